This design comes from an exercise in tuning for small area and a short achievable clock period on the open sky130 flow, not from production work.
The RTL was checked by simulation tests, not by an equivalence proof against the original design.
The runs stand in the order in which they began. Some may have run side by side, so a run need not build on the results above it, and the first need not be the original design.
Some runs may be left out. An edit can pass the tests and still lose a function that they never use.
Power is estimated from default activity; no workload was simulated.

===== design/flow/design.v =====
module fullchip (clk, mem_in, inst, reset, out);
parameter col = 8;
parameter bw = 8;
parameter bw_psum = 2*bw+4;
parameter pr = 8;
input  clk;
input  [pr*bw-1:0] mem_in;
input  [16:0] inst;
input  reset;
output [bw_psum*col-1:0] out;
core core_instance (
      .reset(reset),
      .clk(clk),
      .mem_in(mem_in),
      .inst(inst),
      .out(out)
);
endmodule
module core (clk, mem_in, out, inst, reset);
input  clk;
input  [63:0] mem_in;
input  [16:0] inst;
input  reset;
output [159:0] out;
wire [63:0]  kmem_out;
wire [63:0]  qmem_out;
wire [63:0]  mac_in;
wire [151:0] array_out;
wire [151:0] fifo_out;
wire [151:0] pmem_out;
wire [7:0]   fifo_wr;
wire       ofifo_rd  = inst[16];
wire [2:0] qkmem_add = inst[14:12];
wire [2:0] pmem_add  = inst[10:8];
wire qmem_rd = inst[5];
wire qmem_wr = inst[4];
wire kmem_rd = inst[3];
wire kmem_wr = inst[2];
wire pmem_rd = inst[1];
wire pmem_wr = inst[0];
assign mac_in = inst[6] ? kmem_out : qmem_out;
genvar c;
for (c = 0; c < 8; c = c + 1) begin : out_idx
  assign out[20*c+18:20*c] = pmem_out[19*c+18:19*c];
  assign out[20*c+19]      = pmem_out[19*c+18];
end
mac_array mac_array_instance (
        .clk(clk),
        .reset(reset),
        .in(mac_in),
        .inst(inst[7:6]),
        .fifo_wr(fifo_wr),
        .out(array_out)
);
ofifo ofifo_inst (
        .clk(clk),
        .reset(reset),
        .in(array_out),
        .wr(fifo_wr),
        .rd(ofifo_rd),
        .out(fifo_out)
);
sram_w16 #(.sram_bit(64)) qmem_instance (
        .CLK(clk), .D(mem_in), .Q(qmem_out),
        .RD(qmem_rd), .WR(qmem_wr), .A(qkmem_add)
);
sram_w16 #(.sram_bit(64)) kmem_instance (
        .CLK(clk), .D(mem_in), .Q(kmem_out),
        .RD(kmem_rd), .WR(kmem_wr), .A(qkmem_add)
);
sram_w16 #(.sram_bit(152)) psum_mem_instance (
        .CLK(clk), .D(fifo_out), .Q(pmem_out),
        .RD(pmem_rd), .WR(pmem_wr), .A(pmem_add)
);
endmodule
module mac_array (clk, reset, in, out, fifo_wr, inst);
input  clk, reset;
input  [63:0] in;
input  [1:0] inst;
output [151:0] out;
output [7:0] fifo_wr;
reg [1:0] inst_d [1:9];
wire [63:0] q [0:8];
assign q[0] = in;
always @ (posedge clk or posedge reset) begin
  if (reset) begin
    inst_d[1] <= 2'b00; inst_d[2] <= 2'b00; inst_d[3] <= 2'b00;
    inst_d[4] <= 2'b00; inst_d[5] <= 2'b00; inst_d[6] <= 2'b00;
    inst_d[7] <= 2'b00; inst_d[8] <= 2'b00; inst_d[9] <= 2'b00;
  end
  else begin
    inst_d[1] <= inst;
    inst_d[2] <= inst_d[1]; inst_d[3] <= inst_d[2]; inst_d[4] <= inst_d[3];
    inst_d[5] <= inst_d[4]; inst_d[6] <= inst_d[5]; inst_d[7] <= inst_d[6];
    inst_d[8] <= inst_d[7]; inst_d[9] <= inst_d[8];
  end
end
genvar i;
for (i = 1; i <= 8; i = i + 1) begin : col_idx
  assign fifo_wr[i-1] = inst_d[i+1][1];
  mac_col #(.col_id(i)) mac_col_inst (
        .clk(clk),
        .reset(reset),
        .q_in(q[i-1]),
        .q_out(q[i]),
        .load(inst_d[i][0]),
        .out(out[19*i-1:19*(i-1)])
  );
end
endmodule
module mac_col (clk, reset, q_in, q_out, load, out);
parameter col_id = 1;
input  clk, reset;
input  [63:0] q_in;
output [63:0] q_out;
input  load;
output [18:0] out;
reg  [3:0]  cnt_q;
reg         load_ready_q;
reg  [63:0] key_q;
reg  [63:0] query_q;
assign q_out = query_q;
mac_16in mac_16in_instance (.a(query_q), .b(key_q), .out(out));
always @ (posedge clk)
  query_q <= q_in;
wire capture = load && (cnt_q == 9 - col_id);
always @ (posedge clk or posedge reset) begin
  if (reset) begin
    cnt_q <= 4'd0;
    load_ready_q <= 1'b1;
    key_q <= 64'd0;
  end
  else if (load) begin
    if (capture) begin
      cnt_q <= 4'd0;
      key_q <= q_in;
      load_ready_q <= 1'b0;
    end
    else if (load_ready_q)
      cnt_q <= cnt_q + 4'd1;
  end
end
endmodule
module mac_16in (out, a, b);
  input  [63:0] a;
  input  [63:0] b;
  output [18:0] out;
  wire p1 = a[0] & b[0];
  wire p2 = a[0] & b[1];
  wire p3 = a[0] & b[2];
  wire p4 = a[0] & b[3];
  wire p5 = a[0] & b[4];
  wire p6 = a[0] & b[5];
  wire p7 = a[0] & b[6];
  wire p8 = ~(a[0] & b[7]);
  wire p9 = a[1] & b[0];
  wire p10 = a[1] & b[1];
  wire p11 = a[1] & b[2];
  wire p12 = a[1] & b[3];
  wire p13 = a[1] & b[4];
  wire p14 = a[1] & b[5];
  wire p15 = a[1] & b[6];
  wire p16 = ~(a[1] & b[7]);
  wire p17 = a[2] & b[0];
  wire p18 = a[2] & b[1];
  wire p19 = a[2] & b[2];
  wire p20 = a[2] & b[3];
  wire p21 = a[2] & b[4];
  wire p22 = a[2] & b[5];
  wire p23 = a[2] & b[6];
  wire p24 = ~(a[2] & b[7]);
  wire p25 = a[3] & b[0];
  wire p26 = a[3] & b[1];
  wire p27 = a[3] & b[2];
  wire p28 = a[3] & b[3];
  wire p29 = a[3] & b[4];
  wire p30 = a[3] & b[5];
  wire p31 = a[3] & b[6];
  wire p32 = ~(a[3] & b[7]);
  wire p33 = a[4] & b[0];
  wire p34 = a[4] & b[1];
  wire p35 = a[4] & b[2];
  wire p36 = a[4] & b[3];
  wire p37 = a[4] & b[4];
  wire p38 = a[4] & b[5];
  wire p39 = a[4] & b[6];
  wire p40 = ~(a[4] & b[7]);
  wire p41 = a[5] & b[0];
  wire p42 = a[5] & b[1];
  wire p43 = a[5] & b[2];
  wire p44 = a[5] & b[3];
  wire p45 = a[5] & b[4];
  wire p46 = a[5] & b[5];
  wire p47 = a[5] & b[6];
  wire p48 = ~(a[5] & b[7]);
  wire p49 = a[6] & b[0];
  wire p50 = a[6] & b[1];
  wire p51 = a[6] & b[2];
  wire p52 = a[6] & b[3];
  wire p53 = a[6] & b[4];
  wire p54 = a[6] & b[5];
  wire p55 = a[6] & b[6];
  wire p56 = ~(a[6] & b[7]);
  wire p57 = ~(a[7] & b[0]);
  wire p58 = ~(a[7] & b[1]);
  wire p59 = ~(a[7] & b[2]);
  wire p60 = ~(a[7] & b[3]);
  wire p61 = ~(a[7] & b[4]);
  wire p62 = ~(a[7] & b[5]);
  wire p63 = ~(a[7] & b[6]);
  wire p64 = a[7] & b[7];
  wire p65 = a[8] & b[8];
  wire p66 = a[8] & b[9];
  wire p67 = a[8] & b[10];
  wire p68 = a[8] & b[11];
  wire p69 = a[8] & b[12];
  wire p70 = a[8] & b[13];
  wire p71 = a[8] & b[14];
  wire p72 = ~(a[8] & b[15]);
  wire p73 = a[9] & b[8];
  wire p74 = a[9] & b[9];
  wire p75 = a[9] & b[10];
  wire p76 = a[9] & b[11];
  wire p77 = a[9] & b[12];
  wire p78 = a[9] & b[13];
  wire p79 = a[9] & b[14];
  wire p80 = ~(a[9] & b[15]);
  wire p81 = a[10] & b[8];
  wire p82 = a[10] & b[9];
  wire p83 = a[10] & b[10];
  wire p84 = a[10] & b[11];
  wire p85 = a[10] & b[12];
  wire p86 = a[10] & b[13];
  wire p87 = a[10] & b[14];
  wire p88 = ~(a[10] & b[15]);
  wire p89 = a[11] & b[8];
  wire p90 = a[11] & b[9];
  wire p91 = a[11] & b[10];
  wire p92 = a[11] & b[11];
  wire p93 = a[11] & b[12];
  wire p94 = a[11] & b[13];
  wire p95 = a[11] & b[14];
  wire p96 = ~(a[11] & b[15]);
  wire p97 = a[12] & b[8];
  wire p98 = a[12] & b[9];
  wire p99 = a[12] & b[10];
  wire p100 = a[12] & b[11];
  wire p101 = a[12] & b[12];
  wire p102 = a[12] & b[13];
  wire p103 = a[12] & b[14];
  wire p104 = ~(a[12] & b[15]);
  wire p105 = a[13] & b[8];
  wire p106 = a[13] & b[9];
  wire p107 = a[13] & b[10];
  wire p108 = a[13] & b[11];
  wire p109 = a[13] & b[12];
  wire p110 = a[13] & b[13];
  wire p111 = a[13] & b[14];
  wire p112 = ~(a[13] & b[15]);
  wire p113 = a[14] & b[8];
  wire p114 = a[14] & b[9];
  wire p115 = a[14] & b[10];
  wire p116 = a[14] & b[11];
  wire p117 = a[14] & b[12];
  wire p118 = a[14] & b[13];
  wire p119 = a[14] & b[14];
  wire p120 = ~(a[14] & b[15]);
  wire p121 = ~(a[15] & b[8]);
  wire p122 = ~(a[15] & b[9]);
  wire p123 = ~(a[15] & b[10]);
  wire p124 = ~(a[15] & b[11]);
  wire p125 = ~(a[15] & b[12]);
  wire p126 = ~(a[15] & b[13]);
  wire p127 = ~(a[15] & b[14]);
  wire p128 = a[15] & b[15];
  wire p129 = a[16] & b[16];
  wire p130 = a[16] & b[17];
  wire p131 = a[16] & b[18];
  wire p132 = a[16] & b[19];
  wire p133 = a[16] & b[20];
  wire p134 = a[16] & b[21];
  wire p135 = a[16] & b[22];
  wire p136 = ~(a[16] & b[23]);
  wire p137 = a[17] & b[16];
  wire p138 = a[17] & b[17];
  wire p139 = a[17] & b[18];
  wire p140 = a[17] & b[19];
  wire p141 = a[17] & b[20];
  wire p142 = a[17] & b[21];
  wire p143 = a[17] & b[22];
  wire p144 = ~(a[17] & b[23]);
  wire p145 = a[18] & b[16];
  wire p146 = a[18] & b[17];
  wire p147 = a[18] & b[18];
  wire p148 = a[18] & b[19];
  wire p149 = a[18] & b[20];
  wire p150 = a[18] & b[21];
  wire p151 = a[18] & b[22];
  wire p152 = ~(a[18] & b[23]);
  wire p153 = a[19] & b[16];
  wire p154 = a[19] & b[17];
  wire p155 = a[19] & b[18];
  wire p156 = a[19] & b[19];
  wire p157 = a[19] & b[20];
  wire p158 = a[19] & b[21];
  wire p159 = a[19] & b[22];
  wire p160 = ~(a[19] & b[23]);
  wire p161 = a[20] & b[16];
  wire p162 = a[20] & b[17];
  wire p163 = a[20] & b[18];
  wire p164 = a[20] & b[19];
  wire p165 = a[20] & b[20];
  wire p166 = a[20] & b[21];
  wire p167 = a[20] & b[22];
  wire p168 = ~(a[20] & b[23]);
  wire p169 = a[21] & b[16];
  wire p170 = a[21] & b[17];
  wire p171 = a[21] & b[18];
  wire p172 = a[21] & b[19];
  wire p173 = a[21] & b[20];
  wire p174 = a[21] & b[21];
  wire p175 = a[21] & b[22];
  wire p176 = ~(a[21] & b[23]);
  wire p177 = a[22] & b[16];
  wire p178 = a[22] & b[17];
  wire p179 = a[22] & b[18];
  wire p180 = a[22] & b[19];
  wire p181 = a[22] & b[20];
  wire p182 = a[22] & b[21];
  wire p183 = a[22] & b[22];
  wire p184 = ~(a[22] & b[23]);
  wire p185 = ~(a[23] & b[16]);
  wire p186 = ~(a[23] & b[17]);
  wire p187 = ~(a[23] & b[18]);
  wire p188 = ~(a[23] & b[19]);
  wire p189 = ~(a[23] & b[20]);
  wire p190 = ~(a[23] & b[21]);
  wire p191 = ~(a[23] & b[22]);
  wire p192 = a[23] & b[23];
  wire p193 = a[24] & b[24];
  wire p194 = a[24] & b[25];
  wire p195 = a[24] & b[26];
  wire p196 = a[24] & b[27];
  wire p197 = a[24] & b[28];
  wire p198 = a[24] & b[29];
  wire p199 = a[24] & b[30];
  wire p200 = ~(a[24] & b[31]);
  wire p201 = a[25] & b[24];
  wire p202 = a[25] & b[25];
  wire p203 = a[25] & b[26];
  wire p204 = a[25] & b[27];
  wire p205 = a[25] & b[28];
  wire p206 = a[25] & b[29];
  wire p207 = a[25] & b[30];
  wire p208 = ~(a[25] & b[31]);
  wire p209 = a[26] & b[24];
  wire p210 = a[26] & b[25];
  wire p211 = a[26] & b[26];
  wire p212 = a[26] & b[27];
  wire p213 = a[26] & b[28];
  wire p214 = a[26] & b[29];
  wire p215 = a[26] & b[30];
  wire p216 = ~(a[26] & b[31]);
  wire p217 = a[27] & b[24];
  wire p218 = a[27] & b[25];
  wire p219 = a[27] & b[26];
  wire p220 = a[27] & b[27];
  wire p221 = a[27] & b[28];
  wire p222 = a[27] & b[29];
  wire p223 = a[27] & b[30];
  wire p224 = ~(a[27] & b[31]);
  wire p225 = a[28] & b[24];
  wire p226 = a[28] & b[25];
  wire p227 = a[28] & b[26];
  wire p228 = a[28] & b[27];
  wire p229 = a[28] & b[28];
  wire p230 = a[28] & b[29];
  wire p231 = a[28] & b[30];
  wire p232 = ~(a[28] & b[31]);
  wire p233 = a[29] & b[24];
  wire p234 = a[29] & b[25];
  wire p235 = a[29] & b[26];
  wire p236 = a[29] & b[27];
  wire p237 = a[29] & b[28];
  wire p238 = a[29] & b[29];
  wire p239 = a[29] & b[30];
  wire p240 = ~(a[29] & b[31]);
  wire p241 = a[30] & b[24];
  wire p242 = a[30] & b[25];
  wire p243 = a[30] & b[26];
  wire p244 = a[30] & b[27];
  wire p245 = a[30] & b[28];
  wire p246 = a[30] & b[29];
  wire p247 = a[30] & b[30];
  wire p248 = ~(a[30] & b[31]);
  wire p249 = ~(a[31] & b[24]);
  wire p250 = ~(a[31] & b[25]);
  wire p251 = ~(a[31] & b[26]);
  wire p252 = ~(a[31] & b[27]);
  wire p253 = ~(a[31] & b[28]);
  wire p254 = ~(a[31] & b[29]);
  wire p255 = ~(a[31] & b[30]);
  wire p256 = a[31] & b[31];
  wire p257 = a[32] & b[32];
  wire p258 = a[32] & b[33];
  wire p259 = a[32] & b[34];
  wire p260 = a[32] & b[35];
  wire p261 = a[32] & b[36];
  wire p262 = a[32] & b[37];
  wire p263 = a[32] & b[38];
  wire p264 = ~(a[32] & b[39]);
  wire p265 = a[33] & b[32];
  wire p266 = a[33] & b[33];
  wire p267 = a[33] & b[34];
  wire p268 = a[33] & b[35];
  wire p269 = a[33] & b[36];
  wire p270 = a[33] & b[37];
  wire p271 = a[33] & b[38];
  wire p272 = ~(a[33] & b[39]);
  wire p273 = a[34] & b[32];
  wire p274 = a[34] & b[33];
  wire p275 = a[34] & b[34];
  wire p276 = a[34] & b[35];
  wire p277 = a[34] & b[36];
  wire p278 = a[34] & b[37];
  wire p279 = a[34] & b[38];
  wire p280 = ~(a[34] & b[39]);
  wire p281 = a[35] & b[32];
  wire p282 = a[35] & b[33];
  wire p283 = a[35] & b[34];
  wire p284 = a[35] & b[35];
  wire p285 = a[35] & b[36];
  wire p286 = a[35] & b[37];
  wire p287 = a[35] & b[38];
  wire p288 = ~(a[35] & b[39]);
  wire p289 = a[36] & b[32];
  wire p290 = a[36] & b[33];
  wire p291 = a[36] & b[34];
  wire p292 = a[36] & b[35];
  wire p293 = a[36] & b[36];
  wire p294 = a[36] & b[37];
  wire p295 = a[36] & b[38];
  wire p296 = ~(a[36] & b[39]);
  wire p297 = a[37] & b[32];
  wire p298 = a[37] & b[33];
  wire p299 = a[37] & b[34];
  wire p300 = a[37] & b[35];
  wire p301 = a[37] & b[36];
  wire p302 = a[37] & b[37];
  wire p303 = a[37] & b[38];
  wire p304 = ~(a[37] & b[39]);
  wire p305 = a[38] & b[32];
  wire p306 = a[38] & b[33];
  wire p307 = a[38] & b[34];
  wire p308 = a[38] & b[35];
  wire p309 = a[38] & b[36];
  wire p310 = a[38] & b[37];
  wire p311 = a[38] & b[38];
  wire p312 = ~(a[38] & b[39]);
  wire p313 = ~(a[39] & b[32]);
  wire p314 = ~(a[39] & b[33]);
  wire p315 = ~(a[39] & b[34]);
  wire p316 = ~(a[39] & b[35]);
  wire p317 = ~(a[39] & b[36]);
  wire p318 = ~(a[39] & b[37]);
  wire p319 = ~(a[39] & b[38]);
  wire p320 = a[39] & b[39];
  wire p321 = a[40] & b[40];
  wire p322 = a[40] & b[41];
  wire p323 = a[40] & b[42];
  wire p324 = a[40] & b[43];
  wire p325 = a[40] & b[44];
  wire p326 = a[40] & b[45];
  wire p327 = a[40] & b[46];
  wire p328 = ~(a[40] & b[47]);
  wire p329 = a[41] & b[40];
  wire p330 = a[41] & b[41];
  wire p331 = a[41] & b[42];
  wire p332 = a[41] & b[43];
  wire p333 = a[41] & b[44];
  wire p334 = a[41] & b[45];
  wire p335 = a[41] & b[46];
  wire p336 = ~(a[41] & b[47]);
  wire p337 = a[42] & b[40];
  wire p338 = a[42] & b[41];
  wire p339 = a[42] & b[42];
  wire p340 = a[42] & b[43];
  wire p341 = a[42] & b[44];
  wire p342 = a[42] & b[45];
  wire p343 = a[42] & b[46];
  wire p344 = ~(a[42] & b[47]);
  wire p345 = a[43] & b[40];
  wire p346 = a[43] & b[41];
  wire p347 = a[43] & b[42];
  wire p348 = a[43] & b[43];
  wire p349 = a[43] & b[44];
  wire p350 = a[43] & b[45];
  wire p351 = a[43] & b[46];
  wire p352 = ~(a[43] & b[47]);
  wire p353 = a[44] & b[40];
  wire p354 = a[44] & b[41];
  wire p355 = a[44] & b[42];
  wire p356 = a[44] & b[43];
  wire p357 = a[44] & b[44];
  wire p358 = a[44] & b[45];
  wire p359 = a[44] & b[46];
  wire p360 = ~(a[44] & b[47]);
  wire p361 = a[45] & b[40];
  wire p362 = a[45] & b[41];
  wire p363 = a[45] & b[42];
  wire p364 = a[45] & b[43];
  wire p365 = a[45] & b[44];
  wire p366 = a[45] & b[45];
  wire p367 = a[45] & b[46];
  wire p368 = ~(a[45] & b[47]);
  wire p369 = a[46] & b[40];
  wire p370 = a[46] & b[41];
  wire p371 = a[46] & b[42];
  wire p372 = a[46] & b[43];
  wire p373 = a[46] & b[44];
  wire p374 = a[46] & b[45];
  wire p375 = a[46] & b[46];
  wire p376 = ~(a[46] & b[47]);
  wire p377 = ~(a[47] & b[40]);
  wire p378 = ~(a[47] & b[41]);
  wire p379 = ~(a[47] & b[42]);
  wire p380 = ~(a[47] & b[43]);
  wire p381 = ~(a[47] & b[44]);
  wire p382 = ~(a[47] & b[45]);
  wire p383 = ~(a[47] & b[46]);
  wire p384 = a[47] & b[47];
  wire p385 = a[48] & b[48];
  wire p386 = a[48] & b[49];
  wire p387 = a[48] & b[50];
  wire p388 = a[48] & b[51];
  wire p389 = a[48] & b[52];
  wire p390 = a[48] & b[53];
  wire p391 = a[48] & b[54];
  wire p392 = ~(a[48] & b[55]);
  wire p393 = a[49] & b[48];
  wire p394 = a[49] & b[49];
  wire p395 = a[49] & b[50];
  wire p396 = a[49] & b[51];
  wire p397 = a[49] & b[52];
  wire p398 = a[49] & b[53];
  wire p399 = a[49] & b[54];
  wire p400 = ~(a[49] & b[55]);
  wire p401 = a[50] & b[48];
  wire p402 = a[50] & b[49];
  wire p403 = a[50] & b[50];
  wire p404 = a[50] & b[51];
  wire p405 = a[50] & b[52];
  wire p406 = a[50] & b[53];
  wire p407 = a[50] & b[54];
  wire p408 = ~(a[50] & b[55]);
  wire p409 = a[51] & b[48];
  wire p410 = a[51] & b[49];
  wire p411 = a[51] & b[50];
  wire p412 = a[51] & b[51];
  wire p413 = a[51] & b[52];
  wire p414 = a[51] & b[53];
  wire p415 = a[51] & b[54];
  wire p416 = ~(a[51] & b[55]);
  wire p417 = a[52] & b[48];
  wire p418 = a[52] & b[49];
  wire p419 = a[52] & b[50];
  wire p420 = a[52] & b[51];
  wire p421 = a[52] & b[52];
  wire p422 = a[52] & b[53];
  wire p423 = a[52] & b[54];
  wire p424 = ~(a[52] & b[55]);
  wire p425 = a[53] & b[48];
  wire p426 = a[53] & b[49];
  wire p427 = a[53] & b[50];
  wire p428 = a[53] & b[51];
  wire p429 = a[53] & b[52];
  wire p430 = a[53] & b[53];
  wire p431 = a[53] & b[54];
  wire p432 = ~(a[53] & b[55]);
  wire p433 = a[54] & b[48];
  wire p434 = a[54] & b[49];
  wire p435 = a[54] & b[50];
  wire p436 = a[54] & b[51];
  wire p437 = a[54] & b[52];
  wire p438 = a[54] & b[53];
  wire p439 = a[54] & b[54];
  wire p440 = ~(a[54] & b[55]);
  wire p441 = ~(a[55] & b[48]);
  wire p442 = ~(a[55] & b[49]);
  wire p443 = ~(a[55] & b[50]);
  wire p444 = ~(a[55] & b[51]);
  wire p445 = ~(a[55] & b[52]);
  wire p446 = ~(a[55] & b[53]);
  wire p447 = ~(a[55] & b[54]);
  wire p448 = a[55] & b[55];
  wire p449 = a[56] & b[56];
  wire p450 = a[56] & b[57];
  wire p451 = a[56] & b[58];
  wire p452 = a[56] & b[59];
  wire p453 = a[56] & b[60];
  wire p454 = a[56] & b[61];
  wire p455 = a[56] & b[62];
  wire p456 = ~(a[56] & b[63]);
  wire p457 = a[57] & b[56];
  wire p458 = a[57] & b[57];
  wire p459 = a[57] & b[58];
  wire p460 = a[57] & b[59];
  wire p461 = a[57] & b[60];
  wire p462 = a[57] & b[61];
  wire p463 = a[57] & b[62];
  wire p464 = ~(a[57] & b[63]);
  wire p465 = a[58] & b[56];
  wire p466 = a[58] & b[57];
  wire p467 = a[58] & b[58];
  wire p468 = a[58] & b[59];
  wire p469 = a[58] & b[60];
  wire p470 = a[58] & b[61];
  wire p471 = a[58] & b[62];
  wire p472 = ~(a[58] & b[63]);
  wire p473 = a[59] & b[56];
  wire p474 = a[59] & b[57];
  wire p475 = a[59] & b[58];
  wire p476 = a[59] & b[59];
  wire p477 = a[59] & b[60];
  wire p478 = a[59] & b[61];
  wire p479 = a[59] & b[62];
  wire p480 = ~(a[59] & b[63]);
  wire p481 = a[60] & b[56];
  wire p482 = a[60] & b[57];
  wire p483 = a[60] & b[58];
  wire p484 = a[60] & b[59];
  wire p485 = a[60] & b[60];
  wire p486 = a[60] & b[61];
  wire p487 = a[60] & b[62];
  wire p488 = ~(a[60] & b[63]);
  wire p489 = a[61] & b[56];
  wire p490 = a[61] & b[57];
  wire p491 = a[61] & b[58];
  wire p492 = a[61] & b[59];
  wire p493 = a[61] & b[60];
  wire p494 = a[61] & b[61];
  wire p495 = a[61] & b[62];
  wire p496 = ~(a[61] & b[63]);
  wire p497 = a[62] & b[56];
  wire p498 = a[62] & b[57];
  wire p499 = a[62] & b[58];
  wire p500 = a[62] & b[59];
  wire p501 = a[62] & b[60];
  wire p502 = a[62] & b[61];
  wire p503 = a[62] & b[62];
  wire p504 = ~(a[62] & b[63]);
  wire p505 = ~(a[63] & b[56]);
  wire p506 = ~(a[63] & b[57]);
  wire p507 = ~(a[63] & b[58]);
  wire p508 = ~(a[63] & b[59]);
  wire p509 = ~(a[63] & b[60]);
  wire p510 = ~(a[63] & b[61]);
  wire p511 = ~(a[63] & b[62]);
  wire p512 = a[63] & b[63];
  wire s513 = p8 ^ p15;
  wire c514 = p8 & p15;
  wire s515 = p6 ^ p13 ^ p20;
  wire c516 = (p6 & p13) | (p6 & p20) | (p13 & p20);
  wire s517 = p27 ^ p34 ^ p41;
  wire c518 = (p27 & p34) | (p27 & p41) | (p34 & p41);
  wire s519 = p70 ^ p77 ^ p84;
  wire c520 = (p70 & p77) | (p70 & p84) | (p77 & p84);
  wire s521 = p7 ^ p14 ^ p21;
  wire c522 = (p7 & p14) | (p7 & p21) | (p14 & p21);
  wire s523 = p28 ^ p35 ^ p42;
  wire c524 = (p28 & p35) | (p28 & p42) | (p35 & p42);
  wire s525 = p49 ^ p71 ^ p78;
  wire c526 = (p49 & p71) | (p49 & p78) | (p71 & p78);
  wire s527 = p85 ^ p92 ^ p99;
  wire c528 = (p85 & p92) | (p85 & p99) | (p92 & p99);
  wire s529 = p106 ^ p113 ^ p135;
  wire c530 = (p106 & p113) | (p106 & p135) | (p113 & p135);
  wire s531 = p142 ^ p149 ^ p156;
  wire c532 = (p142 & p149) | (p142 & p156) | (p149 & p156);
  wire s533 = p163 ^ p170 ^ p177;
  wire c534 = (p163 & p170) | (p163 & p177) | (p170 & p177);
  wire s535 = p199 ^ p206 ^ p213;
  wire c536 = (p199 & p206) | (p199 & p213) | (p206 & p213);
  wire s537 = p220 ^ p227;
  wire c538 = p220 & p227;
  wire s539 = p22 ^ p29 ^ p36;
  wire c540 = (p22 & p29) | (p22 & p36) | (p29 & p36);
  wire s541 = p43 ^ p50 ^ p57;
  wire c542 = (p43 & p50) | (p43 & p57) | (p50 & p57);
  wire s543 = p72 ^ p79 ^ p86;
  wire c544 = (p72 & p79) | (p72 & p86) | (p79 & p86);
  wire s545 = p93 ^ p100 ^ p107;
  wire c546 = (p93 & p100) | (p93 & p107) | (p100 & p107);
  wire s547 = p114 ^ p121 ^ p136;
  wire c548 = (p114 & p121) | (p114 & p136) | (p121 & p136);
  wire s549 = p143 ^ p150 ^ p157;
  wire c550 = (p143 & p150) | (p143 & p157) | (p150 & p157);
  wire s551 = p164 ^ p171 ^ p178;
  wire c552 = (p164 & p171) | (p164 & p178) | (p171 & p178);
  wire s553 = p185 ^ p200 ^ p207;
  wire c554 = (p185 & p200) | (p185 & p207) | (p200 & p207);
  wire s555 = p214 ^ p221 ^ p228;
  wire c556 = (p214 & p221) | (p214 & p228) | (p221 & p228);
  wire s557 = p235 ^ p242 ^ p249;
  wire c558 = (p235 & p242) | (p235 & p249) | (p242 & p249);
  wire s559 = p264 ^ p271 ^ p278;
  wire c560 = (p264 & p271) | (p264 & p278) | (p271 & p278);
  wire s561 = p285 ^ p292 ^ p299;
  wire c562 = (p285 & p292) | (p285 & p299) | (p292 & p299);
  wire s563 = p306 ^ p313 ^ p328;
  wire c564 = (p306 & p313) | (p306 & p328) | (p313 & p328);
  wire s565 = p335 ^ p342 ^ p349;
  wire c566 = (p335 & p342) | (p335 & p349) | (p342 & p349);
  wire s567 = p356 ^ p363 ^ p370;
  wire c568 = (p356 & p363) | (p356 & p370) | (p363 & p370);
  wire s569 = p16 ^ p23 ^ p30;
  wire c570 = (p16 & p23) | (p16 & p30) | (p23 & p30);
  wire s571 = p37 ^ p44 ^ p51;
  wire c572 = (p37 & p44) | (p37 & p51) | (p44 & p51);
  wire s573 = p58 ^ p80 ^ p87;
  wire c574 = (p58 & p80) | (p58 & p87) | (p80 & p87);
  wire s575 = p94 ^ p101 ^ p108;
  wire c576 = (p94 & p101) | (p94 & p108) | (p101 & p108);
  wire s577 = p115 ^ p122 ^ p144;
  wire c578 = (p115 & p122) | (p115 & p144) | (p122 & p144);
  wire s579 = p151 ^ p158 ^ p165;
  wire c580 = (p151 & p158) | (p151 & p165) | (p158 & p165);
  wire s581 = p172 ^ p179 ^ p186;
  wire c582 = (p172 & p179) | (p172 & p186) | (p179 & p186);
  wire s583 = p208 ^ p215 ^ p222;
  wire c584 = (p208 & p215) | (p208 & p222) | (p215 & p222);
  wire s585 = p229 ^ p236 ^ p243;
  wire c586 = (p229 & p236) | (p229 & p243) | (p236 & p243);
  wire s587 = p250 ^ p272 ^ p279;
  wire c588 = (p250 & p272) | (p250 & p279) | (p272 & p279);
  wire s589 = p286 ^ p293 ^ p300;
  wire c590 = (p286 & p293) | (p286 & p300) | (p293 & p300);
  wire s591 = p307 ^ p314 ^ p336;
  wire c592 = (p307 & p314) | (p307 & p336) | (p314 & p336);
  wire s593 = p343 ^ p350 ^ p357;
  wire c594 = (p343 & p350) | (p343 & p357) | (p350 & p357);
  wire s595 = p364 ^ p371 ^ p378;
  wire c596 = (p364 & p371) | (p364 & p378) | (p371 & p378);
  wire s597 = p400 ^ p407 ^ p414;
  wire c598 = (p400 & p407) | (p400 & p414) | (p407 & p414);
  wire s599 = p24 ^ p31 ^ p38;
  wire c600 = (p24 & p31) | (p24 & p38) | (p31 & p38);
  wire s601 = p45 ^ p52 ^ p59;
  wire c602 = (p45 & p52) | (p45 & p59) | (p52 & p59);
  wire s603 = p88 ^ p95 ^ p102;
  wire c604 = (p88 & p95) | (p88 & p102) | (p95 & p102);
  wire s605 = p109 ^ p116 ^ p123;
  wire c606 = (p109 & p116) | (p109 & p123) | (p116 & p123);
  wire s607 = p152 ^ p159 ^ p166;
  wire c608 = (p152 & p159) | (p152 & p166) | (p159 & p166);
  wire s609 = p173 ^ p180 ^ p187;
  wire c610 = (p173 & p180) | (p173 & p187) | (p180 & p187);
  wire s611 = p216 ^ p223 ^ p230;
  wire c612 = (p216 & p223) | (p216 & p230) | (p223 & p230);
  wire s613 = p237 ^ p244 ^ p251;
  wire c614 = (p237 & p244) | (p237 & p251) | (p244 & p251);
  wire s615 = p280 ^ p287 ^ p294;
  wire c616 = (p280 & p287) | (p280 & p294) | (p287 & p294);
  wire s617 = p301 ^ p308 ^ p315;
  wire c618 = (p301 & p308) | (p301 & p315) | (p308 & p315);
  wire s619 = p344 ^ p351;
  wire c620 = p344 & p351;
  wire s621 = p32 ^ p39 ^ p46;
  wire c622 = (p32 & p39) | (p32 & p46) | (p39 & p46);
  wire s623 = p53 ^ p60 ^ p96;
  wire c624 = (p53 & p60) | (p53 & p96) | (p60 & p96);
  wire s625 = p103 ^ p110 ^ p117;
  wire c626 = (p103 & p110) | (p103 & p117) | (p110 & p117);
  wire s627 = p124 ^ p160 ^ p167;
  wire c628 = (p124 & p160) | (p124 & p167) | (p160 & p167);
  wire s629 = p174 ^ p181;
  wire c630 = p174 & p181;
  wire s631 = p4 ^ p11 ^ p18;
  wire c632 = (p4 & p11) | (p4 & p18) | (p11 & p18);
  wire s633 = p25 ^ p68 ^ p75;
  wire c634 = (p25 & p68) | (p25 & p75) | (p68 & p75);
  wire s635 = p5 ^ p12 ^ p19;
  wire c636 = (p5 & p12) | (p5 & p19) | (p12 & p19);
  wire s637 = p26 ^ p33 ^ p69;
  wire c638 = (p26 & p33) | (p26 & p69) | (p33 & p69);
  wire s639 = p76 ^ p83 ^ p90;
  wire c640 = (p76 & p83) | (p76 & p90) | (p83 & p90);
  wire s641 = p97 ^ p133 ^ p140;
  wire c642 = (p97 & p133) | (p97 & p140) | (p133 & p140);
  wire s643 = p147 ^ p154 ^ p161;
  wire c644 = (p147 & p154) | (p147 & p161) | (p154 & p161);
  wire s645 = p197 ^ p204 ^ p211;
  wire c646 = (p197 & p204) | (p197 & p211) | (p204 & p211);
  wire s647 = p218 ^ p225 ^ p261;
  wire c648 = (p218 & p225) | (p218 & p261) | (p225 & p261);
  wire s649 = p91 ^ p98 ^ p105;
  wire c650 = (p91 & p98) | (p91 & p105) | (p98 & p105);
  wire s651 = p134 ^ p141 ^ p148;
  wire c652 = (p134 & p141) | (p134 & p148) | (p141 & p148);
  wire s653 = p155 ^ p162 ^ p169;
  wire c654 = (p155 & p162) | (p155 & p169) | (p162 & p169);
  wire s655 = p198 ^ p205 ^ p212;
  wire c656 = (p198 & p205) | (p198 & p212) | (p205 & p212);
  wire s657 = p219 ^ p226 ^ p233;
  wire c658 = (p219 & p226) | (p219 & p233) | (p226 & p233);
  wire s659 = p262 ^ p269 ^ p276;
  wire c660 = (p262 & p269) | (p262 & p276) | (p269 & p276);
  wire s661 = p283 ^ p290 ^ p297;
  wire c662 = (p283 & p290) | (p283 & p297) | (p290 & p297);
  wire s663 = p326 ^ p333 ^ p340;
  wire c664 = (p326 & p333) | (p326 & p340) | (p333 & p340);
  wire s665 = p347 ^ p354 ^ p361;
  wire c666 = (p347 & p354) | (p347 & p361) | (p354 & p361);
  wire s667 = p390 ^ p397 ^ p404;
  wire c668 = (p390 & p397) | (p390 & p404) | (p397 & p404);
  wire s669 = p411 ^ p418;
  wire c670 = p411 & p418;
  wire s671 = p234 ^ p241 ^ p263;
  wire c672 = (p234 & p241) | (p234 & p263) | (p241 & p263);
  wire s673 = p270 ^ p277 ^ p284;
  wire c674 = (p270 & p277) | (p270 & p284) | (p277 & p284);
  wire s675 = p291 ^ p298 ^ p305;
  wire c676 = (p291 & p298) | (p291 & p305) | (p298 & p305);
  wire s677 = p327 ^ p334 ^ p341;
  wire c678 = (p327 & p334) | (p327 & p341) | (p334 & p341);
  wire s679 = p348 ^ p355 ^ p362;
  wire c680 = (p348 & p355) | (p348 & p362) | (p355 & p362);
  wire s681 = p369 ^ p391 ^ p398;
  wire c682 = (p369 & p391) | (p369 & p398) | (p391 & p398);
  wire s683 = p405 ^ p412 ^ p419;
  wire c684 = (p405 & p412) | (p405 & p419) | (p412 & p419);
  wire s685 = p426 ^ p433 ^ p455;
  wire c686 = (p426 & p433) | (p426 & p455) | (p433 & p455);
  wire s687 = p462 ^ p469 ^ p476;
  wire c688 = (p462 & p469) | (p462 & p476) | (p469 & p476);
  wire s689 = p483 ^ p490 ^ p497;
  wire c690 = (p483 & p490) | (p483 & p497) | (p490 & p497);
  wire s691 = s521 ^ s523 ^ s525;
  wire c692 = (s521 & s523) | (s521 & s525) | (s523 & s525);
  wire s693 = s527 ^ s529 ^ s531;
  wire c694 = (s527 & s529) | (s527 & s531) | (s529 & s531);
  wire s695 = s533 ^ s535;
  wire c696 = s533 & s535;
  wire s697 = p377 ^ p392 ^ p399;
  wire c698 = (p377 & p392) | (p377 & p399) | (p392 & p399);
  wire s699 = p406 ^ p413 ^ p420;
  wire c700 = (p406 & p413) | (p406 & p420) | (p413 & p420);
  wire s701 = p427 ^ p434 ^ p441;
  wire c702 = (p427 & p434) | (p427 & p441) | (p434 & p441);
  wire s703 = p456 ^ p463 ^ p470;
  wire c704 = (p456 & p463) | (p456 & p470) | (p463 & p470);
  wire s705 = p477 ^ p484 ^ p491;
  wire c706 = (p477 & p484) | (p477 & p491) | (p484 & p491);
  wire s707 = p498 ^ p505 ^ s539;
  wire c708 = (p498 & p505) | (p498 & s539) | (p505 & s539);
  wire s709 = s541 ^ s543 ^ s545;
  wire c710 = (s541 & s543) | (s541 & s545) | (s543 & s545);
  wire s711 = s547 ^ s549 ^ s551;
  wire c712 = (s547 & s549) | (s547 & s551) | (s549 & s551);
  wire s713 = s553 ^ s555 ^ s557;
  wire c714 = (s553 & s555) | (s553 & s557) | (s555 & s557);
  wire s715 = s559 ^ s561 ^ s563;
  wire c716 = (s559 & s561) | (s559 & s563) | (s561 & s563);
  wire s717 = s565 ^ s567 ^ s513;
  wire c718 = (s565 & s567) | (s565 & s513) | (s567 & s513);
  wire s719 = c522 ^ c524 ^ c526;
  wire c720 = (c522 & c524) | (c522 & c526) | (c524 & c526);
  wire s721 = c528 ^ c530 ^ c532;
  wire c722 = (c528 & c530) | (c528 & c532) | (c530 & c532);
  wire s723 = c534 ^ c536;
  wire c724 = c534 & c536;
  wire s725 = p421 ^ p428 ^ p435;
  wire c726 = (p421 & p428) | (p421 & p435) | (p428 & p435);
  wire s727 = p442 ^ p464 ^ p471;
  wire c728 = (p442 & p464) | (p442 & p471) | (p464 & p471);
  wire s729 = p478 ^ p485 ^ p492;
  wire c730 = (p478 & p485) | (p478 & p492) | (p485 & p492);
  wire s731 = p499 ^ p506 ^ s569;
  wire c732 = (p499 & p506) | (p499 & s569) | (p506 & s569);
  wire s733 = s571 ^ s573 ^ s575;
  wire c734 = (s571 & s573) | (s571 & s575) | (s573 & s575);
  wire s735 = s577 ^ s579 ^ s581;
  wire c736 = (s577 & s579) | (s577 & s581) | (s579 & s581);
  wire s737 = s583 ^ s585 ^ s587;
  wire c738 = (s583 & s585) | (s583 & s587) | (s585 & s587);
  wire s739 = s589 ^ s591 ^ s593;
  wire c740 = (s589 & s591) | (s589 & s593) | (s591 & s593);
  wire s741 = s595 ^ s597 ^ c514;
  wire c742 = (s595 & s597) | (s595 & c514) | (s597 & c514);
  wire s743 = c540 ^ c542 ^ c544;
  wire c744 = (c540 & c542) | (c540 & c544) | (c542 & c544);
  wire s745 = c546 ^ c548 ^ c550;
  wire c746 = (c546 & c548) | (c546 & c550) | (c548 & c550);
  wire s747 = c552 ^ c554 ^ c556;
  wire c748 = (c552 & c554) | (c552 & c556) | (c554 & c556);
  wire s749 = c558 ^ c560 ^ c562;
  wire c750 = (c558 & c560) | (c558 & c562) | (c560 & c562);
  wire s751 = c564 ^ c566 ^ c568;
  wire c752 = (c564 & c566) | (c564 & c568) | (c566 & c568);
  wire s753 = p358 ^ p365 ^ p372;
  wire c754 = (p358 & p365) | (p358 & p372) | (p365 & p372);
  wire s755 = p379 ^ p408 ^ p415;
  wire c756 = (p379 & p408) | (p379 & p415) | (p408 & p415);
  wire s757 = p422 ^ p429 ^ p436;
  wire c758 = (p422 & p429) | (p422 & p436) | (p429 & p436);
  wire s759 = p443 ^ p472 ^ p479;
  wire c760 = (p443 & p472) | (p443 & p479) | (p472 & p479);
  wire s761 = p486 ^ p493 ^ p500;
  wire c762 = (p486 & p493) | (p486 & p500) | (p493 & p500);
  wire s763 = p507 ^ s599 ^ s601;
  wire c764 = (p507 & s599) | (p507 & s601) | (s599 & s601);
  wire s765 = s603 ^ s605 ^ s607;
  wire c766 = (s603 & s605) | (s603 & s607) | (s605 & s607);
  wire s767 = s609 ^ s611 ^ s613;
  wire c768 = (s609 & s611) | (s609 & s613) | (s611 & s613);
  wire s769 = s615 ^ s617 ^ s619;
  wire c770 = (s615 & s617) | (s615 & s619) | (s617 & s619);
  wire s771 = c570 ^ c572 ^ c574;
  wire c772 = (c570 & c572) | (c570 & c574) | (c572 & c574);
  wire s773 = c576 ^ c578 ^ c580;
  wire c774 = (c576 & c578) | (c576 & c580) | (c578 & c580);
  wire s775 = c582 ^ c584 ^ c586;
  wire c776 = (c582 & c584) | (c582 & c586) | (c584 & c586);
  wire s777 = c588 ^ c590 ^ c592;
  wire c778 = (c588 & c590) | (c588 & c592) | (c590 & c592);
  wire s779 = c594 ^ c596 ^ c598;
  wire c780 = (c594 & c596) | (c594 & c598) | (c596 & c598);
  wire s781 = p188 ^ p224 ^ p231;
  wire c782 = (p188 & p224) | (p188 & p231) | (p224 & p231);
  wire s783 = p238 ^ p245 ^ p252;
  wire c784 = (p238 & p245) | (p238 & p252) | (p245 & p252);
  wire s785 = p288 ^ p295 ^ p302;
  wire c786 = (p288 & p295) | (p288 & p302) | (p295 & p302);
  wire s787 = p309 ^ p316 ^ p352;
  wire c788 = (p309 & p316) | (p309 & p352) | (p316 & p352);
  wire s789 = p359 ^ p366 ^ p373;
  wire c790 = (p359 & p366) | (p359 & p373) | (p366 & p373);
  wire s791 = p380 ^ p416 ^ p423;
  wire c792 = (p380 & p416) | (p380 & p423) | (p416 & p423);
  wire s793 = p430 ^ p437 ^ p444;
  wire c794 = (p430 & p437) | (p430 & p444) | (p437 & p444);
  wire s795 = p480 ^ p487 ^ p494;
  wire c796 = (p480 & p487) | (p480 & p494) | (p487 & p494);
  wire s797 = p501 ^ p508 ^ s621;
  wire c798 = (p501 & p508) | (p501 & s621) | (p508 & s621);
  wire s799 = s623 ^ s625 ^ s627;
  wire c800 = (s623 & s625) | (s623 & s627) | (s625 & s627);
  wire s801 = s629 ^ c600 ^ c602;
  wire c802 = (s629 & c600) | (s629 & c602) | (c600 & c602);
  wire s803 = c604 ^ c606 ^ c608;
  wire c804 = (c604 & c606) | (c604 & c608) | (c606 & c608);
  wire s805 = c610 ^ c612 ^ c614;
  wire c806 = (c610 & c612) | (c610 & c614) | (c612 & c614);
  wire s807 = c616 ^ c618 ^ c620;
  wire c808 = (c616 & c618) | (c616 & c620) | (c618 & c620);
  wire s809 = p40 ^ p47 ^ p54;
  wire c810 = (p40 & p47) | (p40 & p54) | (p47 & p54);
  wire s811 = p61 ^ p104 ^ p111;
  wire c812 = (p61 & p104) | (p61 & p111) | (p104 & p111);
  wire s813 = p118 ^ p125 ^ p168;
  wire c814 = (p118 & p125) | (p118 & p168) | (p125 & p168);
  wire s815 = p175 ^ p182 ^ p189;
  wire c816 = (p175 & p182) | (p175 & p189) | (p182 & p189);
  wire s817 = p232 ^ p239 ^ p246;
  wire c818 = (p232 & p239) | (p232 & p246) | (p239 & p246);
  wire s819 = p253 ^ p296 ^ p303;
  wire c820 = (p253 & p296) | (p253 & p303) | (p296 & p303);
  wire s821 = p310 ^ p317 ^ p360;
  wire c822 = (p310 & p317) | (p310 & p360) | (p317 & p360);
  wire s823 = p367 ^ p374 ^ p381;
  wire c824 = (p367 & p374) | (p367 & p381) | (p374 & p381);
  wire s825 = p424 ^ p431 ^ p438;
  wire c826 = (p424 & p431) | (p424 & p438) | (p431 & p438);
  wire s827 = p445 ^ p488 ^ p495;
  wire c828 = (p445 & p488) | (p445 & p495) | (p488 & p495);
  wire s829 = ~(p502 ^ p509);
  wire c830 = p502 | p509;
  wire s831 = c622 ^ c624 ^ c626;
  wire c832 = (c622 & c624) | (c622 & c626) | (c624 & c626);
  wire s833 = p48 ^ p55 ^ p62;
  wire c834 = (p48 & p55) | (p48 & p62) | (p55 & p62);
  wire s835 = p112 ^ p119 ^ p126;
  wire c836 = (p112 & p119) | (p112 & p126) | (p119 & p126);
  wire s837 = p176 ^ p183 ^ p190;
  wire c838 = (p176 & p183) | (p176 & p190) | (p183 & p190);
  wire s839 = p240 ^ p247 ^ p254;
  wire c840 = (p240 & p247) | (p240 & p254) | (p247 & p254);
  wire s841 = p3 ^ p10 ^ p17;
  wire c842 = (p3 & p10) | (p3 & p17) | (p10 & p17);
  wire s843 = p67 ^ p74 ^ p81;
  wire c844 = (p67 & p74) | (p67 & p81) | (p74 & p81);
  wire s845 = p131 ^ p138;
  wire c846 = p131 & p138;
  wire s847 = p82 ^ p89 ^ p132;
  wire c848 = (p82 & p89) | (p82 & p132) | (p89 & p132);
  wire s849 = p139 ^ p146 ^ p153;
  wire c850 = (p139 & p146) | (p139 & p153) | (p146 & p153);
  wire s851 = p196 ^ p203 ^ p210;
  wire c852 = (p196 & p203) | (p196 & p210) | (p203 & p210);
  wire s853 = p217 ^ p260 ^ p267;
  wire c854 = (p217 & p260) | (p217 & p267) | (p260 & p267);
  wire s855 = p274 ^ p281 ^ p324;
  wire c856 = (p274 & p281) | (p274 & p324) | (p281 & p324);
  wire s857 = p331 ^ p338 ^ p345;
  wire c858 = (p331 & p338) | (p331 & p345) | (p338 & p345);
  wire s859 = p268 ^ p275 ^ p282;
  wire c860 = (p268 & p275) | (p268 & p282) | (p275 & p282);
  wire s861 = p289 ^ p325 ^ p332;
  wire c862 = (p289 & p325) | (p289 & p332) | (p325 & p332);
  wire s863 = p339 ^ p346 ^ p353;
  wire c864 = (p339 & p346) | (p339 & p353) | (p346 & p353);
  wire s865 = p389 ^ p396 ^ p403;
  wire c866 = (p389 & p396) | (p389 & p403) | (p396 & p403);
  wire s867 = p410 ^ p417 ^ p453;
  wire c868 = (p410 & p417) | (p410 & p453) | (p417 & p453);
  wire s869 = p460 ^ p467 ^ p474;
  wire c870 = (p460 & p467) | (p460 & p474) | (p467 & p474);
  wire s871 = p481 ^ s635 ^ s637;
  wire c872 = (p481 & s635) | (p481 & s637) | (s635 & s637);
  wire s873 = s639 ^ s641;
  wire c874 = s639 & s641;
  wire s875 = p425 ^ p454 ^ p461;
  wire c876 = (p425 & p454) | (p425 & p461) | (p454 & p461);
  wire s877 = p468 ^ p475 ^ p482;
  wire c878 = (p468 & p475) | (p468 & p482) | (p475 & p482);
  wire s879 = p489 ^ s649 ^ s651;
  wire c880 = (p489 & s649) | (p489 & s651) | (s649 & s651);
  wire s881 = s653 ^ s655 ^ s657;
  wire c882 = (s653 & s655) | (s653 & s657) | (s655 & s657);
  wire s883 = s659 ^ s661 ^ s663;
  wire c884 = (s659 & s661) | (s659 & s663) | (s661 & s663);
  wire s885 = s665 ^ s667 ^ s669;
  wire c886 = (s665 & s667) | (s665 & s669) | (s667 & s669);
  wire s887 = s515 ^ s517 ^ s519;
  wire c888 = (s515 & s517) | (s515 & s519) | (s517 & s519);
  wire s889 = c636 ^ c638 ^ c640;
  wire c890 = (c636 & c638) | (c636 & c640) | (c638 & c640);
  wire s891 = c642 ^ c644;
  wire c892 = c642 & c644;
  wire s893 = s671 ^ s673 ^ s675;
  wire c894 = (s671 & s673) | (s671 & s675) | (s673 & s675);
  wire s895 = s677 ^ s679 ^ s681;
  wire c896 = (s677 & s679) | (s677 & s681) | (s679 & s681);
  wire s897 = s683 ^ s685 ^ s687;
  wire c898 = (s683 & s685) | (s683 & s687) | (s685 & s687);
  wire s899 = s689 ^ s537 ^ c516;
  wire c900 = (s689 & s537) | (s689 & c516) | (s537 & c516);
  wire s901 = c518 ^ c520 ^ c650;
  wire c902 = (c518 & c520) | (c518 & c650) | (c520 & c650);
  wire s903 = c652 ^ c654 ^ c656;
  wire c904 = (c652 & c654) | (c652 & c656) | (c654 & c656);
  wire s905 = c658 ^ c660 ^ c662;
  wire c906 = (c658 & c660) | (c658 & c662) | (c660 & c662);
  wire s907 = c664 ^ c666 ^ c668;
  wire c908 = (c664 & c666) | (c664 & c668) | (c666 & c668);
  wire s909 = c670 ^ s691 ^ s693;
  wire c910 = (c670 & s691) | (c670 & s693) | (s691 & s693);
  wire s911 = s697 ^ s699 ^ s701;
  wire c912 = (s697 & s699) | (s697 & s701) | (s699 & s701);
  wire s913 = s703 ^ s705 ^ c538;
  wire c914 = (s703 & s705) | (s703 & c538) | (s705 & c538);
  wire s915 = c672 ^ c674 ^ c676;
  wire c916 = (c672 & c674) | (c672 & c676) | (c674 & c676);
  wire s917 = c678 ^ c680 ^ c682;
  wire c918 = (c678 & c680) | (c678 & c682) | (c680 & c682);
  wire s919 = c684 ^ c686 ^ c688;
  wire c920 = (c684 & c686) | (c684 & c688) | (c686 & c688);
  wire s921 = c690 ^ s707 ^ s709;
  wire c922 = (c690 & s707) | (c690 & s709) | (s707 & s709);
  wire s923 = s711 ^ s713 ^ s715;
  wire c924 = (s711 & s713) | (s711 & s715) | (s713 & s715);
  wire s925 = s717 ^ s719 ^ s721;
  wire c926 = (s717 & s719) | (s717 & s721) | (s719 & s721);
  wire s927 = s723 ^ c692 ^ c694;
  wire c928 = (s723 & c692) | (s723 & c694) | (c692 & c694);
  wire s929 = s725 ^ s727 ^ s729;
  wire c930 = (s725 & s727) | (s725 & s729) | (s727 & s729);
  wire s931 = c698 ^ c700 ^ c702;
  wire c932 = (c698 & c700) | (c698 & c702) | (c700 & c702);
  wire s933 = c704 ^ c706 ^ s731;
  wire c934 = (c704 & c706) | (c704 & s731) | (c706 & s731);
  wire s935 = s733 ^ s735 ^ s737;
  wire c936 = (s733 & s735) | (s733 & s737) | (s735 & s737);
  wire s937 = s739 ^ s741 ^ s743;
  wire c938 = (s739 & s741) | (s739 & s743) | (s741 & s743);
  wire s939 = s745 ^ s747 ^ s749;
  wire c940 = (s745 & s747) | (s745 & s749) | (s747 & s749);
  wire s941 = s751 ^ c708 ^ c710;
  wire c942 = (s751 & c708) | (s751 & c710) | (c708 & c710);
  wire s943 = c712 ^ c714 ^ c716;
  wire c944 = (c712 & c714) | (c712 & c716) | (c714 & c716);
  wire s945 = c718 ^ c720 ^ c722;
  wire c946 = (c718 & c720) | (c718 & c722) | (c720 & c722);
  wire s947 = s753 ^ s755 ^ s757;
  wire c948 = (s753 & s755) | (s753 & s757) | (s755 & s757);
  wire s949 = s759 ^ s761 ^ c726;
  wire c950 = (s759 & s761) | (s759 & c726) | (s761 & c726);
  wire s951 = c728 ^ c730 ^ s763;
  wire c952 = (c728 & c730) | (c728 & s763) | (c730 & s763);
  wire s953 = s765 ^ s767 ^ s769;
  wire c954 = (s765 & s767) | (s765 & s769) | (s767 & s769);
  wire s955 = s771 ^ s773 ^ s775;
  wire c956 = (s771 & s773) | (s771 & s775) | (s773 & s775);
  wire s957 = s777 ^ s779 ^ c732;
  wire c958 = (s777 & s779) | (s777 & c732) | (s779 & c732);
  wire s959 = c734 ^ c736 ^ c738;
  wire c960 = (c734 & c736) | (c734 & c738) | (c736 & c738);
  wire s961 = c740 ^ c742 ^ c744;
  wire c962 = (c740 & c742) | (c740 & c744) | (c742 & c744);
  wire s963 = c746 ^ c748 ^ c750;
  wire c964 = (c746 & c748) | (c746 & c750) | (c748 & c750);
  wire s965 = s781 ^ s783 ^ s785;
  wire c966 = (s781 & s783) | (s781 & s785) | (s783 & s785);
  wire s967 = s787 ^ s789 ^ s791;
  wire c968 = (s787 & s789) | (s787 & s791) | (s789 & s791);
  wire s969 = s793 ^ s795 ^ c754;
  wire c970 = (s793 & s795) | (s793 & c754) | (s795 & c754);
  wire s971 = c756 ^ c758 ^ c760;
  wire c972 = (c756 & c758) | (c756 & c760) | (c758 & c760);
  wire s973 = c762 ^ s797 ^ s799;
  wire c974 = (c762 & s797) | (c762 & s799) | (s797 & s799);
  wire s975 = s801 ^ s803 ^ s805;
  wire c976 = (s801 & s803) | (s801 & s805) | (s803 & s805);
  wire s977 = s807 ^ c764 ^ c766;
  wire c978 = (s807 & c764) | (s807 & c766) | (c764 & c766);
  wire s979 = c768 ^ c770 ^ c772;
  wire c980 = (c768 & c770) | (c768 & c772) | (c770 & c772);
  wire s981 = c774 ^ c776 ^ c778;
  wire c982 = (c774 & c776) | (c774 & c778) | (c776 & c778);
  wire s983 = s809 ^ s811 ^ s813;
  wire c984 = (s809 & s811) | (s809 & s813) | (s811 & s813);
  wire s985 = s815 ^ s817 ^ s819;
  wire c986 = (s815 & s817) | (s815 & s819) | (s817 & s819);
  wire s987 = s821 ^ s823 ^ s825;
  wire c988 = (s821 & s823) | (s821 & s825) | (s823 & s825);
  wire s989 = s827 ^ s829 ^ c628;
  wire c990 = (s827 & s829) | (s827 & c628) | (s829 & c628);
  wire s991 = c630 ^ c782 ^ c784;
  wire c992 = (c630 & c782) | (c630 & c784) | (c782 & c784);
  wire s993 = c786 ^ c788 ^ c790;
  wire c994 = (c786 & c788) | (c786 & c790) | (c788 & c790);
  wire s995 = c792 ^ c794 ^ c796;
  wire c996 = (c792 & c794) | (c792 & c796) | (c794 & c796);
  wire s997 = s831 ^ c798 ^ c800;
  wire c998 = (s831 & c798) | (s831 & c800) | (c798 & c800);
  wire s999 = c802 ^ c804 ^ c806;
  wire c1000 = (c802 & c804) | (c802 & c806) | (c804 & c806);
  wire s1001 = p304 ^ p311 ^ p318;
  wire c1002 = (p304 & p311) | (p304 & p318) | (p311 & p318);
  wire s1003 = p368 ^ p375 ^ p382;
  wire c1004 = (p368 & p375) | (p368 & p382) | (p375 & p382);
  wire s1005 = p432 ^ p439 ^ p446;
  wire c1006 = (p432 & p439) | (p432 & p446) | (p439 & p446);
  wire s1007 = p496 ^ p503 ^ p510;
  wire c1008 = (p496 & p503) | (p496 & p510) | (p503 & p510);
  wire s1009 = s833 ^ s835 ^ s837;
  wire c1010 = (s833 & s835) | (s833 & s837) | (s835 & s837);
  wire s1011 = s839 ^ c810 ^ c812;
  wire c1012 = (s839 & c810) | (s839 & c812) | (c810 & c812);
  wire s1013 = c814 ^ c816 ^ c818;
  wire c1014 = (c814 & c816) | (c814 & c818) | (c816 & c818);
  wire s1015 = c820 ^ c822 ^ c824;
  wire c1016 = (c820 & c822) | (c820 & c824) | (c822 & c824);
  wire s1017 = c826 ^ c828 ^ c830;
  wire c1018 = (c826 & c828) | (c826 & c830) | (c828 & c830);
  wire s1019 = p56 ^ p63 ^ p120;
  wire c1020 = (p56 & p63) | (p56 & p120) | (p63 & p120);
  wire s1021 = p127 ^ p184 ^ p191;
  wire c1022 = (p127 & p184) | (p127 & p191) | (p184 & p191);
  wire s1023 = p248 ^ p255 ^ p312;
  wire c1024 = (p248 & p255) | (p248 & p312) | (p255 & p312);
  wire s1025 = p319 ^ p376 ^ p383;
  wire c1026 = (p319 & p376) | (p319 & p383) | (p376 & p383);
  wire s1027 = p440 ^ p447 ^ p504;
  wire c1028 = (p440 & p447) | (p440 & p504) | (p447 & p504);
  wire s1029 = p2 ^ p9 ^ p66;
  wire c1030 = (p2 & p9) | (p2 & p66) | (p9 & p66);
  wire s1031 = p73 ^ p130;
  wire c1032 = p73 & p130;
  wire s1033 = p145 ^ p195 ^ p202;
  wire c1034 = (p145 & p195) | (p145 & p202) | (p195 & p202);
  wire s1035 = p209 ^ p259 ^ p266;
  wire c1036 = (p209 & p259) | (p209 & p266) | (p259 & p266);
  wire s1037 = p273 ^ p323 ^ p330;
  wire c1038 = (p273 & p323) | (p273 & p330) | (p323 & p330);
  wire s1039 = p337 ^ p387 ^ p394;
  wire c1040 = (p337 & p387) | (p337 & p394) | (p387 & p394);
  wire s1041 = p388 ^ p395 ^ p402;
  wire c1042 = (p388 & p395) | (p388 & p402) | (p395 & p402);
  wire s1043 = p409 ^ p452 ^ p459;
  wire c1044 = (p409 & p452) | (p409 & p459) | (p452 & p459);
  wire s1045 = p466 ^ p473 ^ s847;
  wire c1046 = (p466 & p473) | (p466 & s847) | (p473 & s847);
  wire s1047 = s849 ^ s851 ^ s853;
  wire c1048 = (s849 & s851) | (s849 & s853) | (s851 & s853);
  wire s1049 = s855 ^ s857 ^ s631;
  wire c1050 = (s855 & s857) | (s855 & s631) | (s857 & s631);
  wire s1051 = s859 ^ s861 ^ s863;
  wire c1052 = (s859 & s861) | (s859 & s863) | (s861 & s863);
  wire s1053 = s865 ^ s867 ^ s869;
  wire c1054 = (s865 & s867) | (s865 & s869) | (s867 & s869);
  wire s1055 = s643 ^ s645 ^ s647;
  wire c1056 = (s643 & s645) | (s643 & s647) | (s645 & s647);
  wire s1057 = c632 ^ c634 ^ c848;
  wire c1058 = (c632 & c634) | (c632 & c848) | (c634 & c848);
  wire s1059 = c850 ^ c852 ^ c854;
  wire c1060 = (c850 & c852) | (c850 & c854) | (c852 & c854);
  wire s1061 = c856 ^ c858;
  wire c1062 = c856 & c858;
  wire s1063 = s875 ^ s877 ^ c646;
  wire c1064 = (s875 & s877) | (s875 & c646) | (s877 & c646);
  wire s1065 = c648 ^ c860 ^ c862;
  wire c1066 = (c648 & c860) | (c648 & c862) | (c860 & c862);
  wire s1067 = c864 ^ c866 ^ c868;
  wire c1068 = (c864 & c866) | (c864 & c868) | (c866 & c868);
  wire s1069 = c870 ^ s879 ^ s881;
  wire c1070 = (c870 & s879) | (c870 & s881) | (s879 & s881);
  wire s1071 = s883 ^ s885 ^ s887;
  wire c1072 = (s883 & s885) | (s883 & s887) | (s885 & s887);
  wire s1073 = s889 ^ s891 ^ c872;
  wire c1074 = (s889 & s891) | (s889 & c872) | (s891 & c872);
  wire s1075 = c876 ^ c878 ^ s893;
  wire c1076 = (c876 & c878) | (c876 & s893) | (c878 & s893);
  wire s1077 = s895 ^ s897 ^ s899;
  wire c1078 = (s895 & s897) | (s895 & s899) | (s897 & s899);
  wire s1079 = s901 ^ s903 ^ s905;
  wire c1080 = (s901 & s903) | (s901 & s905) | (s903 & s905);
  wire s1081 = s907 ^ s695 ^ c880;
  wire c1082 = (s907 & s695) | (s907 & c880) | (s695 & c880);
  wire s1083 = c882 ^ c884 ^ c886;
  wire c1084 = (c882 & c884) | (c882 & c886) | (c884 & c886);
  wire s1085 = c888 ^ c890 ^ c892;
  wire c1086 = (c888 & c890) | (c888 & c892) | (c890 & c892);
  wire s1087 = s911 ^ s913 ^ s915;
  wire c1088 = (s911 & s913) | (s911 & s915) | (s913 & s915);
  wire s1089 = s917 ^ s919 ^ c696;
  wire c1090 = (s917 & s919) | (s917 & c696) | (s919 & c696);
  wire s1091 = c894 ^ c896 ^ c898;
  wire c1092 = (c894 & c896) | (c894 & c898) | (c896 & c898);
  wire s1093 = c900 ^ c902 ^ c904;
  wire c1094 = (c900 & c902) | (c900 & c904) | (c902 & c904);
  wire s1095 = c906 ^ c908 ^ s921;
  wire c1096 = (c906 & c908) | (c906 & s921) | (c908 & s921);
  wire s1097 = s923 ^ s925 ^ s927;
  wire c1098 = (s923 & s925) | (s923 & s927) | (s925 & s927);
  wire s1099 = s929 ^ s931 ^ c724;
  wire c1100 = (s929 & s931) | (s929 & c724) | (s931 & c724);
  wire s1101 = c912 ^ c914 ^ c916;
  wire c1102 = (c912 & c914) | (c912 & c916) | (c914 & c916);
  wire s1103 = c918 ^ c920 ^ s933;
  wire c1104 = (c918 & c920) | (c918 & s933) | (c920 & s933);
  wire s1105 = s935 ^ s937 ^ s939;
  wire c1106 = (s935 & s937) | (s935 & s939) | (s937 & s939);
  wire s1107 = s941 ^ s943 ^ s945;
  wire c1108 = (s941 & s943) | (s941 & s945) | (s943 & s945);
  wire s1109 = c922 ^ c924 ^ c926;
  wire c1110 = (c922 & c924) | (c922 & c926) | (c924 & c926);
  wire s1111 = s947 ^ s949 ^ c752;
  wire c1112 = (s947 & s949) | (s947 & c752) | (s949 & c752);
  wire s1113 = c930 ^ c932 ^ s951;
  wire c1114 = (c930 & c932) | (c930 & s951) | (c932 & s951);
  wire s1115 = s953 ^ s955 ^ s957;
  wire c1116 = (s953 & s955) | (s953 & s957) | (s955 & s957);
  wire s1117 = s959 ^ s961 ^ s963;
  wire c1118 = (s959 & s961) | (s959 & s963) | (s961 & s963);
  wire s1119 = c934 ^ c936 ^ c938;
  wire c1120 = (c934 & c936) | (c934 & c938) | (c936 & c938);
  wire s1121 = c940 ^ c942 ^ c944;
  wire c1122 = (c940 & c942) | (c940 & c944) | (c942 & c944);
  wire s1123 = s965 ^ s967 ^ s969;
  wire c1124 = (s965 & s967) | (s965 & s969) | (s967 & s969);
  wire s1125 = s971 ^ c780 ^ c948;
  wire c1126 = (s971 & c780) | (s971 & c948) | (c780 & c948);
  wire s1127 = c950 ^ s973 ^ s975;
  wire c1128 = (c950 & s973) | (c950 & s975) | (s973 & s975);
  wire s1129 = s977 ^ s979 ^ s981;
  wire c1130 = (s977 & s979) | (s977 & s981) | (s979 & s981);
  wire s1131 = c952 ^ c954 ^ c956;
  wire c1132 = (c952 & c954) | (c952 & c956) | (c954 & c956);
  wire s1133 = c958 ^ c960 ^ c962;
  wire c1134 = (c958 & c960) | (c958 & c962) | (c960 & c962);
  wire s1135 = s983 ^ s985 ^ s987;
  wire c1136 = (s983 & s985) | (s983 & s987) | (s985 & s987);
  wire s1137 = s989 ^ s991 ^ s993;
  wire c1138 = (s989 & s991) | (s989 & s993) | (s991 & s993);
  wire s1139 = s995 ^ c808 ^ c966;
  wire c1140 = (s995 & c808) | (s995 & c966) | (c808 & c966);
  wire s1141 = c968 ^ c970 ^ c972;
  wire c1142 = (c968 & c970) | (c968 & c972) | (c970 & c972);
  wire s1143 = s997 ^ s999 ^ c974;
  wire c1144 = (s997 & s999) | (s997 & c974) | (s999 & c974);
  wire s1145 = c976 ^ c978 ^ c980;
  wire c1146 = (c976 & c978) | (c976 & c980) | (c978 & c980);
  wire s1147 = s1001 ^ s1003 ^ s1005;
  wire c1148 = (s1001 & s1003) | (s1001 & s1005) | (s1003 & s1005);
  wire s1149 = s1007 ^ s1009 ^ s1011;
  wire c1150 = (s1007 & s1009) | (s1007 & s1011) | (s1009 & s1011);
  wire s1151 = s1013 ^ s1015 ^ s1017;
  wire c1152 = (s1013 & s1015) | (s1013 & s1017) | (s1015 & s1017);
  wire s1153 = c832 ^ c984 ^ c986;
  wire c1154 = (c832 & c984) | (c832 & c986) | (c984 & c986);
  wire s1155 = c988 ^ c990 ^ c992;
  wire c1156 = (c988 & c990) | (c988 & c992) | (c990 & c992);
  wire s1157 = c994 ^ c996 ^ c998;
  wire c1158 = (c994 & c996) | (c994 & c998) | (c996 & c998);
  wire s1159 = p511 ^ s1019 ^ s1021;
  wire c1160 = (p511 & s1019) | (p511 & s1021) | (s1019 & s1021);
  wire s1161 = s1023 ^ s1025 ^ s1027;
  wire c1162 = (s1023 & s1025) | (s1023 & s1027) | (s1025 & s1027);
  wire s1163 = c834 ^ c836 ^ c838;
  wire c1164 = (c834 & c836) | (c834 & c838) | (c836 & c838);
  wire s1165 = c840 ^ c1002 ^ c1004;
  wire c1166 = (c840 & c1002) | (c840 & c1004) | (c1002 & c1004);
  wire s1167 = c1006 ^ c1008 ^ c1010;
  wire c1168 = (c1006 & c1008) | (c1006 & c1010) | (c1008 & c1010);
  wire s1169 = c1012 ^ c1014 ^ c1016;
  wire c1170 = (c1012 & c1014) | (c1012 & c1016) | (c1014 & c1016);
  wire s1171 = p64 ^ p128 ^ p192;
  wire c1172 = (p64 & p128) | (p64 & p192) | (p128 & p192);
  wire s1173 = p256 ^ p320 ^ p384;
  wire c1174 = (p256 & p320) | (p256 & p384) | (p320 & p384);
  wire s1175 = p448 ^ p512 ^ c1020;
  wire c1176 = (p448 & p512) | (p448 & c1020) | (p512 & c1020);
  wire s1177 = p137 ^ p194 ^ p201;
  wire c1178 = (p137 & p194) | (p137 & p201) | (p194 & p201);
  wire s1179 = p258 ^ p265 ^ p322;
  wire c1180 = (p258 & p265) | (p258 & p322) | (p265 & p322);
  wire s1181 = p401 ^ p451 ^ p458;
  wire c1182 = (p401 & p451) | (p401 & p458) | (p451 & p458);
  wire s1183 = p465 ^ s1033 ^ s1035;
  wire c1184 = (p465 & s1033) | (p465 & s1035) | (s1033 & s1035);
  wire s1185 = s1037 ^ s1039 ^ s841;
  wire c1186 = (s1037 & s1039) | (s1037 & s841) | (s1039 & s841);
  wire s1187 = s1041 ^ s1043 ^ s633;
  wire c1188 = (s1041 & s1043) | (s1041 & s633) | (s1043 & s633);
  wire s1189 = c842 ^ c844 ^ c846;
  wire c1190 = (c842 & c844) | (c842 & c846) | (c844 & c846);
  wire s1191 = c1034 ^ c1036 ^ c1038;
  wire c1192 = (c1034 & c1036) | (c1034 & c1038) | (c1036 & c1038);
  wire s1193 = c1040 ^ s1045;
  wire c1194 = c1040 & s1045;
  wire s1195 = c1042 ^ c1044 ^ s1051;
  wire c1196 = (c1042 & c1044) | (c1042 & s1051) | (c1044 & s1051);
  wire s1197 = s1053 ^ s1055 ^ s1057;
  wire c1198 = (s1053 & s1055) | (s1053 & s1057) | (s1055 & s1057);
  wire s1199 = s1059 ^ s1061 ^ s871;
  wire c1200 = (s1059 & s1061) | (s1059 & s871) | (s1061 & s871);
  wire s1201 = s873 ^ c1046 ^ c1048;
  wire c1202 = (s873 & c1046) | (s873 & c1048) | (c1046 & c1048);
  wire s1203 = s1063 ^ s1065 ^ s1067;
  wire c1204 = (s1063 & s1065) | (s1063 & s1067) | (s1065 & s1067);
  wire s1205 = c874 ^ c1052 ^ c1054;
  wire c1206 = (c874 & c1052) | (c874 & c1054) | (c1052 & c1054);
  wire s1207 = c1056 ^ c1058 ^ c1060;
  wire c1208 = (c1056 & c1058) | (c1056 & c1060) | (c1058 & c1060);
  wire s1209 = c1062 ^ s1069 ^ s1071;
  wire c1210 = (c1062 & s1069) | (c1062 & s1071) | (s1069 & s1071);
  wire s1211 = c1064 ^ c1066 ^ c1068;
  wire c1212 = (c1064 & c1066) | (c1064 & c1068) | (c1066 & c1068);
  wire s1213 = s1075 ^ s1077 ^ s1079;
  wire c1214 = (s1075 & s1077) | (s1075 & s1079) | (s1077 & s1079);
  wire s1215 = s1081 ^ s1083 ^ s1085;
  wire c1216 = (s1081 & s1083) | (s1081 & s1085) | (s1083 & s1085);
  wire s1217 = s909 ^ c1070 ^ c1072;
  wire c1218 = (s909 & c1070) | (s909 & c1072) | (c1070 & c1072);
  wire s1219 = s1087 ^ s1089 ^ s1091;
  wire c1220 = (s1087 & s1089) | (s1087 & s1091) | (s1089 & s1091);
  wire s1221 = s1093 ^ c910 ^ c1076;
  wire c1222 = (s1093 & c910) | (s1093 & c1076) | (c910 & c1076);
  wire s1223 = c1078 ^ c1080 ^ c1082;
  wire c1224 = (c1078 & c1080) | (c1078 & c1082) | (c1080 & c1082);
  wire s1225 = c1084 ^ c1086 ^ s1095;
  wire c1226 = (c1084 & c1086) | (c1084 & s1095) | (c1086 & s1095);
  wire s1227 = s1099 ^ s1101 ^ c928;
  wire c1228 = (s1099 & s1101) | (s1099 & c928) | (s1101 & c928);
  wire s1229 = c1088 ^ c1090 ^ c1092;
  wire c1230 = (c1088 & c1090) | (c1088 & c1092) | (c1090 & c1092);
  wire s1231 = c1094 ^ s1103 ^ s1105;
  wire c1232 = (c1094 & s1103) | (c1094 & s1105) | (s1103 & s1105);
  wire s1233 = s1107 ^ s1109 ^ c1096;
  wire c1234 = (s1107 & s1109) | (s1107 & c1096) | (s1109 & c1096);
  wire s1235 = s1111 ^ c946 ^ c1100;
  wire c1236 = (s1111 & c946) | (s1111 & c1100) | (c946 & c1100);
  wire s1237 = c1102 ^ s1113 ^ s1115;
  wire c1238 = (c1102 & s1113) | (c1102 & s1115) | (s1113 & s1115);
  wire s1239 = s1117 ^ s1119 ^ s1121;
  wire c1240 = (s1117 & s1119) | (s1117 & s1121) | (s1119 & s1121);
  wire s1241 = c1104 ^ c1106 ^ c1108;
  wire c1242 = (c1104 & c1106) | (c1104 & c1108) | (c1106 & c1108);
  wire s1243 = s1123 ^ s1125 ^ c964;
  wire c1244 = (s1123 & s1125) | (s1123 & c964) | (s1125 & c964);
  wire s1245 = c1112 ^ s1127 ^ s1129;
  wire c1246 = (c1112 & s1127) | (c1112 & s1129) | (s1127 & s1129);
  wire s1247 = s1131 ^ s1133 ^ c1114;
  wire c1248 = (s1131 & s1133) | (s1131 & c1114) | (s1133 & c1114);
  wire s1249 = c1116 ^ c1118 ^ c1120;
  wire c1250 = (c1116 & c1118) | (c1116 & c1120) | (c1118 & c1120);
  wire s1251 = s1135 ^ s1137 ^ s1139;
  wire c1252 = (s1135 & s1137) | (s1135 & s1139) | (s1137 & s1139);
  wire s1253 = s1141 ^ c982 ^ c1124;
  wire c1254 = (s1141 & c982) | (s1141 & c1124) | (c982 & c1124);
  wire s1255 = c1126 ^ s1143 ^ s1145;
  wire c1256 = (c1126 & s1143) | (c1126 & s1145) | (s1143 & s1145);
  wire s1257 = c1128 ^ c1130 ^ c1132;
  wire c1258 = (c1128 & c1130) | (c1128 & c1132) | (c1130 & c1132);
  wire s1259 = s1147 ^ s1149 ^ s1151;
  wire c1260 = (s1147 & s1149) | (s1147 & s1151) | (s1149 & s1151);
  wire s1261 = s1153 ^ s1155 ^ c1000;
  wire c1262 = (s1153 & s1155) | (s1153 & c1000) | (s1155 & c1000);
  wire s1263 = c1136 ^ c1138 ^ c1140;
  wire c1264 = (c1136 & c1138) | (c1136 & c1140) | (c1138 & c1140);
  wire s1265 = c1142 ^ s1157 ^ c1144;
  wire c1266 = (c1142 & s1157) | (c1142 & c1144) | (s1157 & c1144);
  wire s1267 = s1159 ^ s1161 ^ s1163;
  wire c1268 = (s1159 & s1161) | (s1159 & s1163) | (s1161 & s1163);
  wire s1269 = s1165 ^ c1018 ^ c1148;
  wire c1270 = (s1165 & c1018) | (s1165 & c1148) | (c1018 & c1148);
  wire s1271 = s1167 ^ s1169 ^ c1150;
  wire c1272 = (s1167 & s1169) | (s1167 & c1150) | (s1169 & c1150);
  wire s1273 = c1152 ^ c1154 ^ c1156;
  wire c1274 = (c1152 & c1154) | (c1152 & c1156) | (c1154 & c1156);
  wire s1275 = s1171 ^ s1173 ^ c1022;
  wire c1276 = (s1171 & s1173) | (s1171 & c1022) | (s1173 & c1022);
  wire s1277 = c1024 ^ c1026 ^ c1028;
  wire c1278 = (c1024 & c1026) | (c1024 & c1028) | (c1026 & c1028);
  wire s1279 = s1175 ^ c1160 ^ c1162;
  wire c1280 = (s1175 & c1160) | (s1175 & c1162) | (c1160 & c1162);
  wire s1281 = c1164 ^ c1166 ^ c1168;
  wire c1282 = (c1164 & c1166) | (c1164 & c1168) | (c1166 & c1168);
  wire s1283 = p1 ^ p65 ^ p129;
  wire c1284 = (p1 & p65) | (p1 & p129) | (p65 & p129);
  wire s1285 = p329 ^ p386 ^ p393;
  wire c1286 = (p329 & p386) | (p329 & p393) | (p386 & p393);
  wire s1287 = p450 ^ p457 ^ s1177;
  wire c1288 = (p450 & p457) | (p450 & s1177) | (p457 & s1177);
  wire s1289 = s1181 ^ s843 ^ s845;
  wire c1290 = (s1181 & s843) | (s1181 & s845) | (s843 & s845);
  wire s1291 = c1030 ^ c1032 ^ c1178;
  wire c1292 = (c1030 & c1032) | (c1030 & c1178) | (c1032 & c1178);
  wire s1293 = c1180 ^ s1183;
  wire c1294 = c1180 & s1183;
  wire s1295 = c1182 ^ s1187 ^ s1189;
  wire c1296 = (c1182 & s1187) | (c1182 & s1189) | (s1187 & s1189);
  wire s1297 = s1191 ^ s1047 ^ s1049;
  wire c1298 = (s1191 & s1047) | (s1191 & s1049) | (s1047 & s1049);
  wire s1299 = c1184 ^ c1186 ^ s1193;
  wire c1300 = (c1184 & c1186) | (c1184 & s1193) | (c1186 & s1193);
  wire s1301 = c1050 ^ c1188 ^ c1190;
  wire c1302 = (c1050 & c1188) | (c1050 & c1190) | (c1188 & c1190);
  wire s1303 = c1192 ^ s1195 ^ s1197;
  wire c1304 = (c1192 & s1195) | (c1192 & s1197) | (s1195 & s1197);
  wire s1305 = s1199 ^ s1201 ^ c1194;
  wire c1306 = (s1199 & s1201) | (s1199 & c1194) | (s1201 & c1194);
  wire s1307 = s1203 ^ s1205 ^ s1207;
  wire c1308 = (s1203 & s1205) | (s1203 & s1207) | (s1205 & s1207);
  wire s1309 = s1073 ^ c1196 ^ c1198;
  wire c1310 = (s1073 & c1196) | (s1073 & c1198) | (c1196 & c1198);
  wire s1311 = c1200 ^ c1202 ^ s1209;
  wire c1312 = (c1200 & c1202) | (c1200 & s1209) | (c1202 & s1209);
  wire s1313 = s1211 ^ c1074 ^ c1204;
  wire c1314 = (s1211 & c1074) | (s1211 & c1204) | (c1074 & c1204);
  wire s1315 = c1206 ^ c1208 ^ s1213;
  wire c1316 = (c1206 & c1208) | (c1206 & s1213) | (c1208 & s1213);
  wire s1317 = s1215 ^ s1217 ^ c1210;
  wire c1318 = (s1215 & s1217) | (s1215 & c1210) | (s1217 & c1210);
  wire s1319 = c1212 ^ s1219 ^ s1221;
  wire c1320 = (c1212 & s1219) | (c1212 & s1221) | (s1219 & s1221);
  wire s1321 = s1223 ^ s1097 ^ c1214;
  wire c1322 = (s1223 & s1097) | (s1223 & c1214) | (s1097 & c1214);
  wire s1323 = c1216 ^ c1218 ^ s1225;
  wire c1324 = (c1216 & c1218) | (c1216 & s1225) | (c1218 & s1225);
  wire s1325 = s1227 ^ s1229 ^ c1098;
  wire c1326 = (s1227 & s1229) | (s1227 & c1098) | (s1229 & c1098);
  wire s1327 = c1220 ^ c1222 ^ c1224;
  wire c1328 = (c1220 & c1222) | (c1220 & c1224) | (c1222 & c1224);
  wire s1329 = s1231 ^ s1233 ^ c1226;
  wire c1330 = (s1231 & s1233) | (s1231 & c1226) | (s1233 & c1226);
  wire s1331 = s1235 ^ c1110 ^ c1228;
  wire c1332 = (s1235 & c1110) | (s1235 & c1228) | (c1110 & c1228);
  wire s1333 = c1230 ^ s1237 ^ s1239;
  wire c1334 = (c1230 & s1237) | (c1230 & s1239) | (s1237 & s1239);
  wire s1335 = s1241 ^ c1232 ^ c1234;
  wire c1336 = (s1241 & c1232) | (s1241 & c1234) | (c1232 & c1234);
  wire s1337 = s1243 ^ c1122 ^ c1236;
  wire c1338 = (s1243 & c1122) | (s1243 & c1236) | (c1122 & c1236);
  wire s1339 = s1245 ^ s1247 ^ s1249;
  wire c1340 = (s1245 & s1247) | (s1245 & s1249) | (s1247 & s1249);
  wire s1341 = c1238 ^ c1240 ^ c1242;
  wire c1342 = (c1238 & c1240) | (c1238 & c1242) | (c1240 & c1242);
  wire s1343 = s1251 ^ s1253 ^ c1134;
  wire c1344 = (s1251 & s1253) | (s1251 & c1134) | (s1253 & c1134);
  wire s1345 = c1244 ^ s1255 ^ s1257;
  wire c1346 = (c1244 & s1255) | (c1244 & s1257) | (s1255 & s1257);
  wire s1347 = c1246 ^ c1248 ^ c1250;
  wire c1348 = (c1246 & c1248) | (c1246 & c1250) | (c1248 & c1250);
  wire s1349 = s1259 ^ s1261 ^ s1263;
  wire c1350 = (s1259 & s1261) | (s1259 & s1263) | (s1261 & s1263);
  wire s1351 = c1146 ^ c1252 ^ c1254;
  wire c1352 = (c1146 & c1252) | (c1146 & c1254) | (c1252 & c1254);
  wire s1353 = s1265 ^ c1256 ^ c1258;
  wire c1354 = (s1265 & c1256) | (s1265 & c1258) | (c1256 & c1258);
  wire s1355 = s1267 ^ s1269 ^ s1271;
  wire c1356 = (s1267 & s1269) | (s1267 & s1271) | (s1269 & s1271);
  wire s1357 = s1273 ^ c1158 ^ c1260;
  wire c1358 = (s1273 & c1158) | (s1273 & c1260) | (c1158 & c1260);
  wire s1359 = c1262 ^ c1264 ^ c1266;
  wire c1360 = (c1262 & c1264) | (c1262 & c1266) | (c1264 & c1266);
  wire s1361 = s1275 ^ s1277 ^ s1279;
  wire c1362 = (s1275 & s1277) | (s1275 & s1279) | (s1277 & s1279);
  wire s1363 = c1170 ^ c1268 ^ c1270;
  wire c1364 = (c1170 & c1268) | (c1170 & c1270) | (c1268 & c1270);
  wire s1365 = s1281 ^ c1272 ^ c1274;
  wire c1366 = (s1281 & c1272) | (s1281 & c1274) | (c1272 & c1274);
  wire s1367 = c1172 ^ c1174 ^ c1176;
  wire c1368 = (c1172 & c1174) | (c1172 & c1176) | (c1174 & c1176);
  wire s1369 = c1276 ^ c1278 ^ c1280;
  wire c1370 = (c1276 & c1278) | (c1276 & c1280) | (c1278 & c1280);
  wire s1371 = p193 ^ p257 ^ p321;
  wire c1372 = (p193 & p257) | (p193 & p321) | (p257 & p321);
  wire s1373 = s1285 ^ s1179 ^ s1029;
  wire c1374 = (s1285 & s1179) | (s1285 & s1029) | (s1179 & s1029);
  wire s1375 = s1031 ^ c1284;
  wire c1376 = s1031 & c1284;
  wire s1377 = c1286 ^ s1289 ^ s1291;
  wire c1378 = (c1286 & s1289) | (c1286 & s1291) | (s1289 & s1291);
  wire s1379 = s1185 ^ c1288 ^ s1293;
  wire c1380 = (s1185 & c1288) | (s1185 & s1293) | (c1288 & s1293);
  wire s1381 = c1290 ^ c1292 ^ s1295;
  wire c1382 = (c1290 & c1292) | (c1290 & s1295) | (c1292 & s1295);
  wire s1383 = s1297 ^ c1294 ^ s1299;
  wire c1384 = (s1297 & c1294) | (s1297 & s1299) | (c1294 & s1299);
  wire s1385 = s1301 ^ c1296 ^ c1298;
  wire c1386 = (s1301 & c1296) | (s1301 & c1298) | (c1296 & c1298);
  wire s1387 = s1303 ^ s1305 ^ c1300;
  wire c1388 = (s1303 & s1305) | (s1303 & c1300) | (s1305 & c1300);
  wire s1389 = c1302 ^ s1307 ^ s1309;
  wire c1390 = (c1302 & s1307) | (c1302 & s1309) | (s1307 & s1309);
  wire s1391 = c1304 ^ c1306 ^ s1311;
  wire c1392 = (c1304 & c1306) | (c1304 & s1311) | (c1306 & s1311);
  wire s1393 = s1313 ^ c1308 ^ c1310;
  wire c1394 = (s1313 & c1308) | (s1313 & c1310) | (c1308 & c1310);
  wire s1395 = s1315 ^ s1317 ^ c1312;
  wire c1396 = (s1315 & s1317) | (s1315 & c1312) | (s1317 & c1312);
  wire s1397 = c1314 ^ s1319 ^ s1321;
  wire c1398 = (c1314 & s1319) | (c1314 & s1321) | (s1319 & s1321);
  wire s1399 = c1316 ^ c1318 ^ s1323;
  wire c1400 = (c1316 & c1318) | (c1316 & s1323) | (c1318 & s1323);
  wire s1401 = s1325 ^ s1327 ^ c1320;
  wire c1402 = (s1325 & s1327) | (s1325 & c1320) | (s1327 & c1320);
  wire s1403 = c1322 ^ s1329 ^ c1324;
  wire c1404 = (c1322 & s1329) | (c1322 & c1324) | (s1329 & c1324);
  wire s1405 = s1331 ^ c1326 ^ c1328;
  wire c1406 = (s1331 & c1326) | (s1331 & c1328) | (c1326 & c1328);
  wire s1407 = s1333 ^ s1335 ^ c1330;
  wire c1408 = (s1333 & s1335) | (s1333 & c1330) | (s1335 & c1330);
  wire s1409 = s1337 ^ c1332 ^ s1339;
  wire c1410 = (s1337 & c1332) | (s1337 & s1339) | (c1332 & s1339);
  wire s1411 = s1341 ^ c1334 ^ c1336;
  wire c1412 = (s1341 & c1334) | (s1341 & c1336) | (c1334 & c1336);
  wire s1413 = s1343 ^ c1338 ^ s1345;
  wire c1414 = (s1343 & c1338) | (s1343 & s1345) | (c1338 & s1345);
  wire s1415 = s1347 ^ c1340 ^ c1342;
  wire c1416 = (s1347 & c1340) | (s1347 & c1342) | (c1340 & c1342);
  wire s1417 = s1349 ^ s1351 ^ c1344;
  wire c1418 = (s1349 & s1351) | (s1349 & c1344) | (s1351 & c1344);
  wire s1419 = s1353 ^ c1346 ^ c1348;
  wire c1420 = (s1353 & c1346) | (s1353 & c1348) | (c1346 & c1348);
  wire s1421 = s1355 ^ s1357 ^ c1350;
  wire c1422 = (s1355 & s1357) | (s1355 & c1350) | (s1357 & c1350);
  wire s1423 = c1352 ^ s1359 ^ c1354;
  wire c1424 = (c1352 & s1359) | (c1352 & c1354) | (s1359 & c1354);
  wire s1425 = s1361 ^ s1363 ^ s1365;
  wire c1426 = (s1361 & s1363) | (s1361 & s1365) | (s1363 & s1365);
  wire s1427 = c1356 ^ c1358 ^ c1360;
  wire c1428 = (c1356 & c1358) | (c1356 & c1360) | (c1358 & c1360);
  wire s1429 = s1367 ^ s1369 ^ c1282;
  wire c1430 = (s1367 & s1369) | (s1367 & c1282) | (s1369 & c1282);
  wire s1431 = c1362 ^ c1364 ^ c1366;
  wire c1432 = (c1362 & c1364) | (c1362 & c1366) | (c1364 & c1366);
  wire s1433 = p385 ^ p449;
  wire c1434 = p385 & p449;
  wire s1435 = c1372 ^ s1373 ^ s1375;
  wire c1436 = (c1372 & s1373) | (c1372 & s1375) | (s1373 & s1375);
  wire s1437 = c1374 ^ c1376 ^ s1377;
  wire c1438 = (c1374 & c1376) | (c1374 & s1377) | (c1376 & s1377);
  wire s1439 = c1378 ^ s1381 ^ c1380;
  wire c1440 = (c1378 & s1381) | (c1378 & c1380) | (s1381 & c1380);
  wire s1441 = s1385 ^ c1382 ^ s1387;
  wire c1442 = (s1385 & c1382) | (s1385 & s1387) | (c1382 & s1387);
  wire s1443 = c1386 ^ s1389 ^ c1388;
  wire c1444 = (c1386 & s1389) | (c1386 & c1388) | (s1389 & c1388);
  wire s1445 = s1393 ^ c1390 ^ s1395;
  wire c1446 = (s1393 & c1390) | (s1393 & s1395) | (c1390 & s1395);
  wire s1447 = c1394 ^ s1397 ^ c1396;
  wire c1448 = (c1394 & s1397) | (c1394 & c1396) | (s1397 & c1396);
  wire s1449 = s1401 ^ c1398 ^ s1403;
  wire c1450 = (s1401 & c1398) | (s1401 & s1403) | (c1398 & s1403);
  wire s1451 = s1405 ^ c1402 ^ s1407;
  wire c1452 = (s1405 & c1402) | (s1405 & s1407) | (c1402 & s1407);
  wire s1453 = c1406 ^ s1409 ^ s1411;
  wire c1454 = (c1406 & s1409) | (c1406 & s1411) | (s1409 & s1411);
  wire s1455 = s1413 ^ s1415 ^ c1410;
  wire c1456 = (s1413 & s1415) | (s1413 & c1410) | (s1415 & c1410);
  wire s1457 = s1417 ^ s1419 ^ c1414;
  wire c1458 = (s1417 & s1419) | (s1417 & c1414) | (s1419 & c1414);
  wire s1459 = s1421 ^ c1418 ^ s1423;
  wire c1460 = (s1421 & c1418) | (s1421 & s1423) | (c1418 & s1423);
  wire s1461 = s1425 ^ c1422 ^ s1427;
  wire c1462 = (s1425 & c1422) | (s1425 & s1427) | (c1422 & s1427);
  wire s1463 = s1429 ^ s1431 ^ c1426;
  wire c1464 = (s1429 & s1431) | (s1429 & c1426) | (s1431 & c1426);
  wire s1465 = c1368 ^ c1370 ^ c1430;
  wire c1466 = (c1368 & c1370) | (c1368 & c1430) | (c1370 & c1430);
  wire s1467 = s1433 ^ s1371;
  wire c1468 = s1433 & s1371;
  wire s1469 = c1434 ^ s1287 ^ s1435;
  wire c1470 = (c1434 & s1287) | (c1434 & s1435) | (s1287 & s1435);
  wire s1471 = c1436 ^ s1437 ^ s1379;
  wire c1472 = (c1436 & s1437) | (c1436 & s1379) | (s1437 & s1379);
  wire s1473 = c1438 ^ s1439 ^ s1383;
  wire c1474 = (c1438 & s1439) | (c1438 & s1383) | (s1439 & s1383);
  wire s1475 = c1384 ^ c1440 ^ s1441;
  wire c1476 = (c1384 & c1440) | (c1384 & s1441) | (c1440 & s1441);
  wire s1477 = s1443 ^ s1391 ^ c1442;
  wire c1478 = (s1443 & s1391) | (s1443 & c1442) | (s1391 & c1442);
  wire s1479 = c1392 ^ c1444 ^ s1445;
  wire c1480 = (c1392 & c1444) | (c1392 & s1445) | (c1444 & s1445);
  wire s1481 = s1447 ^ s1399 ^ c1446;
  wire c1482 = (s1447 & s1399) | (s1447 & c1446) | (s1399 & c1446);
  wire s1483 = c1400 ^ c1448 ^ s1449;
  wire c1484 = (c1400 & c1448) | (c1400 & s1449) | (c1448 & s1449);
  wire s1485 = c1404 ^ s1451 ^ c1450;
  wire c1486 = (c1404 & s1451) | (c1404 & c1450) | (s1451 & c1450);
  wire s1487 = c1408 ^ s1453 ^ c1452;
  wire c1488 = (c1408 & s1453) | (c1408 & c1452) | (s1453 & c1452);
  wire s1489 = c1412 ^ s1455 ^ c1454;
  wire c1490 = (c1412 & s1455) | (c1412 & c1454) | (s1455 & c1454);
  wire s1491 = c1416 ^ s1457 ^ c1456;
  wire c1492 = (c1416 & s1457) | (c1416 & c1456) | (s1457 & c1456);
  wire s1493 = c1420 ^ s1459 ^ c1458;
  wire c1494 = (c1420 & s1459) | (c1420 & c1458) | (s1459 & c1458);
  wire s1495 = c1424 ^ s1461 ^ c1460;
  wire c1496 = (c1424 & s1461) | (c1424 & c1460) | (s1461 & c1460);
  wire s1497 = s1463 ^ c1428 ^ c1462;
  wire c1498 = (s1463 & c1428) | (s1463 & c1462) | (c1428 & c1462);
  wire s1499 = s1465 ^ c1432 ^ c1464;
  wire c1500 = (s1465 & c1432) | (s1465 & c1464) | (c1432 & c1464);
  wire [18:0] ra = {1'b1, c1466, s1499, s1497, s1495, s1493, s1491, s1489, s1487, s1485, s1483, s1481, s1479, s1477, s1475, s1473, s1471, s1469, s1467};
  wire [18:0] rb = {1'b0, c1500, c1498, c1496, c1494, c1492, c1490, c1488, c1486, c1484, c1482, c1480, c1478, c1476, c1474, c1472, c1470, c1468, s1283};
  assign out = ra + rb;
endmodule
module ofifo (clk, reset, in, out, rd, wr);
  input  clk;
  input  reset;
  input  [7:0] wr;
  input  rd;
  input  [151:0] in;
  output [151:0] out;
  genvar i;
  for (i = 0; i < 8; i = i + 1) begin : col_idx
    fifo_depth16 #(.bw(19)) fifo_instance (
      .clk(clk),
      .reset(reset),
      .rd(rd),
      .wr(wr[i]),
      .in(in[19*(i+1)-1:19*i]),
      .out(out[19*(i+1)-1:19*i])
    );
  end
endmodule
module fifo_depth16 (clk, reset, in, out, rd, wr);
  parameter bw = 19;
  input  clk;
  input  reset;
  input  rd;
  input  wr;
  input  [bw-1:0] in;
  output [bw-1:0] out;
  reg [3:0] rd_ptr;
  reg [3:0] wr_ptr;
  wire [bw-1:0] q [0:7];
  wire empty = (wr_ptr == rd_ptr);
  wire full  = (wr_ptr[2:0] == rd_ptr[2:0]) && (wr_ptr[3] != rd_ptr[3]);
  fifo_mux_8_1 #(.bw(bw)) fifo_mux_8_1a (
    .in0(q[0]), .in1(q[1]), .in2(q[2]), .in3(q[3]),
    .in4(q[4]), .in5(q[5]), .in6(q[6]), .in7(q[7]),
    .sel(rd_ptr[2:0]), .out(out));
  always @ (posedge clk or posedge reset) begin
    if (reset)
      rd_ptr <= 4'b0000;
    else if (rd && !empty)
      rd_ptr <= rd_ptr + 4'd1;
  end
  always @ (posedge clk or posedge reset) begin
    if (reset)
      wr_ptr <= 4'b0000;
    else if (wr && !full)
      wr_ptr <= wr_ptr + 4'd1;
  end
  genvar e;
  for (e = 0; e < 8; e = e + 1) begin : entry
    reg [bw-1:0] data;
    assign q[e] = data;
    always @ (posedge clk)
      if (!reset && wr && wr_ptr[2:0] == e) data <= in;
  end
endmodule
module fifo_mux_8_1 (out, sel, in0, in1, in2, in3, in4, in5, in6, in7);
  parameter bw = 19;
  input  [2:0] sel;
  input  [bw-1:0] in0, in1, in2, in3, in4, in5, in6, in7;
  output [bw-1:0] out;
  wire [bw-1:0] m0, m1;
  fifo_mux_2_1 #(.bw(bw)) mux_lo (.in0(sel[1] ? in2 : in0), .in1(sel[1] ? in3 : in1), .sel(sel[0]), .out(m0));
  fifo_mux_2_1 #(.bw(bw)) mux_hi (.in0(sel[1] ? in6 : in4), .in1(sel[1] ? in7 : in5), .sel(sel[0]), .out(m1));
  fifo_mux_2_1 #(.bw(bw)) mux_out (.in0(m0), .in1(m1), .sel(sel[2]), .out(out));
endmodule
module fifo_mux_2_1 (in0, in1, sel, out);
  parameter bw = 19;
  input  [bw-1:0] in0;
  input  [bw-1:0] in1;
  input  sel;
  output [bw-1:0] out;
  assign out = sel ? in1 : in0;
endmodule
module sram_w16 (CLK, D, Q, RD, WR, A);
  parameter sram_bit = 64;
  input  CLK;
  input  RD;
  input  WR;
  input  [sram_bit-1:0] D;
  input  [2:0] A;
  output reg [sram_bit-1:0] Q;
  wire [sram_bit-1:0] rdata [0:7];
  genvar w;
  for (w = 0; w < 8; w = w + 1) begin : word
    reg [sram_bit-1:0] memory;
    assign rdata[w] = memory;
    always @ (posedge CLK)
      if (WR && A == w) memory <= D;
  end
  always @ (posedge CLK)
    if (RD && !WR) Q <= rdata[A];
endmodule

===== design/flow/flow/run.sh =====
#!/bin/bash
set -euo pipefail
sed '1s/-noshare/-noshare -noabc/' synth_recipe.tcl > my_synth.tcl
MARGIN=$(cat flow/margin.txt)
bash standard.sh SYNTH_SCRIPT=$PWD/my_synth.tcl SETUP_SLACK_MARGIN=$MARGIN finish > flow_make.log 2>&1

===== design/flow/flow/margin.txt =====
5.5

===== design/flow/standard.sh =====
#!/bin/bash
# synth_recipe.tcl (not shown) runs the flow's synth.tcl, then flattens the netlist and writes it again
# the make line also repeats each setting of config.mk as NAME=value (left out here)
make -C /OpenROAD-flow-scripts/flow DESIGN_CONFIG=/design/flow/config.mk WORK_HOME=/design/flow/orfs CLKGATE_MAP_FILE= SYNTH_SCRIPT=/design/flow/synth_recipe.tcl "${@:-finish}"

===== design/flow/config.mk =====
export PLATFORM = sky130hd
export DESIGN_NAME = fullchip
export DESIGN_NICKNAME = fullchip
export VERILOG_FILES = /design/flow/design.v
export SDC_FILE = /design/flow/constraint.sdc
export NUM_CORES = 4
export LEC_CHECK = 0
export ABC_CLOCK_PERIOD_IN_PS = 6000
export CAP_MARGIN = 20
export CORE_MARGIN = 2
export CORE_UTILIZATION = 45
export PLACE_DENSITY = 0.6
export SLEW_MARGIN = 20

===== design/flow/constraint.sdc =====
create_clock -name core_clock -period 12.0 [get_ports {clk}]
set_input_delay 2.4000 -clock core_clock [delete_from_list [all_inputs] [get_ports {clk}]]
set_output_delay 2.4000 -clock core_clock [all_outputs]
set_load 0.01 [all_outputs]

==> run summary, run 1 <==
worst-skew pair later-pin latency=1.13 ns; worst hold stages=0; FILL cells=52600; register area=140000 sq um; Synth Area in Compound Gates=0.0327; via/cell ratio=5.71; simple-gate share of the synthesized area=0.113; row count=293; Syn Nets=23800; top_reg_cell synth=edfxtp_1; WHS=0.349 ns; Hold WC Path Type=reg2reg; TritonCTS clock tree=built; Pins Over Slew Limit=0; Reg2Reg Depth=21; worst rel slew slack=0.189; Setup Skew=0.0895 ns; top-area cell type share of the netlist area=0.392; Post-DP HPWL=624 mm; commonest non-fill, non-tap cell in the layout=edfxtp_1; die area=643000 sq um; Worst Path Arrival=8.28 ns; Total Wirelength=901 mm; WS Path Type=reg2reg; final worst path period share=0.618; top cells by area, synth=edfxtp_1, fa_1, and2_1; CP cell instances=buf_6 > and2_4 > fa_1 > inv_2 > fa_2 > fa_2 > fa_2 > fa_1 > fa_2 > fa_1 > fa_2 > fa_1 > ha_4 > nand4_1 > nand3_2 > a21o_1 > o21bai_4 > a21oi_4 > nor2_4 > a2111o_1 > a21oi_4; TNS Setup=0 ns; Placer Congestion=0.966; worst path buffer plus inverter count=2; initial antenna violation count=59; Final min period=7.42 ns; crit-path most repeated cell=fa_2; Min-Delay Endpoint=core_instance.mac_array_instance.inst_d[2][1]; XOR/XNOR Fraction of Synth Area=0.00655; Worst Tran Pin Value=1.22 ns; Die X=802 um; core area=635000 sq um; clock buffer depth=4; ANT nets after route=0; CTS root buffer=clkbuf_16; die boundary height=802 um; Synth area leader=edfxtp_1; gr usage total=0.278; Post-synth EDFFs=3736; drt initial violations=16000; DR WL/cell=30.5 um; fin area=329000 sq um; layout cells sized above 1=0.210; Worst setup EP type=flop; Multi-input gate area=146000 sq um; largest family of logic cells by synthesized area=adder cells; vias in the first global route=178000; Worst-path clk slew=0.06 ns; Area Growth Syn to Fin=14.8%; Final setup viols=0; Max FO, Critical Path=8; Post-synth ARST share=0.130; commonest non-fill, non-tap cells in the layout=edfxtp_1, fa_1, and2_1; Synth cell types=82; worst hold start=core_instance.mac_array_instance.inst_d[1][1]; multiplexer share of the synthesized area=0.0617; largest net degree at the start of global routing=122; first-pass GRT wire length=1290 mm; status=finished clean; placed cell count=27900; Synth Warn #=14; worst path required time=12.86 ns; Seq/Total Area, Yosys=0.483; Overflow after GRT=0; DRT Pass-1 Iters=7; CP top delay family=adder cells; max_cap viols=0; IO Pins=243; RSZ-0062 raised after global routing=true; CTS Buf Count=535; area share of fa/ha/maj cells after synthesis=0.282; hold_buf cts=0; Nets=24900; flop and latch count out of synthesis=4881; Critical-path top delay cell=fa_2; final hold vios=0; Area after DPL=300000 sq um; Startpoint Class=flop; Syn Inst Count=19500; H-tree depth=6; syn avg cell area=14.7 sq um; routed vias=169000; Starting Density=0.451; Synth Cell Area=286000 sq um; worst stage delay on the critical path=0.59 ns; Remaining DRCs=0; clk sink count=4881; IO buf count=240; R2R setup slack=4.58 ns; non-filler cells, final=29600; fmax=0.135 GHz
[layout make-up]
cell class / instances / share of cell area
antenna: 56 / 0.000426
clock buffer: 709 / 0.0443
clock inverter: 257 / 0.00788
inverter: 997 / 0.0115
multi-input combinational: 13000 / 0.445
sequential: 4881 / 0.425
tap: 8407 / 0.0320
timing repair buffer: 1242 / 0.0334
[timing repair]
action                                  CTS  global route
endpoints found under the hold margin     0             0
setup endpoints to repair               776           776
pin swaps                               330           370
buffers inserted                        480           216
cloned                                    0             0
resized for setup                      1549           426
[layer usage]
metal / up-vias / GRT usage / share of wire
li1: 68900 / - / -
met1: 90700 / 0.375 / 0.40
met2: 7394 / 0.443 / 0.47
met3: 1836 / 0.0509 / 0.078
met4: 10 / 0.127 / 0.055
met5: - / 0 / 0.000087
[logic make-up (layout without fill, tap and decap cells)]
group,Yosys count,in the layout
buffers and inverters,1593,3205
AOI/OAI and AO/OA,1367,1367
xor gates and xnor gates,214,214
adders and majority gates,4168,4168
muxes,1141,1141
DFF,4881,4881
and+or+nand+nor,6145,6145
other,0,56
[per-stage QoR]
stage	util	worst slack, ns
final	0.518	4.58
after global routing	0.517	4.46
after CTS	0.512	4.54
after detailed placement	0.472	3.49
after global placement	0.472	3.59
after floorplan	-	3.63
[worst max path at each step]
stage | start | cells past startpoint | end | slack, ns
2_1_floorplan | inst[13] | 6 | core_instance.kmem_instance.word[5].memory[0] | 3.63
3_3_place_gp | flop | 20 | flop | 3.59
3_5_place_dp | flop | 20 | flop | 3.49
4_1_cts | flop | 21 | flop | 4.54
5_1_grt | flop | 21 | flop | 4.46
6_report | flop | 21 | flop | 4.58
[cell usage after synthesis (10+ instances only)]
library cell and number:
nand2_1 1865, nor3_1 73, inv_1 995, a31oi_1 43, o211ai_1 13, mux4_2 442, o31ai_1 11, o21a_1 14
nand3_1 53, clkbuf_1 440, nand4_1 30, nor2_1 558, xor2_1 71, a22oi_1 183, a211oi_1 68, edfxtp_1 3736
o21bai_1 23, o22a_1 64, o21ai_0 182, mux2i_1 124, a2bb2oi_1 10, buf_1 100, a21boi_0 41, a22o_1 79
a221oi_1 105, xnor2_1 143, o32a_1 26, dfxtp_1 512, nand2b_1 19, ha_1 352, buf_2 48, mux2_2 575
dfrtp_1 625, a21oi_1 309, a21o_1 49, fa_1 3816, and3_1 16, and2_1 3452, o22ai_1 96, nor2b_1 40
Power of run 1 is not shown: the default activity estimate is doubtful for this run.
==> inputs of run 2 (changes only) <==
--- a/design/flow/design.v
+++ b/design/flow/design.v
@@ -25,5 +25,4 @@
 wire [63:0]  kmem_out;
 wire [63:0]  qmem_out;
-wire [63:0]  mac_in;
 wire [151:0] array_out;
 wire [151:0] fifo_out;
@@ -39,5 +38,4 @@
 wire pmem_rd = inst[1];
 wire pmem_wr = inst[0];
-assign mac_in = inst[6] ? kmem_out : qmem_out;
 genvar c;
 for (c = 0; c < 8; c = c + 1) begin : out_idx
@@ -48,5 +46,7 @@
         .clk(clk),
         .reset(reset),
-        .in(mac_in),
+        .in_a(kmem_out),
+        .in_b(qmem_out),
+        .sel(inst[6]),
         .inst(inst[7:6]),
         .fifo_wr(fifo_wr),
@@ -74,7 +74,9 @@
 );
 endmodule
-module mac_array (clk, reset, in, out, fifo_wr, inst);
+module mac_array (clk, reset, in_a, in_b, sel, out, fifo_wr, inst);
 input  clk, reset;
-input  [63:0] in;
+input  [63:0] in_a;    
+input  [63:0] in_b;    
+input  sel;
 input  [1:0] inst;
 output [151:0] out;
@@ -82,5 +84,7 @@
 reg [1:0] inst_d [1:9];
 wire [63:0] q [0:8];
-assign q[0] = in;
+assign q[0] = in_a;
+wire [8:0] ld = {inst_d[8][0], inst_d[7][0], inst_d[6][0], inst_d[5][0],
+                 inst_d[4][0], inst_d[3][0], inst_d[2][0], inst_d[1][0], inst[0]};
 always @ (posedge clk or posedge reset) begin
   if (reset) begin
@@ -99,51 +103,96 @@
 for (i = 1; i <= 8; i = i + 1) begin : col_idx
   assign fifo_wr[i-1] = inst_d[i+1][1];
-  mac_col #(.col_id(i)) mac_col_inst (
+  mac_col #(.col_id(i), .DUAL(i == 1), .LAST(i == 8)) mac_col_inst (
         .clk(clk),
         .reset(reset),
-        .q_in(q[i-1]),
+        .q_a(q[i-1]),
+        .q_b(in_b),
+        .sel(sel),
         .q_out(q[i]),
         .load(inst_d[i][0]),
+        .load_next(ld[i-1]),
         .out(out[19*i-1:19*(i-1)])
   );
 end
 endmodule
-module mac_col (clk, reset, q_in, q_out, load, out);
+module mac_col (clk, reset, q_a, q_b, sel, q_out, load, load_next, out);
 parameter col_id = 1;
+parameter DUAL = 0;
+parameter LAST = 0;
 input  clk, reset;
-input  [63:0] q_in;
+input  [63:0] q_a;
+input  [63:0] q_b;
+input  sel;
 output [63:0] q_out;
-input  load;
+input  load;         
+input  load_next;    
 output [18:0] out;
-reg  [3:0]  cnt_q;
-reg         load_ready_q;
-reg  [63:0] key_q;
-reg  [63:0] query_q;
-assign q_out = query_q;
-mac_16in mac_16in_instance (.a(query_q), .b(key_q), .out(out));
-always @ (posedge clk)
-  query_q <= q_in;
-wire capture = load && (cnt_q == 9 - col_id);
+reg  [3:0]   cnt_q;
+reg          load_ready_q;
+reg  [63:0]  key_q;
+reg  [97:0] prod_q;
+reg          cap_q;      
+reg  [3:0]   cnt_n;
+reg          load_ready_n;
+wire [63:0]  q_in = (DUAL && !sel) ? q_b : q_a;
+wire         capture = load && (cnt_q == 9 - col_id);
+wire [97:0] prod_a;
+mac_s1 mac_s1_a (.a(q_a), .b(key_q | ({64{cap_q}} & q_a)), .r(prod_a));
+generate
+  if (DUAL) begin : dual
+    wire [97:0] prod_b;
+    mac_s1 mac_s1_b (.a(q_b), .b(key_q | ({64{cap_q}} & q_b)), .r(prod_b));
+    always @ (posedge clk)
+      prod_q <= sel ? prod_a : prod_b;
+  end
+  else begin : single
+    always @ (posedge clk)
+      prod_q <= prod_a;
+  end
+endgenerate
+mac_s2 mac_s2_instance (.r(prod_q), .out(out));
+generate
+  if (LAST) begin : no_query
+    assign q_out = 64'd0;
+  end
+  else begin : query
+    reg [63:0] query_q;
+    always @ (posedge clk)
+      query_q <= q_in;
+    assign q_out = query_q;
+  end
+endgenerate
+always @ (*) begin
+  cnt_n = cnt_q;
+  load_ready_n = load_ready_q;
+  if (load) begin
+    if (capture) begin
+      cnt_n = 4'd0;
+      load_ready_n = 1'b0;
+    end
+    else if (load_ready_q)
+      cnt_n = cnt_q + 4'd1;
+  end
+end
 always @ (posedge clk or posedge reset) begin
   if (reset) begin
     cnt_q <= 4'd0;
     load_ready_q <= 1'b1;
+    cap_q <= 1'b0;
     key_q <= 64'd0;
   end
-  else if (load) begin
-    if (capture) begin
-      cnt_q <= 4'd0;
+  else begin
+    cnt_q <= cnt_n;
+    load_ready_q <= load_ready_n;
+    cap_q <= load_next && (cnt_n == 9 - col_id);
+    if (capture)
       key_q <= q_in;
-      load_ready_q <= 1'b0;
-    end
-    else if (load_ready_q)
-      cnt_q <= cnt_q + 4'd1;
   end
 end
 endmodule
-module mac_16in (out, a, b);
+module mac_s1 (r, a, b);
   input  [63:0] a;
   input  [63:0] b;
-  output [18:0] out;
+  output [97:0] r;
   wire p1 = a[0] & b[0];
   wire p2 = a[0] & b[1];
@@ -1516,118 +1565,123 @@
   wire s1369 = c1276 ^ c1278 ^ c1280;
   wire c1370 = (c1276 & c1278) | (c1276 & c1280) | (c1278 & c1280);
-  wire s1371 = p193 ^ p257 ^ p321;
-  wire c1372 = (p193 & p257) | (p193 & p321) | (p257 & p321);
-  wire s1373 = s1285 ^ s1179 ^ s1029;
-  wire c1374 = (s1285 & s1179) | (s1285 & s1029) | (s1179 & s1029);
-  wire s1375 = s1031 ^ c1284;
-  wire c1376 = s1031 & c1284;
-  wire s1377 = c1286 ^ s1289 ^ s1291;
-  wire c1378 = (c1286 & s1289) | (c1286 & s1291) | (s1289 & s1291);
-  wire s1379 = s1185 ^ c1288 ^ s1293;
-  wire c1380 = (s1185 & c1288) | (s1185 & s1293) | (c1288 & s1293);
-  wire s1381 = c1290 ^ c1292 ^ s1295;
-  wire c1382 = (c1290 & c1292) | (c1290 & s1295) | (c1292 & s1295);
-  wire s1383 = s1297 ^ c1294 ^ s1299;
-  wire c1384 = (s1297 & c1294) | (s1297 & s1299) | (c1294 & s1299);
-  wire s1385 = s1301 ^ c1296 ^ c1298;
-  wire c1386 = (s1301 & c1296) | (s1301 & c1298) | (c1296 & c1298);
-  wire s1387 = s1303 ^ s1305 ^ c1300;
-  wire c1388 = (s1303 & s1305) | (s1303 & c1300) | (s1305 & c1300);
-  wire s1389 = c1302 ^ s1307 ^ s1309;
-  wire c1390 = (c1302 & s1307) | (c1302 & s1309) | (s1307 & s1309);
-  wire s1391 = c1304 ^ c1306 ^ s1311;
-  wire c1392 = (c1304 & c1306) | (c1304 & s1311) | (c1306 & s1311);
-  wire s1393 = s1313 ^ c1308 ^ c1310;
-  wire c1394 = (s1313 & c1308) | (s1313 & c1310) | (c1308 & c1310);
-  wire s1395 = s1315 ^ s1317 ^ c1312;
-  wire c1396 = (s1315 & s1317) | (s1315 & c1312) | (s1317 & c1312);
-  wire s1397 = c1314 ^ s1319 ^ s1321;
-  wire c1398 = (c1314 & s1319) | (c1314 & s1321) | (s1319 & s1321);
-  wire s1399 = c1316 ^ c1318 ^ s1323;
-  wire c1400 = (c1316 & c1318) | (c1316 & s1323) | (c1318 & s1323);
-  wire s1401 = s1325 ^ s1327 ^ c1320;
-  wire c1402 = (s1325 & s1327) | (s1325 & c1320) | (s1327 & c1320);
-  wire s1403 = c1322 ^ s1329 ^ c1324;
-  wire c1404 = (c1322 & s1329) | (c1322 & c1324) | (s1329 & c1324);
-  wire s1405 = s1331 ^ c1326 ^ c1328;
-  wire c1406 = (s1331 & c1326) | (s1331 & c1328) | (c1326 & c1328);
-  wire s1407 = s1333 ^ s1335 ^ c1330;
-  wire c1408 = (s1333 & s1335) | (s1333 & c1330) | (s1335 & c1330);
-  wire s1409 = s1337 ^ c1332 ^ s1339;
-  wire c1410 = (s1337 & c1332) | (s1337 & s1339) | (c1332 & s1339);
-  wire s1411 = s1341 ^ c1334 ^ c1336;
-  wire c1412 = (s1341 & c1334) | (s1341 & c1336) | (c1334 & c1336);
-  wire s1413 = s1343 ^ c1338 ^ s1345;
-  wire c1414 = (s1343 & c1338) | (s1343 & s1345) | (c1338 & s1345);
-  wire s1415 = s1347 ^ c1340 ^ c1342;
-  wire c1416 = (s1347 & c1340) | (s1347 & c1342) | (c1340 & c1342);
-  wire s1417 = s1349 ^ s1351 ^ c1344;
-  wire c1418 = (s1349 & s1351) | (s1349 & c1344) | (s1351 & c1344);
-  wire s1419 = s1353 ^ c1346 ^ c1348;
-  wire c1420 = (s1353 & c1346) | (s1353 & c1348) | (c1346 & c1348);
-  wire s1421 = s1355 ^ s1357 ^ c1350;
-  wire c1422 = (s1355 & s1357) | (s1355 & c1350) | (s1357 & c1350);
-  wire s1423 = c1352 ^ s1359 ^ c1354;
-  wire c1424 = (c1352 & s1359) | (c1352 & c1354) | (s1359 & c1354);
-  wire s1425 = s1361 ^ s1363 ^ s1365;
-  wire c1426 = (s1361 & s1363) | (s1361 & s1365) | (s1363 & s1365);
-  wire s1427 = c1356 ^ c1358 ^ c1360;
-  wire c1428 = (c1356 & c1358) | (c1356 & c1360) | (c1358 & c1360);
-  wire s1429 = s1367 ^ s1369 ^ c1282;
-  wire c1430 = (s1367 & s1369) | (s1367 & c1282) | (s1369 & c1282);
-  wire s1431 = c1362 ^ c1364 ^ c1366;
-  wire c1432 = (c1362 & c1364) | (c1362 & c1366) | (c1364 & c1366);
-  wire s1433 = p385 ^ p449;
-  wire c1434 = p385 & p449;
-  wire s1435 = c1372 ^ s1373 ^ s1375;
-  wire c1436 = (c1372 & s1373) | (c1372 & s1375) | (s1373 & s1375);
-  wire s1437 = c1374 ^ c1376 ^ s1377;
-  wire c1438 = (c1374 & c1376) | (c1374 & s1377) | (c1376 & s1377);
-  wire s1439 = c1378 ^ s1381 ^ c1380;
-  wire c1440 = (c1378 & s1381) | (c1378 & c1380) | (s1381 & c1380);
-  wire s1441 = s1385 ^ c1382 ^ s1387;
-  wire c1442 = (s1385 & c1382) | (s1385 & s1387) | (c1382 & s1387);
-  wire s1443 = c1386 ^ s1389 ^ c1388;
-  wire c1444 = (c1386 & s1389) | (c1386 & c1388) | (s1389 & c1388);
-  wire s1445 = s1393 ^ c1390 ^ s1395;
-  wire c1446 = (s1393 & c1390) | (s1393 & s1395) | (c1390 & s1395);
-  wire s1447 = c1394 ^ s1397 ^ c1396;
-  wire c1448 = (c1394 & s1397) | (c1394 & c1396) | (s1397 & c1396);
-  wire s1449 = s1401 ^ c1398 ^ s1403;
-  wire c1450 = (s1401 & c1398) | (s1401 & s1403) | (c1398 & s1403);
-  wire s1451 = s1405 ^ c1402 ^ s1407;
-  wire c1452 = (s1405 & c1402) | (s1405 & s1407) | (c1402 & s1407);
-  wire s1453 = c1406 ^ s1409 ^ s1411;
-  wire c1454 = (c1406 & s1409) | (c1406 & s1411) | (s1409 & s1411);
+  assign r = {c1370, c1368, c1366, c1364, c1362, c1282, s1369, s1367, c1360, c1358, c1356, s1365, s1363, s1361, c1354, c1352, c1350, s1359, s1357, s1355, c1348, c1346, c1344, s1353, s1351, s1349, c1342, c1340, c1338, s1347, s1345, s1343, c1336, c1334, c1332, s1341, s1339, s1337, c1330, c1328, c1326, s1335, s1333, s1331, c1324, c1322, c1320, s1329, s1327, s1325, c1318, c1316, c1314, s1323, s1321, s1319, c1312, c1310, c1308, s1317, s1315, s1313, c1306, c1304, c1302, s1311, s1309, s1307, c1300, c1298, c1296, s1305, s1303, s1301, c1294, c1292, c1290, s1299, s1297, s1295, c1288, c1286, s1185, s1293, s1291, s1289, c1284, s1031, s1029, s1179, s1287, s1285, p449, p385, p321, p257, p193, s1283};
+endmodule
+module mac_s2 (out, r);
+  input  [97:0] r;
+  output [18:0] out;
+  wire s1371 = r[0] ^ r[1] ^ r[2];
+  wire c1372 = (r[0] & r[1]) | (r[0] & r[2]) | (r[1] & r[2]);
+  wire s1373 = r[6] ^ r[7] ^ r[8];
+  wire c1374 = (r[6] & r[7]) | (r[6] & r[8]) | (r[7] & r[8]);
+  wire s1375 = r[9] ^ r[10];
+  wire c1376 = r[9] & r[10];
+  wire s1377 = r[12] ^ r[13] ^ r[14];
+  wire c1378 = (r[12] & r[13]) | (r[12] & r[14]) | (r[13] & r[14]);
+  wire s1379 = r[15] ^ r[16] ^ r[17];
+  wire c1380 = (r[15] & r[16]) | (r[15] & r[17]) | (r[16] & r[17]);
+  wire s1381 = r[18] ^ r[19] ^ r[20];
+  wire c1382 = (r[18] & r[19]) | (r[18] & r[20]) | (r[19] & r[20]);
+  wire s1383 = r[21] ^ r[22] ^ r[23];
+  wire c1384 = (r[21] & r[22]) | (r[21] & r[23]) | (r[22] & r[23]);
+  wire s1385 = r[24] ^ r[25] ^ r[26];
+  wire c1386 = (r[24] & r[25]) | (r[24] & r[26]) | (r[25] & r[26]);
+  wire s1387 = r[27] ^ r[28] ^ r[29];
+  wire c1388 = (r[27] & r[28]) | (r[27] & r[29]) | (r[28] & r[29]);
+  wire s1389 = r[30] ^ r[31] ^ r[32];
+  wire c1390 = (r[30] & r[31]) | (r[30] & r[32]) | (r[31] & r[32]);
+  wire s1391 = r[33] ^ r[34] ^ r[35];
+  wire c1392 = (r[33] & r[34]) | (r[33] & r[35]) | (r[34] & r[35]);
+  wire s1393 = r[36] ^ r[37] ^ r[38];
+  wire c1394 = (r[36] & r[37]) | (r[36] & r[38]) | (r[37] & r[38]);
+  wire s1395 = r[39] ^ r[40] ^ r[41];
+  wire c1396 = (r[39] & r[40]) | (r[39] & r[41]) | (r[40] & r[41]);
+  wire s1397 = r[42] ^ r[43] ^ r[44];
+  wire c1398 = (r[42] & r[43]) | (r[42] & r[44]) | (r[43] & r[44]);
+  wire s1399 = r[45] ^ r[46] ^ r[47];
+  wire c1400 = (r[45] & r[46]) | (r[45] & r[47]) | (r[46] & r[47]);
+  wire s1401 = r[48] ^ r[49] ^ r[50];
+  wire c1402 = (r[48] & r[49]) | (r[48] & r[50]) | (r[49] & r[50]);
+  wire s1403 = r[51] ^ r[52] ^ r[53];
+  wire c1404 = (r[51] & r[52]) | (r[51] & r[53]) | (r[52] & r[53]);
+  wire s1405 = r[54] ^ r[55] ^ r[56];
+  wire c1406 = (r[54] & r[55]) | (r[54] & r[56]) | (r[55] & r[56]);
+  wire s1407 = r[57] ^ r[58] ^ r[59];
+  wire c1408 = (r[57] & r[58]) | (r[57] & r[59]) | (r[58] & r[59]);
+  wire s1409 = r[60] ^ r[61] ^ r[62];
+  wire c1410 = (r[60] & r[61]) | (r[60] & r[62]) | (r[61] & r[62]);
+  wire s1411 = r[63] ^ r[64] ^ r[65];
+  wire c1412 = (r[63] & r[64]) | (r[63] & r[65]) | (r[64] & r[65]);
+  wire s1413 = r[66] ^ r[67] ^ r[68];
+  wire c1414 = (r[66] & r[67]) | (r[66] & r[68]) | (r[67] & r[68]);
+  wire s1415 = r[69] ^ r[70] ^ r[71];
+  wire c1416 = (r[69] & r[70]) | (r[69] & r[71]) | (r[70] & r[71]);
+  wire s1417 = r[72] ^ r[73] ^ r[74];
+  wire c1418 = (r[72] & r[73]) | (r[72] & r[74]) | (r[73] & r[74]);
+  wire s1419 = r[75] ^ r[76] ^ r[77];
+  wire c1420 = (r[75] & r[76]) | (r[75] & r[77]) | (r[76] & r[77]);
+  wire s1421 = r[78] ^ r[79] ^ r[80];
+  wire c1422 = (r[78] & r[79]) | (r[78] & r[80]) | (r[79] & r[80]);
+  wire s1423 = r[81] ^ r[82] ^ r[83];
+  wire c1424 = (r[81] & r[82]) | (r[81] & r[83]) | (r[82] & r[83]);
+  wire s1425 = r[84] ^ r[85] ^ r[86];
+  wire c1426 = (r[84] & r[85]) | (r[84] & r[86]) | (r[85] & r[86]);
+  wire s1427 = r[87] ^ r[88] ^ r[89];
+  wire c1428 = (r[87] & r[88]) | (r[87] & r[89]) | (r[88] & r[89]);
+  wire s1429 = r[90] ^ r[91] ^ r[92];
+  wire c1430 = (r[90] & r[91]) | (r[90] & r[92]) | (r[91] & r[92]);
+  wire s1431 = r[93] ^ r[94] ^ r[95];
+  wire c1432 = (r[93] & r[94]) | (r[93] & r[95]) | (r[94] & r[95]);
+  wire s1433 = r[3] ^ r[4];
+  wire c1434 = r[3] & r[4];
+  wire s1435 = r[11] ^ s1373 ^ s1375;
+  wire c1436 = (r[11] & s1373) | (r[11] & s1375) | (s1373 & s1375);
+  wire s1437 = s1377 ^ s1379 ^ c1374;
+  wire c1438 = (s1377 & s1379) | (s1377 & c1374) | (s1379 & c1374);
+  wire s1439 = s1381 ^ s1383 ^ c1378;
+  wire c1440 = (s1381 & s1383) | (s1381 & c1378) | (s1383 & c1378);
+  wire s1441 = s1385 ^ s1387 ^ c1382;
+  wire c1442 = (s1385 & s1387) | (s1385 & c1382) | (s1387 & c1382);
+  wire s1443 = s1389 ^ s1391 ^ c1386;
+  wire c1444 = (s1389 & s1391) | (s1389 & c1386) | (s1391 & c1386);
+  wire s1445 = s1393 ^ s1395 ^ c1390;
+  wire c1446 = (s1393 & s1395) | (s1393 & c1390) | (s1395 & c1390);
+  wire s1447 = s1397 ^ s1399 ^ c1394;
+  wire c1448 = (s1397 & s1399) | (s1397 & c1394) | (s1399 & c1394);
+  wire s1449 = s1401 ^ s1403 ^ c1398;
+  wire c1450 = (s1401 & s1403) | (s1401 & c1398) | (s1403 & c1398);
+  wire s1451 = s1405 ^ s1407 ^ c1402;
+  wire c1452 = (s1405 & s1407) | (s1405 & c1402) | (s1407 & c1402);
+  wire s1453 = s1409 ^ s1411 ^ c1406;
+  wire c1454 = (s1409 & s1411) | (s1409 & c1406) | (s1411 & c1406);
   wire s1455 = s1413 ^ s1415 ^ c1410;
   wire c1456 = (s1413 & s1415) | (s1413 & c1410) | (s1415 & c1410);
   wire s1457 = s1417 ^ s1419 ^ c1414;
   wire c1458 = (s1417 & s1419) | (s1417 & c1414) | (s1419 & c1414);
-  wire s1459 = s1421 ^ c1418 ^ s1423;
-  wire c1460 = (s1421 & c1418) | (s1421 & s1423) | (c1418 & s1423);
-  wire s1461 = s1425 ^ c1422 ^ s1427;
-  wire c1462 = (s1425 & c1422) | (s1425 & s1427) | (c1422 & s1427);
+  wire s1459 = s1421 ^ s1423 ^ c1418;
+  wire c1460 = (s1421 & s1423) | (s1421 & c1418) | (s1423 & c1418);
+  wire s1461 = s1425 ^ s1427 ^ c1422;
+  wire c1462 = (s1425 & s1427) | (s1425 & c1422) | (s1427 & c1422);
   wire s1463 = s1429 ^ s1431 ^ c1426;
   wire c1464 = (s1429 & s1431) | (s1429 & c1426) | (s1431 & c1426);
-  wire s1465 = c1368 ^ c1370 ^ c1430;
-  wire c1466 = (c1368 & c1370) | (c1368 & c1430) | (c1370 & c1430);
-  wire s1467 = s1433 ^ s1371;
-  wire c1468 = s1433 & s1371;
-  wire s1469 = c1434 ^ s1287 ^ s1435;
-  wire c1470 = (c1434 & s1287) | (c1434 & s1435) | (s1287 & s1435);
-  wire s1471 = c1436 ^ s1437 ^ s1379;
-  wire c1472 = (c1436 & s1437) | (c1436 & s1379) | (s1437 & s1379);
-  wire s1473 = c1438 ^ s1439 ^ s1383;
-  wire c1474 = (c1438 & s1439) | (c1438 & s1383) | (s1439 & s1383);
-  wire s1475 = c1384 ^ c1440 ^ s1441;
-  wire c1476 = (c1384 & c1440) | (c1384 & s1441) | (c1440 & s1441);
-  wire s1477 = s1443 ^ s1391 ^ c1442;
-  wire c1478 = (s1443 & s1391) | (s1443 & c1442) | (s1391 & c1442);
-  wire s1479 = c1392 ^ c1444 ^ s1445;
-  wire c1480 = (c1392 & c1444) | (c1392 & s1445) | (c1444 & s1445);
-  wire s1481 = s1447 ^ s1399 ^ c1446;
-  wire c1482 = (s1447 & s1399) | (s1447 & c1446) | (s1399 & c1446);
-  wire s1483 = c1400 ^ c1448 ^ s1449;
-  wire c1484 = (c1400 & c1448) | (c1400 & s1449) | (c1448 & s1449);
+  wire s1465 = r[96] ^ r[97] ^ c1430;
+  wire c1466 = (r[96] & r[97]) | (r[96] & c1430) | (r[97] & c1430);
+  wire s1467 = r[5] ^ s1433;
+  wire c1468 = r[5] & s1433;
+  wire s1469 = c1372 ^ c1434 ^ s1435;
+  wire c1470 = (c1372 & c1434) | (c1372 & s1435) | (c1434 & s1435);
+  wire s1471 = c1376 ^ s1437 ^ c1436;
+  wire c1472 = (c1376 & s1437) | (c1376 & c1436) | (s1437 & c1436);
+  wire s1473 = c1380 ^ s1439 ^ c1438;
+  wire c1474 = (c1380 & s1439) | (c1380 & c1438) | (s1439 & c1438);
+  wire s1475 = c1384 ^ s1441 ^ c1440;
+  wire c1476 = (c1384 & s1441) | (c1384 & c1440) | (s1441 & c1440);
+  wire s1477 = c1388 ^ s1443 ^ c1442;
+  wire c1478 = (c1388 & s1443) | (c1388 & c1442) | (s1443 & c1442);
+  wire s1479 = c1392 ^ s1445 ^ c1444;
+  wire c1480 = (c1392 & s1445) | (c1392 & c1444) | (s1445 & c1444);
+  wire s1481 = c1396 ^ s1447 ^ c1446;
+  wire c1482 = (c1396 & s1447) | (c1396 & c1446) | (s1447 & c1446);
+  wire s1483 = c1400 ^ s1449 ^ c1448;
+  wire c1484 = (c1400 & s1449) | (c1400 & c1448) | (s1449 & c1448);
   wire s1485 = c1404 ^ s1451 ^ c1450;
   wire c1486 = (c1404 & s1451) | (c1404 & c1450) | (s1451 & c1450);
@@ -1642,10 +1696,10 @@
   wire s1495 = c1424 ^ s1461 ^ c1460;
   wire c1496 = (c1424 & s1461) | (c1424 & c1460) | (s1461 & c1460);
-  wire s1497 = s1463 ^ c1428 ^ c1462;
-  wire c1498 = (s1463 & c1428) | (s1463 & c1462) | (c1428 & c1462);
-  wire s1499 = s1465 ^ c1432 ^ c1464;
-  wire c1500 = (s1465 & c1432) | (s1465 & c1464) | (c1432 & c1464);
+  wire s1497 = c1428 ^ s1463 ^ c1462;
+  wire c1498 = (c1428 & s1463) | (c1428 & c1462) | (s1463 & c1462);
+  wire s1499 = c1432 ^ s1465 ^ c1464;
+  wire c1500 = (c1432 & s1465) | (c1432 & c1464) | (s1465 & c1464);
   wire [18:0] ra = {1'b1, c1466, s1499, s1497, s1495, s1493, s1491, s1489, s1487, s1485, s1483, s1481, s1479, s1477, s1475, s1473, s1471, s1469, s1467};
-  wire [18:0] rb = {1'b0, c1500, c1498, c1496, c1494, c1492, c1490, c1488, c1486, c1484, c1482, c1480, c1478, c1476, c1474, c1472, c1470, c1468, s1283};
+  wire [18:0] rb = {1'b0, c1500, c1498, c1496, c1494, c1492, c1490, c1488, c1486, c1484, c1482, c1480, c1478, c1476, c1474, c1472, c1470, c1468, s1371};
   assign out = ra + rb;
 endmodule
==> design/flow/flow/margin.txt (replaced) <==
7.6
--- a/design/flow/config.mk
+++ b/design/flow/config.mk
@@ -6,5 +6,5 @@
 export NUM_CORES = 4
 export LEC_CHECK = 0
-export ABC_CLOCK_PERIOD_IN_PS = 6000
+export ABC_CLOCK_PERIOD_IN_PS = 4000
 export CAP_MARGIN = 20
 export CORE_MARGIN = 2
==> run 2 against run 1 <==
Net effect: flip-flop and latch count increased by 728; design area increased by 13%; still clean on timing, DRC and antenna; routed wire length increased by 15%; critical path depth decreased by 9; clock skew decreased by 0.0062 ns; non-clock buffer count increased by 654.
==> run summary, run 2 <==
status=finished clean; CTS Buf Count=607; most common cell in the netlist=fa_1; worst path required time=12.98 ns; DR WL/cell=30.4 um; top-area cell type share of the netlist area=0.351; largest net degree at the start of global routing=122; Clk pwr share=0.280; worst hold start=core_instance.mac_array_instance.inst_d[1][1]; syn avg cell area=14.3 sq um; Total Wirelength=1030 mm; worst setup margin=7.06 ns; simple-gate share of the synthesized area=0.113; final worst path period share=0.411; final hold vios=0; H-tree depth=6; share of power burned in registers=0.387; Worst-path clk slew=0.06 ns; Nets=28600; ANT nets after route=0; die area=717000 sq um; IO buf count=240; commonest non-fill, non-tap cell in the layout=fa_1; Synth Area in Compound Gates=0.0396; Syn Nets=27000; Max rail drop VDD=1.57 mV; Final min period=4.94 ns; via/cell ratio=5.66; Synth area leader=edfxtp_1; GR peak layer=met2; Synth Cell Area=320000 sq um; Worst setup EP type=flop; met2 Use GR=0.453; drt initial violations=19500; gr usage total=0.287; Hold WC Path Type=reg2reg; Max FO, Critical Path=16; multiplexer share of the synthesized area=0.0582; TritonCTS clock tree=built; worst-skew pair later-pin latency=1.13 ns; RSZ-0062 raised after global routing=true; clk sink count=5609; Post-DP HPWL=707 mm; Overflow after GRT=0; Worst Tran Pin Value=1.14 ns; Starting Density=0.451; Area Growth Syn to Fin=16.3%; fmax=0.203 GHz; Post-synth EDFFs=3736; Switching Fraction=0.349; met3 Usage GRT=0.0614; Placer Congestion=0.984; Multi-input gate area=165000 sq um; Seq/Total Area, Yosys=0.478; Synth Warn #=14; Pins Over Slew Limit=0; max_cap viols=0; grt met1 use=0.386; placed cell count=32000; R2R setup slack=7.06 ns; first-pass GRT wire length=1480 mm; routed vias=192000; worst rel slew slack=0.238; register area=153000 sq um; switching power total=23500 uW; Setup Skew=0.0833 ns; non-filler cells, final=33900; DRT Pass-1 Iters=8; combinational fraction of design power=0.333; vias in the first global route=204000; WS Path Type=reg2reg; area share of fa/ha/maj cells after synthesis=0.279; pre-CTS WS=5.70 ns; cell internal pwr=43800 uW; Top Registers=core_instance.ofifo_inst.col_idx.fifo_instance.entry.data: 1216 flops, core_instance.psum_mem_instance.word.memory: 1216 flops, core_instance.mac_array_instance.col_idx.mac_col_inst.prod_q: 784 flops; IO Pins=243; Leak=0.146 uW; die boundary height=847 um; TNS Setup=0 ns; initial antenna violation count=86; Synth top cells by count=fa_1, edfxtp_1, nor2b_1; Syn Inst Count=22400; flop and latch count out of synthesis=5609; XOR/XNOR Fraction of Synth Area=0.00584; Post-synth ARST share=0.114; FILL cells=58800; Die X=847 um; CTS root buffer=clkbuf_16; Startpoint Class=flop; core area=708000 sq um; Final setup viols=0; clock buffer depth=4; Power Dens Cells=181 nW/um^2; top cells by area, synth=edfxtp_1, fa_1, dfxtp_1; Remaining DRCs=0; Synth cell types=91; Worst Path Arrival=5.91 ns; row count=309; top_reg_cell synth=edfxtp_1; commonest non-fill, non-tap cells in the layout=fa_1, edfxtp_1, nor2b_1; layout cells sized above 1=0.201; largest family of logic cells by synthesized area=adder cells
==> run 2: cell types whose count changed after synthesis, moves of 74 or more <==
cell and delta:
fa_1 +414, clkbuf_1 +187, o21ai_0 +145, nand2b_1 +284
inv_1 +77, and2_1 -3151, dfxtp_1 +720, nor2b_1 +3543
buf_2 +119, a21oi_1 +398, a21o_1 +106, a221oi_1 +74
==> run 2: worst paths after layout <==
check	endpoint	cells after the start
hold / removal	core_instance.mac_array_instance.inst_d[2][1]	0
hold reg to reg	core_instance.mac_array_instance.inst_d[2][1]	0
min in group asynchronous	asynchronous set/reset pin	2
setup reg to reg	flop	12
setup / recovery	flop	12
max in group asynchronous	asynchronous set/reset pin	5
==> run 2: logic make-up after synthesis <==
| logic type | after synthesis |
|---|---|
| buffers and inverters | 2047 |
| muxes | 1204 |
| adders and majority gates | 4597 |
| AOI/OAI and AO/OA | 1987 |
| DFF | 5609 |
| xor gates and xnor gates | 213 |
| and+or+nand+nor | 6705 |
==> run 2: power by group through the flow <==
| stage | registers [uW] | clock network, uW | logic (uW) |
|---|---|---|---|
| finish | 26100 | 18800 | 22400 |
| global route | 26200 | 19900 | 23600 |
| floorplan | 26000 | 0 | 10900 |
| CTS | 25800 | 19100 | 20700 |
| global placement | 26100 | 0 | 19800 |
| detailed placement | 26100 | 0 | 20000 |
==> run 2: timing repair <==
item                                     CTS  global route
endpoints found under the setup margin  1803           875
resized for setup                       1391           597
hold buffers                               0             0
cloned                                    37            13
hold endpoints to repair                   0             0
pin swaps                                428           426
setup buffers                            554           218
==> run 2: metal layers <==
metal	up-vias	wire length (um)	part of all wire
met5	-	271	0.00026
met4	42	56000	0.054
met3	2203	91600	0.089
met2	9208	475000	0.46
met1	102000	410000	0.40
li1	78600	-	-
==> run 2: layout make-up <==
class                           instances  area share
Clock buffer                          804      0.0446
Inverter                             1077      0.0110
Multi-Input combinational cell      14700       0.443
Tap cell                             9485      0.0319
Timing Repair Buffer                 1896      0.0481
Sequential cell                      5609       0.412
Clock inverter                        310     0.00940
Antenna cell                           48    0.000323
==> run 2: worst max-delay path: stages, from the launching register on <==
cell	delay, ns
dfrtp_4	0.51
buf_12	0.18
buf_12	0.17
a21oi_1	0.16
buf_4	0.25
nor2b_1	0.10
fa_1	0.49
fa_1	0.56
fa_1	0.49
fa_2	0.60
fa_2	0.45
fa_2	0.52
mux2_4	0.29
==> run 2: stage by stage <==
step                      utilization  area [sq um]  total power [uW]  hold slack (ns)
after floorplan                     -        320000             36900            0.326
after global placement          0.476        337000             45800            0.342
after detailed placement        0.476        337000             46100            0.343
after CTS                       0.519        367000             65600            0.357
after global routing            0.525        372000             69600            0.374
final                           0.525        372000             67300            0.354
==> inputs of run 3 (changes only) <==
--- a/design/flow/design.v
+++ b/design/flow/design.v
@@ -138,18 +138,26 @@
 wire         capture = load && (cnt_q == 9 - col_id);
 wire [97:0] prod_a;
-mac_s1 mac_s1_a (.a(q_a), .b(key_q | ({64{cap_q}} & q_a)), .r(prod_a));
+wire [63:0] key_in_force_a = ({64{!load_ready_q}} & key_q) | ({64{cap_q}} & q_a);
+wire [63:0] key_in_force_b = ({64{!load_ready_q}} & key_q) | ({64{cap_q}} & q_b);
+mac_s1 mac_s1_a (.a(q_a), .b(key_in_force_a), .r(prod_a));
 generate
   if (DUAL) begin : dual
     wire [97:0] prod_b;
-    mac_s1 mac_s1_b (.a(q_b), .b(key_q | ({64{cap_q}} & q_b)), .r(prod_b));
-    always @ (posedge clk)
-      prod_q <= sel ? prod_a : prod_b;
+    reg  [97:0] prod_b_q;
+    reg         sel_q;
+    mac_s1 mac_s1_b (.a(q_b), .b(key_in_force_b), .r(prod_b));
+    always @ (posedge clk) begin
+      prod_q <= prod_a;
+      prod_b_q <= prod_b;
+      sel_q <= sel;
+    end
+    mac_s2 mac_s2_instance (.r(sel_q ? prod_q : prod_b_q), .out(out));
   end
   else begin : single
     always @ (posedge clk)
       prod_q <= prod_a;
+    mac_s2 mac_s2_instance (.r(prod_q), .out(out));
   end
 endgenerate
-mac_s2 mac_s2_instance (.r(prod_q), .out(out));
 generate
   if (LAST) begin : no_query
@@ -180,5 +188,4 @@
     load_ready_q <= 1'b1;
     cap_q <= 1'b0;
-    key_q <= 64'd0;
   end
   else begin
@@ -186,8 +193,9 @@
     load_ready_q <= load_ready_n;
     cap_q <= load_next && (cnt_n == 9 - col_id);
-    if (capture)
-      key_q <= q_in;
   end
 end
+always @ (posedge clk)
+  if (capture)
+    key_q <= q_in;
 endmodule
 module mac_s1 (r, a, b);
==> run 3 against run 2 <==
Net effect: worst setup slack better by 0.12 ns; fmax is 2.5% higher; critical path depth is 1 higher; clock skew is 0.033 ns higher; area after synthesis is 0.49% lower; design area is 0.64% higher; flip-flop and latch count is 99 higher; final cell count is 2.5% lower.
==> run summary, run 3 <==
TritonCTS clock tree=built; flop and latch count out of synthesis=5708; CTS root buffer=clkbuf_16; worst rel slew slack=0.219; Synth Warn #=14; Overflow after GRT=0; met3 Usage GRT=0.0627; Syn Inst Count=21200; Placer Congestion=0.960; die boundary height=845 um; Pins Over Slew Limit=0; GR peak layer=met2; row count=308; drt initial violations=19900; Nets=27900; IO Pins=243; top cells by area, synth=edfxtp_1, fa_1, dfxtp_1; Synth cell types=83; met2 Use GR=0.444; gr usage total=0.287; Post-synth ARST share=0.0226; FILL cells=57300; largest net degree at the start of global routing=153; grt met1 use=0.396; Die X=845 um; TNS Setup=0 ns; Syn Nets=25900; Starting Density=0.452; RSZ-0062 raised after global routing=true; status=finished clean; core area=704000 sq um; top-area cell type share of the netlist area=0.401; register area=158000 sq um; Area Growth Syn to Fin=17.6%; Worst-path clk slew=0.06 ns; Synth Cell Area=318000 sq um; initial antenna violation count=108; final hold vios=0; Final min period=4.82 ns; ANT nets after route=0; IO buf count=240; top_reg_cell synth=edfxtp_1; Multi-input gate area=161000 sq um; Synth area leader=edfxtp_1; placed cell count=31000; CTS Buf Count=610; Total Wirelength=1030 mm; Post-DP HPWL=695 mm; Post-synth EDFFs=4248; Worst setup EP type=flop; Synth top cells by count=edfxtp_1, fa_1, nor2b_1; via/cell ratio=5.75; Worst Tran Pin Value=1.17 ns; non-filler cells, final=33100; vias in the first global route=201000; Hold WC Path Type=reg2reg; Setup Skew=0.116 ns; Final setup viols=0; final worst path period share=0.401; worst-skew pair later-pin latency=1.15 ns; Seq/Total Area, Yosys=0.495; max_cap viols=0; commonest non-fill, non-tap cell in the layout=edfxtp_1; layout cells sized above 1=0.216; Max FO, Critical Path=7; Top Registers=core_instance.ofifo_inst.col_idx.fifo_instance.entry.data: 1216 flops, core_instance.psum_mem_instance.word.memory: 1216 flops, core_instance.mac_array_instance.col_idx.mac_col_inst.prod_q: 784 flops; most common cell in the netlist=edfxtp_1; Remaining DRCs=0; worst path required time=12.97 ns; Worst Path Arrival=5.79 ns; clk sink count=5708; WS Path Type=reg2reg; Startpoint Class=flop; commonest non-fill, non-tap cells in the layout=edfxtp_1, fa_1, nor2b_1; fmax=0.208 GHz; DRT Pass-1 Iters=6; syn avg cell area=15.0 sq um; clock buffer depth=4; first-pass GRT wire length=1470 mm; H-tree depth=6; die area=713000 sq um; DR WL/cell=31.1 um; routed vias=190000
## run 3: changes by cell type after synthesis, moves of 153 or more
cell	change
nor2b_1	-855
dfrtp_1	-512
a22oi_1	+374
edfxtp_1	+512
nand2_1	-651
mux2_2	-153
and2_1	+865
a21oi_1	-290
clkbuf_1	-217
## run 3: repair_timing
item                                     CTS  global route
hold buffers                               0             0
cloned                                    73            14
setup buffers                            689           141
pin swaps                                605           471
endpoints found under the hold margin      0             0
endpoints found under the setup margin  2926          1030
gates resized for setup                 1952           510
## run 3: layout make-up
type                       count  share of cell area
inverter                    1110              0.0114
antenna                       64            0.000428
timing repair inverter         5            0.000140
clock buffer                 808              0.0449
tap                         9300              0.0311
sequential                  5708               0.421
timing repair buffer        1983              0.0510
clock inverter               310             0.00856
multi-input combinational  13800               0.431
## run 3: layer usage
layer	up-vias	share of wire
met2	9707	0.45
met3	2104	0.095
met5	-	0.00073
met1	101000	0.40
met4	48	0.049
li1	77000	-
## run 3: cell families (layout without fill, tap and decap cells)
group,after synthesis,in the layout,share of synthesized area
AO/OA/AOI/OAI,1923,1923,0.0416
XOR/XNOR,213,213,0.00587
adder cells (fa/ha/maj),4597,4597,0.281
buffers and inverters,1707,4216,0.0204
flip-flops,5708,5708,0.495
multiplexers,1036,1036,0.0513
other,0,64,0
AND/OR/NAND/NOR,6010,6015,0.105
## run 3: final timing paths
kind,start,to,slack [ns],cells after the start
worst max-delay path,flop,flop,7.18,13
worst min-delay path,core_instance.mac_array_instance.inst_d[1][1],core_instance.mac_array_instance.inst_d[2][1],0.35,0
worst max register to register,flop,flop,7.18,13
worst min register to register,core_instance.mac_array_instance.inst_d[1][1],core_instance.mac_array_instance.inst_d[2][1],0.35,0
max in group asynchronous,reset,asynchronous set/reset pin,9.16,3
min in group asynchronous,reset,core_instance.mac_array_instance.inst_d[9][1],1.51,2
## run 3: worst max-delay path: stages, from the launching register on
cell and delay, ns:
dfstp_2 0.63, buf_6 0.17, buf_6 0.12, buf_16 0.12
nand2b_4 0.15, buf_12 0.13, nand2_8 0.07, and2_4 0.17
fa_2 0.58, fa_2 0.47, fa_2 0.58, fa_2 0.44
fa_2 0.56, fa_2 0.46
## run 3: stage by stage
step | instance area (sq um) | worst slack [ns] | hold WS, ns | util
after global placement | 337000 | 5.29 | 0.335 | 0.479
after detailed placement | 337000 | 5.27 | 0.335 | 0.479
final | 374000 | 7.18 | 0.351 | 0.532
after floorplan | 318000 | 4.86 | 0.331 | -
after global routing | 374000 | 7.15 | 0.368 | 0.531
after CTS | 370000 | 7.23 | 0.350 | 0.526
Power of run 3 is not shown: the default activity estimate is doubtful for this run.
==> inputs of run 4 (changes only) <==
--- a/design/flow/config.mk
+++ b/design/flow/config.mk
@@ -9,5 +9,6 @@
 export CAP_MARGIN = 20
 export CORE_MARGIN = 2
-export CORE_UTILIZATION = 45
-export PLACE_DENSITY = 0.6
+export CORE_UTILIZATION = 60
+export CTS_CLUSTER_SIZE = 30
+export PLACE_DENSITY = 0.72
 export SLEW_MARGIN = 20
==> run 4 against run 3 <==
Net effect: still clean on timing, DRC and antenna; fmax down 0.60%; worst hold slack got worse by 0.0053 ns; critical path depth decreased by 1; clock-buffer cell count fell by 61; register-to-register slack lost 0.03 ns; first-iteration DRC count is 21% higher; routed wire length decreased by 2.3%; clock skew is 0.029 ns lower; via count grew 3.4%; design area fell by 0.48%.
==> run summary, run 4 <==
status=finished clean; vias in the first global route=207000; worst hold stages=0; Seq/Total Area, Yosys=0.495; worst path buffer plus inverter count=3; clock buffer depth=4; top cells by area, synth=edfxtp_1, fa_1, dfxtp_1; routed vias=196000; flop and latch count out of synthesis=5708; largest net degree at the start of global routing=112; worst path required time=12.99 ns; largest family of logic cells by synthesized area=adder cells; TritonCTS clock tree=built; Die X=732 um; Synth Cell Area=318000 sq um; Syn Nets=25900; Placer Congestion=1.00; Overflow after GRT=0; Worst Path Arrival=5.83 ns; area share of fa/ha/maj cells after synthesis=0.281; final hold vios=0; gr usage total=0.377; first-pass GRT wire length=1440 mm; commonest non-fill, non-tap cell in the layout=edfxtp_1; DRT Pass-1 Iters=8; Startpoint Class=flop; worst-skew pair later-pin latency=1.17 ns; Max FO, Critical Path=7; WS Path Type=reg2reg; met3 Usage GRT=0.108; Hold WC Path Type=reg2reg; GR peak layer=met2; multiplexer share of the synthesized area=0.0513; clk sink count=5708; Top Registers=core_instance.ofifo_inst.col_idx.fifo_instance.entry.data: 1216 flops, core_instance.psum_mem_instance.word.memory: 1216 flops, core_instance.mac_array_instance.col_idx.mac_col_inst.prod_q: 784 flops; Area Growth Syn to Fin=17.1%; top-area cell type share of the netlist area=0.401; DR WL/cell=32.5 um; Synth Warn #=14; Syn Inst Count=21200; Total Wirelength=1010 mm; crit-path most repeated cell=fa_2; XOR/XNOR Fraction of Synth Area=0.00587; Worst-path clk slew=0.06 ns; Final min period=4.84 ns; Synth cell types=83; die boundary height=732 um; Synth area leader=edfxtp_1; Synth top cells by count=edfxtp_1, fa_1, nor2b_1; Worst setup EP type=flop; RSZ-0062 raised after global routing=true; CTS Buf Count=586; Starting Density=0.602; CP top delay family=adder cells; Post-synth ARST share=0.0226; IO buf count=240; Worst Tran Pin Value=1.25 ns; commonest non-fill, non-tap cells in the layout=edfxtp_1, fa_1, nor2b_1; die area=536000 sq um; top_reg_cell synth=edfxtp_1; simple-gate share of the synthesized area=0.105; Critical Path Stages=12; TNS Setup=0 ns; syn avg cell area=15.0 sq um; drt initial violations=24100; layout cells sized above 1=0.229; most common cell in the netlist=edfxtp_1; IO Pins=243; CP cell instances=buf_12 > buf_8 > buf_16 > nand2b_4 > nand2_8 > and2_4 > fa_1 > fa_2 > fa_2 > fa_2 > fa_2 > fa_2; core area=528000 sq um; ANT nets after route=0; Post-synth EDFFs=4248; H-tree depth=6; row count=267; grt met1 use=0.510; fmax=0.206 GHz; FILL cells=33900; final worst path period share=0.404; Reg2Reg Depth=12; CTS root buffer=clkbuf_16; Synth Area in Compound Gates=0.0416; Nets=28000; Pins Over Slew Limit=0; met2 Use GR=0.561; Critical-path top delay cell=dfstp_4; initial antenna violation count=107; worst rel slew slack=0.162; via/cell ratio=6.36; max_cap viols=0; Remaining DRCs=0; worst stage delay on the critical path=0.65 ns; Post-DP HPWL=673 mm; Final setup viols=0; Setup Skew=0.0874 ns
==> run 4: changes by cell type in the layout (fill, tap and decap cells not counted), sizes merged, moves of 2 or more <==
cell,previous run,this run
clkbuf,822,754
diode,64,90
clkinvlp,17,15
dlygate4sd2,91,80
and3,31,29
bufbuf,4,7
clkinv,214,245
clkdlybuf4s15,49,43
nor2,493,495
inv,1162,1156
buf,1753,1918
==> run 4: worst register-to-register path, cell delays in order (launching register included) <==
cell and delay [ns]:
dfstp_4 0.65, buf_12 0.14, buf_8 0.13, buf_16 0.13, nand2b_4 0.26, nand2_8 0.13
and2_4 0.20, fa_1 0.55, fa_2 0.47, fa_2 0.59, fa_2 0.47, fa_2 0.55
fa_2 0.45
==> run 4: cell type report <==
type	count	area (sq um)	share of cell area
antenna	90	225	0.000605
clock buffer	747	15700	0.0422
clock inverter	332	3580	0.00963
inverter	1110	4270	0.0115
multi-input combinational	13800	162000	0.435
sequential	5708	158000	0.423
tap	6994	8750	0.0235
timing repair buffer	2127	20200	0.0544
timing repair inverter	7	98.8	0.000266
==> run 4: kinds of logic after synthesis <==
kind of cell | Yosys count
AND/OR/NAND/NOR | 6010
flip-flops | 5708
XOR/XNOR | 213
multiplexers | 1036
adder cells (fa/ha/maj) | 4597
buffers and inverters | 1707
AO/OA/AOI/OAI | 1923
==> run 4: final timing paths <==
check / end / start / slack [ns]
setup / recovery: flop / flop / 7.16
setup reg to reg: flop / flop / 7.16
hold reg to reg: core_instance.mac_array_instance.inst_d[2][1] / core_instance.mac_array_instance.inst_d[1][1] / 0.35
min in group asynchronous: asynchronous set/reset pin / reset / 1.63
max in group asynchronous: asynchronous set/reset pin / reset / 9.39
hold / removal: core_instance.mac_array_instance.inst_d[2][1] / core_instance.mac_array_instance.inst_d[1][1] / 0.35
==> run 4: what timing repair did <==
item | in CTS | in global routing
gates resized for setup | 2037 | 692
endpoints found under the setup margin | 2233 | 1132
setup buffers | 780 | 230
pin swaps | 801 | 631
cloned | 78 | 6
hold buffers | 0 | 0
==> run 4: stage by stage <==
stage / hold slack, ns / util / instances / area, sq um / worst slack, ns
3_5_place_dp: 0.335 / 0.632 / 28600 / 334000 / 5.20
3_3_place_gp: 0.332 / 0.631 / 28600 / 334000 / 5.16
2_1_floorplan: 0.331 / - / 21200 / 318000 / 4.86
5_1_grt: 0.367 / 0.704 / 30800 / 372000 / 7.11
4_1_cts: 0.347 / 0.696 / 30600 / 367000 / 7.17
6_report: 0.346 / 0.705 / 30900 / 372000 / 7.16
==> run 4: layer usage <==
layer	part of all wire	vias up
li1	-	77300
met1	0.36	102000
met2	0.44	13800
met3	0.13	3099
met4	0.066	42
met5	0.00058	-
Power of run 4 is not shown: the default activity estimate is doubtful for this run.
==> inputs of run 5 (changes only) <==
--- a/design/flow/design.v
+++ b/design/flow/design.v
@@ -893,10 +893,10 @@
   wire s689 = p483 ^ p490 ^ p497;
   wire c690 = (p483 & p490) | (p483 & p497) | (p490 & p497);
-  wire s691 = s521 ^ s523 ^ s525;
-  wire c692 = (s521 & s523) | (s521 & s525) | (s523 & s525);
-  wire s693 = s527 ^ s529 ^ s531;
-  wire c694 = (s527 & s529) | (s527 & s531) | (s529 & s531);
-  wire s695 = s533 ^ s535;
-  wire c696 = s533 & s535;
+  wire s691 = s537 ^ c516 ^ c518;
+  wire c692 = (s537 & c516) | (s537 & c518) | (c516 & c518);
+  wire s693 = c520 ^ s521 ^ s523;
+  wire c694 = (c520 & s521) | (c520 & s523) | (s521 & s523);
+  wire s695 = s525 ^ s527;
+  wire c696 = s525 & s527;
   wire s697 = p377 ^ p392 ^ p399;
   wire c698 = (p377 & p392) | (p377 & p399) | (p392 & p399);
@@ -909,22 +909,22 @@
   wire s705 = p477 ^ p484 ^ p491;
   wire c706 = (p477 & p484) | (p477 & p491) | (p484 & p491);
-  wire s707 = p498 ^ p505 ^ s539;
-  wire c708 = (p498 & p505) | (p498 & s539) | (p505 & s539);
-  wire s709 = s541 ^ s543 ^ s545;
-  wire c710 = (s541 & s543) | (s541 & s545) | (s543 & s545);
-  wire s711 = s547 ^ s549 ^ s551;
-  wire c712 = (s547 & s549) | (s547 & s551) | (s549 & s551);
-  wire s713 = s553 ^ s555 ^ s557;
-  wire c714 = (s553 & s555) | (s553 & s557) | (s555 & s557);
-  wire s715 = s559 ^ s561 ^ s563;
-  wire c716 = (s559 & s561) | (s559 & s563) | (s561 & s563);
-  wire s717 = s565 ^ s567 ^ s513;
-  wire c718 = (s565 & s567) | (s565 & s513) | (s567 & s513);
-  wire s719 = c522 ^ c524 ^ c526;
-  wire c720 = (c522 & c524) | (c522 & c526) | (c524 & c526);
-  wire s721 = c528 ^ c530 ^ c532;
-  wire c722 = (c528 & c530) | (c528 & c532) | (c530 & c532);
-  wire s723 = c534 ^ c536;
-  wire c724 = c534 & c536;
+  wire s707 = p498 ^ p505 ^ c538;
+  wire c708 = (p498 & p505) | (p498 & c538) | (p505 & c538);
+  wire s709 = s513 ^ c522 ^ c524;
+  wire c710 = (s513 & c522) | (s513 & c524) | (c522 & c524);
+  wire s711 = c526 ^ c528 ^ c530;
+  wire c712 = (c526 & c528) | (c526 & c530) | (c528 & c530);
+  wire s713 = c532 ^ c534 ^ c536;
+  wire c714 = (c532 & c534) | (c532 & c536) | (c534 & c536);
+  wire s715 = s539 ^ s541 ^ s543;
+  wire c716 = (s539 & s541) | (s539 & s543) | (s541 & s543);
+  wire s717 = s545 ^ s547 ^ s549;
+  wire c718 = (s545 & s547) | (s545 & s549) | (s547 & s549);
+  wire s719 = s551 ^ s553 ^ s555;
+  wire c720 = (s551 & s553) | (s551 & s555) | (s553 & s555);
+  wire s721 = s557 ^ s559 ^ s561;
+  wire c722 = (s557 & s559) | (s557 & s561) | (s559 & s561);
+  wire s723 = s563 ^ s565;
+  wire c724 = s563 & s565;
   wire s725 = p421 ^ p428 ^ p435;
   wire c726 = (p421 & p428) | (p421 & p435) | (p428 & p435);
@@ -933,26 +933,26 @@
   wire s729 = p478 ^ p485 ^ p492;
   wire c730 = (p478 & p485) | (p478 & p492) | (p485 & p492);
-  wire s731 = p499 ^ p506 ^ s569;
-  wire c732 = (p499 & p506) | (p499 & s569) | (p506 & s569);
-  wire s733 = s571 ^ s573 ^ s575;
-  wire c734 = (s571 & s573) | (s571 & s575) | (s573 & s575);
-  wire s735 = s577 ^ s579 ^ s581;
-  wire c736 = (s577 & s579) | (s577 & s581) | (s579 & s581);
-  wire s737 = s583 ^ s585 ^ s587;
-  wire c738 = (s583 & s585) | (s583 & s587) | (s585 & s587);
-  wire s739 = s589 ^ s591 ^ s593;
-  wire c740 = (s589 & s591) | (s589 & s593) | (s591 & s593);
-  wire s741 = s595 ^ s597 ^ c514;
-  wire c742 = (s595 & s597) | (s595 & c514) | (s597 & c514);
-  wire s743 = c540 ^ c542 ^ c544;
-  wire c744 = (c540 & c542) | (c540 & c544) | (c542 & c544);
-  wire s745 = c546 ^ c548 ^ c550;
-  wire c746 = (c546 & c548) | (c546 & c550) | (c548 & c550);
-  wire s747 = c552 ^ c554 ^ c556;
-  wire c748 = (c552 & c554) | (c552 & c556) | (c554 & c556);
-  wire s749 = c558 ^ c560 ^ c562;
-  wire c750 = (c558 & c560) | (c558 & c562) | (c560 & c562);
-  wire s751 = c564 ^ c566 ^ c568;
-  wire c752 = (c564 & c566) | (c564 & c568) | (c566 & c568);
+  wire s731 = p499 ^ p506 ^ c514;
+  wire c732 = (p499 & p506) | (p499 & c514) | (p506 & c514);
+  wire s733 = c540 ^ c542 ^ c544;
+  wire c734 = (c540 & c542) | (c540 & c544) | (c542 & c544);
+  wire s735 = c546 ^ c548 ^ c550;
+  wire c736 = (c546 & c548) | (c546 & c550) | (c548 & c550);
+  wire s737 = c552 ^ c554 ^ c556;
+  wire c738 = (c552 & c554) | (c552 & c556) | (c554 & c556);
+  wire s739 = c558 ^ c560 ^ c562;
+  wire c740 = (c558 & c560) | (c558 & c562) | (c560 & c562);
+  wire s741 = c564 ^ c566 ^ c568;
+  wire c742 = (c564 & c566) | (c564 & c568) | (c566 & c568);
+  wire s743 = s569 ^ s571 ^ s573;
+  wire c744 = (s569 & s571) | (s569 & s573) | (s571 & s573);
+  wire s745 = s575 ^ s577 ^ s579;
+  wire c746 = (s575 & s577) | (s575 & s579) | (s577 & s579);
+  wire s747 = s581 ^ s583 ^ s585;
+  wire c748 = (s581 & s583) | (s581 & s585) | (s583 & s585);
+  wire s749 = s587 ^ s589 ^ s591;
+  wire c750 = (s587 & s589) | (s587 & s591) | (s589 & s591);
+  wire s751 = s593 ^ s595 ^ s597;
+  wire c752 = (s593 & s595) | (s593 & s597) | (s595 & s597);
   wire s753 = p358 ^ p365 ^ p372;
   wire c754 = (p358 & p365) | (p358 & p372) | (p365 & p372);
@@ -965,22 +965,22 @@
   wire s761 = p486 ^ p493 ^ p500;
   wire c762 = (p486 & p493) | (p486 & p500) | (p493 & p500);
-  wire s763 = p507 ^ s599 ^ s601;
-  wire c764 = (p507 & s599) | (p507 & s601) | (s599 & s601);
-  wire s765 = s603 ^ s605 ^ s607;
-  wire c766 = (s603 & s605) | (s603 & s607) | (s605 & s607);
-  wire s767 = s609 ^ s611 ^ s613;
-  wire c768 = (s609 & s611) | (s609 & s613) | (s611 & s613);
-  wire s769 = s615 ^ s617 ^ s619;
-  wire c770 = (s615 & s617) | (s615 & s619) | (s617 & s619);
-  wire s771 = c570 ^ c572 ^ c574;
-  wire c772 = (c570 & c572) | (c570 & c574) | (c572 & c574);
-  wire s773 = c576 ^ c578 ^ c580;
-  wire c774 = (c576 & c578) | (c576 & c580) | (c578 & c580);
-  wire s775 = c582 ^ c584 ^ c586;
-  wire c776 = (c582 & c584) | (c582 & c586) | (c584 & c586);
-  wire s777 = c588 ^ c590 ^ c592;
-  wire c778 = (c588 & c590) | (c588 & c592) | (c590 & c592);
-  wire s779 = c594 ^ c596 ^ c598;
-  wire c780 = (c594 & c596) | (c594 & c598) | (c596 & c598);
+  wire s763 = p507 ^ s619 ^ c570;
+  wire c764 = (p507 & s619) | (p507 & c570) | (s619 & c570);
+  wire s765 = c572 ^ c574 ^ c576;
+  wire c766 = (c572 & c574) | (c572 & c576) | (c574 & c576);
+  wire s767 = c578 ^ c580 ^ c582;
+  wire c768 = (c578 & c580) | (c578 & c582) | (c580 & c582);
+  wire s769 = c584 ^ c586 ^ c588;
+  wire c770 = (c584 & c586) | (c584 & c588) | (c586 & c588);
+  wire s771 = c590 ^ c592 ^ c594;
+  wire c772 = (c590 & c592) | (c590 & c594) | (c592 & c594);
+  wire s773 = c596 ^ c598 ^ s599;
+  wire c774 = (c596 & c598) | (c596 & s599) | (c598 & s599);
+  wire s775 = s601 ^ s603 ^ s605;
+  wire c776 = (s601 & s603) | (s601 & s605) | (s603 & s605);
+  wire s777 = s607 ^ s609 ^ s611;
+  wire c778 = (s607 & s609) | (s607 & s611) | (s609 & s611);
+  wire s779 = s613 ^ s615 ^ s617;
+  wire c780 = (s613 & s615) | (s613 & s617) | (s615 & s617);
   wire s781 = p188 ^ p224 ^ p231;
   wire c782 = (p188 & p224) | (p188 & p231) | (p224 & p231);
@@ -999,16 +999,16 @@
   wire s795 = p480 ^ p487 ^ p494;
   wire c796 = (p480 & p487) | (p480 & p494) | (p487 & p494);
-  wire s797 = p501 ^ p508 ^ s621;
-  wire c798 = (p501 & p508) | (p501 & s621) | (p508 & s621);
-  wire s799 = s623 ^ s625 ^ s627;
-  wire c800 = (s623 & s625) | (s623 & s627) | (s625 & s627);
-  wire s801 = s629 ^ c600 ^ c602;
-  wire c802 = (s629 & c600) | (s629 & c602) | (c600 & c602);
-  wire s803 = c604 ^ c606 ^ c608;
-  wire c804 = (c604 & c606) | (c604 & c608) | (c606 & c608);
-  wire s805 = c610 ^ c612 ^ c614;
-  wire c806 = (c610 & c612) | (c610 & c614) | (c612 & c614);
-  wire s807 = c616 ^ c618 ^ c620;
-  wire c808 = (c616 & c618) | (c616 & c620) | (c618 & c620);
+  wire s797 = p501 ^ p508 ^ c620;
+  wire c798 = (p501 & p508) | (p501 & c620) | (p508 & c620);
+  wire s799 = s629 ^ c600 ^ c602;
+  wire c800 = (s629 & c600) | (s629 & c602) | (c600 & c602);
+  wire s801 = c604 ^ c606 ^ c608;
+  wire c802 = (c604 & c606) | (c604 & c608) | (c606 & c608);
+  wire s803 = c610 ^ c612 ^ c614;
+  wire c804 = (c610 & c612) | (c610 & c614) | (c612 & c614);
+  wire s805 = c616 ^ c618 ^ s621;
+  wire c806 = (c616 & c618) | (c616 & s621) | (c618 & s621);
+  wire s807 = s623 ^ s625 ^ s627;
+  wire c808 = (s623 & s625) | (s623 & s627) | (s625 & s627);
   wire s809 = p40 ^ p47 ^ p54;
   wire c810 = (p40 & p47) | (p40 & p54) | (p47 & p54);
@@ -1033,6 +1033,6 @@
   wire s829 = ~(p502 ^ p509);
   wire c830 = p502 | p509;
-  wire s831 = c622 ^ c624 ^ c626;
-  wire c832 = (c622 & c624) | (c622 & c626) | (c624 & c626);
+  wire s831 = c630 ^ c622 ^ c624;
+  wire c832 = (c630 & c622) | (c630 & c624) | (c622 & c624);
   wire s833 = p48 ^ p55 ^ p62;
   wire c834 = (p48 & p55) | (p48 & p62) | (p55 & p62);
@@ -1073,134 +1073,134 @@
   wire s869 = p460 ^ p467 ^ p474;
   wire c870 = (p460 & p467) | (p460 & p474) | (p467 & p474);
-  wire s871 = p481 ^ s635 ^ s637;
-  wire c872 = (p481 & s635) | (p481 & s637) | (s635 & s637);
-  wire s873 = s639 ^ s641;
-  wire c874 = s639 & s641;
+  wire s871 = p481 ^ c632 ^ c634;
+  wire c872 = (p481 & c632) | (p481 & c634) | (c632 & c634);
+  wire s873 = s635 ^ s637;
+  wire c874 = s635 & s637;
   wire s875 = p425 ^ p454 ^ p461;
   wire c876 = (p425 & p454) | (p425 & p461) | (p454 & p461);
   wire s877 = p468 ^ p475 ^ p482;
   wire c878 = (p468 & p475) | (p468 & p482) | (p475 & p482);
-  wire s879 = p489 ^ s649 ^ s651;
-  wire c880 = (p489 & s649) | (p489 & s651) | (s649 & s651);
-  wire s881 = s653 ^ s655 ^ s657;
-  wire c882 = (s653 & s655) | (s653 & s657) | (s655 & s657);
-  wire s883 = s659 ^ s661 ^ s663;
-  wire c884 = (s659 & s661) | (s659 & s663) | (s661 & s663);
-  wire s885 = s665 ^ s667 ^ s669;
-  wire c886 = (s665 & s667) | (s665 & s669) | (s667 & s669);
-  wire s887 = s515 ^ s517 ^ s519;
-  wire c888 = (s515 & s517) | (s515 & s519) | (s517 & s519);
-  wire s889 = c636 ^ c638 ^ c640;
-  wire c890 = (c636 & c638) | (c636 & c640) | (c638 & c640);
-  wire s891 = c642 ^ c644;
-  wire c892 = c642 & c644;
-  wire s893 = s671 ^ s673 ^ s675;
-  wire c894 = (s671 & s673) | (s671 & s675) | (s673 & s675);
-  wire s895 = s677 ^ s679 ^ s681;
-  wire c896 = (s677 & s679) | (s677 & s681) | (s679 & s681);
-  wire s897 = s683 ^ s685 ^ s687;
-  wire c898 = (s683 & s685) | (s683 & s687) | (s685 & s687);
-  wire s899 = s689 ^ s537 ^ c516;
-  wire c900 = (s689 & s537) | (s689 & c516) | (s537 & c516);
-  wire s901 = c518 ^ c520 ^ c650;
-  wire c902 = (c518 & c520) | (c518 & c650) | (c520 & c650);
-  wire s903 = c652 ^ c654 ^ c656;
-  wire c904 = (c652 & c654) | (c652 & c656) | (c654 & c656);
-  wire s905 = c658 ^ c660 ^ c662;
-  wire c906 = (c658 & c660) | (c658 & c662) | (c660 & c662);
-  wire s907 = c664 ^ c666 ^ c668;
-  wire c908 = (c664 & c666) | (c664 & c668) | (c666 & c668);
-  wire s909 = c670 ^ s691 ^ s693;
-  wire c910 = (c670 & s691) | (c670 & s693) | (s691 & s693);
-  wire s911 = s697 ^ s699 ^ s701;
-  wire c912 = (s697 & s699) | (s697 & s701) | (s699 & s701);
-  wire s913 = s703 ^ s705 ^ c538;
-  wire c914 = (s703 & s705) | (s703 & c538) | (s705 & c538);
-  wire s915 = c672 ^ c674 ^ c676;
-  wire c916 = (c672 & c674) | (c672 & c676) | (c674 & c676);
-  wire s917 = c678 ^ c680 ^ c682;
-  wire c918 = (c678 & c680) | (c678 & c682) | (c680 & c682);
-  wire s919 = c684 ^ c686 ^ c688;
-  wire c920 = (c684 & c686) | (c684 & c688) | (c686 & c688);
-  wire s921 = c690 ^ s707 ^ s709;
-  wire c922 = (c690 & s707) | (c690 & s709) | (s707 & s709);
-  wire s923 = s711 ^ s713 ^ s715;
-  wire c924 = (s711 & s713) | (s711 & s715) | (s713 & s715);
-  wire s925 = s717 ^ s719 ^ s721;
-  wire c926 = (s717 & s719) | (s717 & s721) | (s719 & s721);
-  wire s927 = s723 ^ c692 ^ c694;
-  wire c928 = (s723 & c692) | (s723 & c694) | (c692 & c694);
-  wire s929 = s725 ^ s727 ^ s729;
-  wire c930 = (s725 & s727) | (s725 & s729) | (s727 & s729);
-  wire s931 = c698 ^ c700 ^ c702;
-  wire c932 = (c698 & c700) | (c698 & c702) | (c700 & c702);
-  wire s933 = c704 ^ c706 ^ s731;
-  wire c934 = (c704 & c706) | (c704 & s731) | (c706 & s731);
-  wire s935 = s733 ^ s735 ^ s737;
-  wire c936 = (s733 & s735) | (s733 & s737) | (s735 & s737);
-  wire s937 = s739 ^ s741 ^ s743;
-  wire c938 = (s739 & s741) | (s739 & s743) | (s741 & s743);
-  wire s939 = s745 ^ s747 ^ s749;
-  wire c940 = (s745 & s747) | (s745 & s749) | (s747 & s749);
-  wire s941 = s751 ^ c708 ^ c710;
-  wire c942 = (s751 & c708) | (s751 & c710) | (c708 & c710);
-  wire s943 = c712 ^ c714 ^ c716;
-  wire c944 = (c712 & c714) | (c712 & c716) | (c714 & c716);
-  wire s945 = c718 ^ c720 ^ c722;
-  wire c946 = (c718 & c720) | (c718 & c722) | (c720 & c722);
-  wire s947 = s753 ^ s755 ^ s757;
-  wire c948 = (s753 & s755) | (s753 & s757) | (s755 & s757);
-  wire s949 = s759 ^ s761 ^ c726;
-  wire c950 = (s759 & s761) | (s759 & c726) | (s761 & c726);
-  wire s951 = c728 ^ c730 ^ s763;
-  wire c952 = (c728 & c730) | (c728 & s763) | (c730 & s763);
-  wire s953 = s765 ^ s767 ^ s769;
-  wire c954 = (s765 & s767) | (s765 & s769) | (s767 & s769);
-  wire s955 = s771 ^ s773 ^ s775;
-  wire c956 = (s771 & s773) | (s771 & s775) | (s773 & s775);
-  wire s957 = s777 ^ s779 ^ c732;
-  wire c958 = (s777 & s779) | (s777 & c732) | (s779 & c732);
-  wire s959 = c734 ^ c736 ^ c738;
-  wire c960 = (c734 & c736) | (c734 & c738) | (c736 & c738);
-  wire s961 = c740 ^ c742 ^ c744;
-  wire c962 = (c740 & c742) | (c740 & c744) | (c742 & c744);
-  wire s963 = c746 ^ c748 ^ c750;
-  wire c964 = (c746 & c748) | (c746 & c750) | (c748 & c750);
-  wire s965 = s781 ^ s783 ^ s785;
-  wire c966 = (s781 & s783) | (s781 & s785) | (s783 & s785);
-  wire s967 = s787 ^ s789 ^ s791;
-  wire c968 = (s787 & s789) | (s787 & s791) | (s789 & s791);
-  wire s969 = s793 ^ s795 ^ c754;
-  wire c970 = (s793 & s795) | (s793 & c754) | (s795 & c754);
-  wire s971 = c756 ^ c758 ^ c760;
-  wire c972 = (c756 & c758) | (c756 & c760) | (c758 & c760);
-  wire s973 = c762 ^ s797 ^ s799;
-  wire c974 = (c762 & s797) | (c762 & s799) | (s797 & s799);
-  wire s975 = s801 ^ s803 ^ s805;
-  wire c976 = (s801 & s803) | (s801 & s805) | (s803 & s805);
-  wire s977 = s807 ^ c764 ^ c766;
-  wire c978 = (s807 & c764) | (s807 & c766) | (c764 & c766);
-  wire s979 = c768 ^ c770 ^ c772;
-  wire c980 = (c768 & c770) | (c768 & c772) | (c770 & c772);
-  wire s981 = c774 ^ c776 ^ c778;
-  wire c982 = (c774 & c776) | (c774 & c778) | (c776 & c778);
-  wire s983 = s809 ^ s811 ^ s813;
-  wire c984 = (s809 & s811) | (s809 & s813) | (s811 & s813);
-  wire s985 = s815 ^ s817 ^ s819;
-  wire c986 = (s815 & s817) | (s815 & s819) | (s817 & s819);
-  wire s987 = s821 ^ s823 ^ s825;
-  wire c988 = (s821 & s823) | (s821 & s825) | (s823 & s825);
-  wire s989 = s827 ^ s829 ^ c628;
-  wire c990 = (s827 & s829) | (s827 & c628) | (s829 & c628);
-  wire s991 = c630 ^ c782 ^ c784;
-  wire c992 = (c630 & c782) | (c630 & c784) | (c782 & c784);
-  wire s993 = c786 ^ c788 ^ c790;
-  wire c994 = (c786 & c788) | (c786 & c790) | (c788 & c790);
-  wire s995 = c792 ^ c794 ^ c796;
-  wire c996 = (c792 & c794) | (c792 & c796) | (c794 & c796);
-  wire s997 = s831 ^ c798 ^ c800;
-  wire c998 = (s831 & c798) | (s831 & c800) | (c798 & c800);
-  wire s999 = c802 ^ c804 ^ c806;
-  wire c1000 = (c802 & c804) | (c802 & c806) | (c804 & c806);
+  wire s879 = p489 ^ s669 ^ c636;
+  wire c880 = (p489 & s669) | (p489 & c636) | (s669 & c636);
+  wire s881 = c638 ^ c640 ^ c642;
+  wire c882 = (c638 & c640) | (c638 & c642) | (c640 & c642);
+  wire s883 = c644 ^ c646 ^ c648;
+  wire c884 = (c644 & c646) | (c644 & c648) | (c646 & c648);
+  wire s885 = s649 ^ s651 ^ s653;
+  wire c886 = (s649 & s651) | (s649 & s653) | (s651 & s653);
+  wire s887 = s655 ^ s657 ^ s659;
+  wire c888 = (s655 & s657) | (s655 & s659) | (s657 & s659);
+  wire s889 = s661 ^ s663 ^ s665;
+  wire c890 = (s661 & s663) | (s661 & s665) | (s663 & s665);
+  wire s891 = s667 ^ s515;
+  wire c892 = s667 & s515;
+  wire s893 = c670 ^ c650 ^ c652;
+  wire c894 = (c670 & c650) | (c670 & c652) | (c650 & c652);
+  wire s895 = c654 ^ c656 ^ c658;
+  wire c896 = (c654 & c656) | (c654 & c658) | (c656 & c658);
+  wire s897 = c660 ^ c662 ^ c664;
+  wire c898 = (c660 & c662) | (c660 & c664) | (c662 & c664);
+  wire s899 = c666 ^ c668 ^ s671;
+  wire c900 = (c666 & c668) | (c666 & s671) | (c668 & s671);
+  wire s901 = s673 ^ s675 ^ s677;
+  wire c902 = (s673 & s675) | (s673 & s677) | (s675 & s677);
+  wire s903 = s679 ^ s681 ^ s683;
+  wire c904 = (s679 & s681) | (s679 & s683) | (s681 & s683);
+  wire s905 = s685 ^ s687 ^ s689;
+  wire c906 = (s685 & s687) | (s685 & s689) | (s687 & s689);
+  wire s907 = s529 ^ s531 ^ s533;
+  wire c908 = (s529 & s531) | (s529 & s533) | (s531 & s533);
+  wire s909 = s535 ^ s695 ^ s691;
+  wire c910 = (s535 & s695) | (s535 & s691) | (s695 & s691);
+  wire s911 = c672 ^ c674 ^ c676;
+  wire c912 = (c672 & c674) | (c672 & c676) | (c674 & c676);
+  wire s913 = c678 ^ c680 ^ c682;
+  wire c914 = (c678 & c680) | (c678 & c682) | (c680 & c682);
+  wire s915 = c684 ^ c686 ^ c688;
+  wire c916 = (c684 & c686) | (c684 & c688) | (c686 & c688);
+  wire s917 = c690 ^ s697 ^ s699;
+  wire c918 = (c690 & s697) | (c690 & s699) | (s697 & s699);
+  wire s919 = s701 ^ s703 ^ s705;
+  wire c920 = (s701 & s703) | (s701 & s705) | (s703 & s705);
+  wire s921 = s567 ^ s707 ^ c692;
+  wire c922 = (s567 & s707) | (s567 & c692) | (s707 & c692);
+  wire s923 = c696 ^ s723 ^ s709;
+  wire c924 = (c696 & s723) | (c696 & s709) | (s723 & s709);
+  wire s925 = s711 ^ s713 ^ c694;
+  wire c926 = (s711 & s713) | (s711 & c694) | (s713 & c694);
+  wire s927 = s715 ^ s717 ^ s719;
+  wire c928 = (s715 & s717) | (s715 & s719) | (s717 & s719);
+  wire s929 = c698 ^ c700 ^ c702;
+  wire c930 = (c698 & c700) | (c698 & c702) | (c700 & c702);
+  wire s931 = c704 ^ c706 ^ s725;
+  wire c932 = (c704 & c706) | (c704 & s725) | (c706 & s725);
+  wire s933 = s727 ^ s729 ^ c708;
+  wire c934 = (s727 & s729) | (s727 & c708) | (s729 & c708);
+  wire s935 = s731 ^ c710 ^ c712;
+  wire c936 = (s731 & c710) | (s731 & c712) | (c710 & c712);
+  wire s937 = c714 ^ c724 ^ s733;
+  wire c938 = (c714 & c724) | (c714 & s733) | (c724 & s733);
+  wire s939 = s735 ^ s737 ^ s739;
+  wire c940 = (s735 & s737) | (s735 & s739) | (s737 & s739);
+  wire s941 = s741 ^ c716 ^ c718;
+  wire c942 = (s741 & c716) | (s741 & c718) | (c716 & c718);
+  wire s943 = c720 ^ c722 ^ s743;
+  wire c944 = (c720 & c722) | (c720 & s743) | (c722 & s743);
+  wire s945 = s745 ^ s747 ^ s749;
+  wire c946 = (s745 & s747) | (s745 & s749) | (s747 & s749);
+  wire s947 = c726 ^ c728 ^ c730;
+  wire c948 = (c726 & c728) | (c726 & c730) | (c728 & c730);
+  wire s949 = s753 ^ s755 ^ s757;
+  wire c950 = (s753 & s755) | (s753 & s757) | (s755 & s757);
+  wire s951 = s759 ^ s761 ^ c732;
+  wire c952 = (s759 & s761) | (s759 & c732) | (s761 & c732);
+  wire s953 = c734 ^ c736 ^ c738;
+  wire c954 = (c734 & c736) | (c734 & c738) | (c736 & c738);
+  wire s955 = c740 ^ c742 ^ s763;
+  wire c956 = (c740 & c742) | (c740 & s763) | (c742 & s763);
+  wire s957 = s765 ^ s767 ^ s769;
+  wire c958 = (s765 & s767) | (s765 & s769) | (s767 & s769);
+  wire s959 = s771 ^ c744 ^ c746;
+  wire c960 = (s771 & c744) | (s771 & c746) | (c744 & c746);
+  wire s961 = c748 ^ c750 ^ c752;
+  wire c962 = (c748 & c750) | (c748 & c752) | (c750 & c752);
+  wire s963 = s773 ^ s775 ^ s777;
+  wire c964 = (s773 & s775) | (s773 & s777) | (s775 & s777);
+  wire s965 = c754 ^ c756 ^ c758;
+  wire c966 = (c754 & c756) | (c754 & c758) | (c756 & c758);
+  wire s967 = c760 ^ c762 ^ s781;
+  wire c968 = (c760 & c762) | (c760 & s781) | (c762 & s781);
+  wire s969 = s783 ^ s785 ^ s787;
+  wire c970 = (s783 & s785) | (s783 & s787) | (s785 & s787);
+  wire s971 = s789 ^ s791 ^ s793;
+  wire c972 = (s789 & s791) | (s789 & s793) | (s791 & s793);
+  wire s973 = s795 ^ s797 ^ c764;
+  wire c974 = (s795 & s797) | (s795 & c764) | (s797 & c764);
+  wire s975 = c766 ^ c768 ^ c770;
+  wire c976 = (c766 & c768) | (c766 & c770) | (c768 & c770);
+  wire s977 = c772 ^ s799 ^ s801;
+  wire c978 = (c772 & s799) | (c772 & s801) | (s799 & s801);
+  wire s979 = s803 ^ c774 ^ c776;
+  wire c980 = (s803 & c774) | (s803 & c776) | (c774 & c776);
+  wire s981 = c778 ^ c780 ^ s805;
+  wire c982 = (c778 & c780) | (c778 & s805) | (c780 & s805);
+  wire s983 = c626 ^ c628 ^ c782;
+  wire c984 = (c626 & c628) | (c626 & c782) | (c628 & c782);
+  wire s985 = c784 ^ c786 ^ c788;
+  wire c986 = (c784 & c786) | (c784 & c788) | (c786 & c788);
+  wire s987 = c790 ^ c792 ^ c794;
+  wire c988 = (c790 & c792) | (c790 & c794) | (c792 & c794);
+  wire s989 = c796 ^ s809 ^ s811;
+  wire c990 = (c796 & s809) | (c796 & s811) | (s809 & s811);
+  wire s991 = s813 ^ s815 ^ s817;
+  wire c992 = (s813 & s815) | (s813 & s817) | (s815 & s817);
+  wire s993 = s819 ^ s821 ^ s823;
+  wire c994 = (s819 & s821) | (s819 & s823) | (s821 & s823);
+  wire s995 = s825 ^ s827 ^ s829;
+  wire c996 = (s825 & s827) | (s825 & s829) | (s827 & s829);
+  wire s997 = c798 ^ c800 ^ c802;
+  wire c998 = (c798 & c800) | (c798 & c802) | (c800 & c802);
+  wire s999 = c804 ^ s831 ^ c806;
+  wire c1000 = (c804 & s831) | (c804 & c806) | (s831 & c806);
   wire s1001 = p304 ^ p311 ^ p318;
   wire c1002 = (p304 & p311) | (p304 & p318) | (p311 & p318);
@@ -1211,14 +1211,14 @@
   wire s1007 = p496 ^ p503 ^ p510;
   wire c1008 = (p496 & p503) | (p496 & p510) | (p503 & p510);
-  wire s1009 = s833 ^ s835 ^ s837;
-  wire c1010 = (s833 & s835) | (s833 & s837) | (s835 & s837);
-  wire s1011 = s839 ^ c810 ^ c812;
-  wire c1012 = (s839 & c810) | (s839 & c812) | (c810 & c812);
-  wire s1013 = c814 ^ c816 ^ c818;
-  wire c1014 = (c814 & c816) | (c814 & c818) | (c816 & c818);
-  wire s1015 = c820 ^ c822 ^ c824;
-  wire c1016 = (c820 & c822) | (c820 & c824) | (c822 & c824);
-  wire s1017 = c826 ^ c828 ^ c830;
-  wire c1018 = (c826 & c828) | (c826 & c830) | (c828 & c830);
+  wire s1009 = c810 ^ c812 ^ c814;
+  wire c1010 = (c810 & c812) | (c810 & c814) | (c812 & c814);
+  wire s1011 = c816 ^ c818 ^ c820;
+  wire c1012 = (c816 & c818) | (c816 & c820) | (c818 & c820);
+  wire s1013 = c822 ^ c824 ^ c826;
+  wire c1014 = (c822 & c824) | (c822 & c826) | (c824 & c826);
+  wire s1015 = c828 ^ c830 ^ s833;
+  wire c1016 = (c828 & c830) | (c828 & s833) | (c830 & s833);
+  wire s1017 = s835 ^ s837 ^ s839;
+  wire c1018 = (s835 & s837) | (s835 & s839) | (s837 & s839);
   wire s1019 = p56 ^ p63 ^ p120;
   wire c1020 = (p56 & p63) | (p56 & p120) | (p63 & p120);
@@ -1247,128 +1247,128 @@
   wire s1043 = p409 ^ p452 ^ p459;
   wire c1044 = (p409 & p452) | (p409 & p459) | (p452 & p459);
-  wire s1045 = p466 ^ p473 ^ s847;
-  wire c1046 = (p466 & p473) | (p466 & s847) | (p473 & s847);
-  wire s1047 = s849 ^ s851 ^ s853;
-  wire c1048 = (s849 & s851) | (s849 & s853) | (s851 & s853);
-  wire s1049 = s855 ^ s857 ^ s631;
-  wire c1050 = (s855 & s857) | (s855 & s631) | (s857 & s631);
-  wire s1051 = s859 ^ s861 ^ s863;
-  wire c1052 = (s859 & s861) | (s859 & s863) | (s861 & s863);
-  wire s1053 = s865 ^ s867 ^ s869;
-  wire c1054 = (s865 & s867) | (s865 & s869) | (s867 & s869);
-  wire s1055 = s643 ^ s645 ^ s647;
-  wire c1056 = (s643 & s645) | (s643 & s647) | (s645 & s647);
-  wire s1057 = c632 ^ c634 ^ c848;
-  wire c1058 = (c632 & c634) | (c632 & c848) | (c634 & c848);
-  wire s1059 = c850 ^ c852 ^ c854;
-  wire c1060 = (c850 & c852) | (c850 & c854) | (c852 & c854);
-  wire s1061 = c856 ^ c858;
-  wire c1062 = c856 & c858;
-  wire s1063 = s875 ^ s877 ^ c646;
-  wire c1064 = (s875 & s877) | (s875 & c646) | (s877 & c646);
-  wire s1065 = c648 ^ c860 ^ c862;
-  wire c1066 = (c648 & c860) | (c648 & c862) | (c860 & c862);
-  wire s1067 = c864 ^ c866 ^ c868;
-  wire c1068 = (c864 & c866) | (c864 & c868) | (c866 & c868);
-  wire s1069 = c870 ^ s879 ^ s881;
-  wire c1070 = (c870 & s879) | (c870 & s881) | (s879 & s881);
-  wire s1071 = s883 ^ s885 ^ s887;
-  wire c1072 = (s883 & s885) | (s883 & s887) | (s885 & s887);
-  wire s1073 = s889 ^ s891 ^ c872;
-  wire c1074 = (s889 & s891) | (s889 & c872) | (s891 & c872);
-  wire s1075 = c876 ^ c878 ^ s893;
-  wire c1076 = (c876 & c878) | (c876 & s893) | (c878 & s893);
-  wire s1077 = s895 ^ s897 ^ s899;
-  wire c1078 = (s895 & s897) | (s895 & s899) | (s897 & s899);
-  wire s1079 = s901 ^ s903 ^ s905;
-  wire c1080 = (s901 & s903) | (s901 & s905) | (s903 & s905);
-  wire s1081 = s907 ^ s695 ^ c880;
-  wire c1082 = (s907 & s695) | (s907 & c880) | (s695 & c880);
-  wire s1083 = c882 ^ c884 ^ c886;
-  wire c1084 = (c882 & c884) | (c882 & c886) | (c884 & c886);
-  wire s1085 = c888 ^ c890 ^ c892;
-  wire c1086 = (c888 & c890) | (c888 & c892) | (c890 & c892);
-  wire s1087 = s911 ^ s913 ^ s915;
-  wire c1088 = (s911 & s913) | (s911 & s915) | (s913 & s915);
-  wire s1089 = s917 ^ s919 ^ c696;
-  wire c1090 = (s917 & s919) | (s917 & c696) | (s919 & c696);
-  wire s1091 = c894 ^ c896 ^ c898;
-  wire c1092 = (c894 & c896) | (c894 & c898) | (c896 & c898);
-  wire s1093 = c900 ^ c902 ^ c904;
-  wire c1094 = (c900 & c902) | (c900 & c904) | (c902 & c904);
-  wire s1095 = c906 ^ c908 ^ s921;
-  wire c1096 = (c906 & c908) | (c906 & s921) | (c908 & s921);
-  wire s1097 = s923 ^ s925 ^ s927;
-  wire c1098 = (s923 & s925) | (s923 & s927) | (s925 & s927);
-  wire s1099 = s929 ^ s931 ^ c724;
-  wire c1100 = (s929 & s931) | (s929 & c724) | (s931 & c724);
-  wire s1101 = c912 ^ c914 ^ c916;
-  wire c1102 = (c912 & c914) | (c912 & c916) | (c914 & c916);
-  wire s1103 = c918 ^ c920 ^ s933;
-  wire c1104 = (c918 & c920) | (c918 & s933) | (c920 & s933);
-  wire s1105 = s935 ^ s937 ^ s939;
-  wire c1106 = (s935 & s937) | (s935 & s939) | (s937 & s939);
-  wire s1107 = s941 ^ s943 ^ s945;
-  wire c1108 = (s941 & s943) | (s941 & s945) | (s943 & s945);
-  wire s1109 = c922 ^ c924 ^ c926;
-  wire c1110 = (c922 & c924) | (c922 & c926) | (c924 & c926);
-  wire s1111 = s947 ^ s949 ^ c752;
-  wire c1112 = (s947 & s949) | (s947 & c752) | (s949 & c752);
-  wire s1113 = c930 ^ c932 ^ s951;
-  wire c1114 = (c930 & c932) | (c930 & s951) | (c932 & s951);
-  wire s1115 = s953 ^ s955 ^ s957;
-  wire c1116 = (s953 & s955) | (s953 & s957) | (s955 & s957);
-  wire s1117 = s959 ^ s961 ^ s963;
-  wire c1118 = (s959 & s961) | (s959 & s963) | (s961 & s963);
-  wire s1119 = c934 ^ c936 ^ c938;
-  wire c1120 = (c934 & c936) | (c934 & c938) | (c936 & c938);
-  wire s1121 = c940 ^ c942 ^ c944;
-  wire c1122 = (c940 & c942) | (c940 & c944) | (c942 & c944);
-  wire s1123 = s965 ^ s967 ^ s969;
-  wire c1124 = (s965 & s967) | (s965 & s969) | (s967 & s969);
-  wire s1125 = s971 ^ c780 ^ c948;
-  wire c1126 = (s971 & c780) | (s971 & c948) | (c780 & c948);
-  wire s1127 = c950 ^ s973 ^ s975;
-  wire c1128 = (c950 & s973) | (c950 & s975) | (s973 & s975);
-  wire s1129 = s977 ^ s979 ^ s981;
-  wire c1130 = (s977 & s979) | (s977 & s981) | (s979 & s981);
-  wire s1131 = c952 ^ c954 ^ c956;
-  wire c1132 = (c952 & c954) | (c952 & c956) | (c954 & c956);
-  wire s1133 = c958 ^ c960 ^ c962;
-  wire c1134 = (c958 & c960) | (c958 & c962) | (c960 & c962);
-  wire s1135 = s983 ^ s985 ^ s987;
-  wire c1136 = (s983 & s985) | (s983 & s987) | (s985 & s987);
-  wire s1137 = s989 ^ s991 ^ s993;
-  wire c1138 = (s989 & s991) | (s989 & s993) | (s991 & s993);
-  wire s1139 = s995 ^ c808 ^ c966;
-  wire c1140 = (s995 & c808) | (s995 & c966) | (c808 & c966);
-  wire s1141 = c968 ^ c970 ^ c972;
-  wire c1142 = (c968 & c970) | (c968 & c972) | (c970 & c972);
-  wire s1143 = s997 ^ s999 ^ c974;
-  wire c1144 = (s997 & s999) | (s997 & c974) | (s999 & c974);
-  wire s1145 = c976 ^ c978 ^ c980;
-  wire c1146 = (c976 & c978) | (c976 & c980) | (c978 & c980);
+  wire s1045 = p466 ^ p473 ^ c846;
+  wire c1046 = (p466 & p473) | (p466 & c846) | (p473 & c846);
+  wire s1047 = c842 ^ c844 ^ s847;
+  wire c1048 = (c842 & c844) | (c842 & s847) | (c844 & s847);
+  wire s1049 = s849 ^ s851 ^ s853;
+  wire c1050 = (s849 & s851) | (s849 & s853) | (s851 & s853);
+  wire s1051 = c848 ^ c850 ^ c852;
+  wire c1052 = (c848 & c850) | (c848 & c852) | (c850 & c852);
+  wire s1053 = c854 ^ c856 ^ c858;
+  wire c1054 = (c854 & c856) | (c854 & c858) | (c856 & c858);
+  wire s1055 = s859 ^ s861 ^ s863;
+  wire c1056 = (s859 & s861) | (s859 & s863) | (s861 & s863);
+  wire s1057 = s865 ^ s867 ^ s869;
+  wire c1058 = (s865 & s867) | (s865 & s869) | (s867 & s869);
+  wire s1059 = s639 ^ s641 ^ s643;
+  wire c1060 = (s639 & s641) | (s639 & s643) | (s641 & s643);
+  wire s1061 = s645 ^ s647;
+  wire c1062 = s645 & s647;
+  wire s1063 = c860 ^ c862 ^ c864;
+  wire c1064 = (c860 & c862) | (c860 & c864) | (c862 & c864);
+  wire s1065 = c866 ^ c868 ^ c870;
+  wire c1066 = (c866 & c868) | (c866 & c870) | (c868 & c870);
+  wire s1067 = s875 ^ s877 ^ s517;
+  wire c1068 = (s875 & s877) | (s875 & s517) | (s877 & s517);
+  wire s1069 = s519 ^ c872 ^ c874;
+  wire c1070 = (s519 & c872) | (s519 & c874) | (c872 & c874);
+  wire s1071 = s891 ^ s879 ^ s881;
+  wire c1072 = (s891 & s879) | (s891 & s881) | (s879 & s881);
+  wire s1073 = s883 ^ s885 ^ s887;
+  wire c1074 = (s883 & s885) | (s883 & s887) | (s885 & s887);
+  wire s1075 = c876 ^ c878 ^ c880;
+  wire c1076 = (c876 & c878) | (c876 & c880) | (c878 & c880);
+  wire s1077 = c882 ^ c884 ^ c892;
+  wire c1078 = (c882 & c884) | (c882 & c892) | (c884 & c892);
+  wire s1079 = s893 ^ s895 ^ s897;
+  wire c1080 = (s893 & s895) | (s893 & s897) | (s895 & s897);
+  wire s1081 = c886 ^ c888 ^ c890;
+  wire c1082 = (c886 & c888) | (c886 & c890) | (c888 & c890);
+  wire s1083 = s899 ^ s901 ^ s903;
+  wire c1084 = (s899 & s901) | (s899 & s903) | (s901 & s903);
+  wire s1085 = s905 ^ s907 ^ s693;
+  wire c1086 = (s905 & s907) | (s905 & s693) | (s907 & s693);
+  wire s1087 = c894 ^ c896 ^ c898;
+  wire c1088 = (c894 & c896) | (c894 & c898) | (c896 & c898);
+  wire s1089 = s911 ^ s913 ^ s915;
+  wire c1090 = (s911 & s913) | (s911 & s915) | (s913 & s915);
+  wire s1091 = c900 ^ c902 ^ c904;
+  wire c1092 = (c900 & c902) | (c900 & c904) | (c902 & c904);
+  wire s1093 = c906 ^ c908 ^ s917;
+  wire c1094 = (c906 & c908) | (c906 & s917) | (c908 & s917);
+  wire s1095 = s919 ^ s721 ^ s921;
+  wire c1096 = (s919 & s721) | (s919 & s921) | (s721 & s921);
+  wire s1097 = c910 ^ s923 ^ s925;
+  wire c1098 = (c910 & s923) | (c910 & s925) | (s923 & s925);
+  wire s1099 = c912 ^ c914 ^ c916;
+  wire c1100 = (c912 & c914) | (c912 & c916) | (c914 & c916);
+  wire s1101 = s929 ^ c918 ^ c920;
+  wire c1102 = (s929 & c918) | (s929 & c920) | (c918 & c920);
+  wire s1103 = s931 ^ s751 ^ s933;
+  wire c1104 = (s931 & s751) | (s931 & s933) | (s751 & s933);
+  wire s1105 = c922 ^ s935 ^ c924;
+  wire c1106 = (c922 & s935) | (c922 & c924) | (s935 & c924);
+  wire s1107 = c926 ^ s937 ^ s939;
+  wire c1108 = (c926 & s937) | (c926 & s939) | (s937 & s939);
+  wire s1109 = s941 ^ c928 ^ s943;
+  wire c1110 = (s941 & c928) | (s941 & s943) | (c928 & s943);
+  wire s1111 = c930 ^ s947 ^ c932;
+  wire c1112 = (c930 & s947) | (c930 & c932) | (s947 & c932);
+  wire s1113 = s949 ^ s779 ^ c934;
+  wire c1114 = (s949 & s779) | (s949 & c934) | (s779 & c934);
+  wire s1115 = s951 ^ c936 ^ s953;
+  wire c1116 = (s951 & c936) | (s951 & s953) | (c936 & s953);
+  wire s1117 = c938 ^ c940 ^ c942;
+  wire c1118 = (c938 & c940) | (c938 & c942) | (c940 & c942);
+  wire s1119 = s955 ^ s957 ^ s959;
+  wire c1120 = (s955 & s957) | (s955 & s959) | (s957 & s959);
+  wire s1121 = s961 ^ c944 ^ c946;
+  wire c1122 = (s961 & c944) | (s961 & c946) | (c944 & c946);
+  wire s1123 = c948 ^ s965 ^ c950;
+  wire c1124 = (c948 & s965) | (c948 & c950) | (s965 & c950);
+  wire s1125 = s967 ^ s969 ^ s971;
+  wire c1126 = (s967 & s969) | (s967 & s971) | (s969 & s971);
+  wire s1127 = s807 ^ c952 ^ c954;
+  wire c1128 = (s807 & c952) | (s807 & c954) | (c952 & c954);
+  wire s1129 = s973 ^ s975 ^ c956;
+  wire c1130 = (s973 & s975) | (s973 & c956) | (s975 & c956);
+  wire s1131 = c958 ^ c960 ^ c962;
+  wire c1132 = (c958 & c960) | (c958 & c962) | (c960 & c962);
+  wire s1133 = s977 ^ s979 ^ c964;
+  wire c1134 = (s977 & s979) | (s977 & c964) | (s979 & c964);
+  wire s1135 = c966 ^ s983 ^ s985;
+  wire c1136 = (c966 & s983) | (c966 & s985) | (s983 & s985);
+  wire s1137 = s987 ^ c808 ^ c968;
+  wire c1138 = (s987 & c808) | (s987 & c968) | (c808 & c968);
+  wire s1139 = c970 ^ c972 ^ s989;
+  wire c1140 = (c970 & c972) | (c970 & s989) | (c972 & s989);
+  wire s1141 = s991 ^ s993 ^ s995;
+  wire c1142 = (s991 & s993) | (s991 & s995) | (s993 & s995);
+  wire s1143 = c974 ^ c976 ^ s997;
+  wire c1144 = (c974 & c976) | (c974 & s997) | (c976 & s997);
+  wire s1145 = c978 ^ c980 ^ s999;
+  wire c1146 = (c978 & c980) | (c978 & s999) | (c980 & s999);
   wire s1147 = s1001 ^ s1003 ^ s1005;
   wire c1148 = (s1001 & s1003) | (s1001 & s1005) | (s1003 & s1005);
-  wire s1149 = s1007 ^ s1009 ^ s1011;
-  wire c1150 = (s1007 & s1009) | (s1007 & s1011) | (s1009 & s1011);
-  wire s1151 = s1013 ^ s1015 ^ s1017;
-  wire c1152 = (s1013 & s1015) | (s1013 & s1017) | (s1015 & s1017);
-  wire s1153 = c832 ^ c984 ^ c986;
-  wire c1154 = (c832 & c984) | (c832 & c986) | (c984 & c986);
-  wire s1155 = c988 ^ c990 ^ c992;
-  wire c1156 = (c988 & c990) | (c988 & c992) | (c990 & c992);
-  wire s1157 = c994 ^ c996 ^ c998;
-  wire c1158 = (c994 & c996) | (c994 & c998) | (c996 & c998);
-  wire s1159 = p511 ^ s1019 ^ s1021;
-  wire c1160 = (p511 & s1019) | (p511 & s1021) | (s1019 & s1021);
-  wire s1161 = s1023 ^ s1025 ^ s1027;
-  wire c1162 = (s1023 & s1025) | (s1023 & s1027) | (s1025 & s1027);
-  wire s1163 = c834 ^ c836 ^ c838;
-  wire c1164 = (c834 & c836) | (c834 & c838) | (c836 & c838);
-  wire s1165 = c840 ^ c1002 ^ c1004;
-  wire c1166 = (c840 & c1002) | (c840 & c1004) | (c1002 & c1004);
-  wire s1167 = c1006 ^ c1008 ^ c1010;
-  wire c1168 = (c1006 & c1008) | (c1006 & c1010) | (c1008 & c1010);
+  wire s1149 = s1007 ^ c832 ^ c984;
+  wire c1150 = (s1007 & c832) | (s1007 & c984) | (c832 & c984);
+  wire s1151 = c986 ^ c988 ^ s1009;
+  wire c1152 = (c986 & c988) | (c986 & s1009) | (c988 & s1009);
+  wire s1153 = s1011 ^ s1013 ^ c990;
+  wire c1154 = (s1011 & s1013) | (s1011 & c990) | (s1013 & c990);
+  wire s1155 = c992 ^ c994 ^ c996;
+  wire c1156 = (c992 & c994) | (c992 & c996) | (c994 & c996);
+  wire s1157 = s1015 ^ s1017 ^ c998;
+  wire c1158 = (s1015 & s1017) | (s1015 & c998) | (s1017 & c998);
+  wire s1159 = p511 ^ c834 ^ c836;
+  wire c1160 = (p511 & c834) | (p511 & c836) | (c834 & c836);
+  wire s1161 = c838 ^ c840 ^ c1002;
+  wire c1162 = (c838 & c840) | (c838 & c1002) | (c840 & c1002);
+  wire s1163 = c1004 ^ c1006 ^ c1008;
+  wire c1164 = (c1004 & c1006) | (c1004 & c1008) | (c1006 & c1008);
+  wire s1165 = s1019 ^ s1021 ^ s1023;
+  wire c1166 = (s1019 & s1021) | (s1019 & s1023) | (s1021 & s1023);
+  wire s1167 = s1025 ^ s1027 ^ c1010;
+  wire c1168 = (s1025 & s1027) | (s1025 & c1010) | (s1027 & c1010);
   wire s1169 = c1012 ^ c1014 ^ c1016;
   wire c1170 = (c1012 & c1014) | (c1012 & c1016) | (c1014 & c1016);
@@ -1385,182 +1385,182 @@
   wire s1181 = p401 ^ p451 ^ p458;
   wire c1182 = (p401 & p451) | (p401 & p458) | (p451 & p458);
-  wire s1183 = p465 ^ s1033 ^ s1035;
-  wire c1184 = (p465 & s1033) | (p465 & s1035) | (s1033 & s1035);
-  wire s1185 = s1037 ^ s1039 ^ s841;
-  wire c1186 = (s1037 & s1039) | (s1037 & s841) | (s1039 & s841);
-  wire s1187 = s1041 ^ s1043 ^ s633;
-  wire c1188 = (s1041 & s1043) | (s1041 & s633) | (s1043 & s633);
-  wire s1189 = c842 ^ c844 ^ c846;
-  wire c1190 = (c842 & c844) | (c842 & c846) | (c844 & c846);
-  wire s1191 = c1034 ^ c1036 ^ c1038;
-  wire c1192 = (c1034 & c1036) | (c1034 & c1038) | (c1036 & c1038);
-  wire s1193 = c1040 ^ s1045;
-  wire c1194 = c1040 & s1045;
-  wire s1195 = c1042 ^ c1044 ^ s1051;
-  wire c1196 = (c1042 & c1044) | (c1042 & s1051) | (c1044 & s1051);
-  wire s1197 = s1053 ^ s1055 ^ s1057;
-  wire c1198 = (s1053 & s1055) | (s1053 & s1057) | (s1055 & s1057);
-  wire s1199 = s1059 ^ s1061 ^ s871;
-  wire c1200 = (s1059 & s1061) | (s1059 & s871) | (s1061 & s871);
-  wire s1201 = s873 ^ c1046 ^ c1048;
-  wire c1202 = (s873 & c1046) | (s873 & c1048) | (c1046 & c1048);
-  wire s1203 = s1063 ^ s1065 ^ s1067;
-  wire c1204 = (s1063 & s1065) | (s1063 & s1067) | (s1065 & s1067);
-  wire s1205 = c874 ^ c1052 ^ c1054;
-  wire c1206 = (c874 & c1052) | (c874 & c1054) | (c1052 & c1054);
-  wire s1207 = c1056 ^ c1058 ^ c1060;
-  wire c1208 = (c1056 & c1058) | (c1056 & c1060) | (c1058 & c1060);
-  wire s1209 = c1062 ^ s1069 ^ s1071;
-  wire c1210 = (c1062 & s1069) | (c1062 & s1071) | (s1069 & s1071);
+  wire s1183 = p465 ^ c1032 ^ s845;
+  wire c1184 = (p465 & c1032) | (p465 & s845) | (c1032 & s845);
+  wire s1185 = c1030 ^ s1033 ^ s1035;
+  wire c1186 = (c1030 & s1033) | (c1030 & s1035) | (s1033 & s1035);
+  wire s1187 = c1034 ^ c1036 ^ c1038;
+  wire c1188 = (c1034 & c1036) | (c1034 & c1038) | (c1036 & c1038);
+  wire s1189 = c1040 ^ s1041 ^ s1043;
+  wire c1190 = (c1040 & s1041) | (c1040 & s1043) | (s1041 & s1043);
+  wire s1191 = s855 ^ s857 ^ s631;
+  wire c1192 = (s855 & s857) | (s855 & s631) | (s857 & s631);
+  wire s1193 = s633 ^ s1045;
+  wire c1194 = s633 & s1045;
+  wire s1195 = c1042 ^ c1044 ^ c1046;
+  wire c1196 = (c1042 & c1044) | (c1042 & c1046) | (c1044 & c1046);
+  wire s1197 = s1061 ^ s873 ^ s1051;
+  wire c1198 = (s1061 & s873) | (s1061 & s1051) | (s873 & s1051);
+  wire s1199 = s1053 ^ s871 ^ c1048;
+  wire c1200 = (s1053 & s871) | (s1053 & c1048) | (s871 & c1048);
+  wire s1201 = c1050 ^ s1055 ^ s1057;
+  wire c1202 = (c1050 & s1055) | (c1050 & s1057) | (s1055 & s1057);
+  wire s1203 = c1052 ^ c1054 ^ c1062;
+  wire c1204 = (c1052 & c1054) | (c1052 & c1062) | (c1054 & c1062);
+  wire s1205 = s1063 ^ s1065 ^ c1056;
+  wire c1206 = (s1063 & s1065) | (s1063 & c1056) | (s1065 & c1056);
+  wire s1207 = c1058 ^ c1060 ^ s1067;
+  wire c1208 = (c1058 & c1060) | (c1058 & s1067) | (c1060 & s1067);
+  wire s1209 = s889 ^ s1069 ^ s1071;
+  wire c1210 = (s889 & s1069) | (s889 & s1071) | (s1069 & s1071);
   wire s1211 = c1064 ^ c1066 ^ c1068;
   wire c1212 = (c1064 & c1066) | (c1064 & c1068) | (c1066 & c1068);
-  wire s1213 = s1075 ^ s1077 ^ s1079;
-  wire c1214 = (s1075 & s1077) | (s1075 & s1079) | (s1077 & s1079);
-  wire s1215 = s1081 ^ s1083 ^ s1085;
-  wire c1216 = (s1081 & s1083) | (s1081 & s1085) | (s1083 & s1085);
-  wire s1217 = s909 ^ c1070 ^ c1072;
-  wire c1218 = (s909 & c1070) | (s909 & c1072) | (c1070 & c1072);
-  wire s1219 = s1087 ^ s1089 ^ s1091;
-  wire c1220 = (s1087 & s1089) | (s1087 & s1091) | (s1089 & s1091);
-  wire s1221 = s1093 ^ c910 ^ c1076;
-  wire c1222 = (s1093 & c910) | (s1093 & c1076) | (c910 & c1076);
-  wire s1223 = c1078 ^ c1080 ^ c1082;
-  wire c1224 = (c1078 & c1080) | (c1078 & c1082) | (c1080 & c1082);
-  wire s1225 = c1084 ^ c1086 ^ s1095;
-  wire c1226 = (c1084 & c1086) | (c1084 & s1095) | (c1086 & s1095);
-  wire s1227 = s1099 ^ s1101 ^ c928;
-  wire c1228 = (s1099 & s1101) | (s1099 & c928) | (s1101 & c928);
-  wire s1229 = c1088 ^ c1090 ^ c1092;
-  wire c1230 = (c1088 & c1090) | (c1088 & c1092) | (c1090 & c1092);
-  wire s1231 = c1094 ^ s1103 ^ s1105;
-  wire c1232 = (c1094 & s1103) | (c1094 & s1105) | (s1103 & s1105);
-  wire s1233 = s1107 ^ s1109 ^ c1096;
-  wire c1234 = (s1107 & s1109) | (s1107 & c1096) | (s1109 & c1096);
-  wire s1235 = s1111 ^ c946 ^ c1100;
-  wire c1236 = (s1111 & c946) | (s1111 & c1100) | (c946 & c1100);
-  wire s1237 = c1102 ^ s1113 ^ s1115;
-  wire c1238 = (c1102 & s1113) | (c1102 & s1115) | (s1113 & s1115);
-  wire s1239 = s1117 ^ s1119 ^ s1121;
-  wire c1240 = (s1117 & s1119) | (s1117 & s1121) | (s1119 & s1121);
-  wire s1241 = c1104 ^ c1106 ^ c1108;
-  wire c1242 = (c1104 & c1106) | (c1104 & c1108) | (c1106 & c1108);
-  wire s1243 = s1123 ^ s1125 ^ c964;
-  wire c1244 = (s1123 & s1125) | (s1123 & c964) | (s1125 & c964);
-  wire s1245 = c1112 ^ s1127 ^ s1129;
-  wire c1246 = (c1112 & s1127) | (c1112 & s1129) | (s1127 & s1129);
-  wire s1247 = s1131 ^ s1133 ^ c1114;
-  wire c1248 = (s1131 & s1133) | (s1131 & c1114) | (s1133 & c1114);
-  wire s1249 = c1116 ^ c1118 ^ c1120;
-  wire c1250 = (c1116 & c1118) | (c1116 & c1120) | (c1118 & c1120);
-  wire s1251 = s1135 ^ s1137 ^ s1139;
-  wire c1252 = (s1135 & s1137) | (s1135 & s1139) | (s1137 & s1139);
-  wire s1253 = s1141 ^ c982 ^ c1124;
-  wire c1254 = (s1141 & c982) | (s1141 & c1124) | (c982 & c1124);
-  wire s1255 = c1126 ^ s1143 ^ s1145;
-  wire c1256 = (c1126 & s1143) | (c1126 & s1145) | (s1143 & s1145);
-  wire s1257 = c1128 ^ c1130 ^ c1132;
-  wire c1258 = (c1128 & c1130) | (c1128 & c1132) | (c1130 & c1132);
-  wire s1259 = s1147 ^ s1149 ^ s1151;
-  wire c1260 = (s1147 & s1149) | (s1147 & s1151) | (s1149 & s1151);
-  wire s1261 = s1153 ^ s1155 ^ c1000;
-  wire c1262 = (s1153 & s1155) | (s1153 & c1000) | (s1155 & c1000);
-  wire s1263 = c1136 ^ c1138 ^ c1140;
-  wire c1264 = (c1136 & c1138) | (c1136 & c1140) | (c1138 & c1140);
+  wire s1213 = c1070 ^ s1075 ^ s1077;
+  wire c1214 = (c1070 & s1075) | (c1070 & s1077) | (s1075 & s1077);
+  wire s1215 = c1072 ^ s1079 ^ s1081;
+  wire c1216 = (c1072 & s1079) | (c1072 & s1081) | (s1079 & s1081);
+  wire s1217 = s909 ^ c1074 ^ s1083;
+  wire c1218 = (s909 & c1074) | (s909 & s1083) | (c1074 & s1083);
+  wire s1219 = c1076 ^ c1078 ^ s1087;
+  wire c1220 = (c1076 & c1078) | (c1076 & s1087) | (c1078 & s1087);
+  wire s1221 = c1080 ^ c1082 ^ s1089;
+  wire c1222 = (c1080 & c1082) | (c1080 & s1089) | (c1082 & s1089);
+  wire s1223 = s1091 ^ c1084 ^ c1086;
+  wire c1224 = (s1091 & c1084) | (s1091 & c1086) | (c1084 & c1086);
+  wire s1225 = s1093 ^ s927 ^ s1095;
+  wire c1226 = (s1093 & s927) | (s1093 & s1095) | (s927 & s1095);
+  wire s1227 = c1088 ^ s1099 ^ c1090;
+  wire c1228 = (c1088 & s1099) | (c1088 & c1090) | (s1099 & c1090);
+  wire s1229 = c1092 ^ s1101 ^ c1094;
+  wire c1230 = (c1092 & s1101) | (c1092 & c1094) | (s1101 & c1094);
+  wire s1231 = s945 ^ s1103 ^ c1096;
+  wire c1232 = (s945 & s1103) | (s945 & c1096) | (s1103 & c1096);
+  wire s1233 = s1105 ^ c1098 ^ s1107;
+  wire c1234 = (s1105 & c1098) | (s1105 & s1107) | (c1098 & s1107);
+  wire s1235 = c1100 ^ c1102 ^ s1111;
+  wire c1236 = (c1100 & c1102) | (c1100 & s1111) | (c1102 & s1111);
+  wire s1237 = s1113 ^ s963 ^ c1104;
+  wire c1238 = (s1113 & s963) | (s1113 & c1104) | (s963 & c1104);
+  wire s1239 = c1106 ^ s1115 ^ s1117;
+  wire c1240 = (c1106 & s1115) | (c1106 & s1117) | (s1115 & s1117);
+  wire s1241 = c1108 ^ s1119 ^ s1121;
+  wire c1242 = (c1108 & s1119) | (c1108 & s1121) | (s1119 & s1121);
+  wire s1243 = c1112 ^ s1123 ^ c1114;
+  wire c1244 = (c1112 & s1123) | (c1112 & c1114) | (s1123 & c1114);
+  wire s1245 = s1125 ^ s981 ^ s1127;
+  wire c1246 = (s1125 & s981) | (s1125 & s1127) | (s981 & s1127);
+  wire s1247 = c1116 ^ c1118 ^ s1129;
+  wire c1248 = (c1116 & c1118) | (c1116 & s1129) | (c1118 & s1129);
+  wire s1249 = s1131 ^ c1120 ^ c1122;
+  wire c1250 = (s1131 & c1120) | (s1131 & c1122) | (c1120 & c1122);
+  wire s1251 = c1124 ^ s1135 ^ s1137;
+  wire c1252 = (c1124 & s1135) | (c1124 & s1137) | (s1135 & s1137);
+  wire s1253 = c982 ^ c1126 ^ s1139;
+  wire c1254 = (c982 & c1126) | (c982 & s1139) | (c1126 & s1139);
+  wire s1255 = s1141 ^ c1128 ^ c1130;
+  wire c1256 = (s1141 & c1128) | (s1141 & c1130) | (c1128 & c1130);
+  wire s1257 = c1132 ^ s1143 ^ c1134;
+  wire c1258 = (c1132 & s1143) | (c1132 & c1134) | (s1143 & c1134);
+  wire s1259 = s1147 ^ s1149 ^ c1000;
+  wire c1260 = (s1147 & s1149) | (s1147 & c1000) | (s1149 & c1000);
+  wire s1261 = c1136 ^ c1138 ^ s1151;
+  wire c1262 = (c1136 & c1138) | (c1136 & s1151) | (c1138 & s1151);
+  wire s1263 = s1153 ^ s1155 ^ c1140;
+  wire c1264 = (s1153 & s1155) | (s1153 & c1140) | (s1155 & c1140);
   wire s1265 = c1142 ^ s1157 ^ c1144;
   wire c1266 = (c1142 & s1157) | (c1142 & c1144) | (s1157 & c1144);
   wire s1267 = s1159 ^ s1161 ^ s1163;
   wire c1268 = (s1159 & s1161) | (s1159 & s1163) | (s1161 & s1163);
-  wire s1269 = s1165 ^ c1018 ^ c1148;
-  wire c1270 = (s1165 & c1018) | (s1165 & c1148) | (c1018 & c1148);
-  wire s1271 = s1167 ^ s1169 ^ c1150;
-  wire c1272 = (s1167 & s1169) | (s1167 & c1150) | (s1169 & c1150);
-  wire s1273 = c1152 ^ c1154 ^ c1156;
-  wire c1274 = (c1152 & c1154) | (c1152 & c1156) | (c1154 & c1156);
-  wire s1275 = s1171 ^ s1173 ^ c1022;
-  wire c1276 = (s1171 & s1173) | (s1171 & c1022) | (s1173 & c1022);
-  wire s1277 = c1024 ^ c1026 ^ c1028;
-  wire c1278 = (c1024 & c1026) | (c1024 & c1028) | (c1026 & c1028);
-  wire s1279 = s1175 ^ c1160 ^ c1162;
-  wire c1280 = (s1175 & c1160) | (s1175 & c1162) | (c1160 & c1162);
-  wire s1281 = c1164 ^ c1166 ^ c1168;
-  wire c1282 = (c1164 & c1166) | (c1164 & c1168) | (c1166 & c1168);
+  wire s1269 = c1018 ^ c1148 ^ s1165;
+  wire c1270 = (c1018 & c1148) | (c1018 & s1165) | (c1148 & s1165);
+  wire s1271 = c1150 ^ s1167 ^ c1152;
+  wire c1272 = (c1150 & s1167) | (c1150 & c1152) | (s1167 & c1152);
+  wire s1273 = c1154 ^ c1156 ^ s1169;
+  wire c1274 = (c1154 & c1156) | (c1154 & s1169) | (c1156 & s1169);
+  wire s1275 = c1022 ^ c1024 ^ c1026;
+  wire c1276 = (c1022 & c1024) | (c1022 & c1026) | (c1024 & c1026);
+  wire s1277 = c1028 ^ s1171 ^ s1173;
+  wire c1278 = (c1028 & s1171) | (c1028 & s1173) | (s1171 & s1173);
+  wire s1279 = c1160 ^ c1162 ^ c1164;
+  wire c1280 = (c1160 & c1162) | (c1160 & c1164) | (c1162 & c1164);
+  wire s1281 = s1175 ^ c1166 ^ c1168;
+  wire c1282 = (s1175 & c1166) | (s1175 & c1168) | (c1166 & c1168);
   wire s1283 = p1 ^ p65 ^ p129;
   wire c1284 = (p1 & p65) | (p1 & p129) | (p65 & p129);
   wire s1285 = p329 ^ p386 ^ p393;
   wire c1286 = (p329 & p386) | (p329 & p393) | (p386 & p393);
-  wire s1287 = p450 ^ p457 ^ s1177;
-  wire c1288 = (p450 & p457) | (p450 & s1177) | (p457 & s1177);
-  wire s1289 = s1181 ^ s843 ^ s845;
-  wire c1290 = (s1181 & s843) | (s1181 & s845) | (s843 & s845);
-  wire s1291 = c1030 ^ c1032 ^ c1178;
-  wire c1292 = (c1030 & c1032) | (c1030 & c1178) | (c1032 & c1178);
-  wire s1293 = c1180 ^ s1183;
-  wire c1294 = c1180 & s1183;
-  wire s1295 = c1182 ^ s1187 ^ s1189;
-  wire c1296 = (c1182 & s1187) | (c1182 & s1189) | (s1187 & s1189);
-  wire s1297 = s1191 ^ s1047 ^ s1049;
-  wire c1298 = (s1191 & s1047) | (s1191 & s1049) | (s1047 & s1049);
-  wire s1299 = c1184 ^ c1186 ^ s1193;
-  wire c1300 = (c1184 & c1186) | (c1184 & s1193) | (c1186 & s1193);
-  wire s1301 = c1050 ^ c1188 ^ c1190;
-  wire c1302 = (c1050 & c1188) | (c1050 & c1190) | (c1188 & c1190);
-  wire s1303 = c1192 ^ s1195 ^ s1197;
-  wire c1304 = (c1192 & s1195) | (c1192 & s1197) | (s1195 & s1197);
-  wire s1305 = s1199 ^ s1201 ^ c1194;
-  wire c1306 = (s1199 & s1201) | (s1199 & c1194) | (s1201 & c1194);
-  wire s1307 = s1203 ^ s1205 ^ s1207;
-  wire c1308 = (s1203 & s1205) | (s1203 & s1207) | (s1205 & s1207);
-  wire s1309 = s1073 ^ c1196 ^ c1198;
-  wire c1310 = (s1073 & c1196) | (s1073 & c1198) | (c1196 & c1198);
-  wire s1311 = c1200 ^ c1202 ^ s1209;
-  wire c1312 = (c1200 & c1202) | (c1200 & s1209) | (c1202 & s1209);
-  wire s1313 = s1211 ^ c1074 ^ c1204;
-  wire c1314 = (s1211 & c1074) | (s1211 & c1204) | (c1074 & c1204);
-  wire s1315 = c1206 ^ c1208 ^ s1213;
-  wire c1316 = (c1206 & c1208) | (c1206 & s1213) | (c1208 & s1213);
-  wire s1317 = s1215 ^ s1217 ^ c1210;
-  wire c1318 = (s1215 & s1217) | (s1215 & c1210) | (s1217 & c1210);
-  wire s1319 = c1212 ^ s1219 ^ s1221;
-  wire c1320 = (c1212 & s1219) | (c1212 & s1221) | (s1219 & s1221);
-  wire s1321 = s1223 ^ s1097 ^ c1214;
-  wire c1322 = (s1223 & s1097) | (s1223 & c1214) | (s1097 & c1214);
-  wire s1323 = c1216 ^ c1218 ^ s1225;
-  wire c1324 = (c1216 & c1218) | (c1216 & s1225) | (c1218 & s1225);
-  wire s1325 = s1227 ^ s1229 ^ c1098;
-  wire c1326 = (s1227 & s1229) | (s1227 & c1098) | (s1229 & c1098);
-  wire s1327 = c1220 ^ c1222 ^ c1224;
-  wire c1328 = (c1220 & c1222) | (c1220 & c1224) | (c1222 & c1224);
-  wire s1329 = s1231 ^ s1233 ^ c1226;
-  wire c1330 = (s1231 & s1233) | (s1231 & c1226) | (s1233 & c1226);
-  wire s1331 = s1235 ^ c1110 ^ c1228;
-  wire c1332 = (s1235 & c1110) | (s1235 & c1228) | (c1110 & c1228);
-  wire s1333 = c1230 ^ s1237 ^ s1239;
-  wire c1334 = (c1230 & s1237) | (c1230 & s1239) | (s1237 & s1239);
-  wire s1335 = s1241 ^ c1232 ^ c1234;
-  wire c1336 = (s1241 & c1232) | (s1241 & c1234) | (c1232 & c1234);
-  wire s1337 = s1243 ^ c1122 ^ c1236;
-  wire c1338 = (s1243 & c1122) | (s1243 & c1236) | (c1122 & c1236);
-  wire s1339 = s1245 ^ s1247 ^ s1249;
-  wire c1340 = (s1245 & s1247) | (s1245 & s1249) | (s1247 & s1249);
-  wire s1341 = c1238 ^ c1240 ^ c1242;
-  wire c1342 = (c1238 & c1240) | (c1238 & c1242) | (c1240 & c1242);
-  wire s1343 = s1251 ^ s1253 ^ c1134;
-  wire c1344 = (s1251 & s1253) | (s1251 & c1134) | (s1253 & c1134);
-  wire s1345 = c1244 ^ s1255 ^ s1257;
-  wire c1346 = (c1244 & s1255) | (c1244 & s1257) | (s1255 & s1257);
-  wire s1347 = c1246 ^ c1248 ^ c1250;
-  wire c1348 = (c1246 & c1248) | (c1246 & c1250) | (c1248 & c1250);
-  wire s1349 = s1259 ^ s1261 ^ s1263;
-  wire c1350 = (s1259 & s1261) | (s1259 & s1263) | (s1261 & s1263);
-  wire s1351 = c1146 ^ c1252 ^ c1254;
-  wire c1352 = (c1146 & c1252) | (c1146 & c1254) | (c1252 & c1254);
-  wire s1353 = s1265 ^ c1256 ^ c1258;
-  wire c1354 = (s1265 & c1256) | (s1265 & c1258) | (c1256 & c1258);
-  wire s1355 = s1267 ^ s1269 ^ s1271;
-  wire c1356 = (s1267 & s1269) | (s1267 & s1271) | (s1269 & s1271);
-  wire s1357 = s1273 ^ c1158 ^ c1260;
-  wire c1358 = (s1273 & c1158) | (s1273 & c1260) | (c1158 & c1260);
-  wire s1359 = c1262 ^ c1264 ^ c1266;
-  wire c1360 = (c1262 & c1264) | (c1262 & c1266) | (c1264 & c1266);
+  wire s1287 = p450 ^ p457 ^ s1031;
+  wire c1288 = (p450 & p457) | (p450 & s1031) | (p457 & s1031);
+  wire s1289 = c1178 ^ c1180 ^ s1181;
+  wire c1290 = (c1178 & c1180) | (c1178 & s1181) | (c1180 & s1181);
+  wire s1291 = s1037 ^ s1039 ^ s841;
+  wire c1292 = (s1037 & s1039) | (s1037 & s841) | (s1039 & s841);
+  wire s1293 = s843 ^ s1183;
+  wire c1294 = s843 & s1183;
+  wire s1295 = c1182 ^ c1184 ^ s1187;
+  wire c1296 = (c1182 & c1184) | (c1182 & s1187) | (c1184 & s1187);
+  wire s1297 = c1186 ^ s1189 ^ s1191;
+  wire c1298 = (c1186 & s1189) | (c1186 & s1191) | (s1189 & s1191);
+  wire s1299 = s1047 ^ s1049 ^ s1193;
+  wire c1300 = (s1047 & s1049) | (s1047 & s1193) | (s1049 & s1193);
+  wire s1301 = c1188 ^ c1190 ^ c1192;
+  wire c1302 = (c1188 & c1190) | (c1188 & c1192) | (c1190 & c1192);
+  wire s1303 = s1059 ^ c1194 ^ s1195;
+  wire c1304 = (s1059 & c1194) | (s1059 & s1195) | (c1194 & s1195);
+  wire s1305 = s1197 ^ s1199 ^ s1201;
+  wire c1306 = (s1197 & s1199) | (s1197 & s1201) | (s1199 & s1201);
+  wire s1307 = c1196 ^ s1203 ^ c1198;
+  wire c1308 = (c1196 & s1203) | (c1196 & c1198) | (s1203 & c1198);
+  wire s1309 = c1200 ^ s1205 ^ c1202;
+  wire c1310 = (c1200 & s1205) | (c1200 & c1202) | (s1205 & c1202);
+  wire s1311 = s1207 ^ s1073 ^ s1209;
+  wire c1312 = (s1207 & s1073) | (s1207 & s1209) | (s1073 & s1209);
+  wire s1313 = c1204 ^ c1206 ^ s1211;
+  wire c1314 = (c1204 & c1206) | (c1204 & s1211) | (c1206 & s1211);
+  wire s1315 = c1208 ^ s1085 ^ s1213;
+  wire c1316 = (c1208 & s1085) | (c1208 & s1213) | (s1085 & s1213);
+  wire s1317 = c1210 ^ s1215 ^ s1217;
+  wire c1318 = (c1210 & s1215) | (c1210 & s1217) | (s1215 & s1217);
+  wire s1319 = c1212 ^ c1214 ^ s1219;
+  wire c1320 = (c1212 & c1214) | (c1212 & s1219) | (c1214 & s1219);
+  wire s1321 = c1216 ^ s1221 ^ s1223;
+  wire c1322 = (c1216 & s1221) | (c1216 & s1223) | (s1221 & s1223);
+  wire s1323 = s1097 ^ c1218 ^ s1225;
+  wire c1324 = (s1097 & c1218) | (s1097 & s1225) | (c1218 & s1225);
+  wire s1325 = c1220 ^ s1227 ^ c1222;
+  wire c1326 = (c1220 & s1227) | (c1220 & c1222) | (s1227 & c1222);
+  wire s1327 = c1224 ^ s1229 ^ s1109;
+  wire c1328 = (c1224 & s1229) | (c1224 & s1109) | (s1229 & s1109);
+  wire s1329 = s1231 ^ c1226 ^ s1233;
+  wire c1330 = (s1231 & c1226) | (s1231 & s1233) | (c1226 & s1233);
+  wire s1331 = c1228 ^ c1230 ^ s1235;
+  wire c1332 = (c1228 & c1230) | (c1228 & s1235) | (c1230 & s1235);
+  wire s1333 = c1110 ^ s1237 ^ c1232;
+  wire c1334 = (c1110 & s1237) | (c1110 & c1232) | (s1237 & c1232);
+  wire s1335 = s1239 ^ c1234 ^ s1241;
+  wire c1336 = (s1239 & c1234) | (s1239 & s1241) | (c1234 & s1241);
+  wire s1337 = c1236 ^ s1243 ^ s1133;
+  wire c1338 = (c1236 & s1243) | (c1236 & s1133) | (s1243 & s1133);
+  wire s1339 = c1238 ^ s1245 ^ c1240;
+  wire c1340 = (c1238 & s1245) | (c1238 & c1240) | (s1245 & c1240);
+  wire s1341 = s1247 ^ s1249 ^ c1242;
+  wire c1342 = (s1247 & s1249) | (s1247 & c1242) | (s1249 & c1242);
+  wire s1343 = c1244 ^ s1251 ^ s1145;
+  wire c1344 = (c1244 & s1251) | (c1244 & s1145) | (s1251 & s1145);
+  wire s1345 = s1253 ^ c1246 ^ s1255;
+  wire c1346 = (s1253 & c1246) | (s1253 & s1255) | (c1246 & s1255);
+  wire s1347 = c1248 ^ c1250 ^ s1257;
+  wire c1348 = (c1248 & c1250) | (c1248 & s1257) | (c1250 & s1257);
+  wire s1349 = s1259 ^ c1146 ^ c1252;
+  wire c1350 = (s1259 & c1146) | (s1259 & c1252) | (c1146 & c1252);
+  wire s1351 = s1261 ^ s1263 ^ c1254;
+  wire c1352 = (s1261 & s1263) | (s1261 & c1254) | (s1263 & c1254);
+  wire s1353 = c1256 ^ s1265 ^ c1258;
+  wire c1354 = (c1256 & s1265) | (c1256 & c1258) | (s1265 & c1258);
+  wire s1355 = s1267 ^ s1269 ^ c1158;
+  wire c1356 = (s1267 & s1269) | (s1267 & c1158) | (s1269 & c1158);
+  wire s1357 = c1260 ^ s1271 ^ c1262;
+  wire c1358 = (c1260 & s1271) | (c1260 & c1262) | (s1271 & c1262);
+  wire s1359 = c1264 ^ s1273 ^ c1266;
+  wire c1360 = (c1264 & s1273) | (c1264 & c1266) | (s1273 & c1266);
   wire s1361 = s1275 ^ s1277 ^ s1279;
   wire c1362 = (s1275 & s1277) | (s1275 & s1279) | (s1277 & s1279);
@@ -1573,5 +1573,5 @@
   wire s1369 = c1276 ^ c1278 ^ c1280;
   wire c1370 = (c1276 & c1278) | (c1276 & c1280) | (c1278 & c1280);
-  assign r = {c1370, c1368, c1366, c1364, c1362, c1282, s1369, s1367, c1360, c1358, c1356, s1365, s1363, s1361, c1354, c1352, c1350, s1359, s1357, s1355, c1348, c1346, c1344, s1353, s1351, s1349, c1342, c1340, c1338, s1347, s1345, s1343, c1336, c1334, c1332, s1341, s1339, s1337, c1330, c1328, c1326, s1335, s1333, s1331, c1324, c1322, c1320, s1329, s1327, s1325, c1318, c1316, c1314, s1323, s1321, s1319, c1312, c1310, c1308, s1317, s1315, s1313, c1306, c1304, c1302, s1311, s1309, s1307, c1300, c1298, c1296, s1305, s1303, s1301, c1294, c1292, c1290, s1299, s1297, s1295, c1288, c1286, s1185, s1293, s1291, s1289, c1284, s1031, s1029, s1179, s1287, s1285, p449, p385, p321, p257, p193, s1283};
+  assign r = {c1370, c1368, c1366, c1364, c1362, c1282, s1369, s1367, c1360, c1358, c1356, s1365, s1363, s1361, c1354, c1352, c1350, s1359, s1357, s1355, c1348, c1346, c1344, s1353, s1351, s1349, c1342, c1340, c1338, s1347, s1345, s1343, c1336, c1334, c1332, s1341, s1339, s1337, c1330, c1328, c1326, s1335, s1333, s1331, c1324, c1322, c1320, s1329, s1327, s1325, c1318, c1316, c1314, s1323, s1321, s1319, c1312, c1310, c1308, s1317, s1315, s1313, c1306, c1304, c1302, s1311, s1309, s1307, c1300, c1298, c1296, s1305, s1303, s1301, c1294, c1292, c1290, s1299, s1297, s1295, c1288, c1286, s1185, s1293, s1291, s1289, c1284, s1029, s1179, s1177, s1287, s1285, p449, p385, p321, p257, p193, s1283};
 endmodule
 module mac_s2 (out, r);
@@ -1642,68 +1642,68 @@
   wire s1433 = r[3] ^ r[4];
   wire c1434 = r[3] & r[4];
-  wire s1435 = r[11] ^ s1373 ^ s1375;
-  wire c1436 = (r[11] & s1373) | (r[11] & s1375) | (s1373 & s1375);
-  wire s1437 = s1377 ^ s1379 ^ c1374;
-  wire c1438 = (s1377 & s1379) | (s1377 & c1374) | (s1379 & c1374);
-  wire s1439 = s1381 ^ s1383 ^ c1378;
-  wire c1440 = (s1381 & s1383) | (s1381 & c1378) | (s1383 & c1378);
-  wire s1441 = s1385 ^ s1387 ^ c1382;
-  wire c1442 = (s1385 & s1387) | (s1385 & c1382) | (s1387 & c1382);
-  wire s1443 = s1389 ^ s1391 ^ c1386;
-  wire c1444 = (s1389 & s1391) | (s1389 & c1386) | (s1391 & c1386);
-  wire s1445 = s1393 ^ s1395 ^ c1390;
-  wire c1446 = (s1393 & s1395) | (s1393 & c1390) | (s1395 & c1390);
-  wire s1447 = s1397 ^ s1399 ^ c1394;
-  wire c1448 = (s1397 & s1399) | (s1397 & c1394) | (s1399 & c1394);
-  wire s1449 = s1401 ^ s1403 ^ c1398;
-  wire c1450 = (s1401 & s1403) | (s1401 & c1398) | (s1403 & c1398);
-  wire s1451 = s1405 ^ s1407 ^ c1402;
-  wire c1452 = (s1405 & s1407) | (s1405 & c1402) | (s1407 & c1402);
-  wire s1453 = s1409 ^ s1411 ^ c1406;
-  wire c1454 = (s1409 & s1411) | (s1409 & c1406) | (s1411 & c1406);
-  wire s1455 = s1413 ^ s1415 ^ c1410;
-  wire c1456 = (s1413 & s1415) | (s1413 & c1410) | (s1415 & c1410);
-  wire s1457 = s1417 ^ s1419 ^ c1414;
-  wire c1458 = (s1417 & s1419) | (s1417 & c1414) | (s1419 & c1414);
-  wire s1459 = s1421 ^ s1423 ^ c1418;
-  wire c1460 = (s1421 & s1423) | (s1421 & c1418) | (s1423 & c1418);
-  wire s1461 = s1425 ^ s1427 ^ c1422;
-  wire c1462 = (s1425 & s1427) | (s1425 & c1422) | (s1427 & c1422);
-  wire s1463 = s1429 ^ s1431 ^ c1426;
-  wire c1464 = (s1429 & s1431) | (s1429 & c1426) | (s1431 & c1426);
+  wire s1435 = r[11] ^ s1375 ^ c1372;
+  wire c1436 = (r[11] & s1375) | (r[11] & c1372) | (s1375 & c1372);
+  wire s1437 = c1376 ^ c1374 ^ s1377;
+  wire c1438 = (c1376 & c1374) | (c1376 & s1377) | (c1374 & s1377);
+  wire s1439 = c1378 ^ c1380 ^ s1381;
+  wire c1440 = (c1378 & c1380) | (c1378 & s1381) | (c1380 & s1381);
+  wire s1441 = c1382 ^ c1384 ^ s1385;
+  wire c1442 = (c1382 & c1384) | (c1382 & s1385) | (c1384 & s1385);
+  wire s1443 = c1386 ^ c1388 ^ s1389;
+  wire c1444 = (c1386 & c1388) | (c1386 & s1389) | (c1388 & s1389);
+  wire s1445 = c1390 ^ c1392 ^ s1393;
+  wire c1446 = (c1390 & c1392) | (c1390 & s1393) | (c1392 & s1393);
+  wire s1447 = c1394 ^ c1396 ^ s1397;
+  wire c1448 = (c1394 & c1396) | (c1394 & s1397) | (c1396 & s1397);
+  wire s1449 = c1398 ^ c1400 ^ s1401;
+  wire c1450 = (c1398 & c1400) | (c1398 & s1401) | (c1400 & s1401);
+  wire s1451 = c1402 ^ c1404 ^ s1405;
+  wire c1452 = (c1402 & c1404) | (c1402 & s1405) | (c1404 & s1405);
+  wire s1453 = c1406 ^ c1408 ^ s1409;
+  wire c1454 = (c1406 & c1408) | (c1406 & s1409) | (c1408 & s1409);
+  wire s1455 = c1410 ^ c1412 ^ s1413;
+  wire c1456 = (c1410 & c1412) | (c1410 & s1413) | (c1412 & s1413);
+  wire s1457 = c1414 ^ c1416 ^ s1417;
+  wire c1458 = (c1414 & c1416) | (c1414 & s1417) | (c1416 & s1417);
+  wire s1459 = c1418 ^ c1420 ^ s1421;
+  wire c1460 = (c1418 & c1420) | (c1418 & s1421) | (c1420 & s1421);
+  wire s1461 = c1422 ^ c1424 ^ s1425;
+  wire c1462 = (c1422 & c1424) | (c1422 & s1425) | (c1424 & s1425);
+  wire s1463 = c1426 ^ c1428 ^ s1429;
+  wire c1464 = (c1426 & c1428) | (c1426 & s1429) | (c1428 & s1429);
   wire s1465 = r[96] ^ r[97] ^ c1430;
   wire c1466 = (r[96] & r[97]) | (r[96] & c1430) | (r[97] & c1430);
   wire s1467 = r[5] ^ s1433;
   wire c1468 = r[5] & s1433;
-  wire s1469 = c1372 ^ c1434 ^ s1435;
-  wire c1470 = (c1372 & c1434) | (c1372 & s1435) | (c1434 & s1435);
-  wire s1471 = c1376 ^ s1437 ^ c1436;
-  wire c1472 = (c1376 & s1437) | (c1376 & c1436) | (s1437 & c1436);
-  wire s1473 = c1380 ^ s1439 ^ c1438;
-  wire c1474 = (c1380 & s1439) | (c1380 & c1438) | (s1439 & c1438);
-  wire s1475 = c1384 ^ s1441 ^ c1440;
-  wire c1476 = (c1384 & s1441) | (c1384 & c1440) | (s1441 & c1440);
-  wire s1477 = c1388 ^ s1443 ^ c1442;
-  wire c1478 = (c1388 & s1443) | (c1388 & c1442) | (s1443 & c1442);
-  wire s1479 = c1392 ^ s1445 ^ c1444;
-  wire c1480 = (c1392 & s1445) | (c1392 & c1444) | (s1445 & c1444);
-  wire s1481 = c1396 ^ s1447 ^ c1446;
-  wire c1482 = (c1396 & s1447) | (c1396 & c1446) | (s1447 & c1446);
-  wire s1483 = c1400 ^ s1449 ^ c1448;
-  wire c1484 = (c1400 & s1449) | (c1400 & c1448) | (s1449 & c1448);
-  wire s1485 = c1404 ^ s1451 ^ c1450;
-  wire c1486 = (c1404 & s1451) | (c1404 & c1450) | (s1451 & c1450);
-  wire s1487 = c1408 ^ s1453 ^ c1452;
-  wire c1488 = (c1408 & s1453) | (c1408 & c1452) | (s1453 & c1452);
-  wire s1489 = c1412 ^ s1455 ^ c1454;
-  wire c1490 = (c1412 & s1455) | (c1412 & c1454) | (s1455 & c1454);
-  wire s1491 = c1416 ^ s1457 ^ c1456;
-  wire c1492 = (c1416 & s1457) | (c1416 & c1456) | (s1457 & c1456);
-  wire s1493 = c1420 ^ s1459 ^ c1458;
-  wire c1494 = (c1420 & s1459) | (c1420 & c1458) | (s1459 & c1458);
-  wire s1495 = c1424 ^ s1461 ^ c1460;
-  wire c1496 = (c1424 & s1461) | (c1424 & c1460) | (s1461 & c1460);
-  wire s1497 = c1428 ^ s1463 ^ c1462;
-  wire c1498 = (c1428 & s1463) | (c1428 & c1462) | (s1463 & c1462);
+  wire s1469 = c1434 ^ s1373 ^ s1435;
+  wire c1470 = (c1434 & s1373) | (c1434 & s1435) | (s1373 & s1435);
+  wire s1471 = s1379 ^ c1436 ^ s1437;
+  wire c1472 = (s1379 & c1436) | (s1379 & s1437) | (c1436 & s1437);
+  wire s1473 = s1383 ^ c1438 ^ s1439;
+  wire c1474 = (s1383 & c1438) | (s1383 & s1439) | (c1438 & s1439);
+  wire s1475 = s1387 ^ c1440 ^ s1441;
+  wire c1476 = (s1387 & c1440) | (s1387 & s1441) | (c1440 & s1441);
+  wire s1477 = s1391 ^ c1442 ^ s1443;
+  wire c1478 = (s1391 & c1442) | (s1391 & s1443) | (c1442 & s1443);
+  wire s1479 = s1395 ^ c1444 ^ s1445;
+  wire c1480 = (s1395 & c1444) | (s1395 & s1445) | (c1444 & s1445);
+  wire s1481 = s1399 ^ c1446 ^ s1447;
+  wire c1482 = (s1399 & c1446) | (s1399 & s1447) | (c1446 & s1447);
+  wire s1483 = s1403 ^ c1448 ^ s1449;
+  wire c1484 = (s1403 & c1448) | (s1403 & s1449) | (c1448 & s1449);
+  wire s1485 = s1407 ^ c1450 ^ s1451;
+  wire c1486 = (s1407 & c1450) | (s1407 & s1451) | (c1450 & s1451);
+  wire s1487 = s1411 ^ c1452 ^ s1453;
+  wire c1488 = (s1411 & c1452) | (s1411 & s1453) | (c1452 & s1453);
+  wire s1489 = s1415 ^ c1454 ^ s1455;
+  wire c1490 = (s1415 & c1454) | (s1415 & s1455) | (c1454 & s1455);
+  wire s1491 = s1419 ^ c1456 ^ s1457;
+  wire c1492 = (s1419 & c1456) | (s1419 & s1457) | (c1456 & s1457);
+  wire s1493 = s1423 ^ c1458 ^ s1459;
+  wire c1494 = (s1423 & c1458) | (s1423 & s1459) | (c1458 & s1459);
+  wire s1495 = s1427 ^ c1460 ^ s1461;
+  wire c1496 = (s1427 & c1460) | (s1427 & s1461) | (c1460 & s1461);
+  wire s1497 = s1431 ^ c1462 ^ s1463;
+  wire c1498 = (s1431 & c1462) | (s1431 & s1463) | (c1462 & s1463);
   wire s1499 = c1432 ^ s1465 ^ c1464;
   wire c1500 = (c1432 & s1465) | (c1432 & c1464) | (s1465 & c1464);
==> design/flow/flow/margin.txt (replaced) <==
7.4
--- a/design/flow/config.mk
+++ b/design/flow/config.mk
@@ -6,5 +6,5 @@
 export NUM_CORES = 4
 export LEC_CHECK = 0
-export ABC_CLOCK_PERIOD_IN_PS = 4000
+export ABC_AREA = 1
 export CAP_MARGIN = 20
 export CORE_MARGIN = 2
==> run 5 against run 4 <==
Net effect: design area shrank 4.7%; die area shrank 0.70%; via count grew 6.8%; synthesized cell count grew 25%; register-to-register slack gained 0.13 ns; fmax grew 2.8%; non-clock buffer count shrank 960; critical path type unchanged.
==> run summary, run 5 <==
hold_buf cts=0; Seq/Total Area, Yosys=0.499; Final setup viols=0; Syn Inst Count=26500; vias in the first global route=211000; Synth Warn #=14; CTS root buffer=clkbuf_16; worst rel slew slack=0.182; clk sink count=5708; CTS Buf Count=587; largest family of logic cells by synthesized area=adder cells; Min-Delay Endpoint=core_instance.mac_array_instance.inst_d[2][1]; drt initial violations=26000; Critical-path top delay cell=fa_1; Synth Cell Area=316000 sq um; Synth Area in Compound Gates=0.0455; TritonCTS clock tree=built; crit-path most repeated cell=fa_1; most common cell in the netlist=nor2_1; via/cell ratio=5.99; Post-synth ARST share=0.0226; Overflow after GRT=0; commonest non-fill, non-tap cell in the layout=nor2_1; fmax=0.212 GHz; Synth cell types=42; WS Path Type=reg2reg; Total Wirelength=1050 mm; largest net degree at the start of global routing=187; max_cap viols=0; Worst Path Arrival=5.69 ns; final hold vios=0; Synth area leader=edfxtp_1; layout cells sized above 1=0.0984; Remaining DRCs=0; Top Registers=core_instance.ofifo_inst.col_idx.fifo_instance.entry.data: 1216 flops, core_instance.psum_mem_instance.word.memory: 1216 flops, core_instance.mac_array_instance.col_idx.mac_col_inst.prod_q: 784 flops; Startpoint Class=flop; gr usage total=0.393; top cells by area, synth=edfxtp_1, fa_1, dfxtp_1; XOR/XNOR Fraction of Synth Area=0.00408; Worst Tran Pin Value=1.22 ns; Starting Density=0.602; worst hold stages=0; Placer Congestion=1.04; initial antenna violation count=60; clock buffer depth=4; multiplexer share of the synthesized area=0.00350; worst path required time=12.98 ns; Post-synth EDFFs=4248; Area Growth Syn to Fin=12.4%; first-pass GRT wire length=1480 mm; area share of fa/ha/maj cells after synthesis=0.283; H-tree depth=6; IO Pins=243; die boundary height=729 um; R2R setup slack=7.29 ns; TNS Setup=0 ns; Reg2Reg Depth=13; top-area cell type share of the netlist area=0.404; core area=525000 sq um; status=finished clean; simple-gate share of the synthesized area=0.118; worst stage delay on the critical path=0.65 ns; commonest non-fill, non-tap cells in the layout=nor2_1, edfxtp_1, fa_1; Final min period=4.71 ns; DRT Pass-1 Iters=7; Die X=729 um; top_reg_cell synth=edfxtp_1; Post-DP HPWL=767 mm; worst hold start=core_instance.mac_array_instance.inst_d[1][1]; Setup Skew=0.0834 ns; RSZ-0062 raised after global routing=true; worst-skew pair later-pin latency=1.15 ns; row count=266; ANT nets after route=0; Max FO, Critical Path=11; DR WL/cell=29.9 um; CP cell instances=buf_12 > buf_4 > nand2_1 > nand2_1 > clkinvlp_4 > buf_4 > buf_4 > nor2_1 > fa_1 > fa_1 > fa_1 > fa_1 > fa_1; syn avg cell area=11.9 sq um; final worst path period share=0.393; routed vias=210000; Hold WC Path Type=reg2reg; flop and latch count out of synthesis=5708; IO buf count=240; Worst-path clk slew=0.06 ns; Synth top cells by count=nor2_1, edfxtp_1, fa_1; Nets=32200; Pins Over Slew Limit=0; die area=532000 sq um; Syn Nets=31100; Worst setup EP type=flop; FILL cells=38600
## run 5: per-stage QoR
step,worst slack [ns],utilization,hold slack [ns],area (sq um),std cells
floorplan,3.97,-,0.331,316000,26500
global placement,5.05,0.625,0.338,328000,33400
detailed placement,4.97,0.625,0.343,328000,33400
CTS,7.36,0.669,0.357,351000,34700
global route,7.27,0.677,0.367,355000,35000
finish,7.29,0.677,0.356,355000,35000
## run 5: what timing repair did
| action | CTS | global route |
|---|---|---|
| buffers inserted | 275 | 220 |
| pin swaps | 94 | 113 |
| hold endpoints to repair | 0 | 0 |
| cloned | 19 | 22 |
| resized for setup | 558 | 494 |
| setup endpoints to repair | 1519 | 551 |
## run 5: worst max-delay path by stage
stage	from	slack, ns	to
floorplan	inst[10]	3.97	core_instance.psum_mem_instance.word[0].memory[0]
global placement	inst[14]	5.05	core_instance.kmem_instance.word[3].memory[31]
detailed placement	inst[14]	4.97	core_instance.kmem_instance.word[3].memory[36]
CTS	flop	7.36	flop
global route	flop	7.27	flop
finish	flop	7.29	flop
## run 5: critical path: cells and delay by family (launching register included)
family,cells,cell delay (ns)
flops,1,0.56
buf+inv,5,0.95
fa+ha+maj,5,2.69
simple gates,3,0.35
## run 5: cells by family after synthesis
| group | Yosys count |
|---|---|
| and+or+nand+nor | 9497 |
| adders and majority gates | 4597 |
| muxes | 98 |
| DFF | 5708 |
| buffers and inverters | 3872 |
| xor gates and xnor gates | 147 |
| AOI/OAI and AO/OA | 2547 |
## run 5: routing by layer
metal  global-route usage  vias to the layer above  wire [um]
met2                0.582                    13200     460000
met1                0.530                   106000     387000
met4                0.196                       46      64600
met3                0.124                     2530     134000
met5              0.00281                        -       1200
li1                     -                    87900          -
## run 5: area by class of cell
type / instances / area [sq um] / share of cell area
clock inverter: 294 / 3440 / 0.00969
antenna: 48 / 120 / 0.000338
multi-input combinational: 16900 / 146000 / 0.411
inverter: 3163 / 12400 / 0.0350
clock buffer: 790 / 16000 / 0.0452
sequential: 5708 / 157000 / 0.444
timing repair inverter: 3 / 26.3 / 0.0000740
tap: 6968 / 8720 / 0.0246
timing repair buffer: 1167 / 10800 / 0.0304
Power of run 5 is not shown: the default activity estimate is doubtful for this run.
==> inputs of run 6 (changes only) <==
==> design/flow/flow/margin.txt (replaced) <==
7.2
--- a/design/flow/config.mk
+++ b/design/flow/config.mk
@@ -9,6 +9,5 @@
 export CAP_MARGIN = 20
 export CORE_MARGIN = 2
-export CORE_UTILIZATION = 60
-export CTS_CLUSTER_SIZE = 30
-export PLACE_DENSITY = 0.72
+export CORE_UTILIZATION = 45
+export PLACE_DENSITY = 0.6
 export SLEW_MARGIN = 20
==> run 6 against run 5 <==
Net effect: still clean; via count is 2.6% lower; core utilization is 17 points lower; die area is 33% higher; non-clock buffer count is 284 lower; critical path type unchanged; largest cell class unchanged.
==> run summary, run 6 <==
status=finished clean; Setup Skew=0.0801 ns; Worst Tran Pin Value=1.31 ns; commonest non-fill, non-tap cell in the layout=nor2_1; die boundary height=842 um; Syn Nets=31100; max_cap viols=0; Top Registers=core_instance.ofifo_inst.col_idx.fifo_instance.entry.data: 1216 flops, core_instance.psum_mem_instance.word.memory: 1216 flops, core_instance.mac_array_instance.col_idx.mac_col_inst.prod_q: 784 flops; Area Growth Syn to Fin=12.4%; Post-DP HPWL=792 mm; Seq/Total Area, Yosys=0.499; Starting Density=0.452; most common cell in the netlist=nor2_1; drt initial violations=22900; Startpoint Class=flop; layout cells sized above 1=0.0792; top cells by area, synth=edfxtp_1, fa_1, dfxtp_1; worst-skew pair later-pin latency=1.13 ns; largest net degree at the start of global routing=136; top_reg_cell synth=edfxtp_1; commonest non-fill, non-tap cells in the layout=nor2_1, edfxtp_1, fa_1; row count=307; largest family of logic cells by synthesized area=adder cells; Overflow after GRT=0; Critical-path top delay cell=dfrtp_4; fmax=0.207 GHz; DR WL/cell=28.6 um; final hold vios=0; via/cell ratio=5.51; routed vias=204000; worst path required time=12.92 ns; RSZ-0062 raised after global routing=true; Synth Warn #=14; Total Wirelength=1060 mm; final worst path period share=0.402; top-area cell type share of the netlist area=0.404; die area=708000 sq um; area share of fa/ha/maj cells after synthesis=0.283; multiplexer share of the synthesized area=0.00350; gr usage total=0.298; flop and latch count out of synthesis=5708; clk sink count=5708; clock buffer depth=4; syn avg cell area=11.9 sq um; ANT nets after route=0; Nets=31900; DRT Pass-1 Iters=8; Synth cell types=42; WS Path Type=reg2reg; Syn Inst Count=26500; CTS root buffer=clkbuf_16; Final setup viols=0; Max FO, Critical Path=29; Synth Area in Compound Gates=0.0455; Hold WC Path Type=reg2reg; CTS Buf Count=612; CP cell instances=buf_16 > buf_16 > nand2_1 > nand2_4 > clkinvlp_4 > nor2_2 > fa_2 > fa_2 > fa_1 > fa_1 > fa_1 > fa_1; first-pass GRT wire length=1510 mm; Remaining DRCs=0; Worst-path clk slew=0.07 ns; IO buf count=240; core area=699000 sq um; IO Pins=243; worst stage delay on the critical path=0.54 ns; Synth area leader=edfxtp_1; Die X=842 um; Synth top cells by count=nor2_1, edfxtp_1, fa_1; crit-path most repeated cell=fa_1; vias in the first global route=208000; Post-synth EDFFs=4248; Post-synth ARST share=0.0226; initial antenna violation count=60; TNS Setup=0 ns; worst rel slew slack=0.124; Worst setup EP type=flop; Placer Congestion=1.04; simple-gate share of the synthesized area=0.118; Final min period=4.82 ns; Synth Cell Area=316000 sq um; TritonCTS clock tree=built; XOR/XNOR Fraction of Synth Area=0.00408; Pins Over Slew Limit=0; Worst Path Arrival=5.75 ns; H-tree depth=6
-- run 6: cell counts after synthesis --
No cell type changed its count.
-- run 6: path summary, 6_finish.rpt --
check | end | cells past startpoint | startpoint | slack (ns)
min in group asynchronous | core_instance.mac_array_instance.inst_d[1][1] | 2 | reset | 1.64
worst min-delay path | core_instance.mac_array_instance.inst_d[2][1] | 0 | core_instance.mac_array_instance.inst_d[1][1] | 0.38
worst max register to register | flop | 12 | flop | 7.18
max in group asynchronous | asynchronous set/reset pin | 3 | reset | 8.86
worst max-delay path | flop | 12 | flop | 7.18
worst min register to register | core_instance.mac_array_instance.inst_d[2][1] | 0 | core_instance.mac_array_instance.inst_d[1][1] | 0.38
-- run 6: logic make-up (layout without fill, tap and decap cells) --
family / count (synthesis) / after routing
compound gates: 2547 / 2547
xor+xnor: 147 / 147
fa+ha+maj: 4597 / 4597
buf+inv: 3872 / 5181
flops: 5708 / 5708
mux: 98 / 98
other cells: 0 / 49
simple gates: 9497 / 9499
-- run 6: cell type report --
class,instances,area [sq um]
Timing Repair inverter,5,61.3
Inverter,3163,12200
Multi-Input combinational cell,16900,145000
Clock inverter,309,3130
Tap cell,9270,11600
Antenna cell,49,123
Fill cell,61100,344000
Clock buffer,821,16900
Timing Repair Buffer,883,8100
Sequential cell,5708,157000
-- run 6: layer usage --
layer,routed length [um],vias up,GRT usage
met4,56700,40,0.128
met3,103000,1914,0.0734
li1,-,87400,-
met2,471000,9540,0.453
met5,273,-,0
met1,430000,106000,0.410
-- run 6: repair_timing --
| action | CTS | global route |
|---|---|---|
| buffers inserted | 95 | 125 |
| setup endpoints to repair | 1022 | 459 |
| gates resized for setup | 337 | 216 |
| hold buffers | 0 | 0 |
| pin swaps | 35 | 70 |
| gates cloned | 10 | 5 |
-- run 6: stage by stage --
step	cells	utilization	area [sq um]	setup WS, ns	hold WS (ns)
floorplan	26500	-	316000	3.97	0.331
global placement	35700	0.473	331000	4.73	0.341
detailed placement	35700	0.473	331000	4.67	0.358
CTS	36900	0.505	353000	7.13	0.374
global route	37100	0.508	355000	7.16	0.388
finish	37100	0.508	355000	7.18	0.377
-- run 6: critical path, delay by kind of cell, from the launching register on --
| kind | cells | cell delay [ns] |
|---|---|---|
| fa+ha+maj | 6 | 2.87 |
| flops | 1 | 0.54 |
| buf+inv | 3 | 0.64 |
| simple gates | 3 | 0.52 |
Power of run 6 is not shown: the default activity estimate is doubtful for this run.
==> inputs of run 7 (changes only) <==
==> design/flow/flow/margin.txt (replaced) <==
7.5
--- a/design/flow/config.mk
+++ b/design/flow/config.mk
@@ -9,5 +9,7 @@
 export CAP_MARGIN = 20
 export CORE_MARGIN = 2
-export CORE_UTILIZATION = 45
-export PLACE_DENSITY = 0.6
+export CORE_UTILIZATION = 60
+export CTS_CLUSTER_SIZE = 30
+export PLACE_DENSITY = 0.72
 export SLEW_MARGIN = 20
+export TNS_END_PERCENT = 5
==> run 7 against run 6 <==
Net effect: routed wire length decreased by 0.19%; first-iteration DRC count increased by 7.8%; worst setup slack got worse by 0.046 ns; synthesized cell count unchanged; core utilization increased by 17 points; worst hold slack got worse by 0.027 ns; fmax decreased by 0.94%; global-route usage increased by 9.7 points; critical path depth decreased by 11; die area decreased by 25%; critical path type is now reg2out; largest cell class unchanged; highest routed layer unchanged.
==> run summary, run 7 <==
worst-skew pair later-pin latency=1.15 ns; Critical Path Stages=1; DRT Pass-1 Iters=8; CP top delay family=flip-flops; flop and latch count out of synthesis=5708; clk sink count=5708; Nets=32200; vias in the first global route=211000; gr usage total=0.394; Synth Cell Area=316000 sq um; Critical Path Source=core_instance.psum_mem_instance.Q[112]; commonest non-fill, non-tap cell in the layout=nor2_1; worst hold stages=0; GR peak layer=met2; max_cap viols=0; final worst path period share=0.406; clock buffer depth=4; Seq/Total Area, Yosys=0.499; Synth area leader=edfxtp_1; most common cell in the netlist=nor2_1; Starting Density=0.602; Die X=729 um; Post-synth ARST share=0.0226; drt initial violations=24700; Remaining DRCs=0; worst path required time=9.60 ns; Final setup viols=0; H-tree depth=6; CTS Buf Count=595; Setup Skew=0.108 ns; Syn Inst Count=26500; routed vias=210000; met3 Usage GRT=0.117; Synth Warn #=14; via/cell ratio=5.98; TNS Setup=0 ns; Total Wirelength=1060 mm; top cells by area, synth=edfxtp_1, fa_1, dfxtp_1; layout cells sized above 1=0.105; TritonCTS clock tree=built; CP cell instances=clkdlybuf4s50_1; top-area cell type share of the netlist area=0.404; met2 Use GR=0.580; Startpoint Class=flop; Overflow after GRT=0; die area=532000 sq um; Syn Nets=31100; Reg2Reg Depth=15; RSZ-0062 raised after global routing=true; Worst Path Arrival=2.47 ns; worst path buffer plus inverter count=1; largest net degree at the start of global routing=181; IO Pins=243; Max FO, Critical Path=1; ANT nets after route=0; Worst-path clk slew=0.06 ns; syn avg cell area=11.9 sq um; CTS root buffer=clkbuf_16; IO buf count=240; row count=266; Top Registers=core_instance.ofifo_inst.col_idx.fifo_instance.entry.data: 1216 flops, core_instance.psum_mem_instance.word.memory: 1216 flops, core_instance.mac_array_instance.col_idx.mac_col_inst.prod_q: 784 flops; worst hold start=core_instance.mac_array_instance.inst_d[1][1]; worst stage delay on the critical path=0.72 ns; Critical-path top delay cell=edfxtp_1; status=finished clean; WS Path Type=reg2out; Worst Tran Pin Value=1.31 ns; Hold WC Path Type=reg2reg; Worst setup EP type=output pin; Post-DP HPWL=776 mm; Post-synth EDFFs=4248; initial antenna violation count=56; WHS=0.351 ns; Pins Over Slew Limit=0; DR WL/cell=30.2 um; commonest non-fill, non-tap cells in the layout=nor2_1, edfxtp_1, fa_1; final hold vios=0; Synth top cells by count=nor2_1, edfxtp_1, fa_1; fmax=0.205 GHz; Area Growth Syn to Fin=12.8%; die boundary height=729 um; top_reg_cell synth=edfxtp_1; grt met1 use=0.533; Final min period=4.87 ns; Placer Congestion=1.05; core area=525000 sq um; worst rel slew slack=0.115; Synth cell types=42; first-pass GRT wire length=1480 mm
## run 7: per-layer routing
layer	vias up	share of wire
met5	-	0.00026
met4	40	0.069
met3	2549	0.12
met2	12600	0.44
met1	107000	0.37
li1	87900	-
## run 7: worst paths after layout
check	endpoint	slack (ns)
min in group asynchronous	asynchronous set/reset pin	1.72
max in group asynchronous	asynchronous set/reset pin	8.79
worst max-delay path	out[117]	7.13
worst min register to register	core_instance.mac_array_instance.inst_d[2][1]	0.35
worst min-delay path	core_instance.mac_array_instance.inst_d[2][1]	0.35
worst max register to register	flop	7.24
## run 7: cells by family (layout without fill, tap and decap cells)
| family | Yosys count | in the layout | share of synthesized area |
|---|---|---|---|
| other cells | 0 | 58 | 0 |
| xor+xnor | 147 | 147 | 0.00408 |
| mux | 98 | 98 | 0.00350 |
| simple gates | 9497 | 9502 | 0.118 |
| compound gates | 2547 | 2547 | 0.0455 |
| fa+ha+maj | 4597 | 4597 | 0.283 |
| buf+inv | 3872 | 5439 | 0.0474 |
| flops | 5708 | 5708 | 0.499 |
## run 7: what timing repair did
item | CTS | global route
gates resized for setup | 474 | 649
pin swaps | 84 | 170
hold buffers | 0 | 0
setup endpoints to repair | 2055 | 1799
cloned | 14 | 33
setup buffers | 154 | 379
## run 7: through the flow
stage                     cell area, sq um  setup slack, ns  utilization  instances
after floorplan                     316000             3.97            -      26500
after global placement              327000             4.99        0.624      33300
after detailed placement            328000             4.96        0.625      33300
after CTS                           350000             7.03        0.668      34600
after global routing                356000             7.10        0.679      35000
final                               356000             7.13        0.679      35100
## run 7: cell type report
type,instances,area [sq um]
clock inverters,306,3210
fillers,38200,169000
repair inverters,2,17.5
flip-flops and latches,5708,157000
diodes,58,145
inverters,3163,12300
clock buffers,778,16400
multi-input cells,16900,147000
repair buffers,1190,11300
well taps,6968,8720
Power of run 7 is not shown: the default activity estimate is doubtful for this run.
==> inputs of run 8 (changes only) <==
==> design/flow/flow/margin.txt (replaced) <==
7.4
--- a/design/flow/config.mk
+++ b/design/flow/config.mk
@@ -10,6 +10,6 @@
 export CORE_MARGIN = 2
 export CORE_UTILIZATION = 60
+export CTS_BUF_LIST = sky130_fd_sc_hd__clkbuf_8 sky130_fd_sc_hd__clkbuf_16
 export CTS_CLUSTER_SIZE = 30
 export PLACE_DENSITY = 0.72
 export SLEW_MARGIN = 20
-export TNS_END_PERCENT = 5
==> run 8 against run 7 <==
Net effect: clock skew is 0.023 ns lower; sequential share of layout area is 0.13 points higher; critical path depth up 12; global-route usage shrank 0.13 points; routed wire length fell by 1.2%; die area did not move; final cell count is essentially flat; area after synthesis unchanged; largest cell class unchanged; highest routed layer unchanged.
==> run summary, run 8 <==
syn avg cell area=11.9 sq um; Startpoint Class=flop; hold_buf cts=0; IO buf count=240; drt initial violations=25900; fmax=0.213 GHz; Placer Congestion=1.04; Seq/Total Area, Yosys=0.499; most common cell in the netlist=nor2_1; top_reg_cell synth=edfxtp_1; worst hold stages=0; Synth Warn #=14; Pins Over Slew Limit=0; ANT nets after route=0; Top Registers=core_instance.ofifo_inst.col_idx.fifo_instance.entry.data: 1216 flops, core_instance.psum_mem_instance.word.memory: 1216 flops, core_instance.mac_array_instance.col_idx.mac_col_inst.prod_q: 784 flops; Worst Tran Pin Value=1.23 ns; initial antenna violation count=59; TritonCTS clock tree=built; gr usage total=0.393; top cells by area, synth=edfxtp_1, fa_1, dfxtp_1; Worst-path clk slew=0.07 ns; CTS Buf Count=587; H-tree depth=6; worst stage delay on the critical path=0.65 ns; final hold vios=0; Area Growth Syn to Fin=12.4%; top-area cell type share of the netlist area=0.404; Syn Inst Count=26500; Critical-path top delay cell=fa_1; Synth Cell Area=316000 sq um; flop and latch count out of synthesis=5708; Setup Skew=0.0854 ns; die boundary height=729 um; core area=525000 sq um; worst path required time=12.99 ns; Final setup viols=0; WHS=0.359 ns; via/cell ratio=5.99; WS Path Type=reg2reg; Post-synth ARST share=0.0226; RSZ-0062 raised after global routing=true; IO Pins=243; Die X=729 um; commonest non-fill, non-tap cells in the layout=nor2_1, edfxtp_1, fa_1; Syn Nets=31100; CP cell instances=buf_12 > buf_4 > nand2_1 > nand2_1 > clkinvlp_4 > buf_4 > buf_4 > nor2_1 > fa_1 > fa_1 > fa_1 > fa_1 > fa_1; clock buffer depth=4; Synth cell types=42; Starting Density=0.602; die area=532000 sq um; CTS root buffer=clkbuf_16; Overflow after GRT=0; Hold WC Path Type=reg2reg; Synth top cells by count=nor2_1, edfxtp_1, fa_1; largest net degree at the start of global routing=187; worst-skew pair later-pin latency=1.15 ns; vias in the first global route=211000; max_cap viols=0; final worst path period share=0.391; Post-synth EDFFs=4248; TNS Setup=0 ns; layout cells sized above 1=0.0984; Max FO, Critical Path=11; commonest non-fill, non-tap cell in the layout=nor2_1; Worst setup EP type=flop; first-pass GRT wire length=1480 mm; Total Wirelength=1050 mm; DR WL/cell=29.9 um; Remaining DRCs=0; Nets=32200; Reg2Reg Depth=13; Post-DP HPWL=767 mm; Final min period=4.69 ns; DRT Pass-1 Iters=6; row count=266; Worst Path Arrival=5.68 ns; routed vias=210000; clk sink count=5708; crit-path most repeated cell=fa_1; status=finished clean; worst rel slew slack=0.181; Synth area leader=edfxtp_1
[run 8: cell counts after synthesis]
No cell type changed its count.
[run 8: timing repair]
action / in CTS / in global routing
cloned: 19 / 21
pin swaps: 94 / 114
setup endpoints to repair: 1519 / 536
buffers inserted: 275 / 219
endpoints found under the hold margin: 0 / 0
resized for setup: 558 / 494
[run 8: layer usage]
| layer | up-vias | global-route usage | wire length, um |
|---|---|---|---|
| li1 | 87900 | - | - |
| met1 | 106000 | 0.530 | 387000 |
| met2 | 13200 | 0.582 | 461000 |
| met3 | 2461 | 0.125 | 133000 |
| met4 | 42 | 0.196 | 63600 |
| met5 | - | 0.00281 | 969 |
[run 8: cell families after synthesis]
family,count (synthesis),share of synthesized area
and+or+nand+nor,9497,0.118
DFF,5708,0.499
adders and majority gates,4597,0.283
buffers and inverters,3872,0.0474
AOI/OAI and AO/OA,2547,0.0455
xor gates and xnor gates,147,0.00408
muxes,98,0.00350
[run 8: stage by stage]
step	utilization	worst slack (ns)	std cells	cell area, sq um
after floorplan	-	3.97	26500	316000
after global placement	0.625	5.05	33400	328000
after detailed placement	0.625	4.97	33400	328000
after CTS	0.669	7.36	34700	351000
after global routing	0.677	7.27	35000	355000
final	0.677	7.31	35000	355000
[run 8: path summary, 6_finish.rpt]
check                      slack (ns)                          to  startpoint
max                              7.31                        flop        flop
min                              0.36                        flop        flop
max reg2reg                      7.31                        flop        flop
min reg2reg                      0.36                        flop        flop
max in group asynchronous        8.90  asynchronous set/reset pin       reset
min in group asynchronous        1.92  asynchronous set/reset pin       reset
[run 8: critical path, delay by kind of cell, from the launching register on]
kind / cells / cell delay, ns
adder cells (fa/ha/maj): 5 / 2.68
AND/OR/NAND/NOR: 3 / 0.35
buffers and inverters: 5 / 0.95
flip-flops: 1 / 0.55
[run 8: area by class of cell]
class / count / area, sq um
Sequential cell: 5708 / 157000
Multi-Input combinational cell: 16900 / 146000
Timing Repair inverter: 3 / 26.3
Clock inverter: 455 / 4040
Clock buffer: 629 / 15400
Fill cell: 38600 / 170000
Antenna cell: 50 / 125
Inverter: 3163 / 12400
Timing Repair Buffer: 1165 / 10800
Tap cell: 6968 / 8720
Power of run 8 is not shown: the default activity estimate is doubtful for this run.

==> re-timing with driven ports <==
No port has a modelled driver above. Below, the same layouts with a new extraction and two added sets of constraints.
Step 1, drivers: a clkbuf_16 drives clk and a buf_2 each remaining input, both assumed.
Step 2 times the ports against the registers' clock, not the clock port: input delays grow and output delays shrink by t, the midpoint of the rising clock arrivals with the driver on.
Slacks: ideal / step 1 / step 2; pairs: ideal / step 1.
run | t, ns | slack for setup (ns) | worst setup path after step 2 | cell pins on the clock port's net
run 1 | 1.228 | 4.583 / 4.583 / 4.583 | register to register | 1
run 2 | 1.228 | 7.063 / 7.063 / 6.511 | input to register | 1
run 3 | 1.235 | 7.185 / 7.185 / 6.453 | input to register | 1
run 4 | 1.254 | 7.156 / 7.156 / 6.473 | input to register | 1
run 5 | 1.259 | 7.289 / 7.219 / 6.208 | input to register | 1
run 6 | 1.217 | 7.175 / 7.115 / 6.095 | input to register | 1
run 7 | 1.235 | 7.130 / 6.989 / 6.010 | input to register | 1
run 8 | 1.264 | 7.307 / 7.223 / 6.223 | input to register | 1
After both steps setup and hold are still met in every run listed. The setup slack of run 7, which loses most, moves by -0.141 ns with the drivers and by -1.120 ns with both steps.
